What follows belongs to an exercise in optimizing a design on an open flow for small area and a short achievable clock period; a production flow would make more cautious choices. Where RTL was checked, it was by simulation tests only, not by an equivalence proof against the original. The runs stand in the order in which they began. Some may have run side by side, so a run need not build on the results above it, and the first need not be the original design. Some runs may be left out. An edit can pass the tests and still lose a function that they never use. Only the layout flow was run in runs 2 to 13, 20, 23 and 31; the RTL was not checked for function there.

--- config.mk ---
export PLATFORM = sky130hd
export DESIGN_NAME = fifo_sync
export DESIGN_NICKNAME = fifo_sync
export VERILOG_FILES = /design/flow/design.v
export SDC_FILE = /design/flow/constraint.sdc
export NUM_CORES = 4
export LEC_CHECK = 0
export CAP_MARGIN = 20
export CORE_MARGIN = 2
export CORE_UTILIZATION = 40
export SETUP_SLACK_MARGIN = 0.15
export SLEW_MARGIN = 20
--- constraint.sdc ---
create_clock -name core_clock -period 3.8 [get_ports {clk}]
set_input_delay 0.7600 -clock core_clock [delete_from_list [all_inputs] [get_ports {clk}]]
set_output_delay 0.7600 -clock core_clock [all_outputs]
set_load 0.01 [all_outputs]
--- design.v ---
module fifo_sync #(
  parameter int WIDTH = 32,
  parameter int DEPTH = 16
)(
  input  logic              clk,
  input  logic              rst_n,
  input  logic              in_valid,
  output logic              in_ready,
  input  logic [WIDTH-1:0]  in_data,
  output logic              out_valid,
  input  logic              out_ready,
  output logic [WIDTH-1:0]  out_data,
  output logic              full,
  output logic              empty,
  output logic [$clog2(DEPTH+1)-1:0] count
);
  localparam int ADDR_W = $clog2(DEPTH);
  logic [WIDTH-1:0] mem [0:DEPTH-1];
  logic [ADDR_W-1:0] wptr, rptr;
  logic push, pop;
  assign empty    = (count == 0);
  assign full     = (count == DEPTH[$bits(count)-1:0]);
  assign in_ready  = ~full;
  assign out_valid = ~empty;
  assign push = in_valid && in_ready;
  assign pop  = out_valid && out_ready;
  assign out_data = mem[rptr];
  always_ff @(posedge clk or negedge rst_n) begin
    if (!rst_n) begin
      wptr <= '0;
    end else if (push) begin
      mem[wptr] <= in_data;
      wptr <= wptr + 1'b1;
    end
  end
  always_ff @(posedge clk or negedge rst_n) begin
    if (!rst_n) begin
      rptr <= '0;
    end else if (pop) begin
      rptr <= rptr + 1'b1;
    end
  end
  always_ff @(posedge clk or negedge rst_n) begin
    if (!rst_n) begin
      count <= '0;
    end else begin
      unique case ({push, pop})
        2'b10: count <= count + 1'b1;  
        2'b01: count <= count - 1'b1;  
        default: count <= count;       
      endcase
    end
  end
endmodule
--- run.sh ---
#!/bin/bash
# synth_recipe.tcl (not shown) runs the flow's synth.tcl, then flattens the netlist and writes it again
# the make line also repeats each setting of config.mk as NAME=value (left out here)
make -C /OpenROAD-flow-scripts/flow DESIGN_CONFIG=/design/flow/config.mk WORK_HOME=/design/flow/orfs CLKGATE_MAP_FILE= SYNTH_SCRIPT=/design/flow/synth_recipe.tcl finish
==> impl_metrics.py, run 1 <==
metrics = {
    "logic_synthesis": {
        "synth-edff-count": 512,
        "post_synth.cell_area_avg_um2": 16.39,
        "post_synthesis_net_count": 1280,
        "post-synth-top-area-cell": "edfxtp_1",
        "yosysSeqAreaShare": 0.7779,
        "netlist-cell-type-count": 44,
        "postSynth.topFlopCell": "edfxtp_1",
        "post_synth_inst_count": 1231,
        "async_flop_share": 0.02476,
        "ys.warnings.count": 2,
        "synth_seq_cells": 525,
        "synth_area_leaders": "edfxtp_1 (76%), a22oi_1 (2.8%), mux2i_1 (2.2%), a21oi_1 (2.1%), dfrtp_1 (1.6%)",
        "post_synth_instance_area_um2": 20180,
        "synth_top_area_share": 0.7618,
    },
    "finish": {
        "nNetsFinal": 1416,
        "most-common-layout-cells": "edfxtp_1 (512), a21oi_1 (78), nor2_1 (71)",
        "antenna-diode-count": 0,
        "layout-drive-gt1-share": 0.1720,
        "area.growth.synth_to_final_pct": 21.21,
        "mostFrequentLayoutCell": "edfxtp_1",
    },
    "worst_setup_path": {
        "worstSetupEndpointType": "primary output",
        "crit_path_start_kind": "flop",
        "regToRegStartpoint": "count[1]",
        "worst-setup-path-type": "reg -> out",
        "startpoint": "rptr[0]",
        "reg2reg_depth": 12,
        "cp_data_required_time_ns": 3.04,
        "worst-path-max-fanout": 45,
        "worst-endpoint-arrival_ns": 2.81,
    },
    "placement": {
        "gp_congestion": 0.7673,
        "dp_hpwl_mm": 27.75,
        "total_of_buffers_placed_on_input_and_output_ports": 76,
    },
    "routing": {
        "ant_nets": 0,
        "via_per_inst": 5.650,
        "1st_pass_router_iterations": 6,
        "post_drt_wl_per_cell_um": 24.59,
        "drcViolationCount": 0,
        "drtIter0Drc": 1131,
        "total_number_of_vias": 11750,
        "routed_wl_mm": 51.13,
    },
    "clock_network": {
        "cts_inserted_buffers": 50,
        "clock-root-buffer": "clkbuf_16",
        "clk_path_buf_depth": 3,
        "clkSinkCount": 525,
        "path_clk_slew_ns": 0.06,
        "clock_tree.htree_level_count": 2,
        "cts_tree": "done",
        "worstSkewPairLatency_ns": 0.59,
    },
    "timing": {
        "timing.clock.skew_ns": 0.01696,
        "achievable-frequency_ghz": 0.2803,
        "tightest_slew_ns": 0.6698,
        "report.final.hold_viol_count": 0,
        "timing.max_slew.rel_slack": 0.5520,
        "fin_setup_tns_ns": 0,
        "timing.final.crit_share": 0.9389,
        "finalCriticalPeriod_ns": 3.568,
        "unrepaired_setup_endpoints_after_global_routing": "true",
        "final_report_max_slew_violation_count": 0,
        "report.final.setup_viol": 0,
    },
    "floorplan": {
        "total_core_area_um2": 49970,
        "top_level_ports": 77,
        "row_count": 82,
        "dieArea_um2": 52270,
        "die_height_um": 228.6,
        "die_x_um": 228.6,
        "start_util": 0.4039,
    },
    "grt": {
        "first_global_vias": 11600,
        "grt_usage": 0.1924,
        "grt-ovfl-total": 0,
        "grt_start_max_net_pins": 55,
        "initial_antenna_violation_count": 0,
        "grt_first_pass_wirelength_mm": 75.22,
    },
    "job": {
        "drv_cap": 0,
    },
    "hold_path": {
        "worst_hold_startpoint": "count[4]",
        "hold_path_class": "reg -> reg",
        "worstHoldPathCells": 1,
    },
    "run_status": {
        "outcome": "complete, no violations",
    },
}
final cells by class:
type                    count  area [µm²]
fillers                  4132       25500
flip-flops and latches    525       15710
multi-input cells         605        4482
repair buffers            172        1795
clock buffers              63        1321
well taps                 672       840.8
clock inverters            29       266.5
inverters                  13       48.80
worst max-delay path, cell delays in order (launching register included):
cell	delay, ns
dfrtp_1	0.40
inv_2	0.10
ha_4	0.20
buf_16	0.21
a22o_1	0.25
a221oi_2	0.20
o22ai_1	0.11
o32a_1	0.42
dlygate4sd2_1	0.31
synthesized netlist by cell type (3+ instances only):
library cell,n
a2111oi_0,21
a211o_1,8
a21o_1,9
a21oi_1,83
a221oi_1,36
a222oi_1,12
a22o_1,19
a22oi_1,75
a311oi_1,13
a31oi_1,14
and2_1,4
buf_1,21
buf_2,27
buf_6,6
clkbuf_1,34
dfrtp_1,13
edfxtp_1,512
ha_1,12
inv_1,13
mux2i_1,44
nand2_1,59
nand2b_1,5
nand3_1,22
nand3b_1,7
nor2_1,84
nor2b_1,5
nor3_1,4
o211ai_1,3
o21ai_0,16
o22ai_1,19
o32a_1,9
xnor2_1,8
flip-flops by register name, indices dropped and copies added, names as in the netlist:
name   cells
mem      512
count      5
wptr       4
rptr       4
worst paths after layout:
check	slack [ns]	end
max	0.23	out_data[19]
min	0.52	count[4]
max reg2reg	0.69	count[4]
min reg2reg	0.52	count[4]
max in group asynchronous	2.75	count[0]
min in group asynchronous	0.53	wptr[2]
cells by family (layout without fill, tap and decap cells):
group	Yosys count	count (layout)	synth area share
flip-flops	525	525	0.7779
AO/OA/AOI/OAI	342	342	0.1228
AND/OR/NAND/NOR	196	196	0.04197
multiplexers	44	44	0.02182
XOR/XNOR	10	10	0.004340
buffers and inverters	101	277	0.02269
adder cells (fa/ha/maj)	13	13	0.008431
stage by stage:
step / setup slack (ns) / hold slack (ns) / area [µm²] / std cells / utilization
after detailed placement: 0.1921 / 0.5077 / 22250 / 1958 / 0.4453
after CTS: 0.04061 / 0.5190 / 24230 / 2068 / 0.4849
after global routing: 0.08061 / 0.5430 / 24460 / 2079 / 0.4896
final: 0.2320 / 0.5190 / 24460 / 2079 / 0.4896
after global placement: 0.1886 / 0.5147 / 22250 / 1958 / 0.4453
after floorplan: 0.6548 / 0.4644 / 20200 / 1231 / -
metal layers:
| metal | GRT usage | wire (µm) | vias to the layer above |
|---|---|---|---|
| met1 | 0.2680 | 22170 | 6019 |
| li1 | - | - | 5234 |
| met3 | 0.03443 | 3398 | 71 |
| met2 | 0.3106 | 24480 | 422 |
| met5 | 0 | 0 | - |
| met4 | 0.05596 | 1084 | 0 |
repair_timing:
item	4_1_cts	5_1_grt
hold buffers	0	0
endpoints found under the setup margin	32	22
cloned	0	2
gates resized for setup	106	34
buffers inserted	18	9
pin swaps	13	14
Power of run 1 is not shown: the default activity estimate is doubtful for this run.
==> run 2: changes to the inputs <==
==> design.v (replaced) <==
module fifo_sync #(
  parameter int WIDTH = 32,
  parameter int DEPTH = 16
)(
  input  logic              clk,
  input  logic              rst_n,
  input  logic              in_valid,
  output logic              in_ready,
  input  logic [WIDTH-1:0]  in_data,
  output logic              out_valid,
  input  logic              out_ready,
  output logic [WIDTH-1:0]  out_data,
  output logic              full,
  output logic              empty,
  output logic [$clog2(DEPTH+1)-1:0] count
);
  localparam int CW = $clog2(DEPTH+1);
  localparam int NS = DEPTH - 1;           
  logic [WIDTH-1:0] mem [NS];
  logic [WIDTH-1:0] head;
  logic [3:0]       wptr;                  
  logic [NS-1:0]    roh;                   
  logic [CW-1:0]    cnt;
  logic             full_r, empty_r, rdy_r, vld_r, le1_r;
  function automatic logic [NS-1:0] dec(input logic [3:0] s);
    logic [3:0] x;
    dec = '0;
    x = 4'b0001;
    for (int i = 0; i < NS; i++) begin
      dec[i] = (s == x);
      x = {x[2:0], x[3] ^ x[2]};
    end
  endfunction
  function automatic logic [3:0] nxt(input logic [3:0] s);
    nxt = {s[2:0], s[3] ^ s[2]};
  endfunction
  logic push, pop, ram_push, ram_pop, head_en;
  assign push     = in_valid & rdy_r;
  assign pop      = out_ready & vld_r;
  assign ram_push = push & ~(empty_r | (le1_r & out_ready));
  assign ram_pop  = out_ready & ~le1_r;
  assign head_en  = empty_r | out_ready;
  logic [NS-1:0] wsel, rsel;
  assign wsel = dec(wptr) & {NS{~full_r}};
  assign rsel = roh & {NS{~le1_r}};
  for (genvar g = 0; g < NS; g++) begin : slot
    logic [WIDTH-1:0] q;
    always_ff @(posedge clk) begin
      if (wsel[g]) q <= in_data;
    end
    assign mem[g] = q;
  end
  logic [WIDTH-1:0] head_d;
  always_comb begin
    head_d = {WIDTH{le1_r}} & in_data;
    for (int i = 0; i < NS; i++)
      head_d = head_d | ({WIDTH{rsel[i]}} & mem[i]);
  end
  always_ff @(posedge clk) begin
    if (head_en) head <= head_d;
  end
  always_ff @(posedge clk or negedge rst_n) begin
    if (!rst_n) begin
      wptr <= 4'b0001;
      roh  <= {{(NS-1){1'b0}}, 1'b1};
    end else begin
      if (ram_push) wptr <= nxt(wptr);
      if (ram_pop)  roh  <= {roh[NS-2:0], roh[NS-1]};
    end
  end
  logic [CW-1:0] cnt_d;
  always_comb begin
    case ({push, pop})
      2'b10:   cnt_d = cnt + 1'b1;
      2'b01:   cnt_d = cnt - 1'b1;
      default: cnt_d = cnt;
    endcase
  end
  always_ff @(posedge clk or negedge rst_n) begin
    if (!rst_n) begin
      cnt     <= '0;
      full_r  <= 1'b0;
      empty_r <= 1'b1;
      rdy_r   <= 1'b1;
      vld_r   <= 1'b0;
      le1_r   <= 1'b1;
    end else begin
      cnt     <= cnt_d;
      full_r  <= (cnt_d == DEPTH[CW-1:0]);
      empty_r <= (cnt_d == '0);
      rdy_r   <= (cnt_d != DEPTH[CW-1:0]);
      vld_r   <= (cnt_d != '0);
      le1_r   <= (cnt_d <= 1);
    end
  end
  assign out_data  = head;
  assign count     = cnt;
  assign full      = full_r;
  assign empty     = empty_r;
  assign in_ready  = rdy_r;
  assign out_valid = vld_r;
endmodule
==> run 2 against run 1 <==
Effect of this change:
- worst setup slack better by 0.92 ns
- global-route usage is 1.0 points higher
- non-clock buffer count is 55 lower
- cell count is 8.3% lower
==> impl_metrics.py, run 2 <==
metrics = {
    "routing": {
        "drcViolationCount": 0,
        "drtIter0Drc": 1309,
        "1st_pass_router_iterations": 5,
        "routed_wl_mm": 50.78,
        "via_per_inst": 5.721,
        "ant_nets": 0,
        "total_number_of_vias": 10910,
        "post_drt_wl_per_cell_um": 26.64,
    },
    "finish": {
        "layout.filler_cells": 4183,
        "antenna-diode-count": 0,
        "largest_reg_flops": 480,
        "most-common-layout-cells": "edfxtp_1 (512), a22oi_1 (189), clkdlybuf4s50_1 (76)",
        "largest_registers": "slot.q: 480 flops, head: 32 flops, roh: 15 flops",
        "mostFrequentLayoutCell": "edfxtp_1",
        "nNetsFinal": 1245,
        "layout-drive-gt1-share": 0.1256,
        "final_cell_area_um2": 23340,
        "area.growth.synth_to_final_pct": 18.16,
        "max_flop_register": "slot.q",
    },
    "grt": {
        "initial_antenna_violation_count": 1,
        "grt_usage": 0.2025,
        "grt_first_pass_wirelength_mm": 74.75,
        "first_global_vias": 11160,
        "grt_start_max_net_pins": 64,
        "grt-ovfl-total": 0,
    },
    "job": {
        "drv_cap": 0,
    },
    "placement": {
        "gp_congestion": 0.7420,
        "detailed_place.area_um2": 21530,
        "total_of_buffers_placed_on_input_and_output_ports": 76,
        "dp_hpwl_mm": 27.70,
    },
    "worst_setup_path": {
        "worstSetupEndpointType": "flop",
        "worst-path-max-fanout": 9,
        "cp_data_required_time_ns": 4.31,
        "crit_path_start_kind": "primary input",
        "worst-setup-path-type": "in -> reg",
        "worst-endpoint-arrival_ns": 3.16,
    },
    "floorplan": {
        "dieArea_um2": 51180,
        "total_core_area_um2": 48850,
        "top_level_ports": 77,
        "start_util": 0.4044,
        "die_x_um": 226.2,
        "row_count": 81,
        "die_height_um": 226.2,
    },
    "clock_network": {
        "cts_tree": "done",
        "clock_tree.htree_level_count": 2,
        "clk_path_buf_depth": 3,
        "post-cts-setup-buffers": 0,
        "ctsHoldBuffers": 0,
        "cts_inserted_buffers": 55,
        "clock-root-buffer": "clkbuf_16",
        "path_clk_slew_ns": 0.06,
        "post_cts_resize_count": 0,
        "worstSkewPairLatency_ns": 0.59,
        "clkSinkCount": 541,
    },
    "logic_synthesis": {
        "async_flop_share": 0.05360,
        "yosysSeqAreaShare": 0.8153,
        "yosys-top-cells-count": "edfxtp_1 (512), a22oi_1 (189), clkbuf_1 (69)",
        "synth-edff-count": 512,
        "post_synthesis_net_count": 1144,
        "netlist-cell-type-count": 47,
        "synth_seq_cells": 541,
        "postSynth.topFlopCell": "edfxtp_1",
        "post_synth.cell_area_avg_um2": 17.98,
        "post_synth_instance_area_um2": 19760,
        "yosys.cell_count.top_type": "edfxtp_1",
        "synth_area_leaders": "edfxtp_1 (78%), a22oi_1 (7.2%), dfrtp_1 (3.0%), a222oi_1 (1.6%), clkbuf_1 (1.3%)",
        "ys.warnings.count": 2,
        "synth_top_area_share": 0.7783,
        "post-synth-top-area-cell": "edfxtp_1",
        "post_synth_inst_count": 1099,
    },
    "timing": {
        "report.final.setup_viol": 0,
        "timing.final.crit_share": 0.6978,
        "unrepaired_setup_endpoints_after_global_routing": "false",
        "final_report_max_slew_violation_count": 0,
        "fin_setup_tns_ns": 0,
        "report.final.hold_viol_count": 0,
        "tightest_slew_ns": 1.150,
        "timing.clock.skew_ns": 0.01488,
        "timing.max_slew.rel_slack": 0.2332,
        "worst_hold_slack_after_final_layout_ns": 0.5369,
        "achievable-frequency_ghz": 0.3771,
        "finalCriticalPeriod_ns": 2.652,
    },
    "hold_path": {
        "hold_path_class": "reg -> reg",
    },
    "run_status": {
        "outcome": "complete, no violations",
    },
}
==> run 2: changes by cell type in the layout (fill, tap and decap cells not counted), moves of 20 or more <==
| cell | delta |
|---|---|
| a22oi_1 | +120 |
| nor2_1 | -68 |
| nand2_1 | -51 |
| a21oi_1 | -47 |
| mux2i_1 | -42 |
| clkdlybuf4s50_1 | +32 |
| nor3_1 | +32 |
| nand4_1 | +30 |
| inv_1 | +24 |
| a221oi_1 | -23 |
| dlygate4sd2_1 | -23 |
| buf_4 | -21 |
| a222oi_1 | +20 |
==> run 2: through the flow <==
step	util	setup WS (ns)	instances
2_1_floorplan	-	0.3120	1099
3_3_place_gp	0.4408	0.5831	1807
3_5_place_dp	0.4408	0.5436	1807
4_1_cts	0.4778	1.171	1906
5_1_grt	0.4778	1.019	1906
6_report	0.4778	1.148	1906
==> run 2: final timing paths <==
check / start / to / slack, ns / cells after the start
hold reg to reg: wptr[3] / wptr[3] / 0.54 / 2
max in group asynchronous: rst_n / roh[4] / 2.90 / 2
setup reg to reg: roh[14] / head[30] / 1.30 / 5
min in group asynchronous: rst_n / cnt[1] / 0.56 / 2
setup / recovery: out_ready / le1_r / 1.15 / 8
hold / removal: wptr[3] / wptr[3] / 0.54 / 2
==> run 2: critical path, cell delays in order <==
cell             delay, ns
clkdlybuf4s50_1       0.52
and2_1                0.15
ha_1                  0.33
ha_1                  0.34
nor2b_4               0.15
or4_4                 0.48
and3_4                0.20
nor4b_2               0.23
==> run 2: area by class of cell <==
cell class              instances  area (µm²)  share of cell area
flip-flops and latches        541       16110              0.6901
multi-input cells             450        3333              0.1428
clock buffers                  67        1464             0.06271
repair buffers                117        1131             0.04846
well taps                     664       830.8             0.03559
clock inverters                32       344.1             0.01474
inverters                      35       131.4            0.005628
==> run 2: logic make-up (layout without fill, tap and decap cells) <==
group                    count (synthesis)  after routing  synth area share
AO/OA/AOI/OAI                          270            270            0.1028
buffers and inverters                  108            251           0.02103
flip-flops                             541            541            0.8153
AND/OR/NAND/NOR                        146            146           0.04085
XOR/XNOR                                 2              2         0.0008869
adder cells (fa/ha/maj)                  9              9          0.006080
multiplexers                            23             23           0.01305
==> run 2: per-layer routing <==
layer / up-vias / global-route usage / wire, µm
li1: 4739 / - / -
met1: 5648 / 0.2794 / 21380
met2: 428 / 0.3340 / 24810
met3: 88 / 0.03357 / 3362
met4: 2 / 0.05412 / 1215
met5: - / 0 / 12
Power of run 2 is not shown: the default activity estimate is doubtful for this run.
==> run 3: changes to the inputs <==
--- a/config.mk
+++ b/config.mk
@@ -8,5 +8,5 @@
 export CAP_MARGIN = 20
 export CORE_MARGIN = 2
 export CORE_UTILIZATION = 40
-export SETUP_SLACK_MARGIN = 0.15
+export SETUP_SLACK_MARGIN = 2.0
 export SLEW_MARGIN = 20
==> run 3 against run 2 <==
Effect of this change:
- still clean
- register-to-register slack gained 0.33 ns
- cell count grew 3.6%
- fmax grew 22%
- via count grew 3.9%
- utilization grew 1.9 points
- clock-buffer cell count grew 1
- critical path depth is the same
- cell area grew 4.1%
- non-clock buffer count grew 73
- clock skew grew 0.013 ns
- sequential share of layout area shrank 2.5 points
- die area is the same
- highest routed layer unchanged
==> impl_metrics.py, run 3 <==
metrics = {
    "worst_setup_path": {
        "worst-path-max-fanout": 4,
        "cp_data_required_time_ns": 4.27,
        "worst-endpoint-arrival_ns": 2.65,
        "slowest_delay_ns": 0.55,
        "cp_top_family": "simple AND/OR/NAND/NOR gates",
        "cpMaxStageDelayCell": "dfstp_2",
        "worst-setup-path-type": "reg -> reg",
        "crit_path_start_kind": "flop",
        "worstPathCellList": "nand2_4 -> ha_4 -> buf_6 -> ha_4 -> nor2b_4 -> or4_4 -> and3_4 -> nor4b_4",
        "path_common_cell": "ha_4",
        "crit_buf_inv": 1,
        "worstSetupEndpointType": "flop",
    },
    "logic_synthesis": {
        "ys.warnings.count": 2,
        "post_synth_instance_area_um2": 19760,
        "synth_seq_cells": 541,
        "async_flop_share": 0.05360,
        "synth_area_leaders": "edfxtp_1 (78%), a22oi_1 (7.2%), dfrtp_1 (3.0%), a222oi_1 (1.6%), clkbuf_1 (1.3%)",
        "synth-edff-count": 512,
        "postSynth.topFlopCell": "edfxtp_1",
        "post_synth.cell_area_avg_um2": 17.98,
        "yosys-top-cells-count": "edfxtp_1 (512), a22oi_1 (189), clkbuf_1 (69)",
        "yosysSeqAreaShare": 0.8153,
        "post_synthesis_net_count": 1144,
        "post_synth_inst_count": 1099,
        "synth_top_area_share": 0.7783,
        "post-synth-top-area-cell": "edfxtp_1",
        "yosys.cell_count.top_type": "edfxtp_1",
        "netlist-cell-type-count": 47,
    },
    "finish": {
        "nNetsFinal": 1316,
        "layout-drive-gt1-share": 0.2557,
        "most-common-layout-cells": "edfxtp_1 (512), a22oi_1 (188), buf_4 (73)",
        "largest_reg_flops": 480,
        "final_cell_count_no_fill": 1974,
        "layout.filler_cells": 4057,
        "multi_input_logic_area_um2": 3721,
        "antenna-diode-count": 0,
        "max_flop_register": "slot.q",
        "mostFrequentLayoutCell": "edfxtp_1",
        "largest_registers": "slot.q: 480 flops, head: 32 flops, roh: 15 flops",
        "area.growth.synth_to_final_pct": 22.95,
        "regArea_um2": 16160,
    },
    "grt": {
        "grt-ovfl-total": 0,
        "first_global_vias": 11540,
        "initial_antenna_violation_count": 1,
        "grt_first_pass_wirelength_mm": 76.88,
        "grt_usage": 0.2083,
        "grt_start_max_net_pins": 63,
    },
    "timing": {
        "unrepaired_setup_endpoints_after_global_routing": "true",
        "final_report_max_slew_violation_count": 0,
        "timing.max_slew.rel_slack": 0.5305,
        "timing.final.crit_share": 0.5716,
        "achievable-frequency_ghz": 0.4604,
        "timing.clock.skew_ns": 0.02815,
        "finalCriticalPeriod_ns": 2.172,
        "tightest_slew_ns": 0.7042,
        "fin_setup_tns_ns": 0,
        "report.final.hold_viol_count": 0,
        "report.final.setup_viol": 0,
        "worst_hold_slack_after_final_layout_ns": 0.5872,
    },
    "routing": {
        "dr_wl_met2_mm": 26.35,
        "via_per_inst": 5.742,
        "met1_length_mm": 21.26,
        "drcViolationCount": 0,
        "post_drt_wl_per_cell_um": 26.78,
        "1st_pass_router_iterations": 8,
        "routed_wl_mm": 52.86,
        "wl_met3_mm": 3.902,
        "highest_layer": "met5",
        "ant_nets": 0,
        "total_number_of_vias": 11340,
        "drtIter0Drc": 1267,
    },
    "floorplan": {
        "row_count": 81,
        "die_x_um": 226.2,
        "start_util": 0.4044,
        "die_height_um": 226.2,
        "total_core_area_um2": 48850,
        "top_level_ports": 77,
        "dieArea_um2": 51180,
    },
    "placement": {
        "dpl.cell_count": 1808,
        "dp_hpwl_mm": 26.87,
        "total_of_buffers_placed_on_input_and_output_ports": 76,
        "gp_congestion": 0.7496,
    },
    "clock_network": {
        "cts_tree": "done",
        "clock-root-buffer": "clkbuf_16",
        "clk_path_buf_depth": 3,
        "cts_inserted_buffers": 53,
        "worstSkewPairLatency_ns": 0.58,
        "clock_tree.htree_level_count": 2,
        "path_clk_slew_ns": 0.06,
        "ctsHoldBuffers": 0,
        "clkSinkCount": 541,
    },
    "run_status": {
        "outcome": "complete, no violations",
    },
    "job": {
        "drv_cap": 0,
    },
    "hold_path": {
        "hold_path_class": "in -> async",
    },
}
## run 3: cell count changes in the layout (fill, tap and decap cells not counted), moves of 7 or more
cell,change
buf_6,+26
dfrtp_4,+12
nor3_2,+12
nor3_4,+8
clkdlybuf4s50_1,-43
buf_12,+9
buf_2,+35
ha_1,-7
dfrtp_1,-16
buf_4,+37
nor3_1,-20
## run 3: layer usage
metal / GRT usage / up-vias
li1: - / 4882
met1: 0.2741 / 5892
met2: 0.3555 / 476
met3: 0.03461 / 83
met4: 0.06261 / 2
met5: 0 / -
## run 3: cells by family (layout without fill, tap and decap cells)
kind of cell / Yosys count / after routing / share of synthesized area
AOI/OAI and AO/OA: 270 / 270 / 0.1028
xor gates and xnor gates: 2 / 2 / 0.0008869
adders and majority gates: 9 / 9 / 0.006080
buffers and inverters: 108 / 319 / 0.02103
DFF: 541 / 541 / 0.8153
muxes: 23 / 23 / 0.01305
and+or+nand+nor: 146 / 146 / 0.04085
## run 3: area by class of cell
type,count,area share
Clock inverter,26,0.009942
Sequential cell,541,0.6654
Multi-Input combinational cell,450,0.1532
Timing Repair Buffer,190,0.07273
Inverter,35,0.005512
Clock buffer,68,0.05903
Tap cell,664,0.03420
## run 3: final timing paths
path / slack (ns) / cells after the start / endpoint / start
setup / recovery: 1.63 / 8 / le1_r / rdy_r
hold / removal: 0.59 / 2 / roh[13] / rst_n
setup reg to reg: 1.63 / 8 / le1_r / rdy_r
hold reg to reg: 0.62 / 1 / roh[13] / roh[13]
max in group asynchronous: 2.88 / 2 / wptr[0] / rst_n
min in group core_clock: 0.62 / 1 / roh[13] / roh[13]
## run 3: stage by stage
stage          area, µm²  setup slack (ns)  utilization
6_report           24290             1.628       0.4972
5_1_grt            24290             1.559       0.4972
4_1_cts            23970             1.591       0.4907
3_5_place_dp       21660            0.8065       0.4435
3_3_place_gp       21660            0.8332       0.4435
2_1_floorplan      20010             1.460            -
## run 3: what timing repair did
action	CTS	global route
pin swaps	21	33
hold endpoints to repair	0	0
buffers inserted	61	11
resized for setup	240	52
endpoints found under the setup margin	521	322
Power of run 3 is not shown: the default activity estimate is doubtful for this run.
==> run 4: changes to the inputs <==
--- a/design.v
+++ b/design.v
@@ -68,13 +68,30 @@
       if (ram_pop)  roh  <= {roh[NS-2:0], roh[NS-1]};
     end
   end
-  logic [CW-1:0] cnt_d;
+  logic [CW-1:0] cnt_inc, cnt_dec, cnt_d;
+  logic          is1, is15, le2;
+  assign cnt_inc = cnt + 1'b1;
+  assign cnt_dec = cnt - 1'b1;
+  assign is1     = (cnt == 1);
+  assign is15    = (cnt == DEPTH - 1);
+  assign le2     = (cnt <= 2);
+  logic full_d, empty_d, le1_d;
   always_comb begin
-    case ({push, pop})
-      2'b10:   cnt_d = cnt + 1'b1;
-      2'b01:   cnt_d = cnt - 1'b1;
-      default: cnt_d = cnt;
-    endcase
+    cnt_d   = cnt;
+    full_d  = full_r;
+    empty_d = empty_r;
+    le1_d   = le1_r;
+    if (push & ~pop) begin
+      cnt_d   = cnt_inc;
+      full_d  = is15;
+      empty_d = 1'b0;
+      le1_d   = empty_r;
+    end else if (pop & ~push) begin
+      cnt_d   = cnt_dec;
+      full_d  = 1'b0;
+      empty_d = is1;
+      le1_d   = le2;
+    end
   end
   always_ff @(posedge clk or negedge rst_n) begin
     if (!rst_n) begin
@@ -86,11 +103,11 @@
       le1_r   <= 1'b1;
     end else begin
       cnt     <= cnt_d;
-      full_r  <= (cnt_d == DEPTH[CW-1:0]);
-      empty_r <= (cnt_d == '0);
-      rdy_r   <= (cnt_d != DEPTH[CW-1:0]);
-      vld_r   <= (cnt_d != '0);
-      le1_r   <= (cnt_d <= 1);
+      full_r  <= full_d;
+      empty_r <= empty_d;
+      rdy_r   <= ~full_d;
+      vld_r   <= ~empty_d;
+      le1_r   <= le1_d;
     end
   end
   assign out_data  = head;
--- a/config.mk
+++ b/config.mk
@@ -7,6 +7,7 @@
 export LEC_CHECK = 0
 export CAP_MARGIN = 20
 export CORE_MARGIN = 2
-export CORE_UTILIZATION = 40
-export SETUP_SLACK_MARGIN = 2.0
+export CORE_UTILIZATION = 65
+export CTS_BUF_LIST = sky130_fd_sc_hd__clkbuf_8
+export SETUP_SLACK_MARGIN = 2.2
 export SLEW_MARGIN = 20
==> run 4 against run 3 <==
Effect of this change:
- cell area rose by 8.2%
- worst setup slack gained 0.12 ns
- register-to-register slack better by 0.25 ns
- largest cell class unchanged
- synthesized area rose by 0.89%
- critical path depth down 7
- still clean on timing, DRC and antenna
==> impl_metrics.py, run 4 <==
metrics = {
    "floorplan": {
        "start_util": 0.6550,
        "dieArea_um2": 32080,
        "total_core_area_um2": 30430,
        "die_height_um": 179.1,
        "die_x_um": 179.1,
        "row_count": 64,
        "top_level_ports": 77,
    },
    "logic_synthesis": {
        "async_flop_share": 0.05360,
        "yosys-top-cells-count": "edfxtp_1 (512), a22oi_1 (224), nand2_1 (71)",
        "post_synth_instance_area_um2": 19930,
        "post_synth.cell_area_avg_um2": 18.22,
        "yosysSeqAreaShare": 0.8081,
        "synth_mux_area_frac": 0.01168,
        "synth_area_leaders": "edfxtp_1 (77%), a22oi_1 (8.4%), dfrtp_1 (3.0%), o32a_1 (1.6%), nand2_1 (1.3%)",
        "combinational_family_with_the_most_area_after_synthesis": "compound AO/OA/AOI/OAI gates",
        "netlist-cell-type-count": 36,
        "synth_seq_cells": 541,
        "post_synthesis_net_count": 1141,
        "postSynth.topFlopCell": "edfxtp_1",
        "ys.warnings.count": 2,
        "post-synth-top-area-cell": "edfxtp_1",
        "synth-compound-area-share": 0.1116,
        "yosys.area_share.xor_xnor": 0.001758,
        "yosys.cell_count.top_type": "edfxtp_1",
        "synth_top_area_share": 0.7714,
        "synth_simple_gate_area_frac": 0.03446,
        "post_synth_inst_count": 1094,
        "synth-edff-count": 512,
        "synth-adder-area-share": 0.006905,
    },
    "clock_network": {
        "ctsHoldBuffers": 0,
        "clock-root-buffer": "clkbuf_8",
        "clk_path_buf_depth": 3,
        "worstSkewPairLatency_ns": 0.64,
        "clock_tree.htree_level_count": 3,
        "path_clk_slew_ns": 0.07,
        "cts_inserted_buffers": 80,
        "cts_tree": "done",
        "clkSinkCount": 541,
    },
    "timing": {
        "finalCriticalPeriod_ns": 2.050,
        "achievable-frequency_ghz": 0.4879,
        "final_report_max_slew_violation_count": 0,
        "timing.final.crit_share": 0.5394,
        "report.final.setup_viol": 0,
        "tightest_slew_ns": 0.7197,
        "fin_setup_tns_ns": 0,
        "timing.clock.skew_ns": 0.03986,
        "timing.max_slew.rel_slack": 0.5187,
        "worst_hold_slack_after_final_layout_ns": 0.5551,
        "report.final.hold_viol_count": 0,
        "unrepaired_setup_endpoints_after_global_routing": "true",
    },
    "worst_setup_path": {
        "cp_top_family": "flip-flops",
        "cp_data_required_time_ns": 3.04,
        "worst-endpoint-arrival_ns": 1.29,
        "slowest_delay_ns": 0.55,
        "regToRegStartpoint": "wptr[2]",
        "worst-setup-path-type": "reg -> out",
        "crit_cells": 1,
        "worst-path-max-fanout": 2,
        "startpoint": "empty_r",
        "worstPathCellList": "buf_6",
        "crit_path_start_kind": "flop",
        "critical_path.endpoint": "empty",
        "cpMaxStageDelayCell": "dfstp_2",
        "worstSetupEndpointType": "primary output",
        "crit_buf_inv": 1,
        "reg2reg_depth": 9,
        "worstReg2RegEnd": "slot[7].q[28]",
        "ff2ff_setup_slack_ns": 1.88,
    },
    "finish": {
        "mostFrequentLayoutCell": "edfxtp_1",
        "area.growth.synth_to_final_pct": 31.83,
        "largest_reg_flops": 480,
        "nNetsFinal": 1447,
        "largest_registers": "slot.q: 480 flops, head: 32 flops, roh: 15 flops",
        "max_flop_register": "slot.q",
        "most-common-layout-cells": "edfxtp_1 (512), a22oi_1 (125), a22oi_2 (99)",
        "finalCoreUtilization": 0.8635,
        "layout-drive-gt1-share": 0.3797,
    },
    "routing": {
        "post_drt_wl_per_cell_um": 37.44,
        "routed_wl_mm": 69.49,
        "drcViolationCount": 0,
        "drtIter0Drc": 2262,
        "ant_nets": 0,
        "1st_pass_router_iterations": 6,
        "via_per_inst": 7.275,
        "total_number_of_vias": 13500,
    },
    "job": {
        "drv_cap": 0,
    },
    "grt": {
        "grt_usage": 0.4158,
        "grt-ovfl-total": 0,
        "first_global_vias": 12850,
        "grt_first_pass_wirelength_mm": 90.67,
        "initial_antenna_violation_count": 1,
        "grt_start_max_net_pins": 35,
    },
    "placement": {
        "dp_hpwl_mm": 23.10,
        "gp_congestion": 0.7777,
        "total_of_buffers_placed_on_input_and_output_ports": 76,
    },
    "run_status": {
        "outcome": "complete, no violations",
    },
    "hold_path": {
        "hold_path_class": "in -> async",
    },
}
[run 4: cell count changes after synthesis, sizes merged, moves of 10 or more]
cell    before  now
clkbuf      69   14
o32a         0   32
a222oi      32    0
nand2        8   72
nand2b      11    1
buf          4   58
nand3       32    0
inv         35    9
a22oi      189  224
nor3        37    2
[run 4: final cells by class]
class                      count  area [µm²]
sequential                   541       16180
multi-input combinational    488        4293
fill                        1221        4153
timing repair buffer         280        3855
clock buffer                  80        1101
tap                          396       495.5
clock inverter                61       292.8
inverter                       9       55.05
antenna                        1       2.502
[run 4: routing by layer]
| metal | GRT usage | part of all wire | up-vias |
|---|---|---|---|
| met1 | 0.5382 | 0.31 | 6580 |
| li1 | - | - | 5143 |
| met5 | 0 | 0 | - |
| met2 | 0.6280 | 0.46 | 1393 |
| met4 | 0.2322 | 0.073 | 0 |
| met3 | 0.1361 | 0.16 | 386 |
[run 4: logic make-up after synthesis]
logic type / count (synthesis)
buffers and inverters: 81
adders and majority gates: 11
and+or+nand+nor: 138
AOI/OAI and AO/OA: 298
muxes: 21
xor gates and xnor gates: 4
DFF: 541
[run 4: how the worst min path moves through the flow]
| stage | to | from | slack (ns) | depth (start not counted) |
|---|---|---|---|---|
| 3_5_place_dp | cnt[3] | cnt[3] | 0.54 | 1 |
| 4_1_cts | cnt[2] | rst_n | 0.54 | 2 |
| 5_1_grt | cnt[2] | rst_n | 0.59 | 2 |
| 6_report | cnt[2] | rst_n | 0.56 | 2 |
| 2_1_floorplan | cnt[0] | rst_n | 0.46 | 0 |
| 3_3_place_gp | cnt[3] | cnt[3] | 0.54 | 1 |
[run 4: timing repair]
action / 4_1_cts / 5_1_grt
buffers inserted: 137 / 20
cloned: 41 / 2
endpoints found under the setup margin: 605 / 510
gates resized for setup: 421 / 96
pin swaps: 78 / 54
[run 4: per-stage QoR]
| stage | instance area [µm²] | worst slack [ns] | std cells |
|---|---|---|---|
| after global placement | 20960 | 1.405 | 1514 |
| after floorplan | 20040 | 1.761 | 1094 |
| after CTS | 25640 | 1.754 | 1833 |
| final | 26280 | 1.750 | 1856 |
| after global routing | 26270 | 1.739 | 1855 |
| after detailed placement | 20960 | 1.368 | 1514 |
Power of run 4 is not shown: the default activity estimate is doubtful for this run.
==> run 5: changes to the inputs <==
--- a/config.mk
+++ b/config.mk
@@ -7,7 +7,6 @@
 export LEC_CHECK = 0
 export CAP_MARGIN = 20
 export CORE_MARGIN = 2
-export CORE_UTILIZATION = 65
-export CTS_BUF_LIST = sky130_fd_sc_hd__clkbuf_8
-export SETUP_SLACK_MARGIN = 2.2
+export CORE_UTILIZATION = 40
+export SETUP_SLACK_MARGIN = 2.0
 export SLEW_MARGIN = 20
==> run 5 against run 4 <==
Effect of this change:
- first-iteration DRC count decreased by 44%
- synthesized area unchanged
- routed wire length decreased by 20%
- synthesized cell count unchanged
- clock-buffer cell count decreased by 9
- via count decreased by 14%
- sequential cell count unchanged
- clock skew decreased by 0.014 ns
- critical path depth unchanged
- die area increased by 61%
- sequential share of layout area increased by 5.7 points
- still clean on timing, DRC and antenna
==> impl_metrics.py, run 5 <==
metrics = {
    "run_status": {
        "outcome": "complete, no violations",
    },
    "timing": {
        "report.final.hold_viol_count": 0,
        "final_report_max_slew_violation_count": 0,
        "timing.final.crit_share": 0.5315,
        "unrepaired_setup_endpoints_after_global_routing": "true",
        "fin_setup_tns_ns": 0,
        "finalCriticalPeriod_ns": 2.020,
        "report.final.setup_viol": 0,
        "achievable-frequency_ghz": 0.4952,
        "timing.max_slew.rel_slack": 0.5977,
        "setup_slack_ns": 1.780,
        "tightest_slew_ns": 0.6015,
        "timing.clock.skew_ns": 0.02621,
    },
    "worst_setup_path": {
        "worst-setup-path-type": "reg -> out",
        "slowest_delay_ns": 0.48,
        "worstSetupEndpointType": "primary output",
        "crit_buf_inv": 1,
        "worst-path-max-fanout": 1,
        "crit_path_start_kind": "flop",
        "worstPathCellList": "buf_2",
        "worst-endpoint-arrival_ns": 1.26,
        "cp_data_required_time_ns": 3.04,
        "cp_top_family": "flip-flops",
        "cpMaxStageDelayCell": "edfxtp_1",
    },
    "finish": {
        "nNetsFinal": 1324,
        "area.growth.synth_to_final_pct": 20.59,
        "layout-drive-gt1-share": 0.2371,
        "max_flop_register": "slot.q",
        "mostFrequentLayoutCell": "edfxtp_1",
        "largest_registers": "slot.q: 480 flops, head: 32 flops, roh: 15 flops",
        "antenna-diode-count": 0,
        "most-common-layout-cells": "edfxtp_1 (512), a22oi_1 (220), buf_4 (79)",
        "final_cell_count_no_fill": 1984,
        "largest_reg_flops": 480,
    },
    "logic_synthesis": {
        "async_flop_share": 0.05360,
        "post_synth_instance_area_um2": 19930,
        "synth_seq_cells": 541,
        "netlist-cell-type-count": 36,
        "synth-edff-count": 512,
        "synth_area_leaders": "edfxtp_1 (77%), a22oi_1 (8.4%), dfrtp_1 (3.0%), o32a_1 (1.6%), nand2_1 (1.3%)",
        "post-synth-top-area-cell": "edfxtp_1",
        "synth_top_area_share": 0.7714,
        "post_synth_inst_count": 1094,
        "yosysSeqAreaShare": 0.8081,
        "post_synth.cell_area_avg_um2": 18.22,
        "yosys.cell_count.top_type": "edfxtp_1",
        "yosys-top-cells-count": "edfxtp_1 (512), a22oi_1 (224), nand2_1 (71)",
        "ys.warnings.count": 2,
        "postSynth.topFlopCell": "edfxtp_1",
        "post_synthesis_net_count": 1141,
    },
    "placement": {
        "total_of_buffers_placed_on_input_and_output_ports": 76,
        "dp_hpwl_mm": 26.39,
        "gp_congestion": 0.7507,
        "post_placement_setup_slack_ns": 1.102,
        "dpl.cell_count": 1793,
    },
    "floorplan": {
        "top_level_ports": 77,
        "dieArea_um2": 51630,
        "row_count": 81,
        "total_core_area_um2": 49050,
        "start_util": 0.4063,
        "die_height_um": 227.2,
        "die_x_um": 227.2,
    },
    "clock_network": {
        "worstSkewPairLatency_ns": 0.61,
        "clkSinkCount": 541,
        "clock_tree.htree_level_count": 2,
        "cts_tree": "done",
        "cts_inserted_buffers": 53,
        "clk_path_buf_depth": 3,
        "clock-root-buffer": "clkbuf_16",
        "path_clk_slew_ns": 0.06,
    },
    "grt": {
        "grt_start_max_net_pins": 35,
        "grt_first_pass_wirelength_mm": 75.82,
        "grt-ovfl-total": 0,
        "grt_usage": 0.2076,
        "initial_antenna_violation_count": 2,
        "first_global_vias": 11320,
    },
    "job": {
        "drv_cap": 0,
    },
    "routing": {
        "routed_wl_mm": 55.38,
        "ant_nets": 0,
        "1st_pass_router_iterations": 5,
        "via_per_inst": 5.825,
        "total_number_of_vias": 11560,
        "drcViolationCount": 0,
        "drtIter0Drc": 1268,
        "post_drt_wl_per_cell_um": 27.91,
    },
    "hold_path": {
        "hold_path_class": "reg -> reg",
    },
}
-- run 5: cell counts after synthesis --
No cell type changed its count.
-- run 5: final cells by class --
cell class,count,area [µm²]
Fill cell,4046,25020
Inverter,9,38.79
Clock inverter,27,259.0
Multi-Input combinational cell,481,3536
Sequential cell,541,16160
Timing Repair Buffer,191,1793
Tap cell,664,830.8
Clock buffer,71,1414
-- run 5: path summary, 6_finish.rpt --
path / cells after the start / from / end / slack, ns
max reg2reg: 3 / full_r / slot[2].q[6] / 1.94
min reg2reg: 2 / cnt[3] / cnt[3] / 0.56
max in group asynchronous: 2 / rst_n / roh[10] / 2.89
max: 1 / head[14] / out_data[14] / 1.78
min: 2 / cnt[3] / cnt[3] / 0.56
min in group asynchronous: 2 / rst_n / cnt[2] / 0.57
-- run 5: logic make-up (layout without fill, tap and decap cells) --
logic type      count (synthesis)  in the layout  share of synthesized area
compound gates                298            298                     0.1116
simple gates                  138            147                    0.03446
buf+inv                        81            298                    0.02555
fa+ha+maj                      11             11                   0.006905
flops                         541            541                     0.8081
mux                            21             21                    0.01168
xor+xnor                        4              4                   0.001758
-- run 5: timing repair --
| action | 4_1_cts | 5_1_grt |
|---|---|---|
| setup buffers | 39 | 43 |
| setup endpoints to repair | 536 | 412 |
| hold buffers | 0 | 0 |
| gates cloned | 3 | 8 |
| endpoints found under the hold margin | 0 | 0 |
| pin swaps | 7 | 6 |
| gates resized for setup | 215 | 47 |
-- run 5: per-layer routing --
| layer | up-vias | global-route usage | share of wire |
|---|---|---|---|
| met4 | 4 | 0.07738 | 0.036 |
| met1 | 6042 | 0.2702 | 0.40 |
| li1 | 4869 | - | - |
| met2 | 519 | 0.3476 | 0.49 |
| met3 | 123 | 0.03962 | 0.078 |
| met5 | - | 0 | 0.00040 |
-- run 5: stage by stage --
step	area, µm²	util	hold WS (ns)
after floorplan	19980	-	0.4644
after global placement	21340	0.4350	0.5411
after detailed placement	21360	0.4355	0.5423
after CTS	23400	0.4771	0.5486
after global routing	24040	0.4900	0.5795
final	24040	0.4900	0.5648
Power of run 5 is not shown: the default activity estimate is doubtful for this run.
==> run 6: changes to the inputs <==
--- a/config.mk
+++ b/config.mk
@@ -7,6 +7,6 @@
 export LEC_CHECK = 0
 export CAP_MARGIN = 20
 export CORE_MARGIN = 2
-export CORE_UTILIZATION = 40
-export SETUP_SLACK_MARGIN = 2.0
+export CORE_UTILIZATION = 55
+export SETUP_SLACK_MARGIN = 1.9
 export SLEW_MARGIN = 20
==> run 6 against run 5 <==
Effect of this change:
- critical endpoint is now slot[10].q[25]
- first-iteration DRC count down 31%
- die area fell by 27%
- largest cell class unchanged
- fmax fell by 1.3%
==> impl_metrics.py, run 6 <==
metrics = {
    "timing": {
        "fin_setup_tns_ns": 0,
        "report.final.setup_viol": 0,
        "finalCriticalPeriod_ns": 2.045,
        "achievable-frequency_ghz": 0.4890,
        "final_report_max_slew_violation_count": 0,
        "timing.clock.skew_ns": 0.02262,
        "timing.final.crit_share": 0.5382,
        "report.final.hold_viol_count": 0,
        "timing.max_slew.rel_slack": 0.5097,
        "unrepaired_setup_endpoints_after_global_routing": "true",
        "tightest_slew_ns": 0.7355,
    },
    "logic_synthesis": {
        "synth_top_area_share": 0.7714,
        "postSynth.topFlopCell": "edfxtp_1",
        "synth_seq_cells": 541,
        "synth_area_leaders": "edfxtp_1 (77%), a22oi_1 (8.4%), dfrtp_1 (3.0%), o32a_1 (1.6%), nand2_1 (1.3%)",
        "async_flop_share": 0.05360,
        "yosysSeqAreaShare": 0.8081,
        "post_synth.cell_area_avg_um2": 18.22,
        "yosys.cell_count.top_type": "edfxtp_1",
        "synth-adder-area-share": 0.006905,
        "synth-edff-count": 512,
        "synth_simple_gate_area_frac": 0.03446,
        "post_synthesis_net_count": 1141,
        "post-synth-top-area-cell": "edfxtp_1",
        "post_synth_instance_area_um2": 19930,
        "synth-compound-area-share": 0.1116,
        "post_synth_inst_count": 1094,
        "yosys-top-cells-count": "edfxtp_1 (512), a22oi_1 (224), nand2_1 (71)",
        "ys.warnings.count": 2,
        "combinational_family_with_the_most_area_after_synthesis": "compound AO/OA/AOI/OAI gates",
        "netlist-cell-type-count": 36,
        "synth_mux_area_frac": 0.01168,
        "yosys.area_share.xor_xnor": 0.001758,
    },
    "placement": {
        "dp_hpwl_mm": 25.31,
        "dpl.cell_count": 1586,
        "total_of_buffers_placed_on_input_and_output_ports": 76,
        "gp_congestion": 0.7547,
    },
    "finish": {
        "finalCoreUtilization": 0.6487,
        "largest_reg_flops": 480,
        "antenna-diode-count": 0,
        "max_flop_register": "slot.q",
        "layout-drive-gt1-share": 0.2025,
        "final_cell_count_no_fill": 1730,
        "most-common-layout-cells": "edfxtp_1 (512), a22oi_1 (224), nand2_1 (71)",
        "nNetsFinal": 1272,
        "mostFrequentLayoutCell": "edfxtp_1",
        "largest_registers": "slot.q: 480 flops, head: 32 flops, roh: 15 flops",
        "area.growth.synth_to_final_pct": 16.05,
    },
    "worst_setup_path": {
        "ff2ff_setup_slack_ns": 1.75,
        "worstReg2RegEnd": "slot[10].q[25]",
        "worst-path-max-fanout": 32,
        "crit_path_start_kind": "flop",
        "worstSetupEndpointType": "flop",
        "regToRegStartpoint": "wptr[0]",
        "reg2reg_depth": 2,
        "worst-endpoint-arrival_ns": 2.26,
        "cp_data_required_time_ns": 4.01,
        "startpoint": "wptr[0]",
        "worst-setup-path-type": "reg -> reg",
        "critical_path.endpoint": "slot[10].q[25]",
    },
    "grt": {
        "first_global_vias": 11030,
        "grt_usage": 0.2724,
        "grt_start_max_net_pins": 35,
        "initial_antenna_violation_count": 0,
        "grt-ovfl-total": 0,
        "grt_first_pass_wirelength_mm": 73.72,
    },
    "floorplan": {
        "dieArea_um2": 37780,
        "die_height_um": 194.4,
        "die_x_um": 194.4,
        "top_level_ports": 77,
        "total_core_area_um2": 35660,
        "start_util": 0.5590,
        "row_count": 69,
    },
    "clock_network": {
        "ctsHoldBuffers": 0,
        "cts_inserted_buffers": 54,
        "clkSinkCount": 541,
        "clock-root-buffer": "clkbuf_16",
        "clk_path_buf_depth": 3,
        "path_clk_slew_ns": 0.06,
        "clock_tree.htree_level_count": 2,
        "worstSkewPairLatency_ns": 0.60,
        "cts_tree": "done",
    },
    "routing": {
        "total_number_of_vias": 11050,
        "post_drt_wl_per_cell_um": 29.85,
        "highest_layer": "met4",
        "wl_met3_mm": 3.926,
        "drtIter0Drc": 876,
        "met1_length_mm": 20.77,
        "drcViolationCount": 0,
        "routed_wl_mm": 51.64,
        "dr_wl_met2_mm": 25.61,
        "ant_nets": 0,
        "via_per_inst": 6.384,
        "1st_pass_router_iterations": 18,
    },
    "job": {
        "drv_cap": 0,
    },
    "hold_path": {
        "hold_path_class": "in -> async",
    },
    "run_status": {
        "outcome": "complete, no violations",
    },
}
==> run 6: cell counts after synthesis <==
Identical to the previous run, type by type.
==> run 6: kinds of logic (layout without fill, tap and decap cells) <==
logic type,after synthesis,count (layout)
adder cells (fa/ha/maj),11,11
AO/OA/AOI/OAI,298,298
flip-flops,541,541
XOR/XNOR,4,4
buffers and inverters,81,251
AND/OR/NAND/NOR,138,143
multiplexers,21,21
==> run 6: worst max-delay path, stage by stage (launching register included) <==
cell     delay [ns]
dfstp_2        0.77
and3b_1        0.26
and2_4         0.60
==> run 6: timing repair <==
| action | in CTS | in global routing |
|---|---|---|
| gates cloned | 1 | 4 |
| pin swaps | 5 | 4 |
| setup buffers | 17 | 22 |
| setup endpoints to repair | 484 | 307 |
| resized for setup | 215 | 21 |
==> run 6: area by class of cell <==
type	count	area (µm²)
inverter	9	36.28
tap	461	576.8
timing repair buffer	142	1231
clock inverter	23	162.7
multi-input combinational	477	3468
fill	2515	12520
clock buffer	77	1499
sequential	541	16160
==> run 6: per-stage QoR <==
stage | hold WS (ns) | instance area [µm²] | worst slack, ns
after CTS | 0.5644 | 22870 | 1.691
final | 0.5692 | 23130 | 1.755
after global routing | 0.5894 | 23130 | 1.741
after global placement | 0.5575 | 21070 | 1.247
after detailed placement | 0.5681 | 21090 | 1.214
after floorplan | 0.4644 | 19980 | 1.743
==> run 6: how the worst min path moves through the flow <==
| stage | slack, ns | endpoint | cells past startpoint |
|---|---|---|---|
| final | 0.57 | cnt[3] | 2 |
| after global routing | 0.59 | cnt[3] | 2 |
| after CTS | 0.56 | cnt[3] | 2 |
| after detailed placement | 0.57 | cnt[3] | 1 |
| after global placement | 0.56 | cnt[3] | 1 |
| after floorplan | 0.46 | cnt[0] | 0 |
==> run 6: routing by layer <==
layer / vias to the layer above / global-route usage
li1: 4757 / -
met1: 5728 / 0.3755
met2: 470 / 0.4500
met3: 90 / 0.03887
met4: 0 / 0.09744
met5: - / 0
Power of run 6 is not shown: the default activity estimate is doubtful for this run.
==> run 7: changes to the inputs <==
--- a/design.v
+++ b/design.v
@@ -16,12 +16,12 @@
 );
   localparam int CW = $clog2(DEPTH+1);
   localparam int NS = DEPTH - 1;           
-  logic [WIDTH-1:0] mem [NS];
-  logic [WIDTH-1:0] head;
-  logic [3:0]       wptr;                  
-  logic [NS-1:0]    roh;                   
-  logic [CW-1:0]    cnt;
-  logic             full_r, empty_r, rdy_r, vld_r, le1_r;
+  logic [NS*WIDTH-1:0] mem;
+  logic [WIDTH-1:0]    head;
+  logic [3:0]          wptr;               
+  logic [NS-1:0]       roh;                
+  logic [CW-1:0]       cnt;
+  logic                full_r, empty_r, rdy_r, vld_r, le1_r;
   function automatic logic [NS-1:0] dec(input logic [3:0] s);
     logic [3:0] x;
     dec = '0;
@@ -44,21 +44,19 @@
   assign wsel = dec(wptr) & {NS{~full_r}};
   assign rsel = roh & {NS{~le1_r}};
   for (genvar g = 0; g < NS; g++) begin : slot
-    logic [WIDTH-1:0] q;
-    always_ff @(posedge clk) begin
-      if (wsel[g]) q <= in_data;
-    end
-    assign mem[g] = q;
+    logic [WIDTH-1:0] q, d;
+    fifo_sync_wmux #(.WIDTH(WIDTH)) u_wmux (
+      .we(wsel[g]), .hold(~wsel[g]), .din(in_data), .q(q), .d(d)
+    );
+    always_ff @(posedge clk) q <= d;
+    assign mem[g*WIDTH +: WIDTH] = q;
   end
   logic [WIDTH-1:0] head_d;
-  always_comb begin
-    head_d = {WIDTH{le1_r}} & in_data;
-    for (int i = 0; i < NS; i++)
-      head_d = head_d | ({WIDTH{rsel[i]}} & mem[i]);
-  end
-  always_ff @(posedge clk) begin
-    if (head_en) head <= head_d;
-  end
+  fifo_sync_hmux #(.WIDTH(WIDTH), .N(NS)) u_hmux (
+    .sel(rsel), .d(mem), .sel_in(le1_r), .din(in_data),
+    .en(head_en), .q(head), .y(head_d)
+  );
+  always_ff @(posedge clk) head <= head_d;
   always_ff @(posedge clk or negedge rst_n) begin
     if (!rst_n) begin
       wptr <= 4'b0001;
@@ -117,3 +115,34 @@
   assign in_ready  = rdy_r;
   assign out_valid = vld_r;
 endmodule
+module fifo_sync_wmux #(
+  parameter int WIDTH = 32
+)(
+  input  logic             we,
+  input  logic             hold,
+  input  logic [WIDTH-1:0] din,
+  input  logic [WIDTH-1:0] q,
+  output logic [WIDTH-1:0] d
+);
+  assign d = ({WIDTH{we}} & din) | ({WIDTH{hold}} & q);
+endmodule
+module fifo_sync_hmux #(
+  parameter int WIDTH = 32,
+  parameter int N     = 15
+)(
+  input  logic [N-1:0]       sel,
+  input  logic [N*WIDTH-1:0] d,
+  input  logic               sel_in,
+  input  logic [WIDTH-1:0]   din,
+  input  logic               en,
+  input  logic [WIDTH-1:0]   q,
+  output logic [WIDTH-1:0]   y
+);
+  logic [WIDTH-1:0] r;
+  always_comb begin
+    r = {WIDTH{sel_in}} & din;
+    for (int i = 0; i < N; i++)
+      r = r | ({WIDTH{sel[i]}} & d[i*WIDTH +: WIDTH]);
+  end
+  assign y = ({WIDTH{en}} & r) | ({WIDTH{~en}} & q);
+endmodule
--- a/config.mk
+++ b/config.mk
@@ -10,3 +10,5 @@
 export CORE_UTILIZATION = 55
 export SETUP_SLACK_MARGIN = 1.9
 export SLEW_MARGIN = 20
+export SYNTH_HIERARCHICAL = 1
+export SYNTH_MINIMUM_KEEP_SIZE = 0
==> run 7 against run 6 <==
Effect of this change:
- non-clock buffer count up 131
- utilization increased by 4.5 points
- global-route usage rose by 11 points
- first-iteration DRC count grew to 2.6 times the previous value
- still clean on timing, DRC and antenna
- cell area grew 9.8%
- largest cell class unchanged
==> impl_metrics.py, run 7 <==
metrics = {
    "logic_synthesis": {
        "synth-compound-area-share": 0.3401,
        "async_flop_share": 0.05360,
        "yosys.cell_count.top_type": "a22o_1",
        "synth_seq_cells": 541,
        "synth_area_leaders": "dfxtp_1 (50%), a22o_1 (23%), buf_6 (5.2%), dfrtp_1 (2.9%), a221oi_1 (2.8%)",
        "ys.warnings.count": 8,
        "combinational_family_with_the_most_area_after_synthesis": "compound AO/OA/AOI/OAI gates",
        "postSynth.topFlopCell": "dfxtp_1",
        "synth_mux_area_frac": 0.01273,
        "post_synthesis_net_count": 1705,
        "post-synth-top-area-cell": "dfxtp_1",
        "post_synth_instance_area_um2": 20450,
        "synth_simple_gate_area_frac": 0.03188,
        "yosysSeqAreaShare": 0.5370,
        "synth_top_area_share": 0.5013,
        "post_synth_inst_count": 1656,
        "synth-edff-count": 0,
        "yosys.area_share.xor_xnor": 0.001285,
        "yosys-top-cells-count": "a22o_1 (546), dfxtp_1 (512), buf_6 (95)",
        "netlist-cell-type-count": 38,
        "synth-adder-area-share": 0.007954,
        "post_synth.cell_area_avg_um2": 12.35,
    },
    "routing": {
        "post_drt_wl_per_cell_um": 33.74,
        "routed_wl_mm": 79.39,
        "total_number_of_vias": 17070,
        "ant_nets": 0,
        "drtIter0Drc": 2257,
        "via_per_inst": 7.254,
        "1st_pass_router_iterations": 6,
        "drcViolationCount": 0,
    },
    "clock_network": {
        "cts_tree": "done",
        "worstSkewPairLatency_ns": 0.61,
        "clk_path_buf_depth": 3,
        "path_clk_slew_ns": 0.06,
        "cts_inserted_buffers": 54,
        "clock_tree.htree_level_count": 2,
        "ctsHoldBuffers": 0,
        "clock-root-buffer": "clkbuf_16",
        "clkSinkCount": 541,
    },
    "grt": {
        "grt_first_pass_wirelength_mm": 110.6,
        "first_global_vias": 16320,
        "global_route.usage.met3": 0.1035,
        "grt_start_max_net_pins": 38,
        "initial_antenna_violation_count": 3,
        "grt-ovfl-total": 0,
        "routing_layer_with_the_top_usage_in_global_route": "met2",
        "groute.layer.met1.usage": 0.5267,
        "grtUsageMet2": 0.5744,
        "grt_usage": 0.3862,
    },
    "timing": {
        "achievable-frequency_ghz": 0.4819,
        "tightest_slew_ns": 0.7726,
        "worst_hold_slack_after_final_layout_ns": 0.4717,
        "finalCriticalPeriod_ns": 2.075,
        "timing.clock.skew_ns": 0.01545,
        "timing.max_slew.rel_slack": 0.4833,
        "report.final.setup_viol": 0,
        "unrepaired_setup_endpoints_after_global_routing": "true",
        "final_report_max_slew_violation_count": 0,
        "timing.final.crit_share": 0.5460,
        "report.final.hold_viol_count": 0,
        "setup_slack_ns": 1.725,
        "fin_setup_tns_ns": 0,
    },
    "worst_setup_path": {
        "regToRegStartpoint": "le1_r",
        "ff2ff_setup_slack_ns": 1.73,
        "worst-setup-path-type": "reg -> reg",
        "worstPathCellList": "buf_12 -> nor2b_4 -> buf_6 -> a22o_1 -> a221oi_1 -> a41oi_1",
        "cpMaxStageDelayCell": "dfstp_4",
        "worstSetupEndpointType": "flop",
        "reg2reg_depth": 6,
        "worstReg2RegEnd": "head[1]",
        "worst-path-max-fanout": 16,
        "crit_path_start_kind": "flop",
        "cp_data_required_time_ns": 4.24,
        "worst-endpoint-arrival_ns": 2.52,
        "slowest_delay_ns": 0.70,
    },
    "finish": {
        "layout.filler_cells": 2656,
        "max_flop_register": "slot.q",
        "nNetsFinal": 1887,
        "area.growth.synth_to_final_pct": 24.21,
        "layout-drive-gt1-share": 0.2816,
        "largest_reg_flops": 480,
        "final_cell_area_um2": 25400,
        "mostFrequentLayoutCell": "a22o_1",
        "largest_registers": "slot.q: 480 flops, head: 32 flops, roh: 15 flops",
        "most-common-layout-cells": "a22o_1 (545), dfxtp_1 (488), buf_4 (108)",
    },
    "floorplan": {
        "die_height_um": 196.8,
        "row_count": 70,
        "total_core_area_um2": 36610,
        "die_x_um": 196.8,
        "top_level_ports": 77,
        "dieArea_um2": 38740,
        "start_util": 0.5585,
    },
    "run_status": {
        "outcome": "complete, no violations",
    },
    "job": {
        "drv_cap": 0,
    },
    "placement": {
        "post_placement_setup_slack_ns": 0.8366,
        "total_of_buffers_placed_on_input_and_output_ports": 76,
        "dp_hpwl_mm": 36.38,
        "detailed_place.area_um2": 21170,
        "gp_congestion": 0.7942,
    },
    "hold_path": {
        "holdPathEnd": "slot[12].q[4]",
        "worst_hold_startpoint": "slot[12].q[4]",
        "hold_path_class": "reg -> reg",
        "worstHoldPathCells": 1,
    },
}
[run 7: layout make-up]
class / count / area, µm² / area share
clock inverters: 13 / 143.9 / 0.005665
repair inverters: 1 / 7.507 / 0.0002956
inverters: 23 / 131.4 / 0.005173
diodes: 3 / 7.507 / 0.0002956
multi-input cells: 944 / 8628 / 0.3397
well taps: 468 / 585.6 / 0.02306
flip-flops and latches: 541 / 11030 / 0.4345
clock buffers: 87 / 1658 / 0.06527
repair buffers: 273 / 3202 / 0.1261
[run 7: through the flow]
step           utilization  instances
5_1_grt             0.6935       2350
4_1_cts             0.6751       2319
2_1_floorplan            -       1656
3_5_place_dp        0.5783       2117
3_3_place_gp        0.5770       2115
6_report            0.6937       2353
[run 7: critical path: cells and delay by family, from the launching register on]
kind / cells / cell delay, ns
buf+inv: 2 / 0.36
compound gates: 3 / 0.75
simple gates: 1 / 0.08
flops: 1 / 0.70
[run 7: logic make-up (layout without fill, tap and decap cells)]
logic type	after synthesis	count (layout)
AO/OA/AOI/OAI	780	780
flip-flops	541	541
buffers and inverters	175	397
AND/OR/NAND/NOR	124	128
multiplexers	20	20
adder cells (fa/ha/maj)	13	13
XOR/XNOR	3	3
other	0	3
[run 7: worst max-delay path by stage]
stage               depth (start not counted)      start       end  slack [ns]
floorplan                                   7   in_valid    cnt[3]        1.92
global placement                            5  out_ready  head[18]        0.91
detailed placement                          5  out_ready  head[20]        0.84
CTS                                         5  out_ready  head[20]        1.75
global route                                8      le1_r   head[9]        1.70
finish                                      6      le1_r   head[1]        1.73
[run 7: timing repair]
action / in CTS / in global routing
pin swaps: 17 / 24
resized for setup: 344 / 64
setup buffers: 84 / 21
setup endpoints to repair: 531 / 343
cloned: 18 / 10
[run 7: layer usage]
layer,vias up,wire length [µm]
li1,7035,-
met4,4,3506
met2,1196,34500
met3,265,9538
met5,-,58
met1,8568,31790
Power of run 7 is not shown: the default activity estimate is doubtful for this run.
==> run 8: changes to the inputs <==
==> design.v (replaced) <==
module fifo_sync #(
  parameter int WIDTH = 32,
  parameter int DEPTH = 16
)(
  input  logic              clk,
  input  logic              rst_n,
  input  logic              in_valid,
  output logic              in_ready,
  input  logic [WIDTH-1:0]  in_data,
  output logic              out_valid,
  input  logic              out_ready,
  output logic [WIDTH-1:0]  out_data,
  output logic              full,
  output logic              empty,
  output logic [$clog2(DEPTH+1)-1:0] count
);
  localparam int CW = $clog2(DEPTH+1);
  localparam int NS = DEPTH - 1;           
  logic [WIDTH-1:0] mem [NS];
  logic [WIDTH-1:0] head;
  logic [3:0]       wptr;                  
  logic [NS-1:0]    roh;                   
  logic             roh_n0;                
  logic [NS-1:1]    roh_hi;
  assign roh = {roh_hi, ~roh_n0};
  logic [CW-1:0]    cnt;
  logic             full_r, vld_r, ge2_r;   
  function automatic logic [NS-1:0] dec(input logic [3:0] s);
    logic [3:0] x;
    dec = '0;
    x = 4'b0000;
    for (int i = 0; i < NS; i++) begin
      dec[i] = (s == x);
      x = {x[2:0], ~(x[3] ^ x[2])};
    end
  endfunction
  function automatic logic [3:0] nxt(input logic [3:0] s);
    nxt = {s[2:0], ~(s[3] ^ s[2])};
  endfunction
  logic push, pop, ram_push, ram_pop, head_en;
  assign push     = in_valid & ~full_r;
  assign pop      = out_ready & vld_r;
  assign ram_push = push & vld_r & ~(~ge2_r & out_ready);
  assign ram_pop  = out_ready & ge2_r;
  assign head_en  = ~vld_r | out_ready;
  logic [NS-1:0] wsel, rsel;
  assign wsel = dec(wptr) & {NS{~full_r}};
  assign rsel = roh & {NS{ge2_r}};
  for (genvar g = 0; g < NS; g++) begin : slot
    logic [WIDTH-1:0] q;
    always_ff @(posedge clk) begin
      if (wsel[g]) q <= in_data;
    end
    assign mem[g] = q;
  end
  logic [WIDTH-1:0] head_d;
  always_comb begin
    head_d = {WIDTH{~ge2_r}} & in_data;
    for (int i = 0; i < NS; i++)
      head_d = head_d | ({WIDTH{rsel[i]}} & mem[i]);
  end
  always_ff @(posedge clk) begin
    if (head_en) head <= head_d;
  end
  always_ff @(posedge clk or negedge rst_n) begin
    if (!rst_n) begin
      wptr <= 4'b0000;
      roh_n0 <= 1'b0;
      roh_hi <= '0;
    end else begin
      if (ram_push) wptr <= nxt(wptr);
      if (ram_pop) begin
        roh_n0 <= ~roh[NS-1];
        roh_hi <= roh[NS-2:0];
      end
    end
  end
  logic [CW-1:0] cnt_inc, cnt_dec, cnt_d;
  logic          is1, is15, ge3;
  assign cnt_inc = cnt + 1'b1;
  assign cnt_dec = cnt - 1'b1;
  assign is1     = (cnt == 1);
  assign is15    = (cnt == DEPTH - 1);
  assign ge3     = (cnt >= 3);
  logic full_d, vld_d, ge2_d;
  always_comb begin
    cnt_d  = cnt;
    full_d = full_r;
    vld_d  = vld_r;
    ge2_d  = ge2_r;
    if (push & ~pop) begin
      cnt_d  = cnt_inc;
      full_d = is15;
      vld_d  = 1'b1;
      ge2_d  = vld_r;
    end else if (pop & ~push) begin
      cnt_d  = cnt_dec;
      full_d = 1'b0;
      vld_d  = ~is1;
      ge2_d  = ge3;
    end
  end
  always_ff @(posedge clk or negedge rst_n) begin
    if (!rst_n) begin
      cnt    <= '0;
      full_r <= 1'b0;
      vld_r  <= 1'b0;
      ge2_r  <= 1'b0;
    end else begin
      cnt    <= cnt_d;
      full_r <= full_d;
      vld_r  <= vld_d;
      ge2_r  <= ge2_d;
    end
  end
  assign out_data  = head;
  assign count     = cnt;
  assign full      = full_r;
  assign empty     = ~vld_r;
  assign in_ready  = ~full_r;
  assign out_valid = vld_r;
endmodule
--- a/config.mk
+++ b/config.mk
@@ -10,5 +10,3 @@
 export CORE_UTILIZATION = 55
 export SETUP_SLACK_MARGIN = 1.9
 export SLEW_MARGIN = 20
-export SYNTH_HIERARCHICAL = 1
-export SYNTH_MINIMUM_KEEP_SIZE = 0
==> run 8 against run 7 <==
Effect of this change:
- fmax up 1.9%
- hold slack better by 0.069 ns
- critical path depth down 3
- cell count down 25%
- routed wire length down 31%
- utilization down 3.8 points
- die area down 1.6%
- synthesized area down 1.7%
- critical path type unchanged
- critical endpoint is now slot[9].q[27]
- sequential share of layout area up 24 points
==> impl_metrics.py, run 8 <==
metrics = {
    "floorplan": {
        "top_level_ports": 77,
        "dieArea_um2": 38110,
        "start_util": 0.5532,
        "die_height_um": 195.2,
        "total_core_area_um2": 36350,
        "row_count": 70,
        "die_x_um": 195.2,
    },
    "worst_setup_path": {
        "worst-setup-path-type": "reg -> reg",
        "critical_path.endpoint": "slot[9].q[27]",
        "worst-path-max-fanout": 32,
        "regToRegStartpoint": "wptr[2]",
        "reg2reg_depth": 3,
        "startpoint": "wptr[2]",
        "worstReg2RegEnd": "slot[9].q[27]",
        "worst-endpoint-arrival_ns": 2.25,
        "cp_data_required_time_ns": 4.01,
        "crit_path_start_kind": "flop",
        "worstSetupEndpointType": "flop",
        "ff2ff_setup_slack_ns": 1.76,
    },
    "placement": {
        "dpl.cell_count": 1590,
        "total_of_buffers_placed_on_input_and_output_ports": 76,
        "post_placement_setup_slack_ns": 1.290,
        "gp_congestion": 0.7425,
        "dp_hpwl_mm": 25.53,
    },
    "clock_network": {
        "ctsHoldBuffers": 0,
        "cts_tree": "done",
        "path_clk_slew_ns": 0.06,
        "clock-root-buffer": "clkbuf_16",
        "clock_tree.htree_level_count": 2,
        "worstSkewPairLatency_ns": 0.60,
        "cts_inserted_buffers": 55,
        "clkSinkCount": 539,
        "clk_path_buf_depth": 3,
    },
    "timing": {
        "timing.clock.skew_ns": 0.01704,
        "achievable-frequency_ghz": 0.4911,
        "tightest_slew_ns": 0.7186,
        "report.final.setup_viol": 0,
        "unrepaired_setup_endpoints_after_global_routing": "true",
        "final_report_max_slew_violation_count": 0,
        "timing.final.crit_share": 0.5359,
        "report.final.hold_viol_count": 0,
        "finalCriticalPeriod_ns": 2.036,
        "fin_setup_tns_ns": 0,
        "timing.max_slew.rel_slack": 0.5209,
        "setup_slack_ns": 1.764,
    },
    "logic_synthesis": {
        "synth_area_leaders": "edfxtp_1 (76%), a22o_1 (3.6%), dfrtp_1 (3.4%), a221oi_1 (2.5%), a22oi_1 (1.3%)",
        "synth_seq_cells": 539,
        "netlist-cell-type-count": 40,
        "post_synth_instance_area_um2": 20110,
        "post-synth-top-area-cell": "edfxtp_1",
        "async_flop_share": 0.05009,
        "post_synth.cell_area_avg_um2": 18.50,
        "yosysSeqAreaShare": 0.7982,
        "ys.warnings.count": 2,
        "synth-edff-count": 512,
        "yosys-top-cells-count": "edfxtp_1 (512), a22o_1 (83), a221oi_1 (57)",
        "synth_top_area_share": 0.7646,
        "postSynth.topFlopCell": "edfxtp_1",
        "post_synth_inst_count": 1087,
        "post_synthesis_net_count": 1132,
        "yosys.cell_count.top_type": "edfxtp_1",
    },
    "routing": {
        "total_number_of_vias": 11320,
        "post_drt_wl_per_cell_um": 31.10,
        "drcViolationCount": 0,
        "1st_pass_router_iterations": 5,
        "routed_wl_mm": 54.84,
        "ant_nets": 0,
        "via_per_inst": 6.420,
        "drtIter0Drc": 997,
    },
    "grt": {
        "grt_usage": 0.2913,
        "first_global_vias": 11080,
        "grt-ovfl-total": 0,
        "grt_first_pass_wirelength_mm": 77.54,
        "initial_antenna_violation_count": 1,
        "grt_start_max_net_pins": 35,
    },
    "finish": {
        "largest_reg_flops": 480,
        "most-common-layout-cells": "edfxtp_1 (512), a22o_1 (83), buf_4 (63)",
        "largest_registers": "slot.q: 480 flops, head: 32 flops, roh_hi: 14 flops",
        "nNetsFinal": 1293,
        "mostFrequentLayoutCell": "edfxtp_1",
        "layout-drive-gt1-share": 0.2442,
        "max_flop_register": "slot.q",
        "final_cell_count_no_fill": 1763,
        "area.growth.synth_to_final_pct": 18.62,
    },
    "run_status": {
        "outcome": "complete, no violations",
    },
    "job": {
        "drv_cap": 0,
    },
    "hold_path": {
        "hold_path_class": "in -> async",
    },
}
[run 8: cell count changes after synthesis, moves of 29 or more]
cell	previous run	this run
a22o_2	30	0
edfxtp_1	0	512
a22oi_1	64	34
buf_6	95	17
nand2_1	13	42
a22o_1	546	83
dfxtp_1	512	0
a41oi_1	32	0
[run 8: cell families after synthesis]
group | synth area share
DFF | 0.7982
AOI/OAI and AO/OA | 0.1175
and+or+nand+nor | 0.04412
buffers and inverters | 0.02396
muxes | 0.008898
adders and majority gates | 0.005600
xor gates and xnor gates | 0.001743
[run 8: layout make-up]
type | instances | area (µm²)
Sequential cell | 539 | 16120
Fill cell | 2448 | 12500
Multi-Input combinational cell | 474 | 3789
Timing Repair Buffer | 171 | 1619
Clock buffer | 74 | 1468
Tap cell | 468 | 585.6
Clock inverter | 29 | 242.7
Inverter | 7 | 26.28
Antenna cell | 1 | 2.502
[run 8: timing repair]
| action | in CTS | in global routing |
|---|---|---|
| gates resized for setup | 213 | 25 |
| buffers inserted | 52 | 13 |
| endpoints found under the hold margin | 0 | 0 |
| pin swaps | 5 | 7 |
| cloned | 1 | 3 |
| setup endpoints to repair | 445 | 261 |
[run 8: routing by layer]
layer / track usage / part of all wire / vias to the layer above
li1: - / - / 4812
met1: 0.4167 / 0.40 / 5853
met2: 0.4394 / 0.47 / 569
met3: 0.07634 / 0.10 / 85
met4: 0.1007 / 0.028 / 0
met5: 0 / 0 / -
[run 8: worst min-delay path by stage]
stage                        from    endpoint  cells after the start
final                       rst_n  roh_hi[13]                      2
after global routing        rst_n   roh_hi[9]                      2
after global placement    wptr[3]     wptr[3]                      2
after CTS                   rst_n   roh_hi[1]                      2
after floorplan             rst_n      cnt[0]                      0
after detailed placement  wptr[3]     wptr[3]                      2
[run 8: stage by stage]
step	instance area, µm²	hold slack (ns)	util
3_3_place_gp	21360	0.5230	0.5877
2_1_floorplan	20190	0.4644	-
5_1_grt	23850	0.5691	0.6561
3_5_place_dp	21360	0.5360	0.5877
6_report	23850	0.5404	0.6562
4_1_cts	23600	0.5358	0.6494
[run 8: worst max-delay path: stages (launching register included)]
cell and delay (ns):
dfrtp_1 0.41, inv_1 0.12, ha_1 0.37, and3_4 0.72
Power of run 8 is not shown: the default activity estimate is doubtful for this run.
==> run 9: changes to the inputs <==
--- a/design.v
+++ b/design.v
@@ -18,25 +18,16 @@
   localparam int NS = DEPTH - 1;           
   logic [WIDTH-1:0] mem [NS];
   logic [WIDTH-1:0] head;
-  logic [3:0]       wptr;                  
+  logic [NS-1:0]    woh;                   
+  logic             woh_n0;                
+  logic [NS-1:1]    woh_hi;
+  assign woh = {woh_hi, ~woh_n0};
   logic [NS-1:0]    roh;                   
   logic             roh_n0;                
   logic [NS-1:1]    roh_hi;
   assign roh = {roh_hi, ~roh_n0};
   logic [CW-1:0]    cnt;
   logic             full_r, vld_r, ge2_r;   
-  function automatic logic [NS-1:0] dec(input logic [3:0] s);
-    logic [3:0] x;
-    dec = '0;
-    x = 4'b0000;
-    for (int i = 0; i < NS; i++) begin
-      dec[i] = (s == x);
-      x = {x[2:0], ~(x[3] ^ x[2])};
-    end
-  endfunction
-  function automatic logic [3:0] nxt(input logic [3:0] s);
-    nxt = {s[2:0], ~(s[3] ^ s[2])};
-  endfunction
   logic push, pop, ram_push, ram_pop, head_en;
   assign push     = in_valid & ~full_r;
   assign pop      = out_ready & vld_r;
@@ -44,7 +35,7 @@
   assign ram_pop  = out_ready & ge2_r;
   assign head_en  = ~vld_r | out_ready;
   logic [NS-1:0] wsel, rsel;
-  assign wsel = dec(wptr) & {NS{~full_r}};
+  assign wsel = woh & {NS{~full_r}};
   assign rsel = roh & {NS{ge2_r}};
   for (genvar g = 0; g < NS; g++) begin : slot
     logic [WIDTH-1:0] q;
@@ -64,11 +55,15 @@
   end
   always_ff @(posedge clk or negedge rst_n) begin
     if (!rst_n) begin
-      wptr <= 4'b0000;
+      woh_n0 <= 1'b0;
+      woh_hi <= '0;
       roh_n0 <= 1'b0;
       roh_hi <= '0;
     end else begin
-      if (ram_push) wptr <= nxt(wptr);
+      if (ram_push) begin
+        woh_n0 <= ~woh[NS-1];
+        woh_hi <= woh[NS-2:0];
+      end
       if (ram_pop) begin
         roh_n0 <= ~roh[NS-1];
         roh_hi <= roh[NS-2:0];
==> run 9 against run 8 <==
Effect of this change:
- routed wire length fell by 7.9%
- clock skew shrank 0.0030 ns
- global-route usage fell by 2.2 points
- sequential share of layout area grew 2.4 points
- via count down 3.8%
- synthesized area barely moved
- synthesized cell count decreased by 1.9%
- critical path depth is the same
- critical endpoint is now empty
- cell count down 4.0%
- still clean on timing, DRC and antenna
- clock-buffer cell count rose by 6
==> impl_metrics.py, run 9 <==
metrics = {
    "logic_synthesis": {
        "postSynth.topFlopCell": "edfxtp_1",
        "yosysSeqAreaShare": 0.8127,
        "synth_top_area_share": 0.7653,
        "yosys-top-cells-count": "edfxtp_1 (512), a22oi_1 (99), a221oi_1 (64), a22o_1 (64), buf_2 (48)",
        "post_synth_instance_area_um2": 20090,
        "yosys.cell_count.top_type": "edfxtp_1",
        "post_synth.cell_area_avg_um2": 18.85,
        "async_flop_share": 0.06909,
        "post_synthesis_net_count": 1107,
        "post_synth_inst_count": 1066,
        "post-synth-top-area-cell": "edfxtp_1",
        "netlist-cell-type-count": 34,
        "synth_seq_cells": 550,
        "synth-edff-count": 512,
        "ys.warnings.count": 2,
        "synth_area_leaders": "edfxtp_1 (77%), dfrtp_1 (4.7%), a22oi_1 (3.7%), a221oi_1 (2.8%), a22o_1 (2.8%)",
    },
    "timing": {
        "unrepaired_setup_endpoints_after_global_routing": "true",
        "timing.final.crit_share": 0.5299,
        "finalCriticalPeriod_ns": 2.014,
        "final_report_max_slew_violation_count": 0,
        "achievable-frequency_ghz": 0.4966,
        "timing.max_slew.rel_slack": 0.3790,
        "tightest_slew_ns": 0.9316,
        "report.final.setup_viol": 0,
        "fin_setup_tns_ns": 0,
        "timing.clock.skew_ns": 0.01400,
        "report.final.hold_viol_count": 0,
    },
    "floorplan": {
        "die_x_um": 195.1,
        "row_count": 69,
        "total_core_area_um2": 35740,
        "top_level_ports": 77,
        "start_util": 0.5621,
        "dieArea_um2": 38070,
        "die_height_um": 195.1,
    },
    "worst_setup_path": {
        "worst-path-max-fanout": 3,
        "path_common_cell": "buf_6",
        "worstReg2RegEnd": "head[11]",
        "slowest_delay_ns": 0.40,
        "startpoint": "vld_r",
        "cpMaxStageDelayCell": "dfrtp_1",
        "ff2ff_setup_slack_ns": 1.91,
        "worst-setup-path-type": "reg -> out",
        "cp_data_required_time_ns": 3.04,
        "crit_path_start_kind": "flop",
        "regToRegStartpoint": "roh_hi[13]",
        "reg2reg_depth": 4,
        "worst-endpoint-arrival_ns": 1.25,
        "critical_path.endpoint": "empty",
        "worstPathCellList": "buf_6 -> inv_4 -> buf_6",
        "worstSetupEndpointType": "primary output",
    },
    "grt": {
        "grt-ovfl-total": 0,
        "grt_first_pass_wirelength_mm": 73.71,
        "grt_usage": 0.2695,
        "first_global_vias": 11000,
        "initial_antenna_violation_count": 0,
        "grt_start_max_net_pins": 49,
    },
    "routing": {
        "routed_wl_mm": 50.49,
        "via_per_inst": 6.429,
        "ant_nets": 0,
        "1st_pass_router_iterations": 4,
        "drcViolationCount": 0,
        "total_number_of_vias": 10890,
        "post_drt_wl_per_cell_um": 29.82,
        "drtIter0Drc": 976,
    },
    "clock_network": {
        "ctsHoldBuffers": 0,
        "clock-root-buffer": "clkbuf_16",
        "path_clk_slew_ns": 0.06,
        "clock_tree.htree_level_count": 2,
        "worstSkewPairLatency_ns": 0.59,
        "clk_path_buf_depth": 3,
        "clkSinkCount": 550,
        "cts_tree": "done",
        "cts_inserted_buffers": 54,
    },
    "finish": {
        "antenna-diode-count": 0,
        "largest_reg_flops": 480,
        "most-common-layout-cells": "edfxtp_1 (512), a22oi_1 (99), a22o_1 (64)",
        "max_flop_register": "slot.q",
        "nNetsFinal": 1231,
        "finalCoreUtilization": 0.6549,
        "largest_registers": "slot.q: 480 flops, head: 32 flops",
        "mostFrequentLayoutCell": "edfxtp_1",
        "area.growth.synth_to_final_pct": 16.52,
        "layout-drive-gt1-share": 0.1997,
    },
    "placement": {
        "gp_congestion": 0.7569,
        "total_of_buffers_placed_on_input_and_output_ports": 76,
        "dp_hpwl_mm": 25.58,
    },
    "job": {
        "drv_cap": 0,
    },
    "run_status": {
        "outcome": "complete, no violations",
    },
    "hold_path": {
        "hold_path_class": "in -> async",
    },
}
-- run 9: what timing repair did --
item                                    in CTS  in global routing
resized for setup                          211                 18
gates cloned                                 1                  0
endpoints found under the setup margin     371                102
endpoints found under the hold margin        0                  0
pin swaps                                    0                  0
setup buffers                               19                  9
-- run 9: critical path: cells and delay by family (launching register included) --
kind | cells | cell delay (ns)
buf+inv | 3 | 0.28
flops | 1 | 0.40
-- run 9: layout make-up --
class	count	area, µm²
Sequential cell	550	16380
Fill cell	2491	12330
Multi-Input combinational cell	438	3563
Clock buffer	80	1510
Timing Repair Buffer	138	1214
Tap cell	461	576.8
Clock inverter	18	127.6
Inverter	8	32.53
-- run 9: how the worst min path moves through the flow --
stage          slack [ns]  depth (start not counted)        from        end
2_1_floorplan        0.43                          1  woh_hi[14]     woh_n0
3_3_place_gp         0.47                          1      roh_n0  roh_hi[1]
3_5_place_dp         0.48                          1      roh_n0  roh_hi[1]
4_1_cts              0.32                          1       rst_n  woh_hi[8]
5_1_grt              0.37                          1       rst_n  woh_hi[5]
6_report             0.32                          1       rst_n  woh_hi[8]
-- run 9: logic make-up after synthesis --
kind of cell | synth area share
buf+inv | 0.01812
simple gates | 0.03071
flops | 0.8127
mux | 0.01663
xor+xnor | 0.001744
compound gates | 0.1170
fa+ha+maj | 0.003114
-- run 9: layer usage --
metal / track usage / vias to the layer above / part of all wire
met5: 0 / - / 0
met4: 0.06983 / 0 / 0.021
met3: 0.04767 / 73 / 0.073
met2: 0.4423 / 442 / 0.48
met1: 0.3791 / 5684 / 0.42
li1: - / 4686 / -
-- run 9: stage by stage --
stage | setup slack [ns] | area (µm²) | instances | hold WS (ns)
floorplan | 1.430 | 20160 | 1066 | 0.4332
global placement | 1.259 | 21490 | 1566 | 0.4693
detailed placement | 1.257 | 21490 | 1566 | 0.4824
CTS | 1.620 | 23270 | 1684 | 0.3200
global route | 1.748 | 23410 | 1693 | 0.3685
finish | 1.786 | 23410 | 1693 | 0.3169
Power of run 9 is not shown: the default activity estimate is doubtful for this run.
==> run 10: changes to the inputs <==
--- a/config.mk
+++ b/config.mk
@@ -8,5 +8,7 @@
 export CAP_MARGIN = 20
 export CORE_MARGIN = 2
 export CORE_UTILIZATION = 55
+export CTS_CLUSTER_DIAMETER = 100
+export CTS_CLUSTER_SIZE = 24
 export SETUP_SLACK_MARGIN = 1.9
 export SLEW_MARGIN = 20
==> run 10 against run 9 <==
Effect of this change:
- routed wire length is 1.5% lower
- worst setup slack better by 0.0072 ns
- cell area decreased by 3.3%
- via count decreased by 1.0%
- critical path depth unchanged
- cell count fell by 2.6%
- sequential share of layout area increased by 2.4 points
- global-route usage is 0.69 points lower
- critical endpoint unchanged
- synthesized cell count stayed put
- hold slack better by 0.0091 ns
==> impl_metrics.py, run 10 <==
metrics = {
    "floorplan": {
        "dieArea_um2": 38070,
        "die_height_um": 195.1,
        "total_core_area_um2": 35740,
        "die_x_um": 195.1,
        "top_level_ports": 77,
        "row_count": 69,
        "start_util": 0.5621,
    },
    "worst_setup_path": {
        "reg2reg_depth": 7,
        "cpMaxStageDelayCell": "dfrtp_1",
        "worstReg2RegEnd": "cnt[3]",
        "regToRegStartpoint": "full_r",
        "worst-path-max-fanout": 2,
        "path_common_cell": "buf_6",
        "cp_data_required_time_ns": 3.04,
        "worst-endpoint-arrival_ns": 1.25,
        "crit_path_start_kind": "flop",
        "slowest_delay_ns": 0.41,
        "startpoint": "vld_r",
        "worstPathCellList": "buf_6 -> inv_4 -> buf_6",
        "critical_path.endpoint": "empty",
        "ff2ff_setup_slack_ns": 1.89,
        "worstSetupEndpointType": "primary output",
        "worst-setup-path-type": "reg -> out",
    },
    "logic_synthesis": {
        "async_flop_share": 0.06909,
        "synth_seq_cells": 550,
        "synth_simple_gate_area_frac": 0.03071,
        "post_synth_inst_count": 1066,
        "combinational_family_with_the_most_area_after_synthesis": "compound AO/OA/AOI/OAI gates",
        "ys.warnings.count": 2,
        "yosys-top-cells-count": "edfxtp_1 (512), a22oi_1 (99), a221oi_1 (64), a22o_1 (64), buf_2 (48)",
        "synth-adder-area-share": 0.003114,
        "yosys.cell_count.top_type": "edfxtp_1",
        "postSynth.topFlopCell": "edfxtp_1",
        "netlist-cell-type-count": 34,
        "post-synth-top-area-cell": "edfxtp_1",
        "post_synth_instance_area_um2": 20090,
        "synth_top_area_share": 0.7653,
        "yosysSeqAreaShare": 0.8127,
        "synth_area_leaders": "edfxtp_1 (77%), dfrtp_1 (4.7%), a22oi_1 (3.7%), a221oi_1 (2.8%), a22o_1 (2.8%)",
        "post_synth.cell_area_avg_um2": 18.85,
        "synth-edff-count": 512,
        "synth_mux_area_frac": 0.01663,
        "post_synthesis_net_count": 1107,
        "synth-compound-area-share": 0.1170,
        "yosys.area_share.xor_xnor": 0.001744,
    },
    "clock_network": {
        "path_clk_slew_ns": 0.09,
        "clock-root-buffer": "clkbuf_16",
        "ctsHoldBuffers": 0,
        "worstSkewPairLatency_ns": 0.58,
        "cts_tree": "done",
        "clk_path_buf_depth": 3,
        "clock_tree.htree_level_count": 1,
        "cts_inserted_buffers": 26,
        "clkSinkCount": 550,
    },
    "finish": {
        "layout.filler_cells": 2566,
        "area.growth.synth_to_final_pct": 12.71,
        "layout-drive-gt1-share": 0.1818,
        "regArea_um2": 16380,
        "multi_input_logic_area_um2": 3562,
        "nNetsFinal": 1209,
        "largest_reg_flops": 480,
        "largest_registers": "slot.q: 480 flops, head: 32 flops",
        "antenna-diode-count": 0,
        "mostFrequentLayoutCell": "edfxtp_1",
        "max_flop_register": "slot.q",
        "most-common-layout-cells": "edfxtp_1 (512), a22oi_1 (99), a22o_1 (64)",
    },
    "grt": {
        "first_global_vias": 10770,
        "grt_start_max_net_pins": 49,
        "routing_layer_with_the_top_usage_in_global_route": "met2",
        "groute.layer.met1.usage": 0.3802,
        "global_route.usage.met3": 0.02625,
        "grt-ovfl-total": 0,
        "grtUsageMet2": 0.4381,
        "grt_first_pass_wirelength_mm": 72.55,
        "grt_usage": 0.2626,
        "initial_antenna_violation_count": 0,
    },
    "routing": {
        "total_number_of_vias": 10780,
        "drtIter0Drc": 1029,
        "1st_pass_router_iterations": 5,
        "ant_nets": 0,
        "post_drt_wl_per_cell_um": 30.15,
        "via_per_inst": 6.535,
        "routed_wl_mm": 49.71,
        "drcViolationCount": 0,
    },
    "placement": {
        "total_of_buffers_placed_on_input_and_output_ports": 76,
        "gp_congestion": 0.7569,
        "dp_hpwl_mm": 25.58,
    },
    "hold_path": {
        "hold_path_class": "in -> async",
    },
    "timing": {
        "tightest_slew_ns": 0.9328,
        "timing.final.crit_share": 0.5281,
        "timing.max_slew.rel_slack": 0.3781,
        "fin_setup_tns_ns": 0,
        "final_report_max_slew_violation_count": 0,
        "achievable-frequency_ghz": 0.4984,
        "finalCriticalPeriod_ns": 2.007,
        "report.final.hold_viol_count": 0,
        "timing.clock.skew_ns": 0.01587,
        "report.final.setup_viol": 0,
        "unrepaired_setup_endpoints_after_global_routing": "true",
    },
    "job": {
        "drv_cap": 0,
    },
    "run_status": {
        "outcome": "complete, no violations",
    },
}
[run 10: cell counts after synthesis]
Identical to the previous run, type by type.
[run 10: layout make-up]
class	count	share of cell area
Sequential cell	550	0.7236
Multi-Input combinational cell	438	0.1573
Timing Repair Buffer	144	0.05836
Clock buffer	48	0.03376
Tap cell	461	0.02548
Inverter	8	0.001437
[run 10: routing by layer]
| layer | wire length (µm) | share of wire |
|---|---|---|
| met5 | 0 | 0 |
| met4 | 1095 | 0.022 |
| met3 | 2873 | 0.058 |
| met2 | 24470 | 0.49 |
| met1 | 21270 | 0.43 |
[run 10: through the flow]
stage          hold WS (ns)  cells  instance area, µm²  utilization  setup slack (ns)
2_1_floorplan        0.4332   1066               20160            -             1.430
3_3_place_gp         0.4693   1566               21490       0.6012             1.259
3_5_place_dp         0.4824   1566               21490       0.6012             1.257
4_1_cts              0.3350   1638               22450       0.6281             1.628
5_1_grt              0.3697   1649               22640       0.6335             1.730
6_report             0.3260   1649               22640       0.6335             1.793
[run 10: logic make-up after synthesis]
kind of cell	count (synthesis)
flip-flops	550
AO/OA/AOI/OAI	299
AND/OR/NAND/NOR	99
buffers and inverters	79
multiplexers	30
adder cells (fa/ha/maj)	5
XOR/XNOR	4
[run 10: critical path, delay by kind of cell, from the launching register on]
kind	cells	cell delay, ns
buf+inv	3	0.27
flops	1	0.41
[run 10: how the worst min path moves through the flow]
stage,end,slack (ns),depth (start not counted)
global placement,roh_hi[1],0.47,1
floorplan,woh_n0,0.43,1
global route,woh_hi[5],0.37,1
CTS,woh_hi[6],0.34,1
detailed placement,roh_hi[1],0.48,1
finish,woh_hi[6],0.33,1
[run 10: what timing repair did]
item	in CTS	in global routing
setup buffers	23	11
endpoints found under the setup margin	372	105
resized for setup	214	27
gates cloned	1	0
Power of run 10 is not shown: the default activity estimate is doubtful for this run.
==> run 11: changes to the inputs <==
--- a/config.mk
+++ b/config.mk
@@ -8,7 +8,7 @@
 export CAP_MARGIN = 20
 export CORE_MARGIN = 2
 export CORE_UTILIZATION = 55
-export CTS_CLUSTER_DIAMETER = 100
-export CTS_CLUSTER_SIZE = 24
+export CTS_CLUSTER_DIAMETER = 80
+export CTS_CLUSTER_SIZE = 30
 export SETUP_SLACK_MARGIN = 1.9
 export SLEW_MARGIN = 20
==> run 11 against run 10 <==
Effect of this change:
- clock-buffer cell count down 13
- routed wire length down 0.20%
- first-iteration DRC count up 7.1%
- via count up 0.10%
- die area unchanged
- critical endpoint unchanged
- sequential cell count unchanged
- cell count down 0.67%
- critical path depth unchanged
- synthesized cell count unchanged
- critical path type unchanged
- highest routed layer unchanged
- synthesized area unchanged
==> impl_metrics.py, run 11 <==
metrics = {
    "clock_network": {
        "clkSinkCount": 550,
        "clock-root-buffer": "clkbuf_16",
        "clock_tree.htree_level_count": 1,
        "path_clk_slew_ns": 0.11,
        "cts_tree": "done",
        "cts_inserted_buffers": 24,
        "clk_path_buf_depth": 3,
        "worstSkewPairLatency_ns": 0.57,
    },
    "worst_setup_path": {
        "cpMaxStageDelayCell": "dfrtp_1",
        "path_common_cell": "buf_6",
        "worst-setup-path-type": "reg -> out",
        "crit_buf_inv": 3,
        "crit_path_start_kind": "flop",
        "worst-path-max-fanout": 2,
        "regToRegStartpoint": "roh_hi[13]",
        "worstSetupEndpointType": "primary output",
        "ff2ff_setup_slack_ns": 1.89,
        "worst-endpoint-arrival_ns": 1.26,
        "slowest_delay_ns": 0.42,
        "worstReg2RegEnd": "head[11]",
        "cp_data_required_time_ns": 3.04,
        "reg2reg_depth": 4,
        "cp_top_family": "flip-flops",
        "worstPathCellList": "buf_6 -> inv_4 -> buf_6",
    },
    "floorplan": {
        "die_height_um": 195.1,
        "dieArea_um2": 38070,
        "die_x_um": 195.1,
        "top_level_ports": 77,
        "total_core_area_um2": 35740,
        "row_count": 69,
        "start_util": 0.5621,
    },
    "routing": {
        "ant_nets": 0,
        "routed_wl_mm": 49.62,
        "total_number_of_vias": 10790,
        "post_drt_wl_per_cell_um": 30.29,
        "drcViolationCount": 0,
        "1st_pass_router_iterations": 5,
        "via_per_inst": 6.585,
        "drtIter0Drc": 1102,
    },
    "grt": {
        "grt-ovfl-total": 0,
        "initial_antenna_violation_count": 1,
        "grt_start_max_net_pins": 49,
        "grt_usage": 0.2623,
        "first_global_vias": 10680,
        "grt_first_pass_wirelength_mm": 72.45,
    },
    "timing": {
        "unrepaired_setup_endpoints_after_global_routing": "true",
        "tightest_slew_ns": 0.9214,
        "timing.clock.skew_ns": 0.02996,
        "final_report_max_slew_violation_count": 0,
        "report.final.setup_viol": 0,
        "fin_setup_tns_ns": 0,
        "report.final.hold_viol_count": 0,
        "timing.final.crit_share": 0.5325,
        "achievable-frequency_ghz": 0.4942,
        "timing.max_slew.rel_slack": 0.3857,
        "finalCriticalPeriod_ns": 2.023,
    },
    "logic_synthesis": {
        "post-synth-top-area-cell": "edfxtp_1",
        "postSynth.topFlopCell": "edfxtp_1",
        "synth_seq_cells": 550,
        "yosys-top-cells-count": "edfxtp_1 (512), a22oi_1 (99), a221oi_1 (64), a22o_1 (64), buf_2 (48)",
        "yosys.area_share.xor_xnor": 0.001744,
        "combinational_family_with_the_most_area_after_synthesis": "compound AO/OA/AOI/OAI gates",
        "yosysSeqAreaShare": 0.8127,
        "synth_top_area_share": 0.7653,
        "post_synthesis_net_count": 1107,
        "async_flop_share": 0.06909,
        "synth_area_leaders": "edfxtp_1 (77%), dfrtp_1 (4.7%), a22oi_1 (3.7%), a221oi_1 (2.8%), a22o_1 (2.8%)",
        "post_synth_instance_area_um2": 20090,
        "synth_mux_area_frac": 0.01663,
        "synth-compound-area-share": 0.1170,
        "post_synth.cell_area_avg_um2": 18.85,
        "post_synth_inst_count": 1066,
        "ys.warnings.count": 2,
        "synth-adder-area-share": 0.003114,
        "yosys.cell_count.top_type": "edfxtp_1",
        "netlist-cell-type-count": 34,
        "synth-edff-count": 512,
        "synth_simple_gate_area_frac": 0.03071,
    },
    "finish": {
        "layout-drive-gt1-share": 0.1827,
        "antenna-diode-count": 0,
        "most-common-layout-cells": "edfxtp_1 (512), a22oi_1 (99), a22o_1 (64)",
        "largest_reg_flops": 480,
        "nNetsFinal": 1200,
        "max_flop_register": "slot.q",
        "largest_registers": "slot.q: 480 flops, head: 32 flops",
        "area.growth.synth_to_final_pct": 12.23,
        "layout.filler_cells": 2587,
        "mostFrequentLayoutCell": "edfxtp_1",
    },
    "placement": {
        "dp_hpwl_mm": 25.58,
        "total_of_buffers_placed_on_input_and_output_ports": 76,
        "gp_congestion": 0.7569,
    },
    "run_status": {
        "outcome": "complete, no violations",
    },
    "job": {
        "drv_cap": 0,
    },
    "hold_path": {
        "hold_path_class": "in -> async",
    },
}
==> run 11: cell families after synthesis <==
family / Yosys count
adder cells (fa/ha/maj): 5
XOR/XNOR: 4
buffers and inverters: 79
multiplexers: 30
AND/OR/NAND/NOR: 99
AO/OA/AOI/OAI: 299
flip-flops: 550
==> run 11: timing repair <==
item	CTS	global route
hold buffers	0	0
gates cloned	1	0
endpoints found under the setup margin	390	64
resized for setup	215	14
buffers inserted	20	7
==> run 11: metal layers <==
layer,vias to the layer above,wire length [µm],global-route usage
li1,4587,-,-
met4,0,1067,0.05739
met1,5725,21180,0.3834
met3,64,3044,0.02470
met5,-,0,0
met2,411,24320,0.4362
==> run 11: how the worst max path moves through the flow <==
stage          startpoint      endpoint  slack (ns)  cells after the start
2_1_floorplan      full_r  slot[1].q[0]        1.43                      1
3_3_place_gp    out_ready         ge2_r        1.26                      6
4_1_cts            full_r          full        1.62                      1
3_5_place_dp    out_ready         ge2_r        1.26                      6
5_1_grt             vld_r         empty        1.73                      3
6_report            vld_r         empty        1.78                      3
==> run 11: stage by stage <==
| stage | area [µm²] | cells | hold slack, ns | setup slack, ns | util |
|---|---|---|---|---|---|
| after floorplan | 20160 | 1066 | 0.4332 | 1.430 | - |
| after global placement | 21490 | 1566 | 0.4693 | 1.259 | 0.6012 |
| after detailed placement | 21490 | 1566 | 0.4824 | 1.257 | 0.6012 |
| after CTS | 22430 | 1631 | 0.3345 | 1.616 | 0.6277 |
| after global routing | 22550 | 1638 | 0.3689 | 1.728 | 0.6308 |
| final | 22550 | 1638 | 0.3107 | 1.777 | 0.6308 |
==> run 11: final cells by class <==
cell class,instances,area (µm²),area share
Multi-Input combinational cell,438,3562,0.1580
Timing Repair Buffer,137,1210,0.05367
Clock inverter,9,107.6,0.004773
Tap cell,461,576.8,0.02558
Inverter,8,32.53,0.001443
Clock buffer,35,673.1,0.02986
Sequential cell,550,16380,0.7267
Power of run 11 is not shown: the default activity estimate is doubtful for this run.
==> run 12: changes to the inputs <==
--- a/design.v
+++ b/design.v
@@ -95,6 +95,20 @@
       ge2_d  = ge3;
     end
   end
+  logic vld_o, nvld_o, full_o, nfull_o;
+  always_ff @(posedge clk or negedge rst_n) begin
+    if (!rst_n) begin
+      vld_o   <= 1'b0;
+      nvld_o  <= 1'b0;
+      full_o  <= 1'b0;
+      nfull_o <= 1'b0;
+    end else begin
+      vld_o   <= push | (vld_r & ~(pop & is1));
+      nvld_o  <= push ? 1'b1 : (pop ? ~is1 : vld_r);
+      full_o  <= ~pop & (full_r | (push & is15));
+      nfull_o <= pop ? 1'b0 : (push ? is15 : full_r);
+    end
+  end
   always_ff @(posedge clk or negedge rst_n) begin
     if (!rst_n) begin
       cnt    <= '0;
@@ -110,8 +124,8 @@
   end
   assign out_data  = head;
   assign count     = cnt;
-  assign full      = full_r;
-  assign empty     = ~vld_r;
-  assign in_ready  = ~full_r;
-  assign out_valid = vld_r;
+  assign full      = full_o;
+  assign empty     = ~nvld_o;
+  assign in_ready  = ~nfull_o;
+  assign out_valid = vld_o;
 endmodule
--- a/config.mk
+++ b/config.mk
@@ -7,8 +7,8 @@
 export LEC_CHECK = 0
 export CAP_MARGIN = 20
 export CORE_MARGIN = 2
-export CORE_UTILIZATION = 55
-export CTS_CLUSTER_DIAMETER = 80
-export CTS_CLUSTER_SIZE = 30
+export CORE_UTILIZATION = 68
+export CTS_CLUSTER_DIAMETER = 100
+export CTS_CLUSTER_SIZE = 24
 export SETUP_SLACK_MARGIN = 1.9
 export SLEW_MARGIN = 20
==> run 12 against run 11 <==
Effect of this change:
- global-route usage grew 6.5 points
- critical path depth shrank 2
- sequential cell count increased by 4
- hold slack gained 0.028 ns
- largest cell class unchanged
- fmax up 3.4%
- first-iteration DRC count grew 53%
- critical path type unchanged
- via count rose by 6.0%
- routed wire length is 1.2% higher
- synthesized area increased by 2.4%
- still clean on timing, DRC and antenna
- cell area up 2.8%
- non-clock buffer count grew 43
==> impl_metrics.py, run 12 <==
metrics = {
    "run_status": {
        "outcome": "complete, no violations",
    },
    "routing": {
        "total_number_of_vias": 11440,
        "1st_pass_router_iterations": 5,
        "drtIter0Drc": 1684,
        "via_per_inst": 6.885,
        "post_drt_wl_per_cell_um": 30.24,
        "drcViolationCount": 0,
        "routed_wl_mm": 50.23,
        "ant_nets": 0,
    },
    "finish": {
        "area.growth.synth_to_final_pct": 12.62,
        "max_flop_register": "slot.q",
        "largest_reg_flops": 480,
        "layout-drive-gt1-share": 0.2143,
        "multi_input_logic_area_um2": 3839,
        "final_cell_area_um2": 23180,
        "mostFrequentLayoutCell": "edfxtp_1",
        "finalCoreUtilization": 0.7800,
        "most-common-layout-cells": "edfxtp_1 (512), buf_4 (80), a22o_1 (71)",
        "layout.filler_cells": 1662,
        "largest_registers": "slot.q: 480 flops, head: 32 flops",
        "regArea_um2": 16480,
        "nNetsFinal": 1289,
    },
    "job": {
        "drv_cap": 0,
    },
    "floorplan": {
        "die_height_um": 178.0,
        "die_x_um": 178.0,
        "total_core_area_um2": 29720,
        "top_level_ports": 77,
        "dieArea_um2": 31670,
        "start_util": 0.6926,
        "row_count": 63,
    },
    "placement": {
        "detailed_place.area_um2": 21790,
        "dp_hpwl_mm": 25.75,
        "total_of_buffers_placed_on_input_and_output_ports": 76,
        "gp_congestion": 0.7789,
    },
    "timing": {
        "worst_hold_slack_after_final_layout_ns": 0.3388,
        "achievable-frequency_ghz": 0.5112,
        "timing.final.crit_share": 0.5148,
        "final_report_max_slew_violation_count": 0,
        "report.final.hold_viol_count": 0,
        "timing.clock.skew_ns": 0.02633,
        "tightest_slew_ns": 0.9672,
        "timing.max_slew.rel_slack": 0.3552,
        "finalCriticalPeriod_ns": 1.956,
        "report.final.setup_viol": 0,
        "fin_setup_tns_ns": 0,
        "unrepaired_setup_endpoints_after_global_routing": "true",
    },
    "worst_setup_path": {
        "worst-path-max-fanout": 1,
        "slowest_delay_ns": 0.45,
        "worstPathCellList": "buf_2",
        "cpMaxStageDelayCell": "edfxtp_1",
        "crit_path_start_kind": "flop",
        "crit_buf_inv": 1,
        "cp_data_required_time_ns": 3.04,
        "worst-setup-path-type": "reg -> out",
        "cp_top_family": "flip-flops",
        "worstSetupEndpointType": "primary output",
        "ff2ff_setup_slack_ns": 1.95,
        "worst-endpoint-arrival_ns": 1.20,
    },
    "logic_synthesis": {
        "yosysSeqAreaShare": 0.7981,
        "post_synth.cell_area_avg_um2": 18.56,
        "synth_area_leaders": "edfxtp_1 (75%), dfrtp_1 (5.1%), a22o_1 (3.0%), a221oi_1 (2.1%), a22oi_1 (2.0%)",
        "netlist-cell-type-count": 42,
        "ys.warnings.count": 2,
        "post_synthesis_net_count": 1150,
        "synth-edff-count": 512,
        "post_synth_inst_count": 1109,
        "post_synth_instance_area_um2": 20580,
        "post-synth-top-area-cell": "edfxtp_1",
        "async_flop_share": 0.07581,
        "synth_seq_cells": 554,
        "synth_top_area_share": 0.7470,
        "postSynth.topFlopCell": "edfxtp_1",
        "yosys.cell_count.top_type": "edfxtp_1",
        "yosys-top-cells-count": "edfxtp_1 (512), a22o_1 (71), a22oi_1 (54)",
    },
    "clock_network": {
        "clkSinkCount": 554,
        "clk_path_buf_depth": 3,
        "worstSkewPairLatency_ns": 0.58,
        "cts_tree": "done",
        "clock-root-buffer": "clkbuf_16",
        "cts_inserted_buffers": 27,
        "clock_tree.htree_level_count": 1,
        "path_clk_slew_ns": 0.09,
    },
    "grt": {
        "grt_usage": 0.3270,
        "grt_start_max_net_pins": 43,
        "first_global_vias": 11150,
        "grt_first_pass_wirelength_mm": 72.80,
        "grt-ovfl-total": 0,
        "initial_antenna_violation_count": 1,
    },
    "hold_path": {
        "hold_path_class": "in -> async",
    },
}
-- run 12: cell types whose count changed after synthesis, sizes merged, moves of 29 or more --
cell,before,now
a21boi,32,0
a21oi,2,31
a22oi,99,57
and4,32,0
nand2,8,41
nand3,1,34
nor2b,10,47
-- run 12: layout make-up --
type / instances / share of cell area
Clock buffer: 48 / 0.03255
Sequential cell: 554 / 0.7109
Inverter: 6 / 0.0009717
Tap cell: 390 / 0.02105
Antenna cell: 2 / 0.0002159
Multi-Input combinational cell: 479 / 0.1656
Timing Repair Buffer: 180 / 0.06704
Clock inverter: 2 / 0.001673
-- run 12: stage by stage --
stage / setup slack [ns] / cells
after global placement: 1.194 / 1545
after global routing: 1.832 / 1660
after floorplan: 1.440 / 1109
after CTS: 1.557 / 1647
after detailed placement: 1.160 / 1545
final: 1.844 / 1661
-- run 12: cells by family (layout without fill, tap and decap cells) --
family | count (synthesis) | count (layout) | share of synthesized area
DFF | 554 | 554 | 0.7981
AOI/OAI and AO/OA | 275 | 275 | 0.1130
and+or+nand+nor | 166 | 168 | 0.04341
buffers and inverters | 78 | 236 | 0.02499
muxes | 27 | 27 | 0.01581
adders and majority gates | 5 | 5 | 0.003040
xor gates and xnor gates | 4 | 4 | 0.001703
other | 0 | 2 | 0
-- run 12: path summary, 6_finish.rpt --
check / start / end / depth (start not counted)
max in group asynchronous: rst_n / roh_hi[1] / 1
hold reg to reg: woh_hi[14] / woh_n0 / 1
setup reg to reg: roh_hi[8] / head[18] / 5
hold / removal: rst_n / cnt[3] / 1
min in group core_clock: woh_hi[14] / woh_n0 / 1
setup / recovery: head[17] / out_data[17] / 1
-- run 12: layer usage --
| metal | share of wire | vias up | global-route usage |
|---|---|---|---|
| li1 | - | 4803 | - |
| met1 | 0.38 | 5851 | 0.4738 |
| met2 | 0.47 | 664 | 0.5158 |
| met3 | 0.11 | 116 | 0.06564 |
| met4 | 0.032 | 2 | 0.09597 |
| met5 | 0.00026 | - | 0 |
-- run 12: what timing repair did --
action,4_1_cts,5_1_grt
setup buffers,50,12
hold buffers,0,0
gates resized for setup,186,21
setup endpoints to repair,355,142
pin swaps,1,3
cloned,2,0
hold endpoints to repair,0,0
Power of run 12 is not shown: the default activity estimate is doubtful for this run.
==> run 13: changes to the inputs <==
--- a/config.mk
+++ b/config.mk
@@ -7,7 +7,7 @@
 export LEC_CHECK = 0
 export CAP_MARGIN = 20
 export CORE_MARGIN = 2
-export CORE_UTILIZATION = 68
+export CORE_UTILIZATION = 55
 export CTS_CLUSTER_DIAMETER = 100
 export CTS_CLUSTER_SIZE = 24
 export SETUP_SLACK_MARGIN = 1.9
==> run 13 against run 12 <==
Effect of this change:
- still clean
- hold slack got worse by 0.018 ns
- synthesized area did not move
- clock skew grew 0.0023 ns
- cell area rose by 0.14%
- critical endpoint is now out_data[18]
- largest cell class unchanged
- highest routed layer is now met4
==> impl_metrics.py, run 13 <==
metrics = {
    "grt": {
        "grt-ovfl-total": 0,
        "grt_first_pass_wirelength_mm": 77.13,
        "grt_start_max_net_pins": 43,
        "grt_usage": 0.2837,
        "initial_antenna_violation_count": 0,
        "first_global_vias": 10820,
    },
    "finish": {
        "max_flop_register": "slot.q",
        "most-common-layout-cells": "edfxtp_1 (512), a22o_1 (71), buf_4 (61)",
        "nNetsFinal": 1277,
        "largest_registers": "slot.q: 480 flops, head: 32 flops",
        "layout.filler_cells": 2591,
        "finalCoreUtilization": 0.6325,
        "layout-drive-gt1-share": 0.2096,
        "largest_reg_flops": 480,
        "antenna-diode-count": 0,
        "area.growth.synth_to_final_pct": 12.77,
        "mostFrequentLayoutCell": "edfxtp_1",
    },
    "clock_network": {
        "clk_path_buf_depth": 3,
        "worstSkewPairLatency_ns": 0.57,
        "cts_tree": "done",
        "clock-root-buffer": "clkbuf_16",
        "clock_tree.htree_level_count": 1,
        "path_clk_slew_ns": 0.10,
        "ctsHoldBuffers": 0,
        "clkSinkCount": 554,
        "cts_inserted_buffers": 27,
    },
    "logic_synthesis": {
        "yosysSeqAreaShare": 0.7981,
        "yosys.cell_count.top_type": "edfxtp_1",
        "synth-edff-count": 512,
        "post_synthesis_net_count": 1150,
        "post_synth_inst_count": 1109,
        "netlist-cell-type-count": 42,
        "post_synth_instance_area_um2": 20580,
        "synth_area_leaders": "edfxtp_1 (75%), dfrtp_1 (5.1%), a22o_1 (3.0%), a221oi_1 (2.1%), a22oi_1 (2.0%)",
        "postSynth.topFlopCell": "edfxtp_1",
        "synth_top_area_share": 0.7470,
        "ys.warnings.count": 2,
        "async_flop_share": 0.07581,
        "post-synth-top-area-cell": "edfxtp_1",
        "post_synth.cell_area_avg_um2": 18.56,
        "yosys-top-cells-count": "edfxtp_1 (512), a22o_1 (71), a22oi_1 (54)",
        "synth_seq_cells": 554,
    },
    "routing": {
        "1st_pass_router_iterations": 5,
        "drtIter0Drc": 1307,
        "post_drt_wl_per_cell_um": 31.89,
        "routed_wl_mm": 54.64,
        "drcViolationCount": 0,
        "total_number_of_vias": 11310,
        "ant_nets": 0,
        "via_per_inst": 6.601,
    },
    "timing": {
        "report.final.hold_viol_count": 0,
        "worst_hold_slack_after_final_layout_ns": 0.3207,
        "report.final.setup_viol": 0,
        "timing.clock.skew_ns": 0.02859,
        "finalCriticalPeriod_ns": 1.988,
        "unrepaired_setup_endpoints_after_global_routing": "true",
        "final_report_max_slew_violation_count": 0,
        "setup_slack_ns": 1.812,
        "tightest_slew_ns": 0.9593,
        "fin_setup_tns_ns": 0,
        "timing.max_slew.rel_slack": 0.3605,
        "achievable-frequency_ghz": 0.5031,
        "timing.final.crit_share": 0.5231,
    },
    "worst_setup_path": {
        "ff2ff_setup_slack_ns": 1.98,
        "crit_buf_inv": 1,
        "worst-endpoint-arrival_ns": 1.23,
        "worstPathCellList": "buf_2",
        "worst-path-max-fanout": 1,
        "worst-setup-path-type": "reg -> out",
        "cp_top_family": "flip-flops",
        "crit_path_start_kind": "flop",
        "worstSetupEndpointType": "primary output",
        "cpMaxStageDelayCell": "edfxtp_1",
        "cp_data_required_time_ns": 3.04,
        "slowest_delay_ns": 0.48,
    },
    "floorplan": {
        "total_core_area_um2": 36700,
        "row_count": 70,
        "die_x_um": 197.4,
        "die_height_um": 197.4,
        "start_util": 0.5608,
        "top_level_ports": 77,
        "dieArea_um2": 38980,
    },
    "placement": {
        "dp_hpwl_mm": 26.15,
        "post_placement_setup_slack_ns": 1.161,
        "total_of_buffers_placed_on_input_and_output_ports": 76,
        "gp_congestion": 0.7427,
    },
    "run_status": {
        "outcome": "complete, no violations",
    },
    "hold_path": {
        "hold_path_class": "in -> async",
    },
    "job": {
        "drv_cap": 0,
    },
}
## run 13: cell counts after synthesis
No cell type changed its count.
## run 13: layout make-up
class                   instances  area [µm²]  share of cell area
flip-flops and latches        554       16490              0.7105
well taps                     468       585.6             0.02523
repair buffers                169        1553             0.06690
inverters                       6       22.52           0.0009703
clock buffers                  37       713.2             0.03073
multi-input cells             478        3815              0.1644
clock inverters                 1       30.03            0.001294
## run 13: worst paths after layout
kind                             from       endpoint  cells past startpoint
hold reg to reg            woh_hi[14]         woh_n0                      1
hold / removal                  rst_n         cnt[2]                      1
min in group core_clock    woh_hi[14]         woh_n0                      1
max in group asynchronous       rst_n         roh_n0                      1
setup reg to reg               full_r  slot[4].q[21]                      3
setup / recovery             head[18]   out_data[18]                      1
## run 13: what timing repair did
| item | CTS | global route |
|---|---|---|
| pin swaps | 1 | 0 |
| gates resized for setup | 199 | 13 |
| cloned | 1 | 0 |
| buffers inserted | 44 | 12 |
| endpoints found under the setup margin | 476 | 56 |
## run 13: metrics by stage
step | cell area, µm² | std cells
3_3_place_gp | 21870 | 1618
3_5_place_dp | 21870 | 1618
4_1_cts | 23040 | 1701
2_1_floorplan | 20650 | 1109
5_1_grt | 23210 | 1713
6_report | 23210 | 1713
## run 13: cells by family after synthesis
logic type | synth area share
XOR/XNOR | 0.001703
multiplexers | 0.01581
AO/OA/AOI/OAI | 0.1130
buffers and inverters | 0.02499
AND/OR/NAND/NOR | 0.04341
flip-flops | 0.7981
adder cells (fa/ha/maj) | 0.003040
## run 13: layer usage
layer / GRT usage / wire [µm] / vias up
li1: - / - / 4768
met1: 0.4064 / 22110 / 5917
met2: 0.4648 / 26590 / 547
met3: 0.04371 / 4625 / 76
met4: 0.06711 / 1311 / 0
met5: 0 / 0 / -
Power of run 13 is not shown: the default activity estimate is doubtful for this run.
==> run 14: changes to the inputs <==
--- a/design.v
+++ b/design.v
@@ -46,12 +46,13 @@
   end
   logic [WIDTH-1:0] head_d;
   always_comb begin
-    head_d = {WIDTH{~ge2_r}} & in_data;
+    head_d = ({WIDTH{~head_en}} & head) |
+             ({WIDTH{head_en & ~ge2_r}} & in_data);
     for (int i = 0; i < NS; i++)
-      head_d = head_d | ({WIDTH{rsel[i]}} & mem[i]);
+      head_d = head_d | ({WIDTH{head_en & rsel[i]}} & mem[i]);
   end
   always_ff @(posedge clk) begin
-    if (head_en) head <= head_d;
+    head <= head_d;
   end
   always_ff @(posedge clk or negedge rst_n) begin
     if (!rst_n) begin
==> run 14 against run 13 <==
Effect of this change:
- via count rose by 1.8%
- sequential cell count did not move
- utilization fell by 0.63 points
- clock-buffer cell count rose by 9
- synthesized cell count rose by 7.9%
- clock skew rose by 0.0014 ns
- critical path depth did not move
- cell count rose by 4.3%
==> impl_metrics.py, run 14 <==
metrics = {
    "clock_network": {
        "cts_tree": "done",
        "clk_path_buf_depth": 3,
        "clock-root-buffer": "clkbuf_16",
        "cts_inserted_buffers": 27,
        "worstSkewPairLatency_ns": 0.58,
        "ctsHoldBuffers": 0,
        "path_clk_slew_ns": 0.10,
        "clock_tree.htree_level_count": 1,
        "clkSinkCount": 554,
    },
    "worst_setup_path": {
        "crit_cells": 1,
        "worst-setup-path-type": "reg -> out",
        "cpMaxStageDelayCell": "dfrtp_2",
        "regToRegStartpoint": "full_r",
        "reg2reg_depth": 3,
        "crit_path_start_kind": "flop",
        "cp_top_family": "flip-flops",
        "worst-path-max-fanout": 3,
        "slowest_delay_ns": 0.43,
        "worst-endpoint-arrival_ns": 1.14,
        "cp_data_required_time_ns": 3.04,
        "worstSetupEndpointType": "primary output",
        "startpoint": "cnt[0]",
        "crit_buf_inv": 1,
        "worstPathCellList": "clkbuf_2",
    },
    "logic_synthesis": {
        "synth_top_area_share": 0.7117,
        "synth_seq_cells": 554,
        "async_flop_share": 0.07581,
        "yosysSeqAreaShare": 0.7953,
        "yosys-top-cells-count": "edfxtp_1 (480), a22oi_1 (146), nand2_1 (122)",
        "synth_area_leaders": "edfxtp_1 (71%), a22oi_1 (5.4%), dfrtp_1 (5.2%), dfxtp_1 (3.2%), nand2_1 (2.3%)",
        "postSynth.topFlopCell": "edfxtp_1",
        "synth-edff-count": 480,
        "netlist-cell-type-count": 44,
        "post_synth_instance_area_um2": 20250,
        "post_synthesis_net_count": 1238,
        "post_synth.cell_area_avg_um2": 16.92,
        "ys.warnings.count": 2,
        "yosys.cell_count.top_type": "edfxtp_1",
        "post_synth_inst_count": 1197,
        "post-synth-top-area-cell": "edfxtp_1",
    },
    "routing": {
        "drcViolationCount": 0,
        "post_drt_wl_per_cell_um": 29.45,
        "via_per_inst": 6.444,
        "drtIter0Drc": 1189,
        "total_number_of_vias": 11510,
        "routed_wl_mm": 52.59,
        "1st_pass_router_iterations": 8,
        "ant_nets": 0,
    },
    "run_status": {
        "outcome": "complete, no violations",
    },
    "grt": {
        "first_global_vias": 11420,
        "grt_usage": 0.2768,
        "initial_antenna_violation_count": 1,
        "grt-ovfl-total": 0,
        "grt_start_max_net_pins": 43,
        "grt_first_pass_wirelength_mm": 76.21,
    },
    "timing": {
        "report.final.hold_viol_count": 0,
        "timing.max_slew.rel_slack": 0.3642,
        "final_report_max_slew_violation_count": 0,
        "fin_setup_tns_ns": 0,
        "unrepaired_setup_endpoints_after_global_routing": "true",
        "finalCriticalPeriod_ns": 1.900,
        "tightest_slew_ns": 0.9537,
        "worst_hold_slack_after_final_layout_ns": 0.3255,
        "report.final.setup_viol": 0,
        "timing.clock.skew_ns": 0.03001,
        "achievable-frequency_ghz": 0.5264,
        "timing.final.crit_share": 0.4999,
    },
    "finish": {
        "antenna-diode-count": 0,
        "mostFrequentLayoutCell": "edfxtp_1",
        "final_cell_count_no_fill": 1786,
        "most-common-layout-cells": "edfxtp_1 (480), a22oi_1 (146), nand2_1 (122)",
        "nNetsFinal": 1341,
        "largest_reg_flops": 480,
        "area.growth.synth_to_final_pct": 12.65,
        "layout-drive-gt1-share": 0.1988,
        "max_flop_register": "slot.q",
        "largest_registers": "slot.q: 480 flops, head: 32 flops",
    },
    "floorplan": {
        "row_count": 70,
        "die_x_um": 195.9,
        "total_core_area_um2": 36430,
        "top_level_ports": 77,
        "dieArea_um2": 38370,
        "start_util": 0.5558,
        "die_height_um": 195.9,
    },
    "placement": {
        "dp_hpwl_mm": 26.69,
        "total_of_buffers_placed_on_input_and_output_ports": 76,
        "gp_congestion": 0.7452,
        "dpl.cell_count": 1703,
    },
    "job": {
        "drv_cap": 0,
    },
    "hold_path": {
        "hold_path_class": "in -> async",
    },
}
run 14: cell types whose count changed after synthesis, moves of 39 or more:
cell	before	now
a22oi_1	54	146
nand2_1	40	122
clkbuf_1	6	54
o21ai_0	6	51
a221oi_1	49	7
a22o_1	71	32
run 14: logic make-up after synthesis:
kind of cell,after synthesis,synth area share
flip-flops,554,0.7953
AO/OA/AOI/OAI,307,0.1122
AND/OR/NAND/NOR,214,0.05276
buffers and inverters,86,0.02002
multiplexers,27,0.01495
adder cells (fa/ha/maj),5,0.003089
XOR/XNOR,4,0.001730
run 14: final timing paths:
check / slack (ns) / to
worst max-delay path: 1.90 / count[0]
worst min-delay path: 0.33 / cnt[2]
worst max register to register: 1.92 / slot[10].q[12]
worst min register to register: 0.44 / head[8]
max in group asynchronous: 2.77 / roh_hi[1]
min in group core_clock: 0.44 / head[8]
run 14: per-layer routing:
metal / routed length [µm] / GRT usage
met1: 22240 / 0.4043
met2: 25160 / 0.4469
met3: 3836 / 0.03559
met5: 11 / 0
met4: 1350 / 0.07379
run 14: per-stage QoR:
step / utilization / worst slack [ns] / cell area [µm²]
after global routing: 0.6261 / 1.870 / 22810
after CTS: 0.6250 / 1.718 / 22770
after floorplan: - / 1.475 / 20340
after global placement: 0.5956 / 1.113 / 21700
final: 0.6261 / 1.900 / 22810
after detailed placement: 0.5956 / 1.067 / 21700
run 14: final cells by class:
| class | count | area, µm² |
|---|---|---|
| fillers | 2653 | 13620 |
| multi-input cells | 558 | 3951 |
| inverters | 7 | 30.03 |
| well taps | 468 | 585.6 |
| clock inverters | 1 | 30.03 |
| repair buffers | 152 | 1264 |
| flip-flops and latches | 554 | 16210 |
| clock buffers | 46 | 747.0 |
run 14: repair_timing:
action                     4_1_cts  5_1_grt
pin swaps                        0        1
setup endpoints to repair      526       55
resized for setup              216       23
hold endpoints to repair         0        0
cloned                           1        0
buffers inserted                28        7
Power of run 14 is not shown: the default activity estimate is doubtful for this run.
==> run 15: changes to the inputs <==
--- a/config.mk
+++ b/config.mk
@@ -7,7 +7,7 @@
 export LEC_CHECK = 0
 export CAP_MARGIN = 20
 export CORE_MARGIN = 2
-export CORE_UTILIZATION = 55
+export CORE_UTILIZATION = 70
 export CTS_CLUSTER_DIAMETER = 100
 export CTS_CLUSTER_SIZE = 24
 export SETUP_SLACK_MARGIN = 1.9
==> run 15 against run 14 <==
Effect of this change:
- fmax shrank 2.6%
- worst setup slack lost 0.051 ns
- hold slack gained 0.0080 ns
- register-to-register slack lost 0.07 ns
- via count grew 3.5%
- sequential share of layout area grew 0.33 points
- synthesized cell count is the same
- critical path type is now reg -> reg
==> impl_metrics.py, run 15 <==
metrics = {
    "run_status": {
        "outcome": "complete, no violations",
    },
    "finish": {
        "nNetsFinal": 1342,
        "largest_registers": "slot.q: 480 flops, head: 32 flops",
        "antenna-diode-count": 0,
        "max_flop_register": "slot.q",
        "area.growth.synth_to_final_pct": 12.04,
        "layout.filler_cells": 1550,
        "most-common-layout-cells": "edfxtp_1 (480), a22oi_1 (146), nand2_1 (121)",
        "finalCoreUtilization": 0.7927,
        "mostFrequentLayoutCell": "edfxtp_1",
        "largest_reg_flops": 480,
        "layout-drive-gt1-share": 0.1989,
    },
    "clock_network": {
        "clkSinkCount": 554,
        "ctsHoldBuffers": 0,
        "clock-root-buffer": "clkbuf_16",
        "clock_tree.htree_level_count": 1,
        "worstSkewPairLatency_ns": 0.57,
        "cts_inserted_buffers": 27,
        "clk_path_buf_depth": 3,
        "path_clk_slew_ns": 0.09,
        "cts_tree": "done",
    },
    "worst_setup_path": {
        "worstSetupEndpointType": "flop",
        "worst-endpoint-arrival_ns": 2.41,
        "cp_data_required_time_ns": 4.26,
        "worst-path-max-fanout": 22,
        "worst-setup-path-type": "reg -> reg",
        "crit_path_start_kind": "flop",
        "reg2reg_depth": 4,
    },
    "floorplan": {
        "die_x_um": 174.1,
        "total_core_area_um2": 28630,
        "dieArea_um2": 30310,
        "row_count": 62,
        "top_level_ports": 77,
        "die_height_um": 174.1,
        "start_util": 0.7075,
    },
    "logic_synthesis": {
        "yosys-top-cells-count": "edfxtp_1 (480), a22oi_1 (146), nand2_1 (122)",
        "synth_top_area_share": 0.7117,
        "yosysSeqAreaShare": 0.7953,
        "synth_area_leaders": "edfxtp_1 (71%), a22oi_1 (5.4%), dfrtp_1 (5.2%), dfxtp_1 (3.2%), nand2_1 (2.3%)",
        "yosys.cell_count.top_type": "edfxtp_1",
        "synth_seq_cells": 554,
        "post_synth_inst_count": 1197,
        "post_synth_instance_area_um2": 20250,
        "synth-edff-count": 480,
        "post-synth-top-area-cell": "edfxtp_1",
        "async_flop_share": 0.07581,
        "netlist-cell-type-count": 44,
        "ys.warnings.count": 2,
        "postSynth.topFlopCell": "edfxtp_1",
        "post_synthesis_net_count": 1238,
        "post_synth.cell_area_avg_um2": 16.92,
    },
    "timing": {
        "timing.clock.skew_ns": 0.02199,
        "timing.max_slew.rel_slack": 0.3042,
        "report.final.hold_viol_count": 0,
        "final_report_max_slew_violation_count": 0,
        "unrepaired_setup_endpoints_after_global_routing": "true",
        "tightest_slew_ns": 1.039,
        "achievable-frequency_ghz": 0.5125,
        "finalCriticalPeriod_ns": 1.951,
        "timing.final.crit_share": 0.5134,
        "fin_setup_tns_ns": 0,
        "report.final.setup_viol": 0,
    },
    "placement": {
        "dp_hpwl_mm": 26.63,
        "total_of_buffers_placed_on_input_and_output_ports": 76,
        "gp_congestion": 0.7716,
    },
    "hold_path": {
        "hold_path_class": "in -> async",
    },
    "routing": {
        "total_number_of_vias": 11920,
        "routed_wl_mm": 51.30,
        "ant_nets": 0,
        "post_drt_wl_per_cell_um": 30.07,
        "drtIter0Drc": 1684,
        "via_per_inst": 6.985,
        "drcViolationCount": 0,
        "1st_pass_router_iterations": 7,
    },
    "grt": {
        "grt_usage": 0.3386,
        "initial_antenna_violation_count": 2,
        "grt_first_pass_wirelength_mm": 74.14,
        "grt_start_max_net_pins": 43,
        "first_global_vias": 11600,
        "grt-ovfl-total": 0,
    },
    "job": {
        "drv_cap": 0,
    },
}
run 15: cell counts after synthesis:
No cell type changed its count.
run 15: per-stage QoR:
| stage | cell area [µm²] | worst slack [ns] | std cells | hold WS (ns) |
|---|---|---|---|---|
| global placement | 21540 | 1.154 | 1616 | 0.4355 |
| finish | 22690 | 1.849 | 1706 | 0.3335 |
| CTS | 22540 | 1.728 | 1693 | 0.3545 |
| floorplan | 20340 | 1.475 | 1197 | 0.4444 |
| global route | 22690 | 1.856 | 1706 | 0.3898 |
| detailed placement | 21540 | 1.105 | 1616 | 0.4467 |
run 15: final timing paths:
check / startpoint / endpoint / slack, ns
min reg2reg: head[9] / head[9] / 0.45
min: rst_n / cnt[3] / 0.33
max: roh_hi[7] / head[4] / 1.85
max in group asynchronous: rst_n / roh_hi[3] / 2.75
max reg2reg: roh_hi[7] / head[4] / 1.85
min in group core_clock: head[9] / head[9] / 0.45
run 15: layer usage:
| metal | share of wire | vias up | global-route usage |
|---|---|---|---|
| met5 | 0.00057 | - | 0 |
| met4 | 0.043 | 4 | 0.1257 |
| met3 | 0.11 | 149 | 0.05009 |
| met2 | 0.48 | 785 | 0.5491 |
| met1 | 0.37 | 6014 | 0.4788 |
| li1 | - | 4965 | - |
run 15: cell type report:
| type | count | area [µm²] | area share |
|---|---|---|---|
| clock buffers | 48 | 754.5 | 0.03325 |
| inverters | 7 | 30.03 | 0.001323 |
| flip-flops and latches | 554 | 16190 | 0.7136 |
| repair buffers | 152 | 1256 | 0.05536 |
| clock inverters | 2 | 38.79 | 0.001709 |
| well taps | 384 | 480.5 | 0.02117 |
| multi-input cells | 559 | 3938 | 0.1735 |
run 15: repair_timing:
| action | in CTS | in global routing |
|---|---|---|
| pin swaps | 1 | 0 |
| buffers inserted | 27 | 10 |
| cloned | 0 | 3 |
| gates resized for setup | 219 | 18 |
| endpoints found under the hold margin | 0 | 0 |
| setup endpoints to repair | 299 | 43 |
run 15: cells by family (layout without fill, tap and decap cells):
logic type / after synthesis / in the layout / share of synthesized area
flip-flops: 554 / 554 / 0.7953
AND/OR/NAND/NOR: 214 / 216 / 0.05276
buffers and inverters: 86 / 209 / 0.02002
adder cells (fa/ha/maj): 5 / 5 / 0.003089
AO/OA/AOI/OAI: 307 / 307 / 0.1122
XOR/XNOR: 4 / 4 / 0.001730
multiplexers: 27 / 27 / 0.01495
run 15: critical path: stages, from the launching register on:
cell and delay (ns):
dfrtp_2 0.69, a22o_1 0.33, a221o_1 0.27, nor4_1 0.38, o21ai_0 0.16
Power of run 15 is not shown: the default activity estimate is doubtful for this run.
==> run 16: changes to the inputs <==
--- a/config.mk
+++ b/config.mk
@@ -7,8 +7,8 @@
 export LEC_CHECK = 0
 export CAP_MARGIN = 20
 export CORE_MARGIN = 2
-export CORE_UTILIZATION = 70
+export CORE_UTILIZATION = 55
 export CTS_CLUSTER_DIAMETER = 100
 export CTS_CLUSTER_SIZE = 24
-export SETUP_SLACK_MARGIN = 1.9
+export SETUP_SLACK_MARGIN = 2.05
 export SLEW_MARGIN = 20
==> run 16 against run 15 <==
Effect of this change:
- sequential cell count is the same
- clock skew increased by 0.0097 ns
- still clean on timing, DRC and antenna
- critical endpoint is now count[1]
- clock-buffer cell count unchanged
- register-to-register slack improved by 0.18 ns
==> impl_metrics.py, run 16 <==
metrics = {
    "run_status": {
        "outcome": "complete, no violations",
    },
    "grt": {
        "grt_first_pass_wirelength_mm": 78.20,
        "initial_antenna_violation_count": 0,
        "routing_layer_with_the_top_usage_in_global_route": "met2",
        "grt_start_max_net_pins": 43,
        "grtUsageMet2": 0.4541,
        "first_global_vias": 11310,
        "grt_usage": 0.2875,
        "groute.layer.met1.usage": 0.4088,
        "grt-ovfl-total": 0,
        "global_route.usage.met3": 0.05845,
    },
    "routing": {
        "routed_wl_mm": 55.25,
        "drcViolationCount": 0,
        "ant_nets": 0,
        "drtIter0Drc": 1221,
        "total_number_of_vias": 11810,
        "post_drt_wl_per_cell_um": 29.91,
        "via_per_inst": 6.394,
        "1st_pass_router_iterations": 5,
    },
    "clock_network": {
        "worstSkewPairLatency_ns": 0.58,
        "clkSinkCount": 554,
        "cts_inserted_buffers": 27,
        "clock_tree.htree_level_count": 1,
        "clk_path_buf_depth": 3,
        "cts_tree": "done",
        "path_clk_slew_ns": 0.10,
        "ctsHoldBuffers": 0,
        "clock-root-buffer": "clkbuf_16",
    },
    "worst_setup_path": {
        "cp_top_family": "flip-flops",
        "crit_cells": 1,
        "slowest_delay_ns": 0.43,
        "startpoint": "cnt[1]",
        "crit_path_start_kind": "flop",
        "worstPathCellList": "buf_6",
        "worst-path-max-fanout": 2,
        "worstSetupEndpointType": "primary output",
        "cp_data_required_time_ns": 3.04,
        "crit_buf_inv": 1,
        "worst-setup-path-type": "reg -> out",
        "reg2reg_depth": 5,
        "worstReg2RegEnd": "head[19]",
        "worst-endpoint-arrival_ns": 1.13,
        "critical_path.endpoint": "count[1]",
        "ff2ff_setup_slack_ns": 2.03,
        "regToRegStartpoint": "roh_hi[3]",
        "cpMaxStageDelayCell": "dfrtp_2",
    },
    "finish": {
        "finalCoreUtilization": 0.6553,
        "max_flop_register": "slot.q",
        "multi_input_logic_area_um2": 4076,
        "largest_registers": "slot.q: 480 flops, head: 32 flops",
        "most-common-layout-cells": "edfxtp_1 (480), a22oi_1 (144), nand2_1 (121)",
        "largest_reg_flops": 480,
        "mostFrequentLayoutCell": "edfxtp_1",
        "final_cell_count_no_fill": 1847,
        "regArea_um2": 16210,
        "layout-drive-gt1-share": 0.2438,
        "area.growth.synth_to_final_pct": 17.89,
        "layout.filler_cells": 2560,
        "nNetsFinal": 1399,
    },
    "floorplan": {
        "die_x_um": 195.9,
        "total_core_area_um2": 36430,
        "start_util": 0.5558,
        "dieArea_um2": 38370,
        "top_level_ports": 77,
        "die_height_um": 195.9,
        "row_count": 70,
    },
    "logic_synthesis": {
        "netlist-cell-type-count": 44,
        "postSynth.topFlopCell": "edfxtp_1",
        "post-synth-top-area-cell": "edfxtp_1",
        "post_synth_inst_count": 1197,
        "async_flop_share": 0.07581,
        "post_synth.cell_area_avg_um2": 16.92,
        "synth_seq_cells": 554,
        "post_synthesis_net_count": 1238,
        "post_synth_instance_area_um2": 20250,
        "yosys.cell_count.top_type": "edfxtp_1",
        "yosysSeqAreaShare": 0.7953,
        "ys.warnings.count": 2,
        "synth_area_leaders": "edfxtp_1 (71%), a22oi_1 (5.4%), dfrtp_1 (5.2%), dfxtp_1 (3.2%), nand2_1 (2.3%)",
        "synth_top_area_share": 0.7117,
        "synth-edff-count": 480,
        "yosys-top-cells-count": "edfxtp_1 (480), a22oi_1 (146), nand2_1 (122)",
    },
    "timing": {
        "achievable-frequency_ghz": 0.5287,
        "timing.max_slew.rel_slack": 0.3725,
        "final_report_max_slew_violation_count": 0,
        "report.final.setup_viol": 0,
        "unrepaired_setup_endpoints_after_global_routing": "true",
        "report.final.hold_viol_count": 0,
        "timing.final.crit_share": 0.4977,
        "finalCriticalPeriod_ns": 1.891,
        "fin_setup_tns_ns": 0,
        "timing.clock.skew_ns": 0.03168,
        "tightest_slew_ns": 0.9413,
    },
    "placement": {
        "gp_congestion": 0.7503,
        "dpl.cell_count": 1706,
        "dp_hpwl_mm": 27.14,
        "total_of_buffers_placed_on_input_and_output_ports": 76,
    },
    "job": {
        "drv_cap": 0,
    },
    "hold_path": {
        "hold_path_class": "in -> async",
    },
}
run 16: changes by cell type in the layout (fill, tap and decap cells not counted), sizes merged:
cell	before	now
buf	116	171
clkdlybuf4s50	33	32
diode	0	1
clkinvlp	1	0
clkbuf	50	52
nor2b	17	18
run 16: worst min path at each step:
stage	start	to	slack [ns]	cells past startpoint
after floorplan	woh_hi[14]	woh_n0	0.44	1
after global placement	head[3]	head[3]	0.44	2
after detailed placement	head[18]	head[18]	0.45	2
after CTS	rst_n	cnt[2]	0.34	1
after global routing	rst_n	cnt[2]	0.39	1
final	rst_n	ge2_r	0.32	1
run 16: worst register-to-register path: stages (launching register included):
cell     delay [ns]
dfrtp_4        0.60
buf_12         0.20
a22o_1         0.22
a221o_1        0.28
nor4_2         0.25
o21ai_1        0.11
run 16: cell type report:
| type | instances | area share |
|---|---|---|
| Timing Repair Buffer | 208 | 0.09181 |
| Sequential cell | 554 | 0.6789 |
| Clock buffer | 48 | 0.03160 |
| Clock inverter | 1 | 0.001258 |
| Multi-Input combinational cell | 560 | 0.1707 |
| Inverter | 7 | 0.001101 |
| Tap cell | 468 | 0.02453 |
| Antenna cell | 1 | 0.0001048 |
run 16: layer usage:
metal,part of all wire,vias up
met4,0.027,0
li1,-,5094
met3,0.078,75
met1,0.42,6186
met2,0.47,455
met5,0,-
run 16: timing repair:
action,in CTS,in global routing
pin swaps,14,23
endpoints found under the setup margin,544,308
resized for setup,283,56
setup buffers,66,20
cloned,4,1
run 16: kinds of logic (layout without fill, tap and decap cells):
group / Yosys count / in the layout / synth area share
other: 0 / 1 / 0
buffers and inverters: 86 / 264 / 0.02002
AND/OR/NAND/NOR: 214 / 217 / 0.05276
adder cells (fa/ha/maj): 5 / 5 / 0.003089
multiplexers: 27 / 27 / 0.01495
XOR/XNOR: 4 / 4 / 0.001730
flip-flops: 554 / 554 / 0.7953
AO/OA/AOI/OAI: 307 / 307 / 0.1122
run 16: stage by stage:
stage	setup slack, ns	hold WS [ns]	area [µm²]
after detailed placement	1.129	0.4492	21720
final	1.909	0.3158	23880
after global routing	1.868	0.3856	23870
after floorplan	1.475	0.4444	20370
after CTS	1.740	0.3355	23440
after global placement	1.201	0.4434	21720
Power of run 16 is not shown: the default activity estimate is doubtful for this run.
==> run 17: changes to the inputs <==
--- a/config.mk
+++ b/config.mk
@@ -10,5 +10,5 @@
 export CORE_UTILIZATION = 55
 export CTS_CLUSTER_DIAMETER = 100
 export CTS_CLUSTER_SIZE = 24
-export SETUP_SLACK_MARGIN = 2.05
+export SETUP_SLACK_MARGIN = 1.75
 export SLEW_MARGIN = 20
==> run 17 against run 16 <==
Effect of this change:
- fmax fell by 6.0%
- sequential cell count is the same
- die area did not move
- synthesized cell count unchanged
- clock-buffer cell count is 2 lower
- non-clock buffer count down 56
- utilization decreased by 2.9 points
- clock skew is 0.0081 ns lower
- register-to-register slack got worse by 0.23 ns
- global-route usage shrank 1.9 points
- critical endpoint unchanged
- cell count is 3.3% lower
- still clean on timing, DRC and antenna
- sequential share of layout area is 2.9 points higher
==> impl_metrics.py, run 17 <==
metrics = {
    "worst_setup_path": {
        "crit_path_start_kind": "flop",
        "worstReg2RegEnd": "head[2]",
        "cpMaxStageDelayCell": "dfrtp_2",
        "ff2ff_setup_slack_ns": 1.80,
        "worstSetupEndpointType": "primary output",
        "worstPathCellList": "dlygate4sd2_1",
        "worst-setup-path-type": "reg -> out",
        "slowest_delay_ns": 0.41,
        "worst-path-max-fanout": 2,
        "crit_buf_inv": 1,
        "crit_cells": 1,
        "cp_data_required_time_ns": 3.04,
        "startpoint": "cnt[1]",
        "worst-endpoint-arrival_ns": 1.25,
        "regToRegStartpoint": "roh_hi[10]",
        "cp_top_family": "flip-flops",
        "reg2reg_depth": 5,
    },
    "logic_synthesis": {
        "synth_seq_cells": 554,
        "post_synth.cell_area_avg_um2": 16.92,
        "async_flop_share": 0.07581,
        "synth_area_leaders": "edfxtp_1 (71%), a22oi_1 (5.4%), dfrtp_1 (5.2%), dfxtp_1 (3.2%), nand2_1 (2.3%)",
        "post_synthesis_net_count": 1238,
        "postSynth.topFlopCell": "edfxtp_1",
        "post_synth_inst_count": 1197,
        "post-synth-top-area-cell": "edfxtp_1",
        "yosys-top-cells-count": "edfxtp_1 (480), a22oi_1 (146), nand2_1 (122)",
        "netlist-cell-type-count": 44,
        "ys.warnings.count": 2,
        "synth_top_area_share": 0.7117,
        "post_synth_instance_area_um2": 20250,
        "yosysSeqAreaShare": 0.7953,
        "yosys.cell_count.top_type": "edfxtp_1",
        "synth-edff-count": 480,
    },
    "grt": {
        "grt-ovfl-total": 0,
        "grt_first_pass_wirelength_mm": 74.35,
        "grt_start_max_net_pins": 43,
        "first_global_vias": 11220,
        "initial_antenna_violation_count": 1,
        "grt_usage": 0.2683,
    },
    "clock_network": {
        "ctsHoldBuffers": 0,
        "clkSinkCount": 554,
        "clk_path_buf_depth": 3,
        "path_clk_slew_ns": 0.09,
        "cts_tree": "done",
        "clock_tree.htree_level_count": 1,
        "worstSkewPairLatency_ns": 0.58,
        "clock-root-buffer": "clkbuf_16",
        "cts_inserted_buffers": 27,
    },
    "finish": {
        "most-common-layout-cells": "edfxtp_1 (480), a22oi_1 (146), nand2_1 (122)",
        "largest_registers": "slot.q: 480 flops, head: 32 flops",
        "mostFrequentLayoutCell": "edfxtp_1",
        "layout.filler_cells": 2678,
        "nNetsFinal": 1340,
        "max_flop_register": "slot.q",
        "area.growth.synth_to_final_pct": 12.72,
        "largest_reg_flops": 480,
        "layout-drive-gt1-share": 0.1458,
    },
    "floorplan": {
        "row_count": 70,
        "start_util": 0.5558,
        "die_height_um": 195.9,
        "total_core_area_um2": 36430,
        "top_level_ports": 77,
        "die_x_um": 195.9,
        "dieArea_um2": 38370,
    },
    "timing": {
        "timing.clock.skew_ns": 0.02362,
        "tightest_slew_ns": 1.063,
        "final_report_max_slew_violation_count": 0,
        "achievable-frequency_ghz": 0.4971,
        "report.final.hold_viol_count": 0,
        "unrepaired_setup_endpoints_after_global_routing": "false",
        "report.final.setup_viol": 0,
        "fin_setup_tns_ns": 0,
        "timing.final.crit_share": 0.5293,
        "finalCriticalPeriod_ns": 2.012,
        "timing.max_slew.rel_slack": 0.2916,
    },
    "routing": {
        "total_number_of_vias": 11280,
        "routed_wl_mm": 50.89,
        "post_drt_wl_per_cell_um": 28.49,
        "ant_nets": 0,
        "via_per_inst": 6.315,
        "drtIter0Drc": 1148,
        "1st_pass_router_iterations": 7,
        "drcViolationCount": 0,
    },
    "run_status": {
        "outcome": "complete, no violations",
    },
    "placement": {
        "gp_congestion": 0.7685,
        "total_of_buffers_placed_on_input_and_output_ports": 76,
        "dp_hpwl_mm": 26.87,
    },
    "job": {
        "drv_cap": 0,
    },
    "hold_path": {
        "hold_path_class": "in -> async",
    },
}
run 17: cell count changes in the layout (fill, tap and decap cells not counted), moves of 8 or more:
cell             previous run  this run
dlygate4sd2_1               1        31
dfxtp_1                     0        28
dfxtp_2                    28         4
buf_6                      50         4
dfrtp_2                     3        11
buf_4                      83        66
clkdlybuf4s15_1             0         9
buf_12                     23         5
run 17: cell type report:
cell class | count | area (µm²) | area share
sequential | 554 | 16150 | 0.7075
multi-input combinational | 557 | 3909 | 0.1712
timing repair buffer | 152 | 1378 | 0.06035
clock buffer | 46 | 747.0 | 0.03272
tap | 468 | 585.6 | 0.02565
clock inverter | 1 | 30.03 | 0.001315
inverter | 7 | 26.28 | 0.001151
antenna | 1 | 2.502 | 0.0001096
run 17: per-layer routing:
layer / part of all wire / track usage / vias to the layer above / wire length (µm)
met4: 0.023 / 0.05696 / 0 / 1158
met3: 0.067 / 0.03765 / 68 / 3431
li1: - / - / 4962 / -
met1: 0.43 / 0.3859 / 5857 / 21700
met5: 0 / 0 / - / 0
met2: 0.48 / 0.4443 / 392 / 24600
run 17: through the flow:
step                utilization  hold slack [ns]  instance area, µm²  cells  setup slack, ns
finish                   0.6265           0.3146               22830   1786            1.788
global route             0.6265           0.3797               22830   1785            1.754
CTS                      0.6231           0.3242               22700   1776            1.555
detailed placement       0.5955           0.4419               21700   1706            1.142
global placement         0.5955           0.4359               21700   1706            1.130
floorplan                     -           0.4444               20270   1197            1.266
run 17: worst max-delay path by stage:
stage                     to  slack, ns
6_report            count[1]       1.79
5_1_grt         out_data[25]       1.75
4_1_cts             count[0]       1.55
3_5_place_dp          cnt[3]       1.14
3_3_place_gp          cnt[3]       1.13
2_1_floorplan  slot[10].q[0]       1.27
run 17: timing repair:
action                                  in CTS  in global routing
endpoints found under the setup margin     156                 33
pin swaps                                    1                  0
setup buffers                               23                  9
gates resized for setup                     59                 22
run 17: cell families after synthesis:
kind of cell	Yosys count	share of synthesized area
AOI/OAI and AO/OA	307	0.1122
xor gates and xnor gates	4	0.001730
adders and majority gates	5	0.003089
buffers and inverters	86	0.02002
DFF	554	0.7953
muxes	27	0.01495
and+or+nand+nor	214	0.05276
Power of run 17 is not shown: the default activity estimate is doubtful for this run.
==> run 18: changes to the inputs <==
--- a/config.mk
+++ b/config.mk
@@ -10,5 +10,6 @@
 export CORE_UTILIZATION = 55
 export CTS_CLUSTER_DIAMETER = 100
 export CTS_CLUSTER_SIZE = 24
-export SETUP_SLACK_MARGIN = 1.75
+export GPL_TIMING_DRIVEN = 1
+export SETUP_SLACK_MARGIN = 1.9
 export SLEW_MARGIN = 20
==> run 18 against run 17 <==
Effect of this change:
- via count grew 2.0%
- still clean
- first-iteration DRC count is 3.6% higher
- clock skew rose by 0.0064 ns
- routed wire length increased by 3.4%
- global-route usage increased by 0.85 points
- sequential cell count stayed put
- cell count is the same
- fmax increased by 5.9%
- non-clock buffer count unchanged
- sequential share of layout area increased by 0.29 points
- synthesized cell count is the same
==> impl_metrics.py, run 18 <==
metrics = {
    "floorplan": {
        "row_count": 70,
        "total_core_area_um2": 36430,
        "start_util": 0.5558,
        "die_x_um": 195.9,
        "dieArea_um2": 38370,
        "top_level_ports": 77,
        "die_height_um": 195.9,
    },
    "logic_synthesis": {
        "post_synth_inst_count": 1197,
        "post_synth_instance_area_um2": 20250,
        "yosysSeqAreaShare": 0.7953,
        "post_synth.cell_area_avg_um2": 16.92,
        "yosys.cell_count.top_type": "edfxtp_1",
        "post_synthesis_net_count": 1238,
        "synth_area_leaders": "edfxtp_1 (71%), a22oi_1 (5.4%), dfrtp_1 (5.2%), dfxtp_1 (3.2%), nand2_1 (2.3%)",
        "post-synth-top-area-cell": "edfxtp_1",
        "netlist-cell-type-count": 44,
        "synth_top_area_share": 0.7117,
        "async_flop_share": 0.07581,
        "ys.warnings.count": 2,
        "postSynth.topFlopCell": "edfxtp_1",
        "synth_seq_cells": 554,
        "synth-edff-count": 480,
        "yosys-top-cells-count": "edfxtp_1 (480), a22oi_1 (146), nand2_1 (122)",
    },
    "clock_network": {
        "cts_inserted_buffers": 27,
        "clk_path_buf_depth": 3,
        "cts_tree": "done",
        "clkSinkCount": 554,
        "clock_tree.htree_level_count": 1,
        "worstSkewPairLatency_ns": 0.58,
        "ctsHoldBuffers": 0,
        "path_clk_slew_ns": 0.10,
        "clock-root-buffer": "clkbuf_16",
    },
    "worst_setup_path": {
        "cp_data_required_time_ns": 3.04,
        "slowest_delay_ns": 0.43,
        "cpMaxStageDelayCell": "dfrtp_2",
        "worst-path-max-fanout": 3,
        "worst-setup-path-type": "reg -> out",
        "crit_buf_inv": 1,
        "crit_path_start_kind": "flop",
        "worstSetupEndpointType": "primary output",
        "cp_top_family": "flip-flops",
        "worst-endpoint-arrival_ns": 1.14,
        "worstPathCellList": "clkbuf_2",
    },
    "timing": {
        "timing.clock.skew_ns": 0.03001,
        "unrepaired_setup_endpoints_after_global_routing": "true",
        "finalCriticalPeriod_ns": 1.900,
        "fin_setup_tns_ns": 0,
        "final_report_max_slew_violation_count": 0,
        "timing.max_slew.rel_slack": 0.3642,
        "tightest_slew_ns": 0.9537,
        "achievable-frequency_ghz": 0.5264,
        "report.final.setup_viol": 0,
        "report.final.hold_viol_count": 0,
        "timing.final.crit_share": 0.4999,
    },
    "grt": {
        "grt-ovfl-total": 0,
        "grt_usage": 0.2768,
        "grt_start_max_net_pins": 43,
        "grt_first_pass_wirelength_mm": 76.21,
        "first_global_vias": 11420,
        "initial_antenna_violation_count": 1,
    },
    "finish": {
        "largest_reg_flops": 480,
        "finalCoreUtilization": 0.6261,
        "nNetsFinal": 1341,
        "antenna-diode-count": 0,
        "most-common-layout-cells": "edfxtp_1 (480), a22oi_1 (146), nand2_1 (122)",
        "area.growth.synth_to_final_pct": 12.65,
        "largest_registers": "slot.q: 480 flops, head: 32 flops",
        "max_flop_register": "slot.q",
        "mostFrequentLayoutCell": "edfxtp_1",
        "layout-drive-gt1-share": 0.1988,
    },
    "run_status": {
        "outcome": "complete, no violations",
    },
    "routing": {
        "drcViolationCount": 0,
        "routed_wl_mm": 52.59,
        "drtIter0Drc": 1189,
        "via_per_inst": 6.444,
        "ant_nets": 0,
        "post_drt_wl_per_cell_um": 29.45,
        "1st_pass_router_iterations": 8,
        "total_number_of_vias": 11510,
    },
    "hold_path": {
        "hold_path_class": "in -> async",
    },
    "job": {
        "drv_cap": 0,
    },
    "placement": {
        "gp_congestion": 0.7452,
        "dp_hpwl_mm": 26.69,
        "total_of_buffers_placed_on_input_and_output_ports": 76,
    },
}
-- run 18: cell count changes in the layout (fill, tap and decap cells not counted), moves of 8 or more --
cell,previous run,this run
dfxtp_1,28,1
dfxtp_2,4,29
clkdlybuf4s15_1,9,0
dlygate4sd2_1,31,1
dfrtp_2,11,3
buf_2,1,39
-- run 18: final cells by class --
type / count / area [µm²]
clock buffers: 46 / 747.0
multi-input cells: 558 / 3951
well taps: 468 / 585.6
flip-flops and latches: 554 / 16210
repair buffers: 152 / 1264
fillers: 2653 / 13620
clock inverters: 1 / 30.03
inverters: 7 / 30.03
-- run 18: what timing repair did --
item	CTS	global route
gates cloned	1	0
endpoints found under the setup margin	526	55
gates resized for setup	216	23
pin swaps	0	1
buffers inserted	28	7
-- run 18: metal layers --
layer,share of wire,GRT usage,up-vias,wire [µm]
met5,0.00021,0,-,11
met4,0.026,0.07379,2,1350
met3,0.073,0.03559,82,3836
met2,0.48,0.4469,451,25160
met1,0.42,0.4043,6002,22240
li1,-,-,4972,-
-- run 18: worst paths after layout --
kind                            startpoint             end  slack [ns]  depth (start not counted)
min in group core_clock            head[8]         head[8]        0.44                          2
worst max-delay path                cnt[0]        count[0]        1.90                          1
worst max register to register      full_r  slot[10].q[12]        1.92                          3
max in group asynchronous            rst_n       roh_hi[1]        2.77                          1
worst min register to register     head[8]         head[8]        0.44                          2
worst min-delay path                 rst_n          cnt[2]        0.33                          1
-- run 18: logic make-up (layout without fill, tap and decap cells) --
family | count (synthesis) | count (layout) | share of synthesized area
XOR/XNOR | 4 | 4 | 0.001730
flip-flops | 554 | 554 | 0.7953
AO/OA/AOI/OAI | 307 | 307 | 0.1122
buffers and inverters | 86 | 206 | 0.02002
AND/OR/NAND/NOR | 214 | 215 | 0.05276
adder cells (fa/ha/maj) | 5 | 5 | 0.003089
multiplexers | 27 | 27 | 0.01495
-- run 18: through the flow --
| stage | worst slack, ns | hold WS, ns | cells | cell area, µm² |
|---|---|---|---|---|
| global placement | 1.113 | 0.4345 | 1703 | 21700 |
| CTS | 1.718 | 0.3442 | 1779 | 22770 |
| floorplan | 1.475 | 0.4444 | 1197 | 20340 |
| detailed placement | 1.067 | 0.4415 | 1703 | 21700 |
| global route | 1.870 | 0.3992 | 1786 | 22810 |
| finish | 1.900 | 0.3255 | 1786 | 22810 |
Power of run 18 is not shown: the default activity estimate is doubtful for this run.
==> run 19: changes to the inputs <==
--- a/config.mk
+++ b/config.mk
@@ -8,8 +8,8 @@
 export CAP_MARGIN = 20
 export CORE_MARGIN = 2
 export CORE_UTILIZATION = 55
+export CTS_BUF_LIST = sky130_fd_sc_hd__clkbuf_8 sky130_fd_sc_hd__clkbuf_16
 export CTS_CLUSTER_DIAMETER = 100
 export CTS_CLUSTER_SIZE = 24
-export GPL_TIMING_DRIVEN = 1
 export SETUP_SLACK_MARGIN = 1.9
 export SLEW_MARGIN = 20
==> run 19 against run 18 <==
Effect of this change:
- synthesized cell count is the same
- die area did not move
- cell count unchanged
- sequential share of layout area unchanged
- still clean
- hold slack gained 0.0013 ns
- sequential cell count unchanged
- utilization did not move
- register-to-register slack barely moved
- critical path depth did not move
- clock skew shrank 0.0018 ns
- non-clock buffer count is the same
==> impl_metrics.py, run 19 <==
metrics = {
    "run_status": {
        "outcome": "complete, no violations",
    },
    "timing": {
        "report.final.setup_viol": 0,
        "report.final.hold_viol_count": 0,
        "fin_setup_tns_ns": 0,
        "timing.final.crit_share": 0.5001,
        "unrepaired_setup_endpoints_after_global_routing": "true",
        "timing.max_slew.rel_slack": 0.3622,
        "timing.clock.skew_ns": 0.02825,
        "tightest_slew_ns": 0.9567,
        "final_report_max_slew_violation_count": 0,
        "finalCriticalPeriod_ns": 1.900,
        "achievable-frequency_ghz": 0.5262,
    },
    "worst_setup_path": {
        "cp_data_required_time_ns": 3.04,
        "worstReg2RegEnd": "slot[10].q[20]",
        "slowest_delay_ns": 0.43,
        "worstSetupEndpointType": "primary output",
        "worst-setup-path-type": "reg -> out",
        "crit_cells": 1,
        "ff2ff_setup_slack_ns": 1.92,
        "crit_buf_inv": 1,
        "cpMaxStageDelayCell": "dfrtp_2",
        "worst-path-max-fanout": 3,
        "cp_top_family": "flip-flops",
        "worst-endpoint-arrival_ns": 1.14,
        "crit_path_start_kind": "flop",
        "regToRegStartpoint": "full_r",
        "worstPathCellList": "clkbuf_2",
        "reg2reg_depth": 3,
    },
    "finish": {
        "largest_reg_flops": 480,
        "nNetsFinal": 1341,
        "antenna-diode-count": 0,
        "layout-drive-gt1-share": 0.1988,
        "area.growth.synth_to_final_pct": 12.65,
        "max_flop_register": "slot.q",
        "most-common-layout-cells": "edfxtp_1 (480), a22oi_1 (146), nand2_1 (122)",
        "largest_registers": "slot.q: 480 flops, head: 32 flops",
        "mostFrequentLayoutCell": "edfxtp_1",
    },
    "logic_synthesis": {
        "ys.warnings.count": 2,
        "synth_top_area_share": 0.7117,
        "synth_seq_cells": 554,
        "post_synthesis_net_count": 1238,
        "async_flop_share": 0.07581,
        "yosysSeqAreaShare": 0.7953,
        "post_synth.cell_area_avg_um2": 16.92,
        "synth-edff-count": 480,
        "yosys.cell_count.top_type": "edfxtp_1",
        "post_synth_instance_area_um2": 20250,
        "yosys-top-cells-count": "edfxtp_1 (480), a22oi_1 (146), nand2_1 (122)",
        "netlist-cell-type-count": 44,
        "post-synth-top-area-cell": "edfxtp_1",
        "postSynth.topFlopCell": "edfxtp_1",
        "post_synth_inst_count": 1197,
        "synth_area_leaders": "edfxtp_1 (71%), a22oi_1 (5.4%), dfrtp_1 (5.2%), dfxtp_1 (3.2%), nand2_1 (2.3%)",
    },
    "floorplan": {
        "total_core_area_um2": 36430,
        "start_util": 0.5558,
        "die_height_um": 195.9,
        "die_x_um": 195.9,
        "dieArea_um2": 38370,
        "top_level_ports": 77,
        "row_count": 70,
    },
    "routing": {
        "ant_nets": 0,
        "via_per_inst": 6.459,
        "drtIter0Drc": 1183,
        "1st_pass_router_iterations": 7,
        "routed_wl_mm": 52.52,
        "post_drt_wl_per_cell_um": 29.41,
        "drcViolationCount": 0,
        "total_number_of_vias": 11540,
    },
    "job": {
        "drv_cap": 0,
    },
    "hold_path": {
        "hold_path_class": "in -> async",
    },
    "clock_network": {
        "worstSkewPairLatency_ns": 0.58,
        "clock_tree.htree_level_count": 1,
        "cts_tree": "done",
        "clk_path_buf_depth": 3,
        "clock-root-buffer": "clkbuf_16",
        "clkSinkCount": 554,
        "path_clk_slew_ns": 0.10,
        "cts_inserted_buffers": 27,
    },
    "grt": {
        "grt_usage": 0.2762,
        "grt_start_max_net_pins": 43,
        "grt-ovfl-total": 0,
        "initial_antenna_violation_count": 1,
        "grt_first_pass_wirelength_mm": 76.09,
        "first_global_vias": 11390,
    },
    "placement": {
        "dp_hpwl_mm": 26.69,
        "total_of_buffers_placed_on_input_and_output_ports": 76,
        "gp_congestion": 0.7452,
    },
}
-- run 19: cell counts after synthesis --
Identical to the previous run, type by type.
-- run 19: worst max-delay path by stage --
stage / from / endpoint
6_report: cnt[0] / count[0]
5_1_grt: cnt[0] / count[0]
4_1_cts: cnt[0] / count[0]
3_5_place_dp: out_ready / head[0]
3_3_place_gp: out_ready / head[0]
2_1_floorplan: full_r / slot[14].q[0]
-- run 19: cell type report --
class	instances	area, µm²
clock inverters	20	101.3
inverters	7	30.03
flip-flops and latches	554	16210
repair buffers	152	1264
fillers	2659	13620
clock buffers	27	675.6
well taps	468	585.6
multi-input cells	558	3951
-- run 19: cell families (layout without fill, tap and decap cells) --
logic type      after synthesis  count (layout)  synth area share
compound gates              307             307            0.1122
fa+ha+maj                     5               5          0.003089
flops                       554             554            0.7953
simple gates                214             215           0.05276
xor+xnor                      4               4          0.001730
buf+inv                      86             206           0.02002
mux                          27              27           0.01495
-- run 19: repair_timing --
action	4_1_cts	5_1_grt
endpoints found under the setup margin	526	69
hold buffers	0	0
gates cloned	1	0
resized for setup	216	23
pin swaps	0	1
buffers inserted	25	10
-- run 19: stage by stage --
stage / hold slack, ns / area (µm²) / setup WS, ns / cells / utilization
final: 0.3268 / 22810 / 1.900 / 1786 / 0.6261
after floorplan: 0.4444 / 20340 / 1.475 / 1197 / -
after global placement: 0.4345 / 21700 / 1.113 / 1703 / 0.5956
after global routing: 0.3992 / 22810 / 1.870 / 1786 / 0.6261
after CTS: 0.3442 / 22740 / 1.718 / 1776 / 0.6240
after detailed placement: 0.4415 / 21700 / 1.067 / 1703 / 0.5956
-- run 19: metal layers --
layer	vias to the layer above	global-route usage	routed length, µm
li1	4969	-	-
met1	5995	0.4046	22130
met2	484	0.4447	25020
met3	86	0.03387	3907
met4	2	0.07660	1457
met5	-	0	11
Power of run 19 is not shown: the default activity estimate is doubtful for this run.
==> run 20: changes to the inputs <==
--- a/design.v
+++ b/design.v
@@ -18,14 +18,11 @@
   localparam int NS = DEPTH - 1;           
   logic [WIDTH-1:0] mem [NS];
   logic [WIDTH-1:0] head;
-  logic [NS-1:0]    woh;                   
-  logic             woh_n0;                
-  logic [NS-1:1]    woh_hi;
-  assign woh = {woh_hi, ~woh_n0};
-  logic [NS-1:0]    roh;                   
-  logic             roh_n0;                
-  logic [NS-1:1]    roh_hi;
-  assign roh = {roh_hi, ~roh_n0};
+  logic [NS-1:0]    wsel;                  
+  logic             wsel_n0;               
+  logic [NS-1:1]    wsel_hi;
+  assign wsel = {wsel_hi, ~wsel_n0};
+  logic [NS-1:0]    rsel;                  
   logic [CW-1:0]    cnt;
   logic             full_r, vld_r, ge2_r;   
   logic push, pop, ram_push, ram_pop, head_en;
@@ -34,9 +31,6 @@
   assign ram_push = push & vld_r & ~(~ge2_r & out_ready);
   assign ram_pop  = out_ready & ge2_r;
   assign head_en  = ~vld_r | out_ready;
-  logic [NS-1:0] wsel, rsel;
-  assign wsel = woh & {NS{~full_r}};
-  assign rsel = roh & {NS{ge2_r}};
   for (genvar g = 0; g < NS; g++) begin : slot
     logic [WIDTH-1:0] q;
     always_ff @(posedge clk) begin
@@ -45,31 +39,16 @@
     assign mem[g] = q;
   end
   logic [WIDTH-1:0] head_d;
+  logic hsel_in;
+  assign hsel_in = ~vld_r | (out_ready & ~ge2_r);
   always_comb begin
     head_d = ({WIDTH{~head_en}} & head) |
-             ({WIDTH{head_en & ~ge2_r}} & in_data);
+             ({WIDTH{hsel_in}} & in_data);
     for (int i = 0; i < NS; i++)
-      head_d = head_d | ({WIDTH{head_en & rsel[i]}} & mem[i]);
+      head_d = head_d | ({WIDTH{out_ready & rsel[i]}} & mem[i]);
   end
   always_ff @(posedge clk) begin
     head <= head_d;
-  end
-  always_ff @(posedge clk or negedge rst_n) begin
-    if (!rst_n) begin
-      woh_n0 <= 1'b0;
-      woh_hi <= '0;
-      roh_n0 <= 1'b0;
-      roh_hi <= '0;
-    end else begin
-      if (ram_push) begin
-        woh_n0 <= ~woh[NS-1];
-        woh_hi <= woh[NS-2:0];
-      end
-      if (ram_pop) begin
-        roh_n0 <= ~roh[NS-1];
-        roh_hi <= roh[NS-2:0];
-      end
-    end
   end
   logic [CW-1:0] cnt_inc, cnt_dec, cnt_d;
   logic          is1, is15, ge3;
@@ -123,8 +102,32 @@
       ge2_r  <= ge2_d;
     end
   end
+  logic [NS-1:0] wcur, wnext, rcur, rnext;
+  assign wcur  = full_r ? rsel : wsel;
+  assign wnext = (ram_push ? {wcur[NS-2:0], wcur[NS-1]} : wcur) & {NS{~full_d}};
+  assign rcur  = ge2_r ? rsel : wsel;
+  assign rnext = (ram_pop ? {rcur[NS-2:0], rcur[NS-1]} : rcur) & {NS{ge2_d}};
+  always_ff @(posedge clk or negedge rst_n) begin
+    if (!rst_n) begin
+      wsel_n0 <= 1'b0;
+      wsel_hi <= '0;
+      rsel    <= '0;
+    end else begin
+      rsel    <= rnext;
+      wsel_n0 <= ~wnext[0];
+      wsel_hi <= wnext[NS-1:1];
+    end
+  end
+  logic [CW-1:0] cnt_o;
+  logic          up, dn;
+  assign up = push & ~pop;
+  assign dn = pop & ~push;
+  always_ff @(posedge clk or negedge rst_n) begin
+    if (!rst_n) cnt_o <= '0;
+    else        cnt_o <= cnt + {{(CW-1){dn}}, up | dn};
+  end
   assign out_data  = head;
-  assign count     = cnt;
+  assign count     = cnt_o;
   assign full      = full_o;
   assign empty     = ~nvld_o;
   assign in_ready  = ~nfull_o;
--- a/config.mk
+++ b/config.mk
@@ -8,7 +8,6 @@
 export CAP_MARGIN = 20
 export CORE_MARGIN = 2
 export CORE_UTILIZATION = 55
-export CTS_BUF_LIST = sky130_fd_sc_hd__clkbuf_8 sky130_fd_sc_hd__clkbuf_16
 export CTS_CLUSTER_DIAMETER = 100
 export CTS_CLUSTER_SIZE = 24
 export SETUP_SLACK_MARGIN = 1.9
==> run 20 against run 19 <==
Effect of this change:
- still clean
- synthesized cell count up 3.4%
- cell area up 2.9%
- synthesized area up 3.4%
- worst setup slack worse by 0.023 ns
- die area up 3.3%
- critical path depth up 1
- cell count up 3.9%
- largest cell class unchanged
==> impl_metrics.py, run 20 <==
metrics = {
    "floorplan": {
        "die_x_um": 199.1,
        "dieArea_um2": 39640,
        "die_height_um": 199.1,
        "start_util": 0.5571,
        "top_level_ports": 77,
        "total_core_area_um2": 37580,
        "row_count": 71,
    },
    "timing": {
        "worst_hold_slack_after_final_layout_ns": 0.1687,
        "setup_slack_ns": 1.877,
        "achievable-frequency_ghz": 0.5199,
        "fin_setup_tns_ns": 0,
        "unrepaired_setup_endpoints_after_global_routing": "true",
        "final_report_max_slew_violation_count": 0,
        "timing.max_slew.rel_slack": 0.3572,
        "finalCriticalPeriod_ns": 1.923,
        "report.final.setup_viol": 0,
        "timing.clock.skew_ns": 0.01689,
        "timing.final.crit_share": 0.5062,
        "report.final.hold_viol_count": 0,
        "tightest_slew_ns": 0.9642,
    },
    "worst_setup_path": {
        "worst-path-max-fanout": 1,
        "regToRegStartpoint": "full_r",
        "crit_path_start_kind": "flop",
        "worst-endpoint-arrival_ns": 1.16,
        "cp_data_required_time_ns": 3.04,
        "worst-setup-path-type": "reg -> out",
        "ff2ff_setup_slack_ns": 1.88,
        "worstReg2RegEnd": "rsel[3]",
        "worstSetupEndpointType": "primary output",
        "reg2reg_depth": 8,
    },
    "clock_network": {
        "clock_tree.htree_level_count": 1,
        "clk_path_buf_depth": 3,
        "worstSkewPairLatency_ns": 0.59,
        "cts_tree": "done",
        "cts_inserted_buffers": 27,
        "path_clk_slew_ns": 0.10,
        "clock-root-buffer": "clkbuf_16",
        "clkSinkCount": 559,
    },
    "grt": {
        "first_global_vias": 11440,
        "grt_first_pass_wirelength_mm": 79.76,
        "initial_antenna_violation_count": 0,
        "grt_start_max_net_pins": 48,
        "grt-ovfl-total": 0,
        "grt_usage": 0.2861,
    },
    "finish": {
        "layout-drive-gt1-share": 0.1882,
        "most-common-layout-cells": "edfxtp_1 (480), a22oi_1 (186), nand2_1 (75)",
        "largest_registers": "slot.q: 480 flops, head: 32 flops, rsel: 15 flops",
        "multi_input_logic_area_um2": 4355,
        "nNetsFinal": 1370,
        "area.growth.synth_to_final_pct": 12.08,
        "layout.filler_cells": 2764,
        "largest_reg_flops": 480,
        "max_flop_register": "slot.q",
        "mostFrequentLayoutCell": "edfxtp_1",
        "regArea_um2": 16350,
        "antenna-diode-count": 0,
    },
    "logic_synthesis": {
        "synth_seq_cells": 559,
        "post-synth-top-area-cell": "edfxtp_1",
        "post_synthesis_net_count": 1285,
        "synth-edff-count": 480,
        "post_synth_inst_count": 1238,
        "ys.warnings.count": 2,
        "post_synth_instance_area_um2": 20940,
        "yosys-top-cells-count": "edfxtp_1 (480), a22oi_1 (186), nand2_1 (76)",
        "yosys.cell_count.top_type": "edfxtp_1",
        "synth_top_area_share": 0.6885,
        "netlist-cell-type-count": 47,
        "post_synth.cell_area_avg_um2": 16.91,
        "yosysSeqAreaShare": 0.7753,
        "synth_area_leaders": "edfxtp_1 (69%), a22oi_1 (6.7%), dfrtp_1 (5.6%), dfxtp_1 (3.1%), mux2i_1 (2.1%)",
        "postSynth.topFlopCell": "edfxtp_1",
        "async_flop_share": 0.08408,
    },
    "hold_path": {
        "hold_path_class": "in -> async",
    },
    "routing": {
        "post_drt_wl_per_cell_um": 31.23,
        "via_per_inst": 6.589,
        "drtIter0Drc": 1362,
        "1st_pass_router_iterations": 7,
        "routed_wl_mm": 57.93,
        "drcViolationCount": 0,
        "total_number_of_vias": 12220,
        "ant_nets": 0,
    },
    "placement": {
        "total_of_buffers_placed_on_input_and_output_ports": 76,
        "gp_congestion": 0.7506,
        "post_placement_setup_slack_ns": 0.6952,
        "dp_hpwl_mm": 27.11,
    },
    "run_status": {
        "outcome": "complete, no violations",
    },
    "job": {
        "drv_cap": 0,
    },
}
## run 20: cell types whose count changed after synthesis, moves of 26 or more
cell | previous run | this run
mux2_2 | 26 | 0
mux2i_1 | 1 | 44
a22oi_1 | 146 | 186
nand2_1 | 122 | 76
a221o_1 | 30 | 3
o21ai_0 | 51 | 20
clkbuf_1 | 54 | 27
## run 20: layout make-up
cell class              count  share of cell area
flip-flops and latches    559              0.6968
multi-input cells         575              0.1856
repair buffers            144             0.05402
clock buffers              48             0.03215
well taps                 511             0.02725
inverters                  16            0.002880
clock inverters             2            0.001226
## run 20: worst max-delay path by stage
stage	startpoint	to	slack (ns)	depth (start not counted)
after global routing	full_r	rsel[3]	1.82	8
final	nvld_o	empty	1.88	2
after floorplan	out_ready	cnt_o[4]	1.39	13
after CTS	nvld_o	empty	1.86	2
after global placement	in_valid	rsel[0]	0.77	8
after detailed placement	in_valid	rsel[0]	0.70	8
## run 20: kinds of logic after synthesis
family,synth area share
muxes,0.02104
and+or+nand+nor,0.03873
buffers and inverters,0.02654
xor gates and xnor gates,0.003347
DFF,0.7753
adders and majority gates,0.006933
AOI/OAI and AO/OA,0.1281
## run 20: critical path: stages, from the launching register on
cell and delay [ns]:
dfrtp_1 0.40, inv_1 0.05, buf_2 0.12
## run 20: stage by stage
stage	instances	util	cell area [µm²]
global route	1855	0.6244	23460
global placement	1767	0.5900	22170
detailed placement	1767	0.5900	22170
floorplan	1238	-	21030
finish	1855	0.6244	23460
CTS	1833	0.6157	23130
## run 20: metal layers
layer,vias up,GRT usage,routed length (µm)
met4,0,0.08043,1778
met3,89,0.03747,4325
met5,-,0,0
li1,5159,-,-
met1,6461,0.4118,23800
met2,514,0.4644,28030
## run 20: repair_timing
item,CTS,global route
gates cloned,0,2
hold buffers,0,0
gates resized for setup,234,26
setup buffers,16,20
pin swaps,2,5
endpoints found under the setup margin,111,51
Power of run 20 is not shown: the default activity estimate is doubtful for this run.
==> run 21: changes to the inputs <==
--- a/design.v
+++ b/design.v
@@ -22,7 +22,10 @@
   logic             wsel_n0;               
   logic [NS-1:1]    wsel_hi;
   assign wsel = {wsel_hi, ~wsel_n0};
-  logic [NS-1:0]    rsel;                  
+  logic [NS-1:0]    roh;                   
+  logic             roh_n0;                
+  logic [NS-1:1]    roh_hi;
+  assign roh = {roh_hi, ~roh_n0};
   logic [CW-1:0]    cnt;
   logic             full_r, vld_r, ge2_r;   
   logic push, pop, ram_push, ram_pop, head_en;
@@ -31,6 +34,8 @@
   assign ram_push = push & vld_r & ~(~ge2_r & out_ready);
   assign ram_pop  = out_ready & ge2_r;
   assign head_en  = ~vld_r | out_ready;
+  logic [NS-1:0] rsel;
+  assign rsel = roh & {NS{ge2_r}};
   for (genvar g = 0; g < NS; g++) begin : slot
     logic [WIDTH-1:0] q;
     always_ff @(posedge clk) begin
@@ -39,16 +44,25 @@
     assign mem[g] = q;
   end
   logic [WIDTH-1:0] head_d;
-  logic hsel_in;
-  assign hsel_in = ~vld_r | (out_ready & ~ge2_r);
   always_comb begin
     head_d = ({WIDTH{~head_en}} & head) |
-             ({WIDTH{hsel_in}} & in_data);
+             ({WIDTH{head_en & ~ge2_r}} & in_data);
     for (int i = 0; i < NS; i++)
-      head_d = head_d | ({WIDTH{out_ready & rsel[i]}} & mem[i]);
+      head_d = head_d | ({WIDTH{head_en & rsel[i]}} & mem[i]);
   end
   always_ff @(posedge clk) begin
     head <= head_d;
+  end
+  always_ff @(posedge clk or negedge rst_n) begin
+    if (!rst_n) begin
+      roh_n0 <= 1'b0;
+      roh_hi <= '0;
+    end else begin
+      if (ram_pop) begin
+        roh_n0 <= ~roh[NS-1];
+        roh_hi <= roh[NS-2:0];
+      end
+    end
   end
   logic [CW-1:0] cnt_inc, cnt_dec, cnt_d;
   logic          is1, is15, ge3;
@@ -102,18 +116,14 @@
       ge2_r  <= ge2_d;
     end
   end
-  logic [NS-1:0] wcur, wnext, rcur, rnext;
-  assign wcur  = full_r ? rsel : wsel;
+  logic [NS-1:0] wcur, wnext;
+  assign wcur  = full_r ? roh : wsel;
   assign wnext = (ram_push ? {wcur[NS-2:0], wcur[NS-1]} : wcur) & {NS{~full_d}};
-  assign rcur  = ge2_r ? rsel : wsel;
-  assign rnext = (ram_pop ? {rcur[NS-2:0], rcur[NS-1]} : rcur) & {NS{ge2_d}};
   always_ff @(posedge clk or negedge rst_n) begin
     if (!rst_n) begin
       wsel_n0 <= 1'b0;
       wsel_hi <= '0;
-      rsel    <= '0;
     end else begin
-      rsel    <= rnext;
       wsel_n0 <= ~wnext[0];
       wsel_hi <= wnext[NS-1:1];
     end
==> run 21 against run 20 <==
Effect of this change:
- hold slack gained 0.015 ns
- synthesized cell count is 2.2% lower
- synthesized area decreased by 1.3%
- first-iteration DRC count decreased by 5.4%
- die area fell by 1.3%
- still clean
- critical path type unchanged
==> impl_metrics.py, run 21 <==
metrics = {
    "finish": {
        "final_cell_count_no_fill": 1762,
        "largest_registers": "slot.q: 480 flops, head: 32 flops",
        "antenna-diode-count": 0,
        "layout-drive-gt1-share": 0.1677,
        "nNetsFinal": 1321,
        "layout.filler_cells": 2745,
        "final_cell_area_um2": 22630,
        "largest_reg_flops": 480,
        "max_flop_register": "slot.q",
        "mostFrequentLayoutCell": "edfxtp_1",
        "most-common-layout-cells": "edfxtp_1 (480), a22oi_1 (121), nand2_1 (49)",
        "area.growth.synth_to_final_pct": 9.545,
    },
    "grt": {
        "grt-ovfl-total": 0,
        "grt_first_pass_wirelength_mm": 76.68,
        "first_global_vias": 11040,
        "grt_usage": 0.2757,
        "grt_start_max_net_pins": 48,
        "initial_antenna_violation_count": 0,
    },
    "clock_network": {
        "path_clk_slew_ns": 0.09,
        "cts_inserted_buffers": 27,
        "worstSkewPairLatency_ns": 0.58,
        "clock_tree.htree_level_count": 1,
        "clk_path_buf_depth": 3,
        "cts_tree": "done",
        "ctsHoldBuffers": 0,
        "clkSinkCount": 559,
        "clock-root-buffer": "clkbuf_16",
    },
    "placement": {
        "total_of_buffers_placed_on_input_and_output_ports": 76,
        "gp_congestion": 0.7492,
        "dpl.cell_count": 1695,
        "dp_hpwl_mm": 26.48,
        "detailed_place.area_um2": 21770,
    },
    "routing": {
        "drcViolationCount": 0,
        "total_number_of_vias": 11710,
        "post_drt_wl_per_cell_um": 30.33,
        "1st_pass_router_iterations": 6,
        "routed_wl_mm": 53.43,
        "drtIter0Drc": 1288,
        "ant_nets": 0,
        "via_per_inst": 6.646,
    },
    "worst_setup_path": {
        "worst-setup-path-type": "reg -> out",
        "worst-path-max-fanout": 1,
        "cpMaxStageDelayCell": "dfrtp_1",
        "worst-endpoint-arrival_ns": 1.12,
        "crit_path_start_kind": "flop",
        "cp_data_required_time_ns": 3.04,
        "worstPathCellList": "inv_1 -> buf_2",
        "cp_top_family": "flip-flops",
        "worstSetupEndpointType": "primary output",
        "slowest_delay_ns": 0.37,
        "crit_buf_inv": 2,
    },
    "logic_synthesis": {
        "ys.warnings.count": 2,
        "yosysSeqAreaShare": 0.7856,
        "synth-edff-count": 480,
        "synth_seq_cells": 559,
        "yosys.cell_count.top_type": "edfxtp_1",
        "postSynth.topFlopCell": "edfxtp_1",
        "netlist-cell-type-count": 51,
        "post-synth-top-area-cell": "edfxtp_1",
        "synth_area_leaders": "edfxtp_1 (70%), dfrtp_1 (5.7%), a22oi_1 (4.4%), dfxtp_1 (3.1%), a22o_1 (2.0%)",
        "yosys-top-cells-count": "edfxtp_1 (480), a22oi_1 (121), nand2_1 (50)",
        "post_synth.cell_area_avg_um2": 17.06,
        "synth_top_area_share": 0.6977,
        "post_synth_instance_area_um2": 20660,
        "post_synthesis_net_count": 1258,
        "async_flop_share": 0.08408,
        "post_synth_inst_count": 1211,
    },
    "timing": {
        "timing.final.crit_share": 0.4938,
        "timing.max_slew.rel_slack": 0.2992,
        "finalCriticalPeriod_ns": 1.877,
        "report.final.setup_viol": 0,
        "report.final.hold_viol_count": 0,
        "achievable-frequency_ghz": 0.5329,
        "unrepaired_setup_endpoints_after_global_routing": "true",
        "final_report_max_slew_violation_count": 0,
        "timing.clock.skew_ns": 0.01533,
        "fin_setup_tns_ns": 0,
        "tightest_slew_ns": 1.051,
    },
    "hold_path": {
        "hold_path_class": "in -> async",
    },
    "run_status": {
        "outcome": "complete, no violations",
    },
    "floorplan": {
        "die_height_um": 197.8,
        "die_x_um": 197.8,
        "top_level_ports": 77,
        "total_core_area_um2": 36790,
        "start_util": 0.5616,
        "row_count": 70,
        "dieArea_um2": 39130,
    },
    "job": {
        "drv_cap": 0,
    },
}
run 21: cell types whose count changed in the layout (fill, tap and decap cells not counted), moves of 12 or more:
cell,previous run,this run
a211oi_2,24,2
a221oi_1,13,33
a22o_1,30,47
a22oi_1,186,121
buf_4,49,37
inv_1,11,24
mux2i_1,44,4
nand2_1,75,49
nor2_1,23,37
nor3b_1,14,0
o21ai_1,1,27
run 21: worst paths after layout:
path	startpoint	endpoint	slack [ns]	cells past startpoint
max	nvld_o	empty	1.92	2
min in group core_clock	head[28]	head[28]	0.47	1
min reg2reg	head[28]	head[28]	0.47	1
max reg2reg	roh_hi[7]	head[28]	1.94	5
max in group asynchronous	rst_n	roh_hi[9]	3.13	1
min	rst_n	cnt_o[1]	0.18	1
run 21: area by class of cell:
cell class,instances,area (µm²),area share
sequential,559,16350,0.7224
inverter,29,116.4,0.005142
clock inverter,2,28.78,0.001272
multi-input combinational,540,3909,0.1727
timing repair buffer,117,892.1,0.03942
clock buffer,47,750.7,0.03317
tap,468,585.6,0.02587
run 21: worst reg2reg max path: stages, from the launching register on:
cell and delay, ns:
dfrtp_4 0.67, buf_4 0.32, a22o_1 0.25, a221oi_1 0.22
a41oi_1 0.15, a21o_1 0.17
run 21: routing by layer:
metal	GRT usage	up-vias	wire, µm	part of all wire
met5	0	-	0	0
met4	0.05402	0	1012	0.019
met3	0.03270	70	4242	0.079
met2	0.4253	536	24530	0.46
met1	0.4305	6106	23650	0.44
li1	-	4998	-	-
run 21: cells by family after synthesis:
family	count (synthesis)	share of synthesized area
and+or+nand+nor	147	0.03337
DFF	559	0.7856
muxes	17	0.009024
xor gates and xnor gates	8	0.003391
AOI/OAI and AO/OA	357	0.1328
adders and majority gates	11	0.007025
buffers and inverters	112	0.02877
run 21: repair_timing:
action | CTS | global route
pin swaps | 2 | 2
setup buffers | 11 | 5
endpoints found under the setup margin | 108 | 30
cloned | 0 | 0
gates resized for setup | 222 | 14
run 21: stage by stage:
step / hold slack (ns) / worst slack (ns) / util
floorplan: 0.4644 / 1.534 / -
global placement: 0.4620 / 0.8637 / 0.5917
detailed placement: 0.4704 / 0.7464 / 0.5917
CTS: 0.3947 / 1.896 / 0.6123
global route: 0.2255 / 1.867 / 0.6152
finish: 0.1840 / 1.923 / 0.6152
Power of run 21 is not shown: the default activity estimate is doubtful for this run.
==> run 22: changes to the inputs <==
--- a/config.mk
+++ b/config.mk
@@ -7,7 +7,7 @@
 export LEC_CHECK = 0
 export CAP_MARGIN = 20
 export CORE_MARGIN = 2
-export CORE_UTILIZATION = 55
+export CORE_UTILIZATION = 60
 export CTS_CLUSTER_DIAMETER = 100
 export CTS_CLUSTER_SIZE = 24
 export SETUP_SLACK_MARGIN = 1.9
==> run 22 against run 21 <==
Effect of this change:
- still clean on timing, DRC and antenna
- sequential share of layout area fell by 0.16 points
- clock skew rose by 0.0021 ns
- routed wire length fell by 0.55%
- clock-buffer cell count fell by 2
- utilization rose by 5.7 points
- synthesized cell count did not move
- fmax barely moved
- critical path type unchanged
- largest cell class unchanged
==> impl_metrics.py, run 22 <==
metrics = {
    "floorplan": {
        "total_core_area_um2": 33700,
        "die_x_um": 189.6,
        "top_level_ports": 77,
        "row_count": 67,
        "start_util": 0.6131,
        "dieArea_um2": 35930,
        "die_height_um": 189.6,
    },
    "clock_network": {
        "clock_tree.htree_level_count": 1,
        "worstSkewPairLatency_ns": 0.58,
        "clk_path_buf_depth": 3,
        "cts_inserted_buffers": 27,
        "cts_tree": "done",
        "clkSinkCount": 559,
        "path_clk_slew_ns": 0.09,
        "clock-root-buffer": "clkbuf_16",
    },
    "run_status": {
        "outcome": "complete, no violations",
    },
    "logic_synthesis": {
        "postSynth.topFlopCell": "edfxtp_1",
        "yosysSeqAreaShare": 0.7856,
        "synth_top_area_share": 0.6977,
        "async_flop_share": 0.08408,
        "post_synth_inst_count": 1211,
        "synth_area_leaders": "edfxtp_1 (70%), dfrtp_1 (5.7%), a22oi_1 (4.4%), dfxtp_1 (3.1%), a22o_1 (2.0%)",
        "post_synthesis_net_count": 1258,
        "yosys-top-cells-count": "edfxtp_1 (480), a22oi_1 (121), nand2_1 (50)",
        "yosys.cell_count.top_type": "edfxtp_1",
        "synth_seq_cells": 559,
        "post-synth-top-area-cell": "edfxtp_1",
        "ys.warnings.count": 2,
        "post_synth.cell_area_avg_um2": 17.06,
        "synth-edff-count": 480,
        "netlist-cell-type-count": 51,
        "post_synth_instance_area_um2": 20660,
    },
    "worst_setup_path": {
        "worstSetupEndpointType": "primary output",
        "worst-setup-path-type": "reg -> out",
        "slowest_delay_ns": 0.38,
        "worstPathCellList": "inv_1 -> buf_2",
        "crit_path_start_kind": "flop",
        "cpMaxStageDelayCell": "dfrtp_1",
        "cp_data_required_time_ns": 3.04,
        "worst-endpoint-arrival_ns": 1.12,
        "worst-path-max-fanout": 1,
    },
    "finish": {
        "layout.filler_cells": 2358,
        "largest_registers": "slot.q: 480 flops, head: 32 flops",
        "max_flop_register": "slot.q",
        "antenna-diode-count": 0,
        "largest_reg_flops": 480,
        "nNetsFinal": 1335,
        "layout-drive-gt1-share": 0.1762,
        "most-common-layout-cells": "edfxtp_1 (480), a22oi_1 (121), nand2_1 (49), buf_4 (49), a22o_1 (47)",
        "final_cell_area_um2": 22670,
        "area.growth.synth_to_final_pct": 9.720,
        "mostFrequentLayoutCell": "edfxtp_1",
    },
    "timing": {
        "final_report_max_slew_violation_count": 0,
        "finalCriticalPeriod_ns": 1.875,
        "unrepaired_setup_endpoints_after_global_routing": "true",
        "timing.clock.skew_ns": 0.01746,
        "timing.final.crit_share": 0.4936,
        "timing.max_slew.rel_slack": 0.2232,
        "report.final.hold_viol_count": 0,
        "achievable-frequency_ghz": 0.5332,
        "fin_setup_tns_ns": 0,
        "report.final.setup_viol": 0,
        "tightest_slew_ns": 1.165,
    },
    "grt": {
        "routing_layer_with_the_top_usage_in_global_route": "met2",
        "global_route.usage.met3": 0.03523,
        "grt_usage": 0.3000,
        "grt_first_pass_wirelength_mm": 77.18,
        "grt_start_max_net_pins": 48,
        "grtUsageMet2": 0.4808,
        "grt-ovfl-total": 0,
        "groute.layer.met1.usage": 0.4543,
        "first_global_vias": 11490,
        "initial_antenna_violation_count": 0,
    },
    "routing": {
        "post_drt_wl_per_cell_um": 30.31,
        "total_number_of_vias": 11860,
        "via_per_inst": 6.765,
        "ant_nets": 0,
        "drcViolationCount": 0,
        "1st_pass_router_iterations": 5,
        "routed_wl_mm": 53.14,
        "drtIter0Drc": 1542,
    },
    "job": {
        "drv_cap": 0,
    },
    "placement": {
        "gp_congestion": 0.7625,
        "total_of_buffers_placed_on_input_and_output_ports": 76,
        "detailed_place.area_um2": 21810,
        "dp_hpwl_mm": 27.98,
    },
    "hold_path": {
        "hold_path_class": "in -> async",
    },
}
-- run 22: repair_timing --
action	4_1_cts	5_1_grt
pin swaps	3	1
resized for setup	216	24
endpoints found under the hold margin	0	0
endpoints found under the setup margin	91	34
hold buffers	0	0
cloned	0	1
buffers inserted	15	6
-- run 22: kinds of logic (layout without fill, tap and decap cells) --
logic type,count (synthesis),after routing,share of synthesized area
simple gates,147,147,0.03337
flops,559,559,0.7856
buf+inv,112,206,0.02877
compound gates,357,357,0.1328
mux,17,17,0.009024
xor+xnor,8,8,0.003391
fa+ha+maj,11,11,0.007025
-- run 22: through the flow --
| step | util | worst slack [ns] | cells | hold WS (ns) |
|---|---|---|---|---|
| global route | 0.6726 | 1.862 | 1753 | 0.2280 |
| floorplan | - | 1.534 | 1211 | 0.4644 |
| finish | 0.6726 | 1.925 | 1753 | 0.1784 |
| CTS | 0.6708 | 1.897 | 1746 | 0.3914 |
| global placement | 0.6471 | 0.8322 | 1685 | 0.4626 |
| detailed placement | 0.6471 | 0.7123 | 1685 | 0.4769 |
-- run 22: worst paths after layout --
kind | from | end | slack (ns) | cells after the start
worst max-delay path | nvld_o | empty | 1.92 | 2
worst min-delay path | rst_n | cnt_o[0] | 0.18 | 1
worst max register to register | full_r | cnt_o[4] | 1.95 | 10
worst min register to register | head[2] | head[2] | 0.47 | 2
max in group asynchronous | rst_n | roh_hi[4] | 3.14 | 1
min in group core_clock | head[2] | head[2] | 0.47 | 2
-- run 22: routing by layer --
layer	vias to the layer above	wire length [µm]	share of wire
met1	6132	22220	0.42
met2	614	25100	0.47
met4	0	1255	0.024
met3	80	4560	0.086
li1	5033	-	-
met5	-	0	0
-- run 22: critical path, delay by kind of cell, from the launching register on --
family	cells	cell delay (ns)
buffers and inverters	2	0.16
flip-flops	1	0.38
-- run 22: cell type report --
| class | instances | area (µm²) | area share |
|---|---|---|---|
| clock inverter | 1 | 20.02 | 0.0008831 |
| sequential | 559 | 16340 | 0.7208 |
| inverter | 29 | 113.9 | 0.005023 |
| tap | 448 | 560.5 | 0.02473 |
| clock buffer | 45 | 743.2 | 0.03279 |
| timing repair buffer | 131 | 985.9 | 0.04350 |
| multi-input combinational | 540 | 3905 | 0.1723 |
Power of run 22 is not shown: the default activity estimate is doubtful for this run.
==> run 23: changes to the inputs <==
--- a/design.v
+++ b/design.v
@@ -128,16 +128,8 @@
       wsel_hi <= wnext[NS-1:1];
     end
   end
-  logic [CW-1:0] cnt_o;
-  logic          up, dn;
-  assign up = push & ~pop;
-  assign dn = pop & ~push;
-  always_ff @(posedge clk or negedge rst_n) begin
-    if (!rst_n) cnt_o <= '0;
-    else        cnt_o <= cnt + {{(CW-1){dn}}, up | dn};
-  end
   assign out_data  = head;
-  assign count     = cnt_o;
+  assign count     = cnt;
   assign full      = full_o;
   assign empty     = ~nvld_o;
   assign in_ready  = ~nfull_o;
--- a/config.mk
+++ b/config.mk
@@ -7,7 +7,7 @@
 export LEC_CHECK = 0
 export CAP_MARGIN = 20
 export CORE_MARGIN = 2
-export CORE_UTILIZATION = 60
+export CORE_UTILIZATION = 55
 export CTS_CLUSTER_DIAMETER = 100
 export CTS_CLUSTER_SIZE = 24
 export SETUP_SLACK_MARGIN = 1.9
==> run 23 against run 22 <==
Effect of this change:
- via count decreased by 4.2%
- clock-buffer cell count grew 3
- synthesized area is 0.15% lower
- synthesized cell count shrank 5.2%
- sequential share of layout area fell by 0.78 points
- utilization is 5.4 points lower
- hold slack improved by 0.16 ns
- register-to-register slack hardly changed
- global-route usage is 3.6 points lower
- cell area up 0.44%
- largest cell class unchanged
- worst setup slack got worse by 0.011 ns
- critical path type unchanged
- critical endpoint is now count[3]
- routed wire length is 3.2% lower
==> impl_metrics.py, run 23 <==
metrics = {
    "run_status": {
        "outcome": "complete, no violations",
    },
    "finish": {
        "area.growth.synth_to_final_pct": 10.37,
        "largest_registers": "slot.q: 480 flops, head: 32 flops",
        "layout.filler_cells": 2678,
        "max_flop_register": "slot.q",
        "mostFrequentLayoutCell": "edfxtp_1",
        "antenna-diode-count": 0,
        "regArea_um2": 16230,
        "multi_input_logic_area_um2": 4089,
        "final_cell_count_no_fill": 1711,
        "nNetsFinal": 1265,
        "most-common-layout-cells": "edfxtp_1 (480), a221oi_1 (74), a22o_1 (66)",
        "largest_reg_flops": 480,
        "layout-drive-gt1-share": 0.2164,
    },
    "routing": {
        "total_number_of_vias": 11360,
        "drcViolationCount": 0,
        "via_per_inst": 6.641,
        "post_drt_wl_per_cell_um": 30.07,
        "drtIter0Drc": 1230,
        "ant_nets": 0,
        "routed_wl_mm": 51.45,
        "1st_pass_router_iterations": 6,
    },
    "logic_synthesis": {
        "ys.warnings.count": 2,
        "synth_area_leaders": "edfxtp_1 (70%), dfrtp_1 (5.1%), a221oi_1 (3.2%), dfxtp_1 (3.1%), a22o_1 (2.8%)",
        "post-synth-top-area-cell": "edfxtp_1",
        "netlist-cell-type-count": 51,
        "postSynth.topFlopCell": "edfxtp_1",
        "synth-adder-area-share": 0.003639,
        "post_synth_inst_count": 1148,
        "synth-edff-count": 480,
        "async_flop_share": 0.07581,
        "combinational_family_with_the_most_area_after_synthesis": "compound AO/OA/AOI/OAI gates",
        "yosys-top-cells-count": "edfxtp_1 (480), a221oi_1 (75), a22o_1 (66)",
        "synth-compound-area-share": 0.1422,
        "yosysSeqAreaShare": 0.7807,
        "synth_top_area_share": 0.6987,
        "yosys.area_share.xor_xnor": 0.001698,
        "post_synth.cell_area_avg_um2": 17.97,
        "synth_mux_area_frac": 0.008552,
        "synth_seq_cells": 554,
        "yosys.cell_count.top_type": "edfxtp_1",
        "post_synth_instance_area_um2": 20630,
        "synth_simple_gate_area_frac": 0.03706,
        "post_synthesis_net_count": 1190,
    },
    "timing": {
        "finalCriticalPeriod_ns": 1.886,
        "report.final.hold_viol_count": 0,
        "timing.final.crit_share": 0.4964,
        "fin_setup_tns_ns": 0,
        "unrepaired_setup_endpoints_after_global_routing": "true",
        "timing.max_slew.rel_slack": 0.2509,
        "timing.clock.skew_ns": 0.02867,
        "achievable-frequency_ghz": 0.5301,
        "tightest_slew_ns": 1.124,
        "report.final.setup_viol": 0,
        "final_report_max_slew_violation_count": 0,
    },
    "worst_setup_path": {
        "cpMaxStageDelayCell": "dfrtp_2",
        "crit_path_start_kind": "flop",
        "worstSetupEndpointType": "primary output",
        "worstPathCellList": "buf_6",
        "startpoint": "cnt[3]",
        "worst-endpoint-arrival_ns": 1.13,
        "ff2ff_setup_slack_ns": 1.96,
        "worst-path-max-fanout": 2,
        "cp_data_required_time_ns": 3.04,
        "crit_buf_inv": 1,
        "slowest_delay_ns": 0.43,
        "worst-setup-path-type": "reg -> out",
        "cp_top_family": "flip-flops",
        "regToRegStartpoint": "roh_hi[3]",
        "reg2reg_depth": 4,
        "worstReg2RegEnd": "head[20]",
    },
    "grt": {
        "grt_start_max_net_pins": 43,
        "grt_usage": 0.2638,
        "initial_antenna_violation_count": 0,
        "grt-ovfl-total": 0,
        "grt_first_pass_wirelength_mm": 73.91,
        "first_global_vias": 10980,
    },
    "floorplan": {
        "dieArea_um2": 39070,
        "total_core_area_um2": 36790,
        "die_height_um": 197.7,
        "top_level_ports": 77,
        "row_count": 70,
        "die_x_um": 197.7,
        "start_util": 0.5608,
    },
    "clock_network": {
        "cts_inserted_buffers": 27,
        "clock_tree.htree_level_count": 1,
        "clkSinkCount": 554,
        "worstSkewPairLatency_ns": 0.58,
        "path_clk_slew_ns": 0.10,
        "clock-root-buffer": "clkbuf_16",
        "cts_tree": "done",
        "clk_path_buf_depth": 3,
    },
    "job": {
        "drv_cap": 0,
    },
    "placement": {
        "dpl.cell_count": 1630,
        "total_of_buffers_placed_on_input_and_output_ports": 76,
        "dp_hpwl_mm": 26.74,
        "gp_congestion": 0.7473,
    },
    "hold_path": {
        "hold_path_class": "in -> async",
    },
}
## run 23: changes by cell type in the layout (fill, tap and decap cells not counted), moves of 16 or more
cell,previous run,this run
o21ai_0,29,12
nand4_1,20,4
o21bai_1,0,20
and2_1,1,21
a221oi_1,32,74
a22oi_1,121,39
o21ai_1,27,0
a22o_1,47,66
## run 23: what timing repair did
| item | CTS | global route |
|---|---|---|
| pin swaps | 1 | 0 |
| setup endpoints to repair | 91 | 41 |
| gates resized for setup | 225 | 26 |
| hold buffers | 0 | 0 |
| buffers inserted | 20 | 10 |
| gates cloned | 1 | 1 |
## run 23: how the worst max path moves through the flow
stage	slack, ns	endpoint	cells after the start
after CTS	1.75	count[0]	1
after global routing	1.85	wsel_hi[7]	6
final	1.91	count[3]	1
after detailed placement	0.88	head[4]	5
after global placement	0.94	head[6]	5
after floorplan	1.87	cnt[3]	6
## run 23: layer usage
layer	vias up	part of all wire	track usage
li1	4903	-	-
met1	5943	0.43	0.3964
met2	464	0.48	0.4233
met3	53	0.077	0.03056
met4	0	0.017	0.05291
met5	-	0	0
## run 23: layout make-up
cell class | count | area share
tap | 468 | 0.02572
timing repair inverter | 2 | 0.0005495
clock inverter | 1 | 0.001319
timing repair buffer | 127 | 0.04413
clock buffer | 48 | 0.03314
inverter | 12 | 0.002528
multi-input combinational | 499 | 0.1796
sequential | 554 | 0.7130
## run 23: per-stage QoR
stage	cell area [µm²]	utilization	hold slack (ns)	setup WS, ns
floorplan	20660	-	0.4495	1.870
global placement	21700	0.5898	0.4531	0.9404
detailed placement	21700	0.5899	0.4600	0.8841
CTS	22560	0.6132	0.3476	1.747
global route	22770	0.6189	0.3965	1.846
finish	22770	0.6189	0.3346	1.914
## run 23: cell families after synthesis
| family | Yosys count |
|---|---|
| flops | 554 |
| compound gates | 327 |
| simple gates | 146 |
| buf+inv | 95 |
| mux | 16 |
| fa+ha+maj | 6 |
| xor+xnor | 4 |
Power of run 23 is not shown: the default activity estimate is doubtful for this run.
==> run 24: changes to the inputs <==
--- a/design.v
+++ b/design.v
@@ -128,8 +128,16 @@
       wsel_hi <= wnext[NS-1:1];
     end
   end
+  logic [CW-1:0] cnt_o;
+  logic          up, dn;
+  assign up = push & ~pop;
+  assign dn = pop & ~push;
+  always_ff @(posedge clk or negedge rst_n) begin
+    if (!rst_n) cnt_o <= '0;
+    else        cnt_o <= cnt + {{(CW-1){dn}}, up | dn};
+  end
   assign out_data  = head;
-  assign count     = cnt;
+  assign count     = cnt_o;
   assign full      = full_o;
   assign empty     = ~nvld_o;
   assign in_ready  = ~nfull_o;
--- a/config.mk
+++ b/config.mk
@@ -9,6 +9,6 @@
 export CORE_MARGIN = 2
 export CORE_UTILIZATION = 55
 export CTS_CLUSTER_DIAMETER = 100
-export CTS_CLUSTER_SIZE = 24
-export SETUP_SLACK_MARGIN = 1.9
+export CTS_CLUSTER_SIZE = 28
+export SETUP_SLACK_MARGIN = 1.95
 export SLEW_MARGIN = 20
==> run 24 against run 23 <==
Effect of this change:
- via count increased by 4.5%
- utilization about the same
- first-iteration DRC count increased by 20%
- still clean
- sequential cell count rose by 5
- die area grew 0.14%
- largest cell class unchanged
- global-route usage rose by 1.6 points
- sequential share of layout area rose by 0.47 points
==> impl_metrics.py, run 24 <==
metrics = {
    "run_status": {
        "outcome": "complete, no violations",
    },
    "finish": {
        "mostFrequentLayoutCell": "edfxtp_1",
        "antenna-diode-count": 0,
        "most-common-layout-cells": "edfxtp_1 (480), a22oi_1 (121), nand2_1 (49), buf_4 (49), a22o_1 (47)",
        "layout-drive-gt1-share": 0.1739,
        "area.growth.synth_to_final_pct": 10.25,
        "nNetsFinal": 1336,
        "final_cell_area_um2": 22780,
        "largest_reg_flops": 480,
        "max_flop_register": "slot.q",
        "largest_registers": "slot.q: 480 flops, head: 32 flops",
        "final_cell_count_no_fill": 1773,
        "layout.filler_cells": 2743,
    },
    "clock_network": {
        "clkSinkCount": 559,
        "clk_path_buf_depth": 3,
        "path_clk_slew_ns": 0.11,
        "cts_inserted_buffers": 23,
        "cts_tree": "done",
        "worstSkewPairLatency_ns": 0.57,
        "clock_tree.htree_level_count": 1,
        "ctsHoldBuffers": 0,
        "clock-root-buffer": "clkbuf_16",
    },
    "worst_setup_path": {
        "ff2ff_setup_slack_ns": 1.98,
        "slowest_delay_ns": 0.39,
        "cp_data_required_time_ns": 3.04,
        "worstPathCellList": "inv_1 -> buf_2",
        "worst-setup-path-type": "reg -> out",
        "crit_buf_inv": 2,
        "worst-path-max-fanout": 1,
        "reg2reg_depth": 10,
        "startpoint": "nfull_o",
        "worstSetupEndpointType": "primary output",
        "critical_path.endpoint": "in_ready",
        "cpMaxStageDelayCell": "dfrtp_1",
        "cp_top_family": "flip-flops",
        "crit_cells": 2,
        "crit_path_start_kind": "flop",
        "regToRegStartpoint": "full_r",
        "worstReg2RegEnd": "cnt_o[4]",
        "worst-endpoint-arrival_ns": 1.12,
    },
    "logic_synthesis": {
        "post_synth_instance_area_um2": 20660,
        "synth_top_area_share": 0.6977,
        "post-synth-top-area-cell": "edfxtp_1",
        "post_synthesis_net_count": 1258,
        "yosys-top-cells-count": "edfxtp_1 (480), a22oi_1 (121), nand2_1 (50)",
        "post_synth_inst_count": 1211,
        "synth_area_leaders": "edfxtp_1 (70%), dfrtp_1 (5.7%), a22oi_1 (4.4%), dfxtp_1 (3.1%), a22o_1 (2.0%)",
        "synth-edff-count": 480,
        "synth_seq_cells": 559,
        "yosys.cell_count.top_type": "edfxtp_1",
        "post_synth.cell_area_avg_um2": 17.06,
        "netlist-cell-type-count": 51,
        "postSynth.topFlopCell": "edfxtp_1",
        "async_flop_share": 0.08408,
        "yosysSeqAreaShare": 0.7856,
        "ys.warnings.count": 2,
    },
    "routing": {
        "post_drt_wl_per_cell_um": 30.70,
        "dr_wl_met2_mm": 25.38,
        "1st_pass_router_iterations": 5,
        "wl_met3_mm": 5.002,
        "met1_length_mm": 23.08,
        "drcViolationCount": 0,
        "drtIter0Drc": 1474,
        "ant_nets": 0,
        "routed_wl_mm": 54.44,
        "highest_layer": "met4",
        "total_number_of_vias": 11870,
        "via_per_inst": 6.697,
    },
    "hold_path": {
        "hold_path_class": "in -> async",
    },
    "floorplan": {
        "dieArea_um2": 39130,
        "start_util": 0.5616,
        "die_height_um": 197.8,
        "die_x_um": 197.8,
        "total_core_area_um2": 36790,
        "row_count": 70,
        "top_level_ports": 77,
    },
    "timing": {
        "report.final.setup_viol": 0,
        "timing.final.crit_share": 0.4958,
        "report.final.hold_viol_count": 0,
        "timing.max_slew.rel_slack": 0.2203,
        "finalCriticalPeriod_ns": 1.884,
        "unrepaired_setup_endpoints_after_global_routing": "true",
        "fin_setup_tns_ns": 0,
        "tightest_slew_ns": 1.170,
        "final_report_max_slew_violation_count": 0,
        "timing.clock.skew_ns": 0.01763,
        "achievable-frequency_ghz": 0.5308,
        "worst_hold_slack_after_final_layout_ns": 0.1791,
    },
    "placement": {
        "gp_congestion": 0.7688,
        "total_of_buffers_placed_on_input_and_output_ports": 76,
        "detailed_place.area_um2": 21850,
        "dp_hpwl_mm": 27.67,
        "dpl.cell_count": 1703,
    },
    "grt": {
        "grt-ovfl-total": 0,
        "grt_first_pass_wirelength_mm": 77.20,
        "grt_start_max_net_pins": 48,
        "first_global_vias": 11190,
        "grt_usage": 0.2799,
        "initial_antenna_violation_count": 0,
    },
    "job": {
        "drv_cap": 0,
    },
}
[run 24: changes by cell type after synthesis, moves of 16 or more]
| cell | change |
|---|---|
| nand4_1 | +16 |
| o21bai_1 | -20 |
| o21ai_1 | +27 |
| a221oi_1 | -42 |
| and3_1 | -17 |
| a22oi_1 | +82 |
| a22o_1 | -19 |
| and2_1 | -19 |
| o21ai_0 | +17 |
[run 24: cells by family (layout without fill, tap and decap cells)]
logic type	count (synthesis)	after routing	synth area share
flip-flops	559	559	0.7856
AO/OA/AOI/OAI	357	357	0.1328
AND/OR/NAND/NOR	147	147	0.03337
buffers and inverters	112	206	0.02877
multiplexers	17	17	0.009024
adder cells (fa/ha/maj)	11	11	0.007025
XOR/XNOR	8	8	0.003391
[run 24: layout make-up]
class / instances / area (µm²) / share of cell area
Tap cell: 468 / 585.6 / 0.02571
Timing Repair Buffer: 136 / 1182 / 0.05191
Sequential cell: 559 / 16350 / 0.7178
Multi-Input combinational cell: 540 / 3901 / 0.1713
Clock buffer: 41 / 643.1 / 0.02824
Inverter: 29 / 116.4 / 0.005109
[run 24: per-stage QoR]
step	util	setup slack [ns]
floorplan	-	1.534
global placement	0.5931	0.8712
detailed placement	0.5939	0.8101
CTS	0.6132	1.897
global route	0.6192	1.856
finish	0.6192	1.916
[run 24: worst min path at each step]
stage	start	slack, ns	depth (start not counted)	to
after floorplan	rst_n	0.46	0	cnt[0]
final	rst_n	0.18	1	cnt_o[4]
after global placement	head[20]	0.46	1	head[20]
after CTS	rst_n	0.39	1	cnt_o[4]
after detailed placement	head[4]	0.47	1	head[4]
after global routing	rst_n	0.21	1	cnt_o[4]
[run 24: routing by layer]
metal / global-route usage / vias to the layer above
li1: - / 5031
met3: 0.03611 / 61
met4: 0.04762 / 0
met1: 0.4234 / 6190
met5: 0 / -
met2: 0.4473 / 591
[run 24: repair_timing]
item                                    4_1_cts  5_1_grt
hold endpoints to repair                      0        0
cloned                                        0        1
pin swaps                                     3        5
endpoints found under the setup margin       94       49
resized for setup                           227       20
buffers inserted                             16       11
Power of run 24 is not shown: the default activity estimate is doubtful for this run.
==> run 25: changes to the inputs <==
==> flow/run.sh (new file) <==
#!/bin/bash
# The standard layout (standard.sh: standard synthesis and ORFS flow,
# unchanged), except that the port buffers that ORFS inserts before global
# placement are the smallest buffer instead of ORFS's default choice
# (clkdlybuf4s50_1). Repair still resizes them as timing needs.
set -euo pipefail
export BUFFER_PORTS_ARGS="-buffer_cell sky130_fd_sc_hd__buf_1"
bash standard.sh > standard.log 2>&1
==> standard.sh (new file) <==
#!/bin/bash
# synth_recipe.tcl (not shown) runs the flow's synth.tcl, then flattens the netlist and writes it again
# the make line also repeats each setting of config.mk as NAME=value (left out here)
make -C /OpenROAD-flow-scripts/flow DESIGN_CONFIG=/design/flow/config.mk WORK_HOME=/design/flow/orfs CLKGATE_MAP_FILE= SYNTH_SCRIPT=/design/flow/synth_recipe.tcl "${@:-finish}"
removed: run.sh
==> run 25 against run 24 <==
Effect of this change:
- clock skew down 0.0039 ns
- cell count shrank 0.56%
- non-clock buffer count decreased by 11
- hold slack gained 0.091 ns
- synthesized area unchanged
- synthesized cell count stayed put
- still clean on timing, DRC and antenna
==> impl_metrics.py, run 25 <==
metrics = {
    "floorplan": {
        "die_height_um": 197.8,
        "start_util": 0.5616,
        "total_core_area_um2": 36790,
        "top_level_ports": 77,
        "die_x_um": 197.8,
        "dieArea_um2": 39130,
        "row_count": 70,
    },
    "grt": {
        "initial_antenna_violation_count": 0,
        "grt-ovfl-total": 0,
        "grt_start_max_net_pins": 43,
        "grt_first_pass_wirelength_mm": 76.70,
        "first_global_vias": 11060,
        "grt_usage": 0.2753,
    },
    "logic_synthesis": {
        "post-synth-top-area-cell": "edfxtp_1",
        "synth_area_leaders": "edfxtp_1 (70%), dfrtp_1 (5.7%), a22oi_1 (4.4%), dfxtp_1 (3.1%), a22o_1 (2.0%)",
        "post_synthesis_net_count": 1258,
        "yosysSeqAreaShare": 0.7856,
        "ys.warnings.count": 2,
        "post_synth.cell_area_avg_um2": 17.06,
        "netlist-cell-type-count": 51,
        "synth-edff-count": 480,
        "post_synth_inst_count": 1211,
        "yosys.cell_count.top_type": "edfxtp_1",
        "post_synth_instance_area_um2": 20660,
        "async_flop_share": 0.08408,
        "synth_seq_cells": 559,
        "postSynth.topFlopCell": "edfxtp_1",
        "synth_top_area_share": 0.6977,
        "yosys-top-cells-count": "edfxtp_1 (480), a22oi_1 (121), nand2_1 (50)",
    },
    "finish": {
        "area.growth.synth_to_final_pct": 8.860,
        "most-common-layout-cells": "edfxtp_1 (480), a22oi_1 (121), nand2_1 (50)",
        "nNetsFinal": 1325,
        "largest_reg_flops": 480,
        "layout-drive-gt1-share": 0.1683,
        "max_flop_register": "slot.q",
        "mostFrequentLayoutCell": "edfxtp_1",
        "antenna-diode-count": 0,
        "largest_registers": "slot.q: 480 flops, head: 32 flops",
        "finalCoreUtilization": 0.6114,
        "final_cell_count_no_fill": 1763,
    },
    "hold_path": {
        "hold_path_class": "in -> async",
    },
    "clock_network": {
        "cts_tree": "done",
        "clock_tree.htree_level_count": 1,
        "cts_inserted_buffers": 23,
        "clock-root-buffer": "clkbuf_16",
        "path_clk_slew_ns": 0.10,
        "worstSkewPairLatency_ns": 0.57,
        "clk_path_buf_depth": 3,
        "clkSinkCount": 559,
        "ctsHoldBuffers": 0,
    },
    "placement": {
        "dpl.cell_count": 1700,
        "dp_hpwl_mm": 27.60,
        "post_placement_setup_slack_ns": 1.076,
        "gp_congestion": 0.7572,
        "total_of_buffers_placed_on_input_and_output_ports": 76,
    },
    "routing": {
        "drtIter0Drc": 1355,
        "drcViolationCount": 0,
        "ant_nets": 0,
        "post_drt_wl_per_cell_um": 30.82,
        "1st_pass_router_iterations": 5,
        "total_number_of_vias": 11800,
        "routed_wl_mm": 54.34,
        "via_per_inst": 6.690,
    },
    "worst_setup_path": {
        "startpoint": "nvld_o",
        "cp_data_required_time_ns": 3.04,
        "worst-path-max-fanout": 1,
        "cp_top_family": "flip-flops",
        "worst-endpoint-arrival_ns": 1.11,
        "worstSetupEndpointType": "primary output",
        "regToRegStartpoint": "full_r",
        "cpMaxStageDelayCell": "dfrtp_1",
        "crit_buf_inv": 2,
        "worstPathCellList": "inv_1 -> buf_2",
        "crit_path_start_kind": "flop",
        "worst-setup-path-type": "reg -> out",
        "slowest_delay_ns": 0.38,
    },
    "timing": {
        "achievable-frequency_ghz": 0.5360,
        "fin_setup_tns_ns": 0,
        "setup_slack_ns": 1.934,
        "final_report_max_slew_violation_count": 0,
        "report.final.hold_viol_count": 0,
        "finalCriticalPeriod_ns": 1.866,
        "timing.clock.skew_ns": 0.01374,
        "timing.final.crit_share": 0.4910,
        "tightest_slew_ns": 0.9710,
        "timing.max_slew.rel_slack": 0.3526,
        "unrepaired_setup_endpoints_after_global_routing": "true",
        "report.final.setup_viol": 0,
    },
    "job": {
        "drv_cap": 0,
    },
    "run_status": {
        "outcome": "complete, no violations",
    },
}
## run 25: cell counts after synthesis
Identical to the previous run, type by type.
## run 25: cell type report
class,instances,area (µm²)
flip-flops and latches,559,16340
clock buffers,41,643.1
multi-input cells,540,3914
repair buffers,125,882.1
clock inverters,1,8.758
well taps,468,585.6
inverters,29,116.4
fillers,2706,14300
## run 25: worst register-to-register path, cell delays in order (launching register included)
cell	delay, ns
dfrtp_2	0.46
nor2b_4	0.16
ha_4	0.23
inv_4	0.06
ha_4	0.12
inv_2	0.04
fa_2	0.36
inv_2	0.05
a21o_1	0.11
a21oi_2	0.05
xnor2_1	0.11
## run 25: stage by stage
stage | hold slack, ns | area [µm²]
after floorplan | 0.4644 | 20710
final | 0.2704 | 22490
after global placement | 0.4588 | 21340
after global routing | 0.3236 | 22490
after detailed placement | 0.4652 | 21340
after CTS | 0.2869 | 22200
## run 25: kinds of logic after synthesis
| logic type | synth area share |
|---|---|
| DFF | 0.7856 |
| xor gates and xnor gates | 0.003391 |
| AOI/OAI and AO/OA | 0.1328 |
| and+or+nand+nor | 0.03337 |
| buffers and inverters | 0.02877 |
| muxes | 0.009024 |
| adders and majority gates | 0.007025 |
## run 25: repair_timing
action | CTS | global route
gates resized for setup | 70 | 50
setup buffers | 10 | 11
cloned | 0 | 0
setup endpoints to repair | 78 | 61
pin swaps | 2 | 4
## run 25: worst paths after layout
path                                   to  slack (ns)  cells past startpoint
max in group asynchronous       roh_hi[7]        2.78                      2
worst min register to register    head[1]        0.47                      1
worst max-delay path                empty        1.93                      2
min in group core_clock           head[1]        0.47                      1
worst min-delay path               cnt[1]        0.27                      1
worst max register to register   cnt_o[4]        1.95                     10
## run 25: routing by layer
metal | track usage | share of wire | vias to the layer above | wire (µm)
li1 | - | - | 5017 | -
met1 | 0.4269 | 0.44 | 6188 | 23720
met2 | 0.4330 | 0.46 | 533 | 25220
met3 | 0.02913 | 0.081 | 57 | 4382
met4 | 0.04818 | 0.019 | 0 | 1011
met5 | 0 | 0 | - | 0
Power of run 25 is not shown: the default activity estimate is doubtful for this run.
==> run 26: changes to the inputs <==
==> flow/run.sh (replaced) <==
#!/bin/bash
# The standard layout (standard.sh: standard synthesis and ORFS flow,
# unchanged), except that the port buffers that ORFS inserts before global
# placement are the smallest buffer instead of ORFS's default choice
# (clkdlybuf4s50_1), and ORFS's power recovery after global routing
# (RECOVER_POWER, percent of paths with positive slack) is on.
set -euo pipefail
export BUFFER_PORTS_ARGS="-buffer_cell sky130_fd_sc_hd__buf_1"
export RECOVER_POWER=10
bash standard.sh > standard.log 2>&1
==> run 26 against run 25 <==
Effect of this change:
- non-clock buffer count unchanged
- via count fell by 0.33%
- the layout now fails its checks (capacitance limit, slew limit)
- largest cell class unchanged
- critical path type unchanged
- synthesized cell count stayed put
- die area unchanged
- synthesized area is the same
- register-to-register slack barely moved
- sequential share of layout area barely moved
- sequential cell count did not move
- clock-buffer cell count unchanged
- cell count unchanged
- cell area about the same
==> impl_metrics.py, run 26 <==
metrics = {
    "worst_setup_path": {
        "critical_path.endpoint": "empty",
        "regToRegStartpoint": "full_r",
        "crit_path_start_kind": "flop",
        "worstSetupEndpointType": "primary output",
        "worst-endpoint-arrival_ns": 1.11,
        "worstReg2RegEnd": "cnt_o[4]",
        "startpoint": "nvld_o",
        "worst-setup-path-type": "reg -> out",
        "worst-path-max-fanout": 1,
        "cp_data_required_time_ns": 3.04,
        "ff2ff_setup_slack_ns": 1.95,
        "reg2reg_depth": 10,
    },
    "logic_synthesis": {
        "postSynth.topFlopCell": "edfxtp_1",
        "post_synth_inst_count": 1211,
        "yosys.cell_count.top_type": "edfxtp_1",
        "synth_top_area_share": 0.6977,
        "ys.warnings.count": 2,
        "yosysSeqAreaShare": 0.7856,
        "synth_seq_cells": 559,
        "async_flop_share": 0.08408,
        "post_synth.cell_area_avg_um2": 17.06,
        "yosys-top-cells-count": "edfxtp_1 (480), a22oi_1 (121), nand2_1 (50)",
        "netlist-cell-type-count": 51,
        "post_synth_instance_area_um2": 20660,
        "post-synth-top-area-cell": "edfxtp_1",
        "synth_area_leaders": "edfxtp_1 (70%), dfrtp_1 (5.7%), a22oi_1 (4.4%), dfxtp_1 (3.1%), a22o_1 (2.0%)",
        "post_synthesis_net_count": 1258,
        "synth-edff-count": 480,
    },
    "floorplan": {
        "row_count": 70,
        "top_level_ports": 77,
        "start_util": 0.5616,
        "dieArea_um2": 39130,
        "total_core_area_um2": 36790,
        "die_x_um": 197.8,
        "die_height_um": 197.8,
    },
    "clock_network": {
        "cts_tree": "done",
        "clock-root-buffer": "clkbuf_16",
        "path_clk_slew_ns": 0.11,
        "clk_path_buf_depth": 3,
        "clock_tree.htree_level_count": 1,
        "worstSkewPairLatency_ns": 0.57,
        "cts_inserted_buffers": 23,
        "clkSinkCount": 559,
        "ctsHoldBuffers": 0,
    },
    "finish": {
        "largest_reg_flops": 480,
        "area.growth.synth_to_final_pct": 8.848,
        "mostFrequentLayoutCell": "edfxtp_1",
        "most-common-layout-cells": "edfxtp_1 (480), a22oi_1 (121), nand2_1 (50)",
        "layout-drive-gt1-share": 0.1668,
        "nNetsFinal": 1325,
        "multi_input_logic_area_um2": 3914,
        "antenna-diode-count": 0,
        "max_flop_register": "slot.q",
        "largest_registers": "slot.q: 480 flops, head: 32 flops",
        "layout.filler_cells": 2707,
        "regArea_um2": 16340,
        "finalCoreUtilization": 0.6113,
    },
    "grt": {
        "grt_first_pass_wirelength_mm": 76.70,
        "grt_usage": 0.2753,
        "initial_antenna_violation_count": 0,
        "grt_start_max_net_pins": 43,
        "grt-ovfl-total": 0,
        "first_global_vias": 11060,
    },
    "timing": {
        "report.final.hold_viol_count": 0,
        "unrepaired_setup_endpoints_after_global_routing": "true",
        "achievable-frequency_ghz": 0.5356,
        "timing.max_slew.rel_slack": -0.1608,
        "tightest_slew_ns": 1.741,
        "final_report_max_slew_violation_count": 34,
        "timing.clock.skew_ns": 0.01365,
        "finalCriticalPeriod_ns": 1.867,
        "report.final.setup_viol": 0,
        "fin_setup_tns_ns": 0,
        "timing.final.crit_share": 0.4913,
    },
    "routing": {
        "post_drt_wl_per_cell_um": 30.79,
        "total_number_of_vias": 11760,
        "drcViolationCount": 0,
        "via_per_inst": 6.668,
        "routed_wl_mm": 54.28,
        "drtIter0Drc": 1351,
        "1st_pass_router_iterations": 7,
        "ant_nets": 0,
    },
    "placement": {
        "total_of_buffers_placed_on_input_and_output_ports": 76,
        "gp_congestion": 0.7572,
        "dp_hpwl_mm": 27.60,
    },
    "run_status": {
        "outcome": "finished with violations",
        "failed_layout_checks": "capacitance limit, slew limit",
    },
    "job": {
        "drv_cap": 1,
    },
    "hold_path": {
        "hold_path_class": "reg -> reg",
    },
}
-- run 26: worst min-delay path by stage --
stage,start,slack [ns],cells past startpoint,endpoint
2_1_floorplan,rst_n,0.46,0,cnt[0]
3_3_place_gp,head[25],0.46,1,head[25]
3_5_place_dp,head[20],0.47,1,head[20]
4_1_cts,rst_n,0.29,1,nfull_o
5_1_grt,head[4],0.50,1,head[4]
6_report,head[1],0.47,1,head[1]
-- run 26: worst max-delay path, cell delays in order, from the launching register on --
cell	delay, ns
dfrtp_1	0.38
inv_1	0.05
buf_2	0.11
-- run 26: what timing repair did --
action,4_1_cts,5_1_grt
pin swaps,2,4
buffers inserted,10,11
resized for setup,70,50
endpoints found under the setup margin,78,61
-- run 26: through the flow --
step | std cells | hold slack [ns] | instance area (µm²) | setup WS [ns]
2_1_floorplan | 1211 | 0.4644 | 20710 | 1.534
3_3_place_gp | 1700 | 0.4588 | 21340 | 1.226
3_5_place_dp | 1700 | 0.4652 | 21340 | 1.076
4_1_cts | 1752 | 0.2869 | 22200 | 1.910
5_1_grt | 1763 | 0.4990 | 22490 | 1.490
6_report | 1763 | 0.4732 | 22490 | 1.933
-- run 26: final cells by class --
cell class	count	area share
well taps	468	0.02604
multi-input cells	540	0.1740
clock inverters	1	0.0003895
inverters	29	0.005174
flip-flops and latches	559	0.7266
clock buffers	41	0.02860
repair buffers	125	0.03917
-- run 26: kinds of logic after synthesis --
family          after synthesis  synth area share
mux                          17          0.009024
flops                       559            0.7856
simple gates                147           0.03337
fa+ha+maj                    11          0.007025
compound gates              357            0.1328
xor+xnor                      8          0.003391
buf+inv                     112           0.02877
-- run 26: metal layers --
layer | up-vias | wire, µm | GRT usage
li1 | 5015 | - | -
met4 | 0 | 955 | 0.04818
met3 | 55 | 4244 | 0.02913
met2 | 527 | 25280 | 0.4330
met5 | - | 0 | 0
met1 | 6159 | 23790 | 0.4269
Power of run 26 is not shown: the default activity estimate is doubtful for this run.
==> run 27: changes to the inputs <==
--- a/flow/run.sh
+++ b/flow/run.sh
@@ -6,5 +6,5 @@
 # (RECOVER_POWER, percent of paths with positive slack) is on.
 set -euo pipefail
 export BUFFER_PORTS_ARGS="-buffer_cell sky130_fd_sc_hd__buf_1"
-export RECOVER_POWER=10
+export RECOVER_POWER=50
 bash standard.sh > standard.log 2>&1
==> run 27 against run 26 <==
Effect of this change:
- the layout still fails its checks (capacitance limit, slew limit)
- synthesized cell count did not move
- routed wire length barely moved
- worst setup slack got worse by 0.38 ns
- sequential cell count did not move
- critical endpoint is now roh_hi[3]
- highest routed layer unchanged
==> impl_metrics.py, run 27 <==
metrics = {
    "run_status": {
        "outcome": "finished with violations",
        "failed_layout_checks": "capacitance limit, slew limit",
    },
    "worst_setup_path": {
        "worstPathCellList": "clkbuf_1 -> clkbuf_1",
        "path_common_cell": "clkbuf_1",
        "worstSetupEndpointType": "asynchronous set/reset pin",
        "crit_path_start_kind": "primary input",
        "slowest_delay_ns": 1.22,
        "worst-endpoint-arrival_ns": 2.74,
        "worst-path-max-fanout": 33,
        "worst-setup-path-type": "in -> async",
        "cp_data_required_time_ns": 4.30,
        "crit_buf_inv": 2,
        "cp_top_family": "buffers and inverters",
        "cpMaxStageDelayCell": "clkbuf_1",
    },
    "logic_synthesis": {
        "synth_area_leaders": "edfxtp_1 (70%), dfrtp_1 (5.7%), a22oi_1 (4.4%), dfxtp_1 (3.1%), a22o_1 (2.0%)",
        "netlist-cell-type-count": 51,
        "postSynth.topFlopCell": "edfxtp_1",
        "post_synthesis_net_count": 1258,
        "yosysSeqAreaShare": 0.7856,
        "yosys.area_share.xor_xnor": 0.003391,
        "synth_simple_gate_area_frac": 0.03337,
        "ys.warnings.count": 2,
        "post-synth-top-area-cell": "edfxtp_1",
        "synth_mux_area_frac": 0.009024,
        "async_flop_share": 0.08408,
        "synth-adder-area-share": 0.007025,
        "post_synth.cell_area_avg_um2": 17.06,
        "post_synth_instance_area_um2": 20660,
        "synth_seq_cells": 559,
        "combinational_family_with_the_most_area_after_synthesis": "compound AO/OA/AOI/OAI gates",
        "synth_top_area_share": 0.6977,
        "post_synth_inst_count": 1211,
        "yosys-top-cells-count": "edfxtp_1 (480), a22oi_1 (121), nand2_1 (50)",
        "synth-compound-area-share": 0.1328,
        "synth-edff-count": 480,
        "yosys.cell_count.top_type": "edfxtp_1",
    },
    "floorplan": {
        "die_height_um": 197.8,
        "row_count": 70,
        "total_core_area_um2": 36790,
        "top_level_ports": 77,
        "start_util": 0.5616,
        "die_x_um": 197.8,
        "dieArea_um2": 39130,
    },
    "timing": {
        "timing.clock.skew_ns": 0.01558,
        "final_report_max_slew_violation_count": 34,
        "tightest_slew_ns": 1.732,
        "unrepaired_setup_endpoints_after_global_routing": "true",
        "report.final.setup_viol": 0,
        "report.final.hold_viol_count": 0,
        "finalCriticalPeriod_ns": 2.243,
        "timing.final.crit_share": 0.5902,
        "timing.max_slew.rel_slack": -0.1544,
        "fin_setup_tns_ns": 0,
        "achievable-frequency_ghz": 0.4458,
    },
    "placement": {
        "dp_hpwl_mm": 27.60,
        "total_of_buffers_placed_on_input_and_output_ports": 76,
        "gp_congestion": 0.7572,
    },
    "clock_network": {
        "cts_inserted_buffers": 23,
        "worstSkewPairLatency_ns": 0.58,
        "clock-root-buffer": "clkbuf_16",
        "clkSinkCount": 559,
        "path_clk_slew_ns": 0.11,
        "cts_tree": "done",
        "clock_tree.htree_level_count": 1,
        "clk_path_buf_depth": 3,
    },
    "finish": {
        "layout.filler_cells": 2708,
        "largest_reg_flops": 480,
        "area.growth.synth_to_final_pct": 8.806,
        "nNetsFinal": 1325,
        "largest_registers": "slot.q: 480 flops, head: 32 flops",
        "antenna-diode-count": 0,
        "layout-drive-gt1-share": 0.1629,
        "max_flop_register": "slot.q",
        "most-common-layout-cells": "edfxtp_1 (480), a22oi_1 (121), clkbuf_1 (52)",
        "mostFrequentLayoutCell": "edfxtp_1",
    },
    "routing": {
        "drtIter0Drc": 1359,
        "ant_nets": 0,
        "via_per_inst": 6.683,
        "total_number_of_vias": 11780,
        "1st_pass_router_iterations": 7,
        "routed_wl_mm": 54.27,
        "post_drt_wl_per_cell_um": 30.78,
        "drcViolationCount": 0,
    },
    "grt": {
        "first_global_vias": 11060,
        "initial_antenna_violation_count": 0,
        "grt-ovfl-total": 0,
        "grt_first_pass_wirelength_mm": 76.70,
        "grt_usage": 0.2753,
        "grt_start_max_net_pins": 43,
    },
    "hold_path": {
        "hold_path_class": "reg -> reg",
    },
    "job": {
        "drv_cap": 1,
    },
}
==> run 27: metrics by stage <==
stage / instance area (µm²) / instances / util / hold slack [ns] / setup slack, ns
3_3_place_gp: 21340 / 1700 / 0.5800 / 0.4588 / 1.226
5_1_grt: 22480 / 1763 / 0.6111 / 0.4990 / 1.068
2_1_floorplan: 20710 / 1211 / - / 0.4644 / 1.534
6_report: 22480 / 1763 / 0.6111 / 0.4729 / 1.557
3_5_place_dp: 21340 / 1700 / 0.5800 / 0.4652 / 1.076
4_1_cts: 22200 / 1752 / 0.6036 / 0.2869 / 1.910
==> run 27: worst paths after layout <==
check / startpoint / to / slack [ns] / cells past startpoint
setup / recovery: rst_n / roh_hi[3] / 1.56 / 2
hold / removal: head[1] / head[1] / 0.47 / 1
setup reg to reg: wsel_hi[8] / wsel_hi[9] / 1.76 / 3
hold reg to reg: head[1] / head[1] / 0.47 / 1
max in group core_clock: wsel_hi[8] / wsel_hi[9] / 1.76 / 3
min in group asynchronous: rst_n / wsel_hi[10] / 0.63 / 1
==> run 27: area by class of cell <==
class                           count  area, µm²  area share
Clock inverter                      1      8.758   0.0003896
Inverter                           29      116.4    0.005176
Sequential cell                   559      16330      0.7266
Multi-Input combinational cell    540       3914      0.1741
Tap cell                          468      585.6     0.02605
Timing Repair Buffer              125      877.1     0.03902
Clock buffer                       41      643.1     0.02861
==> run 27: metal layers <==
layer | track usage | up-vias | wire (µm)
met5 | 0 | - | 0
met1 | 0.4269 | 6166 | 23630
met2 | 0.4330 | 537 | 25270
li1 | - | 5018 | -
met3 | 0.02913 | 61 | 4364
met4 | 0.04818 | 0 | 1008
==> run 27: kinds of logic after synthesis <==
| group | count (synthesis) |
|---|---|
| and+or+nand+nor | 147 |
| adders and majority gates | 11 |
| DFF | 559 |
| buffers and inverters | 112 |
| AOI/OAI and AO/OA | 357 |
| xor gates and xnor gates | 8 |
| muxes | 17 |
==> run 27: worst register-to-register path: stages (launching register included) <==
cell     delay (ns)
dfrtp_1        1.11
buf_4          0.54
nand2_1        0.12
a31oi_1        0.20
==> run 27: what timing repair did <==
action | 4_1_cts | 5_1_grt
buffers inserted | 10 | 11
endpoints found under the setup margin | 78 | 61
hold buffers | 0 | 0
pin swaps | 2 | 4
resized for setup | 70 | 50
Power of run 27 is not shown: the default activity estimate is doubtful for this run.
==> run 28: changes to the inputs <==
==> flow/run.sh (replaced) <==
#!/bin/bash
# The standard layout (standard.sh: standard synthesis and ORFS flow,
# unchanged), except that the port buffers that ORFS inserts before global
# placement are the smallest buffer instead of ORFS's default choice
# (clkdlybuf4s50_1). Repair still resizes them as timing needs.
set -euo pipefail
export BUFFER_PORTS_ARGS="-buffer_cell sky130_fd_sc_hd__buf_1"
bash standard.sh > standard.log 2>&1
--- a/config.mk
+++ b/config.mk
@@ -7,7 +7,7 @@
 export LEC_CHECK = 0
 export CAP_MARGIN = 20
 export CORE_MARGIN = 2
-export CORE_UTILIZATION = 55
+export CORE_UTILIZATION = 70
 export CTS_CLUSTER_DIAMETER = 100
 export CTS_CLUSTER_SIZE = 28
 export SETUP_SLACK_MARGIN = 1.95
==> run 28 against run 27 <==
Effect of this change:
- the run now finishes clean
- fmax increased by 19%
- cell count decreased by 4.7%
- global-route usage increased by 5.1 points
- via count increased by 2.0%
- sequential share of layout area increased by 0.48 points
- register-to-register slack improved by 0.15 ns
- highest routed layer is now met5
==> impl_metrics.py, run 28 <==
metrics = {
    "logic_synthesis": {
        "synth_top_area_share": 0.6977,
        "post_synth.cell_area_avg_um2": 17.06,
        "yosysSeqAreaShare": 0.7856,
        "netlist-cell-type-count": 51,
        "post-synth-top-area-cell": "edfxtp_1",
        "synth-edff-count": 480,
        "synth_area_leaders": "edfxtp_1 (70%), dfrtp_1 (5.7%), a22oi_1 (4.4%), dfxtp_1 (3.1%), a22o_1 (2.0%)",
        "post_synthesis_net_count": 1258,
        "ys.warnings.count": 2,
        "postSynth.topFlopCell": "edfxtp_1",
        "yosys-top-cells-count": "edfxtp_1 (480), a22oi_1 (121), nand2_1 (50)",
        "async_flop_share": 0.08408,
        "yosys.cell_count.top_type": "edfxtp_1",
        "synth_seq_cells": 559,
        "post_synth_inst_count": 1211,
        "post_synth_instance_area_um2": 20660,
    },
    "timing": {
        "timing.max_slew.rel_slack": 0.2251,
        "final_report_max_slew_violation_count": 0,
        "finalCriticalPeriod_ns": 1.891,
        "unrepaired_setup_endpoints_after_global_routing": "true",
        "timing.clock.skew_ns": 0.01765,
        "worst_hold_slack_after_final_layout_ns": 0.2800,
        "fin_setup_tns_ns": 0,
        "setup_slack_ns": 1.909,
        "report.final.hold_viol_count": 0,
        "timing.final.crit_share": 0.4975,
        "report.final.setup_viol": 0,
        "achievable-frequency_ghz": 0.5289,
        "tightest_slew_ns": 1.162,
    },
    "routing": {
        "drtIter0Drc": 1753,
        "routed_wl_mm": 50.45,
        "drcViolationCount": 0,
        "via_per_inst": 7.155,
        "total_number_of_vias": 12020,
        "ant_nets": 0,
        "post_drt_wl_per_cell_um": 30.03,
        "1st_pass_router_iterations": 8,
    },
    "finish": {
        "layout-drive-gt1-share": 0.1559,
        "largest_registers": "slot.q: 480 flops, head: 32 flops",
        "max_flop_register": "slot.q",
        "area.growth.synth_to_final_pct": 8.043,
        "largest_reg_flops": 480,
        "mostFrequentLayoutCell": "edfxtp_1",
        "antenna-diode-count": 0,
        "layout.filler_cells": 1637,
        "nNetsFinal": 1327,
        "final_cell_count_no_fill": 1680,
        "most-common-layout-cells": "edfxtp_1 (480), a22oi_1 (121), nand2_1 (50)",
    },
    "worst_setup_path": {
        "crit_path_start_kind": "flop",
        "cpMaxStageDelayCell": "dfrtp_2",
        "worstSetupEndpointType": "flop",
        "worst-setup-path-type": "reg -> reg",
        "ff2ff_setup_slack_ns": 1.91,
        "worst-path-max-fanout": 4,
        "worstReg2RegEnd": "cnt_o[4]",
        "worstPathCellList": "nor2b_4 -> ha_4 -> inv_4 -> ha_4 -> inv_2 -> fa_2 -> inv_2 -> a21o_1 -> a21oi_2 -> xnor2_1",
        "startpoint": "full_r",
        "worst-endpoint-arrival_ns": 2.34,
        "regToRegStartpoint": "full_r",
        "cp_data_required_time_ns": 4.25,
        "reg2reg_depth": 10,
        "slowest_delay_ns": 0.47,
    },
    "clock_network": {
        "cts_tree": "done",
        "ctsHoldBuffers": 0,
        "path_clk_slew_ns": 0.10,
        "cts_inserted_buffers": 23,
        "clkSinkCount": 559,
        "worstSkewPairLatency_ns": 0.56,
        "clock-root-buffer": "clkbuf_16",
        "clock_tree.htree_level_count": 1,
        "clk_path_buf_depth": 3,
    },
    "floorplan": {
        "start_util": 0.7159,
        "die_height_um": 175.8,
        "row_count": 62,
        "total_core_area_um2": 28860,
        "die_x_um": 175.8,
        "top_level_ports": 77,
        "dieArea_um2": 30900,
    },
    "run_status": {
        "outcome": "complete, no violations",
    },
    "placement": {
        "total_of_buffers_placed_on_input_and_output_ports": 76,
        "post_placement_setup_slack_ns": 1.137,
        "dp_hpwl_mm": 25.31,
        "dpl.cell_count": 1607,
        "gp_congestion": 0.7724,
    },
    "grt": {
        "grt_start_max_net_pins": 48,
        "initial_antenna_violation_count": 1,
        "first_global_vias": 11600,
        "grt_first_pass_wirelength_mm": 72.97,
        "grt_usage": 0.3263,
        "grt-ovfl-total": 0,
    },
    "job": {
        "drv_cap": 0,
    },
    "hold_path": {
        "hold_path_class": "in -> async",
    },
}
==> run 28: cell count changes in the layout (fill, tap and decap cells not counted), sizes merged <==
cell / delta
clkbuf: -34
buf: +36
inv: -1
==> run 28: worst max-delay path by stage <==
stage                  to  slack (ns)  cells after the start
5_1_grt          cnt_o[4]        1.88                     10
6_report         cnt_o[4]        1.91                     10
2_1_floorplan    cnt_o[4]        1.53                     11
3_3_place_gp   wsel_hi[1]        1.24                      8
4_1_cts          head[28]        1.84                      5
3_5_place_dp   wsel_hi[1]        1.14                      8
==> run 28: per-stage QoR <==
stage | area (µm²) | utilization
CTS | 21980 | 0.7616
global placement | 21150 | 0.7329
finish | 22320 | 0.7735
detailed placement | 21150 | 0.7329
floorplan | 20710 | -
global route | 22320 | 0.7735
==> run 28: cells by family after synthesis <==
family	synth area share
XOR/XNOR	0.003391
adder cells (fa/ha/maj)	0.007025
multiplexers	0.009024
flip-flops	0.7856
AND/OR/NAND/NOR	0.03337
buffers and inverters	0.02877
AO/OA/AOI/OAI	0.1328
==> run 28: critical path, delay by kind of cell (launching register included) <==
kind	cells	cell delay (ns)
AO/OA/AOI/OAI	2	0.16
XOR/XNOR	1	0.12
adder cells (fa/ha/maj)	3	0.69
buffers and inverters	3	0.15
flip-flops	1	0.47
AND/OR/NAND/NOR	1	0.19
==> run 28: repair_timing <==
item | 4_1_cts | 5_1_grt
setup endpoints to repair | 75 | 56
gates resized for setup | 61 | 37
setup buffers | 11 | 19
pin swaps | 2 | 1
==> run 28: cell type report <==
class	count	area, µm²	share of cell area
Sequential cell	559	16330	0.7314
Timing Repair Buffer	127	834.6	0.03739
Tap cell	384	480.5	0.02152
Clock buffer	41	643.1	0.02881
Multi-Input combinational cell	540	3923	0.1757
Inverter	29	113.9	0.005101
==> run 28: per-layer routing <==
layer	routed length, µm	track usage
met5	12	0
met4	1370	0.07369
met3	6033	0.04957
met2	23510	0.5217
met1	19520	0.4898
Power of run 28 is not shown: the default activity estimate is doubtful for this run.
==> run 29: changes to the inputs <==
--- a/config.mk
+++ b/config.mk
@@ -7,8 +7,9 @@
 export LEC_CHECK = 0
 export CAP_MARGIN = 20
 export CORE_MARGIN = 2
-export CORE_UTILIZATION = 70
+export CORE_UTILIZATION = 62
 export CTS_CLUSTER_DIAMETER = 100
 export CTS_CLUSTER_SIZE = 28
+export PLACE_DENSITY = 0.75
 export SETUP_SLACK_MARGIN = 1.95
 export SLEW_MARGIN = 20
==> run 29 against run 28 <==
Effect of this change:
- sequential cell count unchanged
- critical path depth unchanged
- largest cell class unchanged
- utilization decreased by 9.1 points
- via count decreased by 1.3%
- still clean
- synthesized cell count unchanged
- hold slack improved by 0.013 ns
- clock-buffer cell count unchanged
==> impl_metrics.py, run 29 <==
metrics = {
    "floorplan": {
        "total_core_area_um2": 32700,
        "top_level_ports": 77,
        "die_x_um": 186.5,
        "row_count": 66,
        "die_height_um": 186.5,
        "dieArea_um2": 34800,
        "start_util": 0.6318,
    },
    "logic_synthesis": {
        "yosys.cell_count.top_type": "edfxtp_1",
        "synth_area_leaders": "edfxtp_1 (70%), dfrtp_1 (5.7%), a22oi_1 (4.4%), dfxtp_1 (3.1%), a22o_1 (2.0%)",
        "synth-edff-count": 480,
        "synth_seq_cells": 559,
        "post_synth_instance_area_um2": 20660,
        "async_flop_share": 0.08408,
        "synth_top_area_share": 0.6977,
        "ys.warnings.count": 2,
        "post_synth.cell_area_avg_um2": 17.06,
        "yosysSeqAreaShare": 0.7856,
        "post-synth-top-area-cell": "edfxtp_1",
        "netlist-cell-type-count": 51,
        "yosys-top-cells-count": "edfxtp_1 (480), a22oi_1 (121), nand2_1 (50)",
        "post_synth_inst_count": 1211,
        "postSynth.topFlopCell": "edfxtp_1",
        "post_synthesis_net_count": 1258,
    },
    "finish": {
        "regArea_um2": 16320,
        "largest_reg_flops": 480,
        "mostFrequentLayoutCell": "edfxtp_1",
        "max_flop_register": "slot.q",
        "largest_registers": "slot.q: 480 flops, head: 32 flops",
        "multi_input_logic_area_um2": 3897,
        "layout-drive-gt1-share": 0.1537,
        "nNetsFinal": 1326,
        "most-common-layout-cells": "edfxtp_1 (480), a22oi_1 (121), nand2_1 (48)",
        "layout.filler_cells": 2186,
        "area.growth.synth_to_final_pct": 8.030,
    },
    "timing": {
        "achievable-frequency_ghz": 0.5356,
        "final_report_max_slew_violation_count": 0,
        "unrepaired_setup_endpoints_after_global_routing": "true",
        "tightest_slew_ns": 1.196,
        "timing.max_slew.rel_slack": 0.2025,
        "fin_setup_tns_ns": 0,
        "timing.final.crit_share": 0.4913,
        "finalCriticalPeriod_ns": 1.867,
        "timing.clock.skew_ns": 0.01285,
        "report.final.setup_viol": 0,
        "report.final.hold_viol_count": 0,
    },
    "job": {
        "drv_cap": 0,
    },
    "hold_path": {
        "hold_path_class": "in -> async",
    },
    "clock_network": {
        "clock_tree.htree_level_count": 1,
        "cts_tree": "done",
        "path_clk_slew_ns": 0.11,
        "clock-root-buffer": "clkbuf_16",
        "ctsHoldBuffers": 0,
        "clkSinkCount": 559,
        "cts_inserted_buffers": 23,
        "worstSkewPairLatency_ns": 0.56,
        "clk_path_buf_depth": 3,
    },
    "grt": {
        "grt-ovfl-total": 0,
        "grt_usage": 0.2860,
        "first_global_vias": 11390,
        "initial_antenna_violation_count": 1,
        "grt_start_max_net_pins": 36,
        "grt_first_pass_wirelength_mm": 73.14,
    },
    "routing": {
        "drcViolationCount": 0,
        "1st_pass_router_iterations": 6,
        "routed_wl_mm": 50.49,
        "via_per_inst": 6.823,
        "ant_nets": 0,
        "drtIter0Drc": 1695,
        "total_number_of_vias": 11860,
        "post_drt_wl_per_cell_um": 29.05,
    },
    "worst_setup_path": {
        "slowest_delay_ns": 0.45,
        "regToRegStartpoint": "full_r",
        "worst-setup-path-type": "reg -> reg",
        "worst-endpoint-arrival_ns": 2.31,
        "crit_path_start_kind": "flop",
        "worst-path-max-fanout": 3,
        "worstSetupEndpointType": "flop",
        "cp_data_required_time_ns": 4.25,
        "path_common_cell": "ha_4",
        "worstPathCellList": "nor2b_4 -> ha_4 -> inv_4 -> ha_4 -> inv_2 -> fa_2 -> inv_1 -> a21o_1 -> a21oi_2 -> xnor2_1",
        "cpMaxStageDelayCell": "dfrtp_2",
        "ff2ff_setup_slack_ns": 1.93,
        "worstReg2RegEnd": "cnt_o[4]",
        "reg2reg_depth": 10,
    },
    "placement": {
        "dp_hpwl_mm": 25.53,
        "total_of_buffers_placed_on_input_and_output_ports": 76,
        "gp_congestion": 0.7934,
    },
    "run_status": {
        "outcome": "complete, no violations",
    },
}
==> run 29: cell counts after synthesis <==
No cell type changed its count.
==> run 29: repair_timing <==
action / 4_1_cts / 5_1_grt
endpoints found under the hold margin: 0 / 0
cloned: 0 / 1
pin swaps: 2 / 2
setup endpoints to repair: 67 / 69
buffers inserted: 7 / 19
gates resized for setup: 48 / 54
==> run 29: worst max-delay path, delay by kind of cell, from the launching register on <==
| family | cells | cell delay, ns |
|---|---|---|
| buffers and inverters | 3 | 0.15 |
| AOI/OAI and AO/OA | 2 | 0.17 |
| and+or+nand+nor | 1 | 0.17 |
| adders and majority gates | 3 | 0.69 |
| xor gates and xnor gates | 1 | 0.12 |
| DFF | 1 | 0.45 |
==> run 29: cell type report <==
type,instances,share of cell area
Sequential cell,559,0.7314
Multi-Input combinational cell,540,0.1746
Timing Repair Buffer,126,0.03521
Clock buffer,41,0.02881
Tap cell,442,0.02478
Inverter,29,0.005101
Antenna cell,1,0.0001121
==> run 29: worst max path at each step <==
stage | start | endpoint | slack [ns] | cells after the start
after floorplan | in_valid | cnt_o[4] | 1.53 | 11
after global placement | out_ready | wsel_hi[1] | 1.24 | 8
after detailed placement | out_ready | wsel_hi[1] | 1.14 | 8
after CTS | nfull_o | in_ready | 1.93 | 2
after global routing | full_r | cnt_o[4] | 1.87 | 10
final | full_r | cnt_o[4] | 1.93 | 10
==> run 29: stage by stage <==
| step | setup WS [ns] | cells | area [µm²] | hold slack [ns] | utilization |
|---|---|---|---|---|---|
| CTS | 1.926 | 1717 | 22030 | 0.3129 | 0.6738 |
| finish | 1.933 | 1738 | 22320 | 0.2935 | 0.6825 |
| detailed placement | 1.145 | 1669 | 21250 | 0.4614 | 0.6499 |
| global route | 1.873 | 1737 | 22320 | 0.3565 | 0.6824 |
| floorplan | 1.534 | 1211 | 20710 | 0.4644 | - |
| global placement | 1.242 | 1669 | 21250 | 0.4505 | 0.6499 |
==> run 29: layer usage <==
metal | up-vias | routed length (µm) | global-route usage
li1 | 5012 | - | -
met1 | 5966 | 19160 | 0.4239
met2 | 798 | 23920 | 0.4524
met3 | 83 | 6272 | 0.04420
met4 | 0 | 1145 | 0.07723
met5 | - | 0 | 0
==> run 29: cells by family (layout without fill, tap and decap cells) <==
| group | after synthesis | after routing | synth area share |
|---|---|---|---|
| compound gates | 357 | 357 | 0.1328 |
| xor+xnor | 8 | 8 | 0.003391 |
| fa+ha+maj | 11 | 11 | 0.007025 |
| buf+inv | 112 | 196 | 0.02877 |
| flops | 559 | 559 | 0.7856 |
| mux | 17 | 17 | 0.009024 |
| other cells | 0 | 1 | 0 |
| simple gates | 147 | 147 | 0.03337 |
Power of run 29 is not shown: the default activity estimate is doubtful for this run.
==> run 30: changes to the inputs <==
--- a/config.mk
+++ b/config.mk
@@ -10,6 +10,5 @@
 export CORE_UTILIZATION = 62
 export CTS_CLUSTER_DIAMETER = 100
 export CTS_CLUSTER_SIZE = 28
-export PLACE_DENSITY = 0.75
 export SETUP_SLACK_MARGIN = 1.95
 export SLEW_MARGIN = 20
==> run 30 against run 29 <==
Effect of this change:
- still clean on timing, DRC and antenna
- utilization rose by 0.24 points
- non-clock buffer count decreased by 1
- hold slack lost 0.013 ns
- via count increased by 0.26%
- highest routed layer is now met5
==> impl_metrics.py, run 30 <==
metrics = {
    "run_status": {
        "outcome": "complete, no violations",
    },
    "timing": {
        "report.final.setup_viol": 0,
        "unrepaired_setup_endpoints_after_global_routing": "true",
        "tightest_slew_ns": 1.121,
        "final_report_max_slew_violation_count": 0,
        "achievable-frequency_ghz": 0.5323,
        "timing.clock.skew_ns": 0.01326,
        "finalCriticalPeriod_ns": 1.879,
        "fin_setup_tns_ns": 0,
        "timing.final.crit_share": 0.4944,
        "timing.max_slew.rel_slack": 0.2530,
        "report.final.hold_viol_count": 0,
    },
    "floorplan": {
        "dieArea_um2": 34800,
        "top_level_ports": 77,
        "die_x_um": 186.5,
        "total_core_area_um2": 32700,
        "row_count": 66,
        "start_util": 0.6318,
        "die_height_um": 186.5,
    },
    "finish": {
        "largest_reg_flops": 480,
        "nNetsFinal": 1325,
        "max_flop_register": "slot.q",
        "most-common-layout-cells": "edfxtp_1 (480), a22oi_1 (121), nand2_1 (50)",
        "area.growth.synth_to_final_pct": 8.406,
        "mostFrequentLayoutCell": "edfxtp_1",
        "largest_registers": "slot.q: 480 flops, head: 32 flops",
        "antenna-diode-count": 0,
        "layout-drive-gt1-share": 0.1593,
    },
    "logic_synthesis": {
        "post-synth-top-area-cell": "edfxtp_1",
        "ys.warnings.count": 2,
        "synth_top_area_share": 0.6977,
        "post_synth_instance_area_um2": 20660,
        "yosys.cell_count.top_type": "edfxtp_1",
        "yosys-top-cells-count": "edfxtp_1 (480), a22oi_1 (121), nand2_1 (50)",
        "netlist-cell-type-count": 51,
        "post_synthesis_net_count": 1258,
        "async_flop_share": 0.08408,
        "synth_area_leaders": "edfxtp_1 (70%), dfrtp_1 (5.7%), a22oi_1 (4.4%), dfxtp_1 (3.1%), a22o_1 (2.0%)",
        "post_synth.cell_area_avg_um2": 17.06,
        "synth-edff-count": 480,
        "synth_seq_cells": 559,
        "postSynth.topFlopCell": "edfxtp_1",
        "post_synth_inst_count": 1211,
        "yosysSeqAreaShare": 0.7856,
    },
    "placement": {
        "dp_hpwl_mm": 26.84,
        "gp_congestion": 0.7948,
        "total_of_buffers_placed_on_input_and_output_ports": 76,
    },
    "clock_network": {
        "clock_tree.htree_level_count": 1,
        "clk_path_buf_depth": 3,
        "clkSinkCount": 559,
        "ctsHoldBuffers": 0,
        "worstSkewPairLatency_ns": 0.56,
        "path_clk_slew_ns": 0.10,
        "cts_tree": "done",
        "clock-root-buffer": "clkbuf_16",
        "cts_inserted_buffers": 23,
    },
    "worst_setup_path": {
        "worstPathCellList": "inv_1 -> buf_2",
        "worstSetupEndpointType": "primary output",
        "slowest_delay_ns": 0.38,
        "crit_path_start_kind": "flop",
        "cp_data_required_time_ns": 3.04,
        "crit_buf_inv": 2,
        "worst-endpoint-arrival_ns": 1.12,
        "cp_top_family": "flip-flops",
        "worst-path-max-fanout": 1,
        "worst-setup-path-type": "reg -> out",
        "cpMaxStageDelayCell": "dfrtp_1",
    },
    "routing": {
        "drcViolationCount": 0,
        "via_per_inst": 6.853,
        "post_drt_wl_per_cell_um": 31.01,
        "routed_wl_mm": 53.81,
        "drtIter0Drc": 1345,
        "total_number_of_vias": 11890,
        "1st_pass_router_iterations": 5,
        "ant_nets": 0,
    },
    "job": {
        "drv_cap": 0,
    },
    "grt": {
        "grt_usage": 0.3061,
        "grt-ovfl-total": 0,
        "initial_antenna_violation_count": 2,
        "first_global_vias": 11360,
        "grt_first_pass_wirelength_mm": 77.14,
        "grt_start_max_net_pins": 48,
    },
    "hold_path": {
        "hold_path_class": "in -> async",
    },
}
[run 30: cell counts after synthesis]
No cell type changed its count.
[run 30: routing by layer]
layer  part of all wire  wire length [µm]  vias to the layer above  track usage
li1                   -                 -                     5006            -
met1               0.41             22100                     6194       0.4684
met2               0.47             25130                      609       0.4861
met3              0.099              5335                       77      0.03799
met4              0.023              1216                        4      0.06013
met5            0.00048                26                        -            0
[run 30: final cells by class]
cell class	count	area, µm²
well taps	442	553.0
inverters	29	113.9
flip-flops and latches	559	16330
fillers	2246	10300
repair buffers	125	862.1
clock buffers	40	639.4
multi-input cells	540	3896
[run 30: final timing paths]
kind	from	to	slack, ns	depth (start not counted)
worst max-delay path	nfull_o	in_ready	1.92	2
worst min-delay path	rst_n	cnt[1]	0.28	2
worst max register to register	full_r	cnt_o[4]	1.94	10
worst min register to register	head[28]	head[28]	0.46	1
max in group asynchronous	rst_n	roh_hi[3]	3.02	2
min in group core_clock	head[28]	head[28]	0.46	1
[run 30: worst register-to-register path: cells and delay by family (launching register included)]
kind | cells | cell delay [ns]
xor gates and xnor gates | 1 | 0.12
buffers and inverters | 3 | 0.14
DFF | 1 | 0.46
and+or+nand+nor | 1 | 0.16
AOI/OAI and AO/OA | 2 | 0.16
adders and majority gates | 3 | 0.69
[run 30: metrics by stage]
step / setup WS (ns) / instances / util / area, µm² / hold WS [ns]
2_1_floorplan: 1.534 / 1211 / - / 20710 / 0.4644
3_3_place_gp: 1.246 / 1672 / 0.6509 / 21290 / 0.4469
3_5_place_dp: 1.132 / 1674 / 0.6518 / 21310 / 0.4606
4_1_cts: 1.902 / 1723 / 0.6773 / 22150 / 0.2978
5_1_grt: 1.864 / 1735 / 0.6849 / 22400 / 0.3285
6_report: 1.921 / 1735 / 0.6849 / 22400 / 0.2804
[run 30: timing repair]
action                     in CTS  in global routing
gates cloned                    0                  0
resized for setup              65                 40
pin swaps                       2                  2
setup buffers                   9                 12
setup endpoints to repair      79                 50
[run 30: cells by family (layout without fill, tap and decap cells)]
family | count (synthesis) | after routing | share of synthesized area
flip-flops | 559 | 559 | 0.7856
AO/OA/AOI/OAI | 357 | 357 | 0.1328
AND/OR/NAND/NOR | 147 | 147 | 0.03337
buffers and inverters | 112 | 194 | 0.02877
multiplexers | 17 | 17 | 0.009024
adder cells (fa/ha/maj) | 11 | 11 | 0.007025
XOR/XNOR | 8 | 8 | 0.003391
Power of run 30 is not shown: the default activity estimate is doubtful for this run.
==> run 31: changes to the inputs <==
--- a/design.v
+++ b/design.v
@@ -128,16 +128,8 @@
       wsel_hi <= wnext[NS-1:1];
     end
   end
-  logic [CW-1:0] cnt_o;
-  logic          up, dn;
-  assign up = push & ~pop;
-  assign dn = pop & ~push;
-  always_ff @(posedge clk or negedge rst_n) begin
-    if (!rst_n) cnt_o <= '0;
-    else        cnt_o <= cnt + {{(CW-1){dn}}, up | dn};
-  end
   assign out_data  = head;
-  assign count     = cnt_o;
+  assign count     = cnt;
   assign full      = full_o;
   assign empty     = ~nvld_o;
   assign in_ready  = ~nfull_o;
==> run 31 against run 30 <==
Effect of this change:
- largest cell class unchanged
- critical path depth down 1
- via count down 1.4%
- global-route usage down 1.3 points
- clock skew down 0.0032 ns
- clock-buffer cell count down 1
- critical endpoint is now count[0]
- critical path type unchanged
==> impl_metrics.py, run 31 <==
metrics = {
    "placement": {
        "detailed_place.area_um2": 21260,
        "dpl.cell_count": 1609,
        "total_of_buffers_placed_on_input_and_output_ports": 76,
        "gp_congestion": 0.7725,
        "dp_hpwl_mm": 26.85,
    },
    "routing": {
        "routed_wl_mm": 51.68,
        "ant_nets": 0,
        "drcViolationCount": 0,
        "highest_layer": "met4",
        "dr_wl_met2_mm": 24.43,
        "post_drt_wl_per_cell_um": 30.63,
        "wl_met3_mm": 4.663,
        "met1_length_mm": 21.48,
        "total_number_of_vias": 11730,
        "drtIter0Drc": 1433,
        "1st_pass_router_iterations": 8,
        "via_per_inst": 6.950,
    },
    "logic_synthesis": {
        "async_flop_share": 0.07581,
        "synth_top_area_share": 0.6987,
        "yosysSeqAreaShare": 0.7807,
        "post_synth_inst_count": 1148,
        "yosys-top-cells-count": "edfxtp_1 (480), a221oi_1 (75), a22o_1 (66)",
        "yosys.cell_count.top_type": "edfxtp_1",
        "postSynth.topFlopCell": "edfxtp_1",
        "post_synth_instance_area_um2": 20630,
        "synth-edff-count": 480,
        "synth_seq_cells": 554,
        "post_synthesis_net_count": 1190,
        "post_synth.cell_area_avg_um2": 17.97,
        "ys.warnings.count": 2,
        "netlist-cell-type-count": 51,
        "synth_area_leaders": "edfxtp_1 (70%), dfrtp_1 (5.1%), a221oi_1 (3.2%), dfxtp_1 (3.1%), a22o_1 (2.8%)",
        "post-synth-top-area-cell": "edfxtp_1",
    },
    "timing": {
        "finalCriticalPeriod_ns": 1.880,
        "report.final.setup_viol": 0,
        "report.final.hold_viol_count": 0,
        "unrepaired_setup_endpoints_after_global_routing": "true",
        "timing.max_slew.rel_slack": 0.2384,
        "timing.final.crit_share": 0.4947,
        "timing.clock.skew_ns": 0.01011,
        "tightest_slew_ns": 1.142,
        "final_report_max_slew_violation_count": 0,
        "achievable-frequency_ghz": 0.5320,
        "fin_setup_tns_ns": 0,
    },
    "floorplan": {
        "dieArea_um2": 34750,
        "top_level_ports": 77,
        "die_x_um": 186.4,
        "start_util": 0.6325,
        "die_height_um": 186.4,
        "row_count": 66,
        "total_core_area_um2": 32620,
    },
    "worst_setup_path": {
        "critical_path.endpoint": "count[0]",
        "worst-endpoint-arrival_ns": 1.12,
        "regToRegStartpoint": "roh_hi[12]",
        "slowest_delay_ns": 0.44,
        "worstSetupEndpointType": "primary output",
        "worstPathCellList": "buf_6",
        "reg2reg_depth": 4,
        "startpoint": "cnt[0]",
        "cpMaxStageDelayCell": "dfrtp_2",
        "worst-path-max-fanout": 3,
        "crit_buf_inv": 1,
        "worstReg2RegEnd": "head[0]",
        "worst-setup-path-type": "reg -> out",
        "cp_top_family": "flip-flops",
        "crit_cells": 1,
        "cp_data_required_time_ns": 3.04,
        "ff2ff_setup_slack_ns": 1.98,
        "crit_path_start_kind": "flop",
    },
    "finish": {
        "layout-drive-gt1-share": 0.2201,
        "largest_reg_flops": 480,
        "final_cell_count_no_fill": 1687,
        "largest_registers": "slot.q: 480 flops, head: 32 flops",
        "mostFrequentLayoutCell": "edfxtp_1",
        "most-common-layout-cells": "edfxtp_1 (480), a221oi_1 (73), a22o_1 (66)",
        "antenna-diode-count": 0,
        "final_cell_area_um2": 22600,
        "max_flop_register": "slot.q",
        "layout.filler_cells": 2141,
        "area.growth.synth_to_final_pct": 9.559,
        "nNetsFinal": 1272,
    },
    "grt": {
        "grt_first_pass_wirelength_mm": 75.20,
        "initial_antenna_violation_count": 0,
        "first_global_vias": 11390,
        "grt_usage": 0.2934,
        "grt_start_max_net_pins": 43,
        "grt-ovfl-total": 0,
    },
    "clock_network": {
        "cts_tree": "done",
        "path_clk_slew_ns": 0.11,
        "ctsHoldBuffers": 0,
        "clk_path_buf_depth": 3,
        "cts_inserted_buffers": 23,
        "worstSkewPairLatency_ns": 0.56,
        "clock_tree.htree_level_count": 1,
        "clkSinkCount": 554,
        "clock-root-buffer": "clkbuf_16",
    },
    "hold_path": {
        "hold_path_class": "in -> async",
    },
    "job": {
        "drv_cap": 0,
    },
    "run_status": {
        "outcome": "complete, no violations",
    },
}
run 31: how the worst min path moves through the flow:
stage            endpoint  slack [ns]  cells past startpoint
2_1_floorplan    head[27]        0.45                      2
3_3_place_gp     head[26]        0.45                      2
3_5_place_dp     head[26]        0.46                      2
4_1_cts        wsel_hi[3]        0.43                      1
5_1_grt        roh_hi[14]        0.22                      1
6_report       roh_hi[14]        0.19                      1
run 31: timing repair:
action | in CTS | in global routing
pin swaps | 1 | 1
setup endpoints to repair | 96 | 58
setup buffers | 19 | 16
hold endpoints to repair | 0 | 0
gates resized for setup | 90 | 47
gates cloned | 1 | 2
run 31: area by class of cell:
cell class,instances,area (µm²),area share
sequential,554,16220,0.7178
inverter,12,57.56,0.002546
timing repair buffer,138,983.4,0.04351
timing repair inverter,1,5.005,0.0002214
tap,442,553.0,0.02447
clock inverter,1,8.758,0.0003875
clock buffer,39,635.6,0.02812
multi-input combinational,500,4134,0.1829
run 31: logic make-up (layout without fill, tap and decap cells):
logic type      after synthesis  count (layout)  synth area share
mux                          16              16          0.008552
compound gates              327             327            0.1422
fa+ha+maj                     6               6          0.003639
simple gates                146             147           0.03706
buf+inv                      95             191           0.02614
xor+xnor                      4               4          0.001699
flops                       554             554            0.7807
run 31: through the flow:
step             util  hold slack [ns]  setup slack, ns
2_1_floorplan       -           0.4495            1.870
3_3_place_gp   0.6503           0.4547            1.301
3_5_place_dp   0.6518           0.4605            1.198
4_1_cts        0.6823           0.4327            1.863
5_1_grt        0.6929           0.2243            1.889
6_report       0.6929           0.1852            1.920
run 31: routing by layer:
layer  GRT usage  vias up
met5           0        -
met4     0.06708        0
met3     0.03555       80
met2      0.4666      627
met1      0.4437     6100
li1            -     4918
Power of run 31 is not shown: the default activity estimate is doubtful for this run.
==> run 32: changes to the inputs <==
--- a/design.v
+++ b/design.v
@@ -128,8 +128,16 @@
       wsel_hi <= wnext[NS-1:1];
     end
   end
+  logic [CW-1:0] cnt_o;
+  logic          up, dn;
+  assign up = push & ~pop;
+  assign dn = pop & ~push;
+  always_ff @(posedge clk or negedge rst_n) begin
+    if (!rst_n) cnt_o <= '0;
+    else        cnt_o <= cnt + {{(CW-1){dn}}, up | dn};
+  end
   assign out_data  = head;
-  assign count     = cnt;
+  assign count     = cnt_o;
   assign full      = full_o;
   assign empty     = ~nvld_o;
   assign in_ready  = ~nfull_o;
--- a/config.mk
+++ b/config.mk
@@ -10,5 +10,5 @@
 export CORE_UTILIZATION = 62
 export CTS_CLUSTER_DIAMETER = 100
 export CTS_CLUSTER_SIZE = 28
-export SETUP_SLACK_MARGIN = 1.95
+export SETUP_SLACK_MARGIN = 1.9
 export SLEW_MARGIN = 20
==> run 32 against run 31 <==
Effect of this change:
- still clean on timing, DRC and antenna
- register-to-register slack got worse by 0.04 ns
- clock-buffer cell count fell by 1
- cell count grew 2.3%
==> impl_metrics.py, run 32 <==
metrics = {
    "job": {
        "drv_cap": 0,
    },
    "worst_setup_path": {
        "ff2ff_setup_slack_ns": 1.94,
        "crit_path_start_kind": "flop",
        "reg2reg_depth": 7,
        "worst-endpoint-arrival_ns": 1.12,
        "worst-setup-path-type": "reg -> out",
        "regToRegStartpoint": "cnt[0]",
        "worst-path-max-fanout": 1,
        "cp_data_required_time_ns": 3.04,
        "worstReg2RegEnd": "wsel_hi[1]",
        "worstSetupEndpointType": "primary output",
    },
    "logic_synthesis": {
        "post-synth-top-area-cell": "edfxtp_1",
        "synth_area_leaders": "edfxtp_1 (70%), dfrtp_1 (5.7%), a22oi_1 (4.4%), dfxtp_1 (3.1%), a22o_1 (2.0%)",
        "async_flop_share": 0.08408,
        "yosys.cell_count.top_type": "edfxtp_1",
        "post_synth_inst_count": 1211,
        "postSynth.topFlopCell": "edfxtp_1",
        "synth_top_area_share": 0.6977,
        "ys.warnings.count": 2,
        "synth_seq_cells": 559,
        "yosys-top-cells-count": "edfxtp_1 (480), a22oi_1 (121), nand2_1 (50)",
        "yosysSeqAreaShare": 0.7856,
        "synth-edff-count": 480,
        "post_synthesis_net_count": 1258,
        "post_synth.cell_area_avg_um2": 17.06,
        "netlist-cell-type-count": 51,
        "post_synth_instance_area_um2": 20660,
    },
    "placement": {
        "gp_congestion": 0.7772,
        "detailed_place.area_um2": 21290,
        "dpl.cell_count": 1672,
        "dp_hpwl_mm": 26.42,
        "total_of_buffers_placed_on_input_and_output_ports": 76,
    },
    "floorplan": {
        "top_level_ports": 77,
        "die_height_um": 186.5,
        "dieArea_um2": 34800,
        "total_core_area_um2": 32700,
        "die_x_um": 186.5,
        "start_util": 0.6318,
        "row_count": 66,
    },
    "timing": {
        "report.final.setup_viol": 0,
        "finalCriticalPeriod_ns": 1.876,
        "fin_setup_tns_ns": 0,
        "report.final.hold_viol_count": 0,
        "tightest_slew_ns": 1.091,
        "worst_hold_slack_after_final_layout_ns": 0.1208,
        "timing.clock.skew_ns": 0.01468,
        "timing.max_slew.rel_slack": 0.2726,
        "final_report_max_slew_violation_count": 0,
        "achievable-frequency_ghz": 0.5331,
        "unrepaired_setup_endpoints_after_global_routing": "true",
        "timing.final.crit_share": 0.4936,
    },
    "clock_network": {
        "clk_path_buf_depth": 3,
        "ctsHoldBuffers": 0,
        "clock-root-buffer": "clkbuf_16",
        "clkSinkCount": 559,
        "cts_tree": "done",
        "cts_inserted_buffers": 23,
        "clock_tree.htree_level_count": 1,
        "path_clk_slew_ns": 0.11,
        "worstSkewPairLatency_ns": 0.56,
    },
    "run_status": {
        "outcome": "complete, no violations",
    },
    "finish": {
        "largest_registers": "slot.q: 480 flops, head: 32 flops",
        "mostFrequentLayoutCell": "edfxtp_1",
        "max_flop_register": "slot.q",
        "final_cell_count_no_fill": 1726,
        "most-common-layout-cells": "edfxtp_1 (480), a22oi_1 (121), buf_1 (64)",
        "antenna-diode-count": 0,
        "layout.filler_cells": 2283,
        "nNetsFinal": 1318,
        "layout-drive-gt1-share": 0.1176,
        "final_cell_area_um2": 22180,
        "largest_reg_flops": 480,
        "area.growth.synth_to_final_pct": 7.346,
    },
    "grt": {
        "grt_usage": 0.3028,
        "first_global_vias": 11090,
        "grt_first_pass_wirelength_mm": 76.30,
        "grt_start_max_net_pins": 43,
        "initial_antenna_violation_count": 1,
        "grt-ovfl-total": 0,
    },
    "routing": {
        "routed_wl_mm": 52.88,
        "1st_pass_router_iterations": 5,
        "post_drt_wl_per_cell_um": 30.63,
        "drtIter0Drc": 1458,
        "via_per_inst": 6.786,
        "ant_nets": 0,
        "total_number_of_vias": 11710,
        "drcViolationCount": 0,
    },
    "hold_path": {
        "hold_path_class": "in -> async",
    },
}
==> run 32: final cells by class <==
| cell class | count | area [µm²] | share of cell area |
|---|---|---|---|
| inverter | 29 | 113.9 | 0.005134 |
| sequential | 559 | 16300 | 0.7351 |
| clock buffer | 38 | 631.9 | 0.02849 |
| tap | 442 | 553.0 | 0.02494 |
| multi-input combinational | 540 | 3885 | 0.1752 |
| timing repair buffer | 118 | 691.9 | 0.03120 |
==> run 32: repair_timing <==
| item | in CTS | in global routing |
|---|---|---|
| endpoints found under the setup margin | 57 | 38 |
| pin swaps | 1 | 2 |
| gates resized for setup | 22 | 18 |
| setup buffers | 6 | 8 |
==> run 32: worst max-delay path, cell delays in order (launching register included) <==
cell,delay (ns)
dfrtp_1,0.39
inv_1,0.05
buf_2,0.12
==> run 32: through the flow <==
stage            util  setup WS, ns
2_1_floorplan       -         1.534
3_3_place_gp   0.6509         1.240
3_5_place_dp   0.6510         1.142
4_1_cts        0.6734         1.888
5_1_grt        0.6782         1.865
6_report       0.6782         1.924
==> run 32: cells by family (layout without fill, tap and decap cells) <==
| group | count (synthesis) | in the layout | synth area share |
|---|---|---|---|
| AOI/OAI and AO/OA | 357 | 357 | 0.1328 |
| xor gates and xnor gates | 8 | 8 | 0.003391 |
| adders and majority gates | 11 | 11 | 0.007025 |
| buffers and inverters | 112 | 185 | 0.02877 |
| DFF | 559 | 559 | 0.7856 |
| muxes | 17 | 17 | 0.009024 |
| and+or+nand+nor | 147 | 147 | 0.03337 |
==> run 32: worst max-delay path by stage <==
stage                     startpoint    endpoint  slack, ns  cells past startpoint
after floorplan             in_valid    cnt_o[4]       1.53                     11
after global placement     out_ready  wsel_hi[1]       1.24                      8
after detailed placement   out_ready  wsel_hi[1]       1.14                      8
after CTS                     cnt[0]  wsel_hi[1]       1.89                      7
after global routing          full_r    cnt_o[4]       1.87                     10
final                        nfull_o    in_ready       1.92                      2
==> run 32: per-layer routing <==
metal	vias to the layer above	wire [µm]	share of wire	track usage
met4	2	832	0.016	0.05037
met5	-	11	0.00021	0
met2	560	24670	0.47	0.4690
met3	52	4597	0.087	0.03555
li1	4988	-	-	-
met1	6111	22760	0.43	0.4801
Power of run 32 is not shown: the default activity estimate is doubtful for this run.

## static timing again, ports no longer ideal
The results above use ideal ports. As a check the final layouts listed here were re-extracted and re-timed, cells and wires unchanged. Step 1: set_driving_cell puts a clkbuf_16 on clk and a buf_2 on each other input, an assumption about the parent block. Step 2 times the ports against the registers' clock, not the clock port: input delays grow and output delays shrink by t, the midpoint of the rising clock arrivals with the driver on. a / b / c = ideal / step 1 / step 2; a / b = the first two.
| run | t, ns | setup slack, ns | cell pins on the clock port's net |
|---|---|---|---|
| run 1 | 0.637 | 0.232 / 0.175 / 0.407 | 1 |
| run 2 | 0.643 | 1.148 / 1.178 / 0.535 | 1 |
| run 3 | 0.627 | 1.628 / 1.628 / 1.098 | 1 |
| run 4 | 0.661 | 1.750 / 1.706 / 1.496 | 1 |
| run 5 | 0.653 | 1.780 / 1.726 / 1.451 | 1 |
| run 6 | 0.645 | 1.755 / 1.748 / 1.451 | 1 |
| run 7 | 0.661 | 1.725 / 1.709 / 1.298 | 1 |
| run 8 | 0.644 | 1.764 / 1.764 / 1.332 | 1 |
| run 9 | 0.643 | 1.786 / 1.731 / 1.380 | 1 |
| run 10 | 0.623 | 1.793 / 1.736 / 1.420 | 1 |
| run 11 | 0.613 | 1.777 / 1.722 / 1.337 | 1 |
| run 12 | 0.610 | 1.844 / 1.797 / 1.394 | 1 |
| run 13 | 0.611 | 1.812 / 1.759 / 1.413 | 1 |
| run 14 | 0.618 | 1.900 / 1.847 / 1.362 | 1 |
| run 15 | 0.621 | 1.849 / 1.849 / 1.369 | 1 |
| run 16 | 0.627 | 1.909 / 1.850 / 1.588 | 1 |
| run 17 | 0.623 | 1.788 / 1.736 / 1.341 | 1 |
| run 18 | 0.618 | 1.900 / 1.847 / 1.362 | 1 |
| run 19 | 0.619 | 1.900 / 1.845 / 1.363 | 1 |
| run 20 | 0.639 | 1.877 / 1.820 / 1.310 | 1 |
| run 21 | 0.626 | 1.923 / 1.870 / 1.383 | 1 |
| run 22 | 0.629 | 1.925 / 1.866 / 1.341 | 1 |
| run 23 | 0.615 | 1.914 / 1.860 / 1.353 | 1 |
| run 24 | 0.615 | 1.916 / 1.859 / 1.398 | 1 |
| run 25 | 0.617 | 1.934 / 1.881 / 1.430 | 1 |
| run 26 | 0.619 | 1.933 / 1.879 / 1.337 | 1 |
| run 27 | 0.621 | 1.557 / 1.577 / 0.956 | 1 |
| run 28 | 0.603 | 1.909 / 1.879 / 1.413 | 1 |
| run 29 | 0.608 | 1.933 / 1.885 / 1.439 | 1 |
| run 30 | 0.611 | 1.921 / 1.867 / 1.410 | 1 |
| run 31 | 0.611 | 1.920 / 1.867 / 1.429 | 1 |
| run 32 | 0.607 | 1.924 / 1.871 / 1.429 | 1 |
For run 2, which loses most, drivers alone change the setup slack by +0.030 ns; drivers and shift together by -0.613 ns. Setup slack includes reset recovery checks.
